Source: an optimization exercise on an open RTL-to-GDS flow (aim: small area). Production flows keep margins and buffers that such runs may drop. Where RTL was checked, it was by simulation tests only, not by an equivalence proof against the original. Runs are listed by start time; runs that overlapped did not see each other's results, and the first one shown may already differ from the original design. Some runs may be left out. An edit can pass the tests and still lose a function that they never use. Only the layout flow was run in runs 3 to 5; the RTL was not checked for function there. The clock cells of runs 10 to 14 come from the design's own scripts or RTL, not from TritonCTS. The flow treats the clock pin as an ideal source. Dropping or thinning the clock tree relies on that and would not hold on a real chip. Power and IR drop assume default switching activity.

==> flow/design.v <==
module UnitGenerator #(parameter CLK_SPEED=16_000_000)
(
  input  CLK,           
  input  rst,           
  output wire UnitClock,
  output wire UnitTick,  
  input  PIN_24,  
  input  PIN_23,
  input  PIN_22,
  input  PIN_21,
  input  PIN_19,  
  input  PIN_18,
  input  PIN_17,
  input  PIN_16,
  input  PIN_15,
  input  PIN_14
  );
  reg morse_clk;
  reg [31:0] result;
  reg [3:0] multiplier;
  reg [31:0] speed;
  reg [31:0] calculatedValue;
  reg [31:0] threshold;
  reg [31:0] clockCounter;
  function [31:0] funct (input [3:0] multiplierFlags);
    reg [31:0] out;
    begin
      case(multiplierFlags)
        4'b0001: out = 32'd1;
        4'b0010: out = 32'd10;
        4'b0100: out = 32'd1_000;  
        4'b1000: out = 32'd1_000_000;  
        default: out = 32'd0;
      endcase
      funct = out;
    end
  endfunction
  always @(*)
    begin
      multiplier = {PIN_24, PIN_23, PIN_22, PIN_21};
      result = funct(multiplier);
      speed = {26'd0, PIN_19, PIN_18, PIN_17, PIN_16, PIN_15, PIN_14};
      calculatedValue = result * speed;
      if (calculatedValue == 32'd0)
        threshold = 32'hFFFF_FFFF;
      else
        threshold = CLK_SPEED / calculatedValue;
    end
  wire hit = (clockCounter >= threshold);
  always @(posedge CLK)
    begin
      if (rst)
      begin
        morse_clk <= 1'b1;
        clockCounter <= 32'd0;
      end
      else if (hit)
      begin
        morse_clk <= ~morse_clk;
        clockCounter <= 32'd0;
      end
      else clockCounter <= clockCounter + 32'd1;
    end
  assign UnitClock = morse_clk;
  assign UnitTick = hit & ~morse_clk;
endmodule
module Sentence #(parameter CLK_SPEED=16_000_000)
  (
    input  CLK,
    input  rst,        
    input  UnitTick,   
    output wire ONOFF,
    output wire isDash
  );
  localparam [7:0] Sx = 8'd5;
  localparam [7:0] Ox = 8'd11;
  localparam [16:0] S = 17'b10101;
  localparam [16:0] O = 17'b11101110111;
  localparam CHAR = 0;
  localparam AFTER_CHAR = 1;
  localparam MAX = 3;
  reg        loading;               
  reg [3:0]  STATE;
  reg [7:0]  characterIncrementer;
  reg [31:0] bitIncrementer;
  reg        onoff;
  reg        indash;
  reg [16:0] currentCharacter;
  reg [7:0]  currentCharacterLength;
  function AreWeInADash (input [16:0] character,
                         input [31:0] bit_i);
    reg out;
    reg here, next, prev;
    begin
      here = (bit_i < 32'd17) ? character[bit_i[4:0]] : 1'b0;
      next = (bit_i < 32'd16) ? character[bit_i[4:0] + 5'd1] : 1'b0;
      prev = (bit_i >= 32'd1 && bit_i < 32'd18) ? character[bit_i[4:0] - 5'd1] : 1'b0;
      if (here && next)
        out = 1'b1;
      else if (here && prev)
        out = 1'b1;
      else
        out = 1'b0;
      AreWeInADash = out;
    end
  endfunction
  always @(*)
    begin
      case (characterIncrementer)
        8'd0: begin currentCharacter = S; currentCharacterLength = Sx; end
        8'd1: begin currentCharacter = O; currentCharacterLength = Ox; end
        8'd2: begin currentCharacter = S; currentCharacterLength = Sx; end
        default: begin currentCharacter = 17'd0; currentCharacterLength = 8'd0; end
      endcase
    end
  always @ (posedge CLK) begin
    if (rst)
    begin
      loading <= 1'b1;
      STATE <= CHAR;
      characterIncrementer <= 8'd0;
      bitIncrementer <= 32'd0;
      onoff <= 1'b0;
      indash <= 1'b0;
    end
    else if (UnitTick)
    begin
      if (loading)
        loading <= 1'b0;
      else
      begin
        case(STATE)
          CHAR:
            begin
              indash <= AreWeInADash(currentCharacter, bitIncrementer);
              if (bitIncrementer == {24'd0, currentCharacterLength})
              begin
                bitIncrementer <= 32'd0;
                characterIncrementer <= characterIncrementer + 8'd1;
                STATE <= AFTER_CHAR;
                onoff <= 1'b0;
              end
              else
              begin
                onoff <= (bitIncrementer < 32'd17) ? currentCharacter[bitIncrementer[4:0]] : 1'b0;
                bitIncrementer <= bitIncrementer + 32'd1;
              end
            end
          AFTER_CHAR:
            begin
              onoff <= 1'b0;
              if (bitIncrementer == 32'd3)
              begin
                if (characterIncrementer == MAX)
                begin
                  characterIncrementer <= 8'd0;
                  bitIncrementer <= 32'd0;
                  STATE <= CHAR;
                end
                else
                begin
                  bitIncrementer <= 32'd0;
                  STATE <= CHAR;
                end
              end
              else
              begin
                bitIncrementer <= bitIncrementer + 32'd1;
              end
            end
          default: ;
        endcase
      end
    end
  end
  assign ONOFF = onoff;
  assign isDash = indash;
endmodule
module LaserMorse_Top #(parameter CLK_SPEED=16_000_000)
  (input  CLK,           
   input  rst,           
   output PIN_12,
   output PIN_13,
   output LED,
   output USBPU,   
   input  PIN_24,  
   input  PIN_23,  
   input  PIN_22,  
   input  PIN_21,  
   input  PIN_19,  
   input  PIN_18,
   input  PIN_17,
   input  PIN_16,
   input  PIN_15,
   input  PIN_14
    );
  wire unitClock;
  wire unitTick;
  wire ledOnOff;
  wire isDash;
    UnitGenerator #(.CLK_SPEED(CLK_SPEED)) unit(.CLK(CLK),
                        .rst(rst),
                        .UnitClock(unitClock),
                        .UnitTick(unitTick),
                        .PIN_24(PIN_24),
                        .PIN_23(PIN_23),
                        .PIN_22(PIN_22),
                        .PIN_21(PIN_21),
                        .PIN_19(PIN_19),
                        .PIN_18(PIN_18),
                        .PIN_17(PIN_17),
                        .PIN_16(PIN_16),
                        .PIN_15(PIN_15),
                        .PIN_14(PIN_14)
                        );
    Sentence #(.CLK_SPEED(CLK_SPEED)) sentence(.CLK(CLK),
                      .rst(rst),
                      .UnitTick(unitTick),
                      .ONOFF(ledOnOff),
                      .isDash(isDash)
                      );
  assign LED = ledOnOff;
  assign PIN_13 = ledOnOff;
  assign PIN_12 = isDash;
  assign USBPU = 0;
endmodule
==> flow/run.sh <==
#!/bin/bash
# synth_recipe.tcl (not shown) runs the flow's synth.tcl, then flattens the netlist and writes it again
# the make line also repeats each setting of config.mk as NAME=value (left out here)
make -C /OpenROAD-flow-scripts/flow DESIGN_CONFIG=/design/flow/config.mk WORK_HOME=/design/flow/orfs CLKGATE_MAP_FILE= SYNTH_SCRIPT=/design/flow/synth_recipe.tcl finish
==> flow/config.mk <==
export PLATFORM = sky130hd
export DESIGN_NAME = LaserMorse_Top
export DESIGN_NICKNAME = LaserMorse_Top
export VERILOG_FILES = /design/flow/design.v
export SDC_FILE = /design/flow/constraint.sdc
export NUM_CORES = 4
export LEC_CHECK = 0
export CAP_MARGIN = 20
export CORE_MARGIN = 2
export CORE_UTILIZATION = 40
export SLEW_MARGIN = 20
==> flow/constraint.sdc <==
create_clock -name core_clock -period 130.0 [get_ports {CLK}]
set_input_delay 26.0000 -clock core_clock [delete_from_list [all_inputs] [get_ports {CLK}]]
set_output_delay 26.0000 -clock core_clock [all_outputs]
set_load 0.01 [all_outputs]
==> summary.txt, run 1 <==
STA
  • Slew Limit Fails: 0
  • Fmax: 0.00811 GHz
  • Final setup viols: 0
  • Tcrit/Tclk final: 94.8%
  • Setup_tns: 0 ps
  • Final Hold Vio Count: 0
  • Slew headroom: 15.0%
  • Worst slew pin tran: 1240 ps
  • Worst Clk Skew: 7.89 ps
  • Final setup margin: 6730 ps
  • Tmin final: 123270 ps
  • RSZ-0062 raised after global routing: no

Synth
  • Mean Syn Cell Area: 7.02 µm²
  • Primary FF master, synth: dfxtp_1
  • Post-synthesis sequential area ratio: 4.18%
  • Post-Synthesis Cell Area: 36900 µm²
  • Distinct cells, synth: 119
  • Post-Synthesis Cells: 5251
  • Synthesized flop and latch total: 77
  • Number of synthesized flops with an enable pin: 0
  • Async S/R FF share, synth: 0%
  • Yosys Warn Count: 2

GRT
  • Grt met2 use: 45.7%
  • Global-route wire length before repair: 214000 µm
  • GRT busiest layer: met2
  • Antenna violations before repair: 2
  • Largest net degree at the start of global routing: 38
  • Total grt overflow: 0
  • Met1 usage: 38.5%
  • Vias in the first global route: 36900
  • GRT Overall Usage: 28.5%
  • Met3 usage: 3.38%

Detailed routing
  • Initial drt markers: 3531
  • First-pass DRT Iterations: 7
  • Final WL: 140000 µm
  • Routed Antenna Nets: 0
  • DR DRC count: 0
  • Routed wire length per instance: 22.0 µm
  • Vias: 40000
  • Vias per cell: 6.28

Clock network
  • H-tree levels: 3
  • Cts bufs inserted: 9
  • CTS tree: yes
  • Clock Sinks: 77
  • Longest Clk Path Bufs: 2
  • Root Buffer: clkbuf_16
  • Clock Latency Late Sink: 330 ps
  • CTS clock-pin slew for the worst setup and hold paths: 60 ps

Floorplan
  • Core area: 91500 µm²
  • Row count: 111
  • Initial Utilization: 40.3%
  • Die X: 308 µm
  • IO Count: 16
  • Die ar.: 94600 µm²
  • Die Span Y: 308 µm

Worst setup path
  • Slowest CP cell: clkdlybuf4s50_1
  • Crit path largest cell delay: 1000 ps
  • Critical Path AT: 123470 ps
  • Worst setup EP type: flop
  • R2R Setup Slk: 124430 ps
  • Crit path kind: in2reg
  • WP data required: 130200 ps
  • Crit-path max FO: 37
  • Setup crit start kind: input pin

Placed design
  • Final GP Congestion: 1.01
  • # placed instances: 6353
  • Pre-CTS WS: 7050 ps
  • I/O Buffers: 14
  • Hpwl dp: 107000 µm

Final layout
  • Syn-to-layout area delta: 5.69%
  • Fillers: 9519
  • Final cell count without fillers: 6375
  • Final nets: 5799
  • Layout cell share with drive strength beyond 1: 6.42%
  • Core Util, Final: 42.6%

Outcome
  • Status: complete, no violations

Min path
  • Hold WC Path Type: reg2reg

Run
  • Max cap viols: 0
==> repair_timing <==
action                                 4_1_cts  5_1_grt
hold buffers                                 0        0
resized for setup                            0        6
endpoints found under the hold margin        0        0
setup buffers                                0        4
setup endpoints to repair                    0       77
==> worst paths after layout <==
| kind | startpoint | end | depth (start not counted) |
|---|---|---|---|
| worst max register to register | unit.clockCounter[0] | sentence.bitIncrementer[25] | 24 |
| worst min register to register | sentence.indash | sentence.indash | 1 |
| worst max-delay path | PIN_22 | sentence.bitIncrementer[25] | 360 |
| worst min-delay path | sentence.indash | sentence.indash | 1 |
==> per-layer routing <==
layer | vias up | wire [µm]
li1 | 19400 | -
met1 | 18700 | 62300
met2 | 1576 | 60700
met3 | 363 | 10600
met4 | 4 | 6850
met5 | - | 27
==> flip-flops by register name, indices dropped and copies added, names as in the netlist <==
| register | count |
|---|---|
| unit.morse_clk | 1 |
| sentence.bitIncrementer | 32 |
| sentence.indash | 1 |
| unit.clockCounter | 32 |
| sentence.onoff | 1 |
| sentence.loading | 1 |
| sentence.characterIncrementer | 8 |
| sentence.STATE | 1 |
==> cell usage after synthesis, types with 16 or more instances <==
cell | number | area share, %
nor2_1 | 596 | 6.1
ha_1 | 575 | 20
nand2_1 | 465 | 4.7
a21oi_1 | 417 | 5.7
xnor2_1 | 279 | 6.6
o21ai_0 | 274 | 3.7
a21o_1 | 226 | 4.6
inv_1 | 220 | 2.2
nor3_1 | 164 | 2.2
xor2_1 | 155 | 3.7
nand3_1 | 138 | 1.9
clkbuf_1 | 113 | 1.2
o21a_1 | 111 | 2.3
mux2_2 | 103 | 3.1
nand2b_1 | 83 | 1.4
dfxtp_1 | 77 | 4.2
a31oi_1 | 74 | 1.3
nand4_1 | 70 | 1.2
or3_1 | 56 | 0.95
and2_1 | 54 | 0.92
nor2b_1 | 53 | 0.90
a211oi_1 | 52 | 1.1
and3_1 | 50 | 0.85
o31ai_1 | 50 | 1.0
o211ai_1 | 46 | 0.94
nor4_1 | 45 | 0.76
or2_2 | 45 | 0.76
o21bai_1 | 42 | 0.86
mux2i_1 | 33 | 0.90
fa_1 | 28 | 1.5
a211o_1 | 25 | 0.59
buf_2 | 23 | 0.31
o21ai_1 | 23 | 0.31
a21boi_0 | 21 | 0.43
or4_1 | 21 | 0.43
o22ai_1 | 20 | 0.34
nor3b_1 | 19 | 0.39
buf_1 | 18 | 0.18
a2111oi_0 | 17 | 0.40
o221ai_1 | 16 | 0.38
o31a_1 | 16 | 0.38
==> cells in the final DEF, fill, tap and decap left out, types with 25 or more instances in the layout <==
cell | synthesis | final
o211ai_1 | 46 | 46
o31ai_1 | 50 | 49
xnor2_1 | 279 | 274
nor3_1 | 164 | 162
a31oi_1 | 74 | 74
or3_1 | 56 | 56
nor4_1 | 45 | 39
ha_1 | 575 | 575
nor2_1 | 596 | 594
nand3_1 | 138 | 138
o21ai_0 | 274 | 273
nand2_1 | 465 | 462
or2_2 | 45 | 45
a211o_1 | 25 | 25
nand4_1 | 70 | 70
fa_1 | 28 | 28
o21bai_1 | 42 | 42
mux2_2 | 103 | 103
o21a_1 | 111 | 111
a21o_1 | 226 | 226
xor2_1 | 155 | 152
a211oi_1 | 52 | 52
a21oi_1 | 417 | 416
and3_1 | 50 | 50
inv_1 | 220 | 217
buf_4 | 7 | 68
nor2b_1 | 53 | 53
nand2b_1 | 83 | 83
mux2i_1 | 33 | 33
and2_1 | 54 | 54
dfxtp_1 | 77 | 77
==> critical path, delay by kind of cell <==
kind                       cells  cell delay (ps)
adders and majority gates     35            11490
xor gates and xnor gates       3              450
and+or+nand+nor              110            28860
AOI/OAI and AO/OA            185            48300
muxes                          7             2510
buffers and inverters         20             5580
==> through the flow <==
step	hold slack, ps	instance area (µm²)
detailed placement	484	38500
CTS	500	38800
floorplan	441	36900
finish	498	39000
global route	544	38900
global placement	485	38500
==> cell type report <==
type	count	area (µm²)	area share, %
antenna	1	2.50	0.00642
clock buffer	11	233	0.597
clock inverter	4	73.8	0.190
inverter	222	833	2.14
multi-input combinational	4790	34100	87.6
sequential	77	1540	3.96
tap	1186	1480	3.81
timing repair buffer	84	678	1.74
==> cell families after synthesis <==
family / count (synthesis) / synth area share (%)
mux: 150 / 4.51
other cells: 1 / 0.0102
xor+xnor: 434 / 10.3
compound gates: 1675 / 30.7
fa+ha+maj: 603 / 21.0
buf+inv: 385 / 4.11
flops: 77 / 4.18
simple gates: 1926 / 25.2
Power of run 1 is not shown: default switching activity piles up to over one toggle a cycle in this logic, so the estimate is an artifact.
==> run 2: changes to the inputs <==
==> flow/design.v (replaced) <==
module UnitGenerator
(
  input  CLK,           
  input  rst,           
  output wire UnitClock,
  output wire UnitTick,  
  input  PIN_24,  
  input  PIN_23,
  input  PIN_22,
  input  PIN_21,
  input  PIN_19,  
  input  PIN_18,
  input  PIN_17,
  input  PIN_16,
  input  PIN_15,
  input  PIN_14
  );
  reg        morse_clk;
  reg [38:0] cnt;
  wire [3:0] m = {PIN_24, PIN_23, PIN_22, PIN_21};
  wire [5:0] s = {PIN_19, PIN_18, PIN_17, PIN_16, PIN_15, PIN_14};
  reg [31:0] t1;   
  always @(*)
    case (s)
      6'd0: t1 = 32'h00000000;
      6'd1: t1 = 32'h16000000;
      6'd2: t1 = 32'h08000000;
      6'd3: t1 = 32'h05333333;
      6'd4: t1 = 32'h04000000;
      6'd5: t1 = 32'h03200000;
      6'd6: t1 = 32'h02666666;
      6'd7: t1 = 32'h02285714;
      6'd8: t1 = 32'h02000000;
      6'd9: t1 = 32'h01777777;
      6'd10: t1 = 32'h01600000;
      6'd11: t1 = 32'h01454545;
      6'd12: t1 = 32'h01333333;
      6'd13: t1 = 32'h01230769;
      6'd14: t1 = 32'h01142857;
      6'd15: t1 = 32'h01066666;
      6'd16: t1 = 32'h01000000;
      6'd17: t1 = 32'h00941176;
      6'd18: t1 = 32'h00888888;
      6'd19: t1 = 32'h00842105;
      6'd20: t1 = 32'h00800000;
      6'd21: t1 = 32'h00761904;
      6'd22: t1 = 32'h00727272;
      6'd23: t1 = 32'h00695652;
      6'd24: t1 = 32'h00666666;
      6'd25: t1 = 32'h00640000;
      6'd26: t1 = 32'h00615384;
      6'd27: t1 = 32'h00592592;
      6'd28: t1 = 32'h00571428;
      6'd29: t1 = 32'h00551724;
      6'd30: t1 = 32'h00533333;
      6'd31: t1 = 32'h00516129;
      6'd32: t1 = 32'h00500000;
      6'd33: t1 = 32'h00484848;
      6'd34: t1 = 32'h00470588;
      6'd35: t1 = 32'h00457142;
      6'd36: t1 = 32'h00444444;
      6'd37: t1 = 32'h00432432;
      6'd38: t1 = 32'h00421052;
      6'd39: t1 = 32'h00410256;
      6'd40: t1 = 32'h00400000;
      6'd41: t1 = 32'h00390243;
      6'd42: t1 = 32'h00380952;
      6'd43: t1 = 32'h00372093;
      6'd44: t1 = 32'h00363636;
      6'd45: t1 = 32'h00355555;
      6'd46: t1 = 32'h00347826;
      6'd47: t1 = 32'h00340425;
      6'd48: t1 = 32'h00333333;
      6'd49: t1 = 32'h00326530;
      6'd50: t1 = 32'h00320000;
      6'd51: t1 = 32'h00313725;
      6'd52: t1 = 32'h00307692;
      6'd53: t1 = 32'h00301886;
      6'd54: t1 = 32'h00296296;
      6'd55: t1 = 32'h00290909;
      6'd56: t1 = 32'h00285714;
      6'd57: t1 = 32'h00280701;
      6'd58: t1 = 32'h00275862;
      6'd59: t1 = 32'h00271186;
      6'd60: t1 = 32'h00266666;
      6'd61: t1 = 32'h00262295;
      6'd62: t1 = 32'h00258064;
      6'd63: t1 = 32'h00253968;
    endcase
  reg [38:0] inc;
  reg        c;
  integer i;
  always @(*) begin
    c = 1'b1;
    for (i = 0; i < 9; i = i + 1) begin
      inc[4*i +: 4] = (c && cnt[4*i +: 4] == 4'd9) ? 4'd0 : cnt[4*i +: 4] + {3'd0, c};
      c = c && cnt[4*i +: 4] == 4'd9;
    end
    inc[38:36] = cnt[38:36] + {2'd0, c};
  end
  wire ones = (cnt == 39'h4_2949_6729_5);    
  function ge(input [31:0] a, input [31:0] b, input integer w);
    integer k;
    reg g;
    begin
      g = 1'b1;
      for (k = 0; k < w; k = k + 1)
        g = (a[k] & ~b[k]) | (a[k] & g) | (~b[k] & g);
      ge = g;
    end
  endfunction
  wire ge1    = (|cnt[38:32]) || ge(cnt[31:0], t1, 32);
  wire ge10   = (|cnt[38:28]) || ge({4'd0, cnt[27:0]}, {4'd0, t1[31:4]}, 28);
  wire ge1k   = (|cnt[38:20]) || ge({12'd0, cnt[19:0]}, {12'd0, t1[31:12]}, 20);
  wire ge1m   = (|cnt[38:8])  || ge({24'd0, cnt[7:0]}, {24'd0, t1[31:24]}, 8);
  reg ge_sel;
  always @(*)
    case (m)
      4'b0001: ge_sel = ge1;
      4'b0010: ge_sel = ge10;
      4'b0100: ge_sel = ge1k;
      4'b1000: ge_sel = ge1m;
      default: ge_sel = 1'b0;
    endcase
  wire hit = ones || (ge_sel && s != 6'd0);
  always @(posedge CLK)
    if (rst) begin
      morse_clk <= 1'b1;
      cnt <= 39'd0;
    end else if (hit) begin
      morse_clk <= ~morse_clk;
      cnt <= 39'd0;
    end else
      cnt <= inc;
  assign UnitClock = morse_clk;
  assign UnitTick = hit & ~morse_clk;
endmodule
module Sentence
  (
    input  CLK,
    input  rst,        
    input  UnitTick,   
    output wire ONOFF,
    output wire isDash
  );
  localparam [1:0] SEG_S2 = 2'b00;
  localparam [1:0] SEG_S1 = 2'b01;
  localparam [1:0] SEG_O  = 2'b10;
  reg [1:0] seg;
  reg [3:0] rem;
  reg       onoff;
  reg       indash;
  reg [1:0] seg_n;
  reg [3:0] rem_n;
  always @(*) begin
    seg_n = seg;
    rem_n = rem;
    if (rst) begin
      seg_n = SEG_S2;
      rem_n = 4'd0;
    end else if (UnitTick) begin
      if (rem == 4'd0) begin
        seg_n = (seg == SEG_S2) ? SEG_S1 : (seg == SEG_S1) ? SEG_O : SEG_S2;
        rem_n = (seg == SEG_S1) ? 4'd15 : 4'd9;
      end else
        rem_n = rem - 4'd1;
    end
  end
  wire on_n   = (rem_n[3] | rem_n[2]) & (seg_n[1] ? ~(rem_n[1] & rem_n[0]) : ~rem_n[0]);
  always @(posedge CLK) begin
    seg    <= seg_n;
    rem    <= rem_n;
    onoff  <= on_n;
    indash <= on_n & seg_n[1];
  end
  assign ONOFF = onoff;
  assign isDash = indash;
endmodule
module LaserMorse_Top #(parameter CLK_SPEED=16_000_000)
  (input  CLK,           
   input  rst,           
   output PIN_12,
   output PIN_13,
   output LED,
   output USBPU,   
   input  PIN_24,  
   input  PIN_23,  
   input  PIN_22,  
   input  PIN_21,  
   input  PIN_19,  
   input  PIN_18,
   input  PIN_17,
   input  PIN_16,
   input  PIN_15,
   input  PIN_14
    );
  wire unitClock;
  wire unitTick;
  wire ledOnOff;
  wire isDash;
  UnitGenerator unit(.CLK(CLK), .rst(rst),
                     .UnitClock(unitClock), .UnitTick(unitTick),
                     .PIN_24(PIN_24), .PIN_23(PIN_23), .PIN_22(PIN_22), .PIN_21(PIN_21),
                     .PIN_19(PIN_19), .PIN_18(PIN_18), .PIN_17(PIN_17),
                     .PIN_16(PIN_16), .PIN_15(PIN_15), .PIN_14(PIN_14));
  Sentence sentence(.CLK(CLK), .rst(rst), .UnitTick(unitTick),
                    .ONOFF(ledOnOff), .isDash(isDash));
  assign LED = ledOnOff;
  assign PIN_13 = ledOnOff;
  assign PIN_12 = isDash;
  assign USBPU = 1'b0;
endmodule
--- a/flow/config.mk
+++ b/flow/config.mk
@@ -6,4 +6,5 @@
 export NUM_CORES = 4
 export LEC_CHECK = 0
+export ABC_AREA = 1
 export CAP_MARGIN = 20
 export CORE_MARGIN = 2
==> summary.txt, run 2 <==
Worst setup path
  • Crit-path max FO: 12 (was 37)
  • Crit path kind: in2reg (unchanged)
  • Worst r2r path cells: 19 (was 24)
  • Critical Path AT: 30620 ps (was 123470 ps)
  • Worst flop-to-flop path startpoint: unit.cnt[4] (was unit.clockCounter[0])
  • Delay-heaviest family, CP: simple AND/OR/NAND/NOR gates (was compound AO/OA/AOI/OAI gates)
  • WP data required: 130240 ps (was 130200 ps)
  • Worst Setup SP: PIN_15 (was PIN_22)
  • Crit path top cell by count: nand2_1
  • Worst r2r dst: unit.cnt[38] (was sentence.bitIncrementer[25])
  • Worst setup path end: unit.cnt[13] (was sentence.bitIncrementer[25])
  • Slowest CP cell: clkdlybuf4s50_1 (unchanged)
  • Setup crit start kind: input pin (unchanged)
  • Crit path largest cell delay: 740 ps (was 1000 ps)
  • Worst setup EP type: flop (unchanged)
  • CP Depth: 37 (was 360)
  • CP bufs+invs: 3 (was 20)
  • R2R Setup Slk: 126490 ps (was 124430 ps)

Clock network
  • H-tree levels: 2 (was 3)
  • CTS tree: yes (unchanged)
  • Clock Latency Late Sink: 290 ps (was 330 ps)
  • Root Buffer: clkbuf_16 (unchanged)
  • Hold Buf Count CTS: 0 (unchanged)
  • Clock Sinks: 48 (was 77)
  • Longest Clk Path Bufs: 2 (unchanged)
  • Setup Buffers After CTS: 0 (unchanged)
  • CTS clock-pin slew for the worst setup and hold paths: 60 ps (about the same)
  • Post-CTS sizing: 0 (unchanged)
  • Cts bufs inserted: 5 (was 9)

Placed design
  • Final GP Congestion: 1.01 (about the same)
  • I/O Buffers: 14 (unchanged)
  • Hpwl dp: 12300 µm (was 107000 µm)
  • Post-detailed-placement cell area: 5540 µm² (was 38500 µm²)
  • # placed instances: 1084 (was 6353)
  • Pre-CTS WS: 99400 ps (was 7050 ps)

Outcome
  • Status: complete, no violations (unchanged)

Final layout
  • Final cell count without fillers: 1091 (was 6375)
  • Commonest non-fill, non-tap cell in the layout: nand2_1 (was nor2_1)
  • Final nets: 961 (was 5799)
  • Top reg by flops: unit.cnt
  • Highest-count cells in the layout ignoring fill and taps: 260 x nand2_1, 140 x inv_1, 87 x nor2_1, 74 x nand3_1, 48 x dfxtp_1 (was 594 x nor2_1, 575 x ha_1, 462 x nand2_1, 416 x a21oi_1, 274 x xnor2_1)
  • Layout cell share with drive strength beyond 1: 5.68% (was 6.42%)
  • Fillers: 1445 (was 9519)
  • Post-route cell area: 5680 µm² (was 39000 µm²)
  • Syn-to-layout area delta: 6.69% (was 5.69%)
  • Largest regs: unit.cnt x39, sentence.rem x4, sentence.seg x2 (was sentence.bitIncrementer x32, unit.clockCounter x32, sentence.characterIncrementer x8)
  • # diodes: 0 (was 1)
  • Max reg flops: 39

Pwr
  • Final Total Pwr: 39.5 µW
  • Leakage power: 2.84 nW
  • Power Density: 6.95 nW/µm²
  • Worst VDD drop: 0.00000584 V

Synth
  • Post-Synthesis Cells: 921 (was 5251)
  • Number of synthesized flops with an enable pin: 0 (unchanged)
  • Commonest cells in the netlist: 260 x nand2_1, 140 x inv_1, 87 x nor2_1 (was 596 x nor2_1, 575 x ha_1, 465 x nand2_1)
  • Async S/R FF share, synth: 0% (unchanged)
  • Most frequent cell after synthesis: nand2_1 (was nor2_1)
  • Top area cells in the synthesized netlist: nand2_1 18%, dfxtp_1 18%, inv_1 9.9% (was ha_1 20%, xnor2_1 6.6%, nor2_1 6.1%)
  • Distinct cells, synth: 48 (was 119)
  • Top cell type by total area after synthesis: nand2_1 (was ha_1)
  • Mean Syn Cell Area: 5.78 µm² (was 7.02 µm²)
  • Yosys Warn Count: 2 (unchanged)
  • Area share of the largest cell type after synthesis: 18.3% (was 19.5%)
  • Post-synthesis sequential area ratio: 18.0% (was 4.18%)
  • Post-Synthesis Cell Area: 5330 µm² (was 36900 µm²)
  • Synthesized flop and latch total: 48 (was 77)
  • Primary FF master, synth: dfxtp_1 (unchanged)

Floorplan
  • Die ar.: 14300 µm² (was 94600 µm²)
  • Initial Utilization: 40.6% (was 40.3%)
  • Core area: 13100 µm² (was 91500 µm²)
  • Row count: 42 (was 111)
  • Die X: 119 µm (was 308 µm)
  • Die Span Y: 119 µm (was 308 µm)
  • IO Count: 16 (unchanged)

Run
  • Max cap viols: 0 (unchanged)

GRT
  • Global-route wire length before repair: 26800 µm (was 214000 µm)
  • Antenna violations before repair: 0 (was 2)
  • GRT Overall Usage: 23.2% (was 28.5%)
  • Vias in the first global route: 5286 (was 36900)
  • Total grt overflow: 0 (unchanged)
  • Largest net degree at the start of global routing: 40 (was 38)

STA
  • Final Hold Vio Count: 0 (unchanged)
  • Worst slew pin tran: 612 ps (was 1240 ps)
  • Slew Limit Fails: 0 (unchanged)
  • RSZ-0062 raised after global routing: no (unchanged)
  • Tcrit/Tclk final: 23.4% (was 94.8%)
  • Tmin final: 30380 ps (was 123270 ps)
  • Fmax: 0.0329 GHz (was 0.00811 GHz)
  • Worst Clk Skew: 4.81 ps (was 7.89 ps)
  • Final setup viols: 0 (unchanged)
  • Setup_tns: 0 ps (unchanged)
  • Slew headroom: 58.9% (was 15.0%)
  • Final setup margin: 99620 ps (was 6730 ps)

Detailed routing
  • Vias per cell: 5.39 (was 6.28)
  • DR DRC count: 0 (unchanged)
  • Routed Antenna Nets: 0 (unchanged)
  • Initial drt markers: 811 (was 3531)
  • Routed wire length per instance: 15.0 µm (was 22.0 µm)
  • Vias: 5877 (was 40000)
  • Final WL: 16400 µm (was 140000 µm)
  • First-pass DRT Iterations: 7 (unchanged)

Min path
  • Hold Path Depth: 2 (was 1)
  • Hold WC Path Type: reg2reg (unchanged)
run 2: changes by cell type in the layout (fill, tap and decap cells not counted), moves of 77 or more:
cell	previous run	this run
ha_1	575	34
nor2_1	594	87
a21oi_1	416	37
xnor2_1	274	10
o21ai_0	273	37
a21o_1	226	0
nand2_1	462	260
nor3_1	162	13
xor2_1	152	9
o21a_1	111	0
mux2_2	103	0
nand2b_1	83	0
inv_1	217	140
run 2: area by class of cell:
type	instances	area [µm²]	share of cell area, %
clock buffer	6	139	2.44
clock inverter	1	8.76	0.154
inverter	152	571	10.0
multi-input combinational	688	3600	63.3
sequential	48	961	16.9
tap	176	220	3.87
timing repair buffer	20	185	3.26
run 2: worst min path at each step:
stage                     slack, ps             from         endpoint
after floorplan                 460      unit.cnt[0]      unit.cnt[0]
final                           510  sentence.seg[0]  sentence.seg[0]
after global placement          480  sentence.seg[0]  sentence.seg[0]
after detailed placement        490  sentence.seg[0]  sentence.seg[0]
after CTS                       500  sentence.seg[0]  sentence.seg[0]
after global routing            550  sentence.seg[1]  sentence.seg[1]
run 2: kinds of logic after synthesis:
family	Yosys count	synth area share, %
AND/OR/NAND/NOR	478	38.5
buffers and inverters	185	14.4
AO/OA/AOI/OAI	156	17.8
flip-flops	48	18.0
adder cells (fa/ha/maj)	34	7.99
XOR/XNOR	19	3.12
other	1	0.0704
run 2: metrics by stage:
stage / utilization [%] / hold slack (ps)
2_1_floorplan: - / 456
3_3_place_gp: 42.1 / 481
3_5_place_dp: 42.1 / 493
4_1_cts: 43.3 / 504
5_1_grt: 43.3 / 547
6_report: 43.3 / 506
run 2: power breakdown:
group / leakage [nW] / switching, mW / total (mW) / internal, mW
sequential: 0.387 / 0.000244 / 0.0151 / 0.0148
clock: 0.0729 / 0.00544 / 0.0130 / 0.00758
combinational: 2.38 / 0.00795 / 0.0114 / 0.00348
run 2: worst register-to-register path, delay by kind of cell, from the launching register on:
family	cells	cell delay, ps
AND/OR/NAND/NOR	10	1750
buffers and inverters	6	710
flip-flops	1	500
adder cells (fa/ha/maj)	2	330
XOR/XNOR	1	110
run 2: layer usage:
metal / vias to the layer above / track usage, % / share of wire [%]
li1: 2966 / - / -
met1: 2563 / 33.4 / 46
met2: 299 / 33.8 / 41
met3: 49 / 4.07 / 9.6
met4: 0 / 9.85 / 3.7
met5: - / 0 / 0
==> run 3: changes to the inputs <==
--- a/flow/design.v
+++ b/flow/design.v
@@ -17,5 +17,6 @@
   );
   reg        morse_clk;
-  reg [38:0] cnt;
+  reg [5:0]  hi;
+  reg [31:0] lo;
   wire [3:0] m = {PIN_24, PIN_23, PIN_22, PIN_21};
   wire [5:0] s = {PIN_19, PIN_18, PIN_17, PIN_16, PIN_15, PIN_14};
@@ -88,16 +89,20 @@
       6'd63: t1 = 32'h00253968;
     endcase
-  reg [38:0] inc;
+  reg [31:0] lo_inc;
+  reg [5:0]  hi_inc;
   reg        c;
   integer i;
   always @(*) begin
     c = 1'b1;
-    for (i = 0; i < 9; i = i + 1) begin
-      inc[4*i +: 4] = (c && cnt[4*i +: 4] == 4'd9) ? 4'd0 : cnt[4*i +: 4] + {3'd0, c};
-      c = c && cnt[4*i +: 4] == 4'd9;
-    end
-    inc[38:36] = cnt[38:36] + {2'd0, c};
-  end
-  wire ones = (cnt == 39'h4_2949_6729_5);    
+    for (i = 0; i < 8; i = i + 1) begin
+      lo_inc[4*i]   = lo[4*i] ^ c;
+      lo_inc[4*i+1] = (lo[4*i+1] ^ (c & lo[4*i])) & ~(c & lo[4*i+3]);
+      lo_inc[4*i+2] = lo[4*i+2] ^ (c & lo[4*i+1] & lo[4*i]);
+      lo_inc[4*i+3] = c ? ((lo[4*i+3] & ~lo[4*i]) | (lo[4*i+2] & lo[4*i+1] & lo[4*i])) : lo[4*i+3];
+      c = c & lo[4*i+3] & lo[4*i];
+    end
+    hi_inc = hi + {5'd0, c};
+  end
+  wire ones = (hi == 6'd42) && (lo == 32'h94967295);    
   function ge(input [31:0] a, input [31:0] b, input integer w);
     integer k;
@@ -110,27 +115,31 @@
     end
   endfunction
-  wire ge1    = (|cnt[38:32]) || ge(cnt[31:0], t1, 32);
-  wire ge10   = (|cnt[38:28]) || ge({4'd0, cnt[27:0]}, {4'd0, t1[31:4]}, 28);
-  wire ge1k   = (|cnt[38:20]) || ge({12'd0, cnt[19:0]}, {12'd0, t1[31:12]}, 20);
-  wire ge1m   = (|cnt[38:8])  || ge({24'd0, cnt[7:0]}, {24'd0, t1[31:24]}, 8);
-  reg ge_sel;
-  always @(*)
+  reg [31:0] t;
+  reg        mok;
+  always @(*) begin
+    t = t1; mok = 1'b1;
     case (m)
-      4'b0001: ge_sel = ge1;
-      4'b0010: ge_sel = ge10;
-      4'b0100: ge_sel = ge1k;
-      4'b1000: ge_sel = ge1m;
-      default: ge_sel = 1'b0;
+      4'b0001: t = t1;
+      4'b0010: t = {4'd0, t1[31:4]};
+      4'b0100: t = {12'd0, t1[31:12]};
+      4'b1000: t = {24'd0, t1[31:24]};
+      default: mok = 1'b0;
     endcase
+  end
+  wire ge_sel = mok & ((|hi) | ge(lo, t, 32));
   wire hit = ones || (ge_sel && s != 6'd0);
   always @(posedge CLK)
     if (rst) begin
       morse_clk <= 1'b1;
-      cnt <= 39'd0;
+      hi <= 6'd0;
+      lo <= 32'd0;
     end else if (hit) begin
       morse_clk <= ~morse_clk;
-      cnt <= 39'd0;
-    end else
-      cnt <= inc;
+      hi <= 6'd0;
+      lo <= 32'd0;
+    end else begin
+      hi <= hi_inc;
+      lo <= lo_inc;
+    end
   assign UnitClock = morse_clk;
   assign UnitTick = hit & ~morse_clk;
==> flow/flow/run.sh (new file) <==
#!/bin/bash
# Own layout flow: the standard layout (standard.sh), except that the
# synthesis maps the logic with an area-only ABC script (flow/abc_min.script)
# instead of ORFS's abc_area.script, which also buffers and upsizes for a
# delay target. Everything else in synthesis is ORFS's synth.tcl as
# synth_recipe.tcl runs it, so the registers are the standard ones.
set -euo pipefail
here=$(pwd)
flowdir=$here/flow

# synth.tcl with the ABC script replaced
sed "s|^source \$::env(SCRIPTS_DIR)/synth_preamble.tcl\$|&\nset abc_args [lreplace \$abc_args 1 1 $flowdir/abc_min.script]|" \
  "$FLOW_HOME/scripts/synth.tcl" > "$here/synth_min.tcl"
grep -q "abc_min.script" "$here/synth_min.tcl"
# synth_recipe.tcl, sourcing that instead of ORFS's synth.tcl
sed "s|^source \$::env(SCRIPTS_DIR)/synth.tcl\$|source $here/synth_min.tcl|" \
  "$here/synth_recipe.tcl" > "$here/synth_own.tcl"
grep -q "synth_min.tcl" "$here/synth_own.tcl"

bash "$here/standard.sh" SYNTH_SCRIPT="$here/synth_own.tcl" finish > "$here/flow_make.log" 2>&1
==> flow/flow/abc_min.script (new file) <==
strash
dch
map -a
topo
==> flow/standard.sh (new file) <==
#!/bin/bash
# synth_recipe.tcl (not shown) runs the flow's synth.tcl, then flattens the netlist and writes it again
# the make line also repeats each setting of config.mk as NAME=value (left out here)
make -C /OpenROAD-flow-scripts/flow DESIGN_CONFIG=/design/flow/config.mk WORK_HOME=/design/flow/orfs CLKGATE_MAP_FILE= SYNTH_SCRIPT=/design/flow/synth_recipe.tcl "${@:-finish}"
removed: flow/run.sh
==> summary.txt, run 3 <==
Pwr
  • Power Density: 7.56 nW/µm² (was 6.95 nW/µm²)
  • Sequential power share: 39.4% (was 38.1%)
  • Clock network power share: 31.3% (was 33.0%)
  • P_sw: 13.6 µW (about the same)
  • Leakage power: 1.70 nW (was 2.84 nW)
  • Comb power frac: 29.3% (was 28.9%)
  • Internal power: 23.5 µW (was 25.9 µW)
  • Worst VDD drop: 0.00000413 V (was 0.00000584 V)
  • Net Sw Frac: 36.5% (was 34.5%)

Clock network
  • Clock Latency Late Sink: 320 ps (was 290 ps)
  • Longest Clk Path Bufs: 2 (unchanged)
  • Hold Buf Count CTS: 0 (unchanged)
  • Post-CTS sizing: 0 (unchanged)
  • CTS clock-pin slew for the worst setup and hold paths: 90 ps (was 60 ps)
  • CTS tree: yes (unchanged)
  • Clock Sinks: 47 (was 48)
  • H-tree levels: 2 (unchanged)
  • Cts bufs inserted: 5 (unchanged)
  • Root Buffer: clkbuf_8 (was clkbuf_16)
  • Setup Buffers After CTS: 0 (unchanged)

Synth
  • Most frequent cell after synthesis: nor2_1 (was nand2_1)
  • Async S/R FF share, synth: 0% (unchanged)
  • Top area cells in the synthesized netlist: dfxtp_1 21%, nor2_1 11%, clkinv_1 9.6% (was nand2_1 18%, dfxtp_1 18%, inv_1 9.9%)
  • Post-Synthesis Cell Area: 4420 µm² (was 5330 µm²)
  • Commonest cells in the netlist: 125 x nor2_1, 113 x clkinv_1, 80 x nand2_1 (was 260 x nand2_1, 140 x inv_1, 87 x nor2_1)
  • Synthesized flop and latch total: 47 (was 48)
  • Top cell type by total area after synthesis: dfxtp_1 (was nand2_1)
  • Distinct cells, synth: 37 (was 48)
  • Post-Synthesis Cells: 708 (was 921)
  • Primary FF master, synth: dfxtp_1 (unchanged)
  • Post-synthesis sequential area ratio: 21.3% (was 18.0%)
  • Yosys Warn Count: 2 (unchanged)
  • Number of synthesized flops with an enable pin: 0 (unchanged)
  • Area share of the largest cell type after synthesis: 21.3% (was 18.3%)
  • Mean Syn Cell Area: 6.24 µm² (was 5.78 µm²)

Worst setup path
  • Slowest CP cell: o311ai_0 (was clkdlybuf4s50_1)
  • Crit path largest cell delay: 790 ps (was 740 ps)
  • Crit-path max FO: 11 (was 12)
  • Setup crit start kind: input pin (unchanged)
  • Delay-heaviest family, CP: compound AO/OA/AOI/OAI gates (was simple AND/OR/NAND/NOR gates)
  • WP data required: 130270 ps (was 130240 ps)
  • Critical Path AT: 34560 ps (was 30620 ps)
  • R2R Setup Slk: 123960 ps (was 126490 ps)
  • Worst setup EP type: flop (unchanged)
  • CP bufs+invs: 7 (was 3)
  • Crit path kind: in2reg (unchanged)
  • Crit path top cell by count: nor2_1 (was nand2_1)

Run
  • Max cap viols: 0 (unchanged)

STA
  • Final Hold Vio Count: 0 (unchanged)
  • Tcrit/Tclk final: 26.4% (was 23.4%)
  • Tmin final: 34290 ps (was 30380 ps)
  • Slew Limit Fails: 0 (unchanged)
  • Worst slew pin tran: 862 ps (was 612 ps)
  • Final setup viols: 0 (unchanged)
  • Worst Clk Skew: 10.8 ps (was 4.81 ps)
  • RSZ-0062 raised after global routing: no (unchanged)
  • Setup_tns: 0 ps (unchanged)
  • Slew headroom: 41.8% (was 58.9%)
  • Fmax: 0.0292 GHz (was 0.0329 GHz)

Placed design
  • Hpwl dp: 13400 µm (was 12300 µm)
  • Final GP Congestion: 1.02 (was 1.01)
  • I/O Buffers: 14 (unchanged)
  • # placed instances: 868 (was 1084)

Final layout
  • Highest-count cells in the layout ignoring fill and taps: 125 x nor2_1, 112 x clkinv_1, 80 x nand2_1, 62 x o21ai_0, 61 x a21oi_1 (was 260 x nand2_1, 140 x inv_1, 87 x nor2_1, 74 x nand3_1, 48 x dfxtp_1)
  • Final nets: 777 (was 961)
  • # diodes: 0 (unchanged)
  • Final cell count without fillers: 876 (was 1091)
  • Multi-input gate area in the final layout: 3050 µm² (was 3600 µm²)
  • Layout cell share with drive strength beyond 1: 4.35% (was 5.68%)
  • Fillers: 1173 (was 1445)
  • Reg area: 941 µm² (was 961 µm²)
  • Syn-to-layout area delta: 11.0% (was 6.69%)
  • Commonest non-fill, non-tap cell in the layout: nor2_1 (was nand2_1)

GRT
  • Antenna violations before repair: 0 (unchanged)
  • Total grt overflow: 0 (unchanged)
  • Vias in the first global route: 4956 (was 5286)
  • GRT Overall Usage: 29.5% (was 23.2%)
  • Largest net degree at the start of global routing: 38 (was 40)
  • Global-route wire length before repair: 27000 µm (was 26800 µm)

Detailed routing
  • DR DRC count: 0 (unchanged)
  • Routed Antenna Nets: 0 (unchanged)
  • Final WL: 17000 µm (was 16400 µm)
  • Initial drt markers: 407 (was 811)
  • Vias: 5331 (was 5877)
  • Vias per cell: 6.09 (was 5.39)
  • Routed wire length per instance: 19.4 µm (was 15.0 µm)
  • First-pass DRT Iterations: 5 (was 7)

Floorplan
  • Core area: 10800 µm² (was 13100 µm²)
  • Row count: 38 (was 42)
  • Die X: 109 µm (was 119 µm)
  • Die ar.: 11900 µm² (was 14300 µm²)
  • Die Span Y: 109 µm (was 119 µm)
  • Initial Utilization: 41.0% (was 40.6%)
  • IO Count: 16 (unchanged)

Outcome
  • Status: complete, no violations (unchanged)

Min path
  • Hold WC Path Type: reg2reg (unchanged)
run 3: cell count changes after synthesis, moves of 19 or more:
cell / change
a21oi_1: +24
clkinv_1: +112
inv_1: -140
nand2_1: -180
nand3_1: -51
nor2_1: +38
nor3_1: +19
o21ai_0: +25
run 3: layout make-up:
class | count | share of cell area [%]
multi-input combinational | 546 | 62.2
tap | 140 | 3.57
inverter | 113 | 8.64
sequential | 47 | 19.2
clock inverter | 3 | 0.943
clock buffer | 5 | 1.40
timing repair buffer | 22 | 4.08
run 3: worst reg2reg max path: cells and delay by family, from the launching register on:
| kind | cells | cell delay [ps] |
|---|---|---|
| AND/OR/NAND/NOR | 11 | 1080 |
| adder cells (fa/ha/maj) | 5 | 1360 |
| AO/OA/AOI/OAI | 24 | 2750 |
| buffers and inverters | 4 | 400 |
| flip-flops | 1 | 400 |
run 3: logic make-up after synthesis:
| group | synth area share [%] |
|---|---|
| AND/OR/NAND/NOR | 27.7 |
| AO/OA/AOI/OAI | 29.6 |
| buffers and inverters | 9.93 |
| flip-flops | 21.3 |
| adder cells (fa/ha/maj) | 9.62 |
| XOR/XNOR | 1.59 |
| other | 0.0848 |
| multiplexers | 0.255 |
run 3: final timing paths:
| path | endpoint | start | cells after the start |
|---|---|---|---|
| hold reg to reg | unit.lo[1] | flop | 1 |
| setup / recovery | sentence.indash | PIN_15 | 51 |
| setup reg to reg | sentence.indash | unit.lo[0] | 44 |
| hold / removal | unit.lo[1] | flop | 1 |
run 3: power groups by stage:
stage	Sequential, mW	Clock, mW	Combinational, mW
detailed placement	0.0150	0	0.0104
global placement	0.0149	0	0.0107
global route	0.0146	0.0124	0.0117
CTS	0.0146	0.0119	0.0104
floorplan	0.0149	0	0.00655
finish	0.0146	0.0116	0.0109
run 3: metrics by stage:
| stage | worst slack (ps) | hold slack (ps) | power [mW] | util (%) | cell area, µm² |
|---|---|---|---|---|---|
| 6_report | 95710 | 452 | 0.0371 | 45.5 | 4910 |
| 5_1_grt | 94670 | 484 | 0.0387 | 45.5 | 4910 |
| 4_1_cts | 95460 | 441 | 0.0369 | 45.5 | 4910 |
| 3_5_place_dp | 95180 | 426 | 0.0253 | 44.4 | 4790 |
| 3_3_place_gp | 95300 | 410 | 0.0256 | 44.4 | 4790 |
| 2_1_floorplan | 96300 | 407 | 0.0215 | - | 4420 |
run 3: routing by layer:
| layer | global-route usage [%] | wire [µm] |
|---|---|---|
| met1 | 39.5 | 7380 |
| met4 | 10.8 | 580 |
| met3 | 4.30 | 1380 |
| met5 | 0 | 0 |
| met2 | 47.9 | 7700 |
==> run 4: changes to the inputs <==
==> flow/flow/run.sh (replaced) <==
#!/bin/bash
# Own layout flow: the standard layout (standard.sh) with these changes:
#  - synthesis maps the logic with an area-only ABC script (flow/abc_min.script)
#    instead of ORFS's abc_area.script (which buffers and upsizes for a delay
#    target), and leaves adders to ABC instead of mapping them to ha/fa cells
#    first. Everything else is ORFS's synth.tcl as synth_recipe.tcl runs it, so
#    the registers are the standard ones.
#  - port buffers are the smallest buffer, sky130_fd_sc_hd__buf_1.
set -euo pipefail
here=$(pwd)
flowdir=$here/flow

sed -e "s|^source \$::env(SCRIPTS_DIR)/synth_preamble.tcl\$|&\nset abc_args [lreplace \$abc_args 1 1 $flowdir/abc_min.script]|" \
    -e 's|^  \[env_var_exists_and_non_empty ADDER_MAP_FILE\] &&$|  0 \&\&|' \
  "$FLOW_HOME/scripts/synth.tcl" > "$here/synth_min.tcl"
grep -q "abc_min.script" "$here/synth_min.tcl"
grep -q "^  0 &&" "$here/synth_min.tcl"
sed "s|^source \$::env(SCRIPTS_DIR)/synth.tcl\$|source $here/synth_min.tcl|" \
  "$here/synth_recipe.tcl" > "$here/synth_own.tcl"
grep -q "synth_min.tcl" "$here/synth_own.tcl"

bash "$here/standard.sh" SYNTH_SCRIPT="$here/synth_own.tcl" \
  "BUFFER_PORTS_ARGS=-buffer_cell sky130_fd_sc_hd__buf_1" finish > "$here/flow_make.log" 2>&1
--- a/flow/config.mk
+++ b/flow/config.mk
@@ -6,7 +6,7 @@
 export NUM_CORES = 4
 export LEC_CHECK = 0
-export ABC_AREA = 1
 export CAP_MARGIN = 20
 export CORE_MARGIN = 2
 export CORE_UTILIZATION = 40
+export CTS_BUF_LIST = sky130_fd_sc_hd__clkbuf_8
 export SLEW_MARGIN = 20
==> summary.txt, run 4 <==
STA
  • Final setup margin: 95880 ps (was 95710 ps)
  • Slew headroom: 39.3% (was 41.8%)
  • Fmax: 0.0293 GHz (was 0.0292 GHz)
  • Final Hold Vio Count: 0 (unchanged)
  • Setup_tns: 0 ps (unchanged)
  • Tcrit/Tclk final: 26.2% (was 26.4%)
  • Final setup viols: 0 (unchanged)
  • Worst slew pin tran: 899 ps (was 862 ps)
  • Slew Limit Fails: 0 (unchanged)
  • RSZ-0062 raised after global routing: no (unchanged)
  • Worst Clk Skew: 6.91 ps (was 10.8 ps)
  • Tmin final: 34120 ps (was 34290 ps)
  • Final hold slack: 480 ps (was 452 ps)

Final layout
  • Commonest non-fill, non-tap cell in the layout: nor2_1 (unchanged)
  • Syn-to-layout area delta: 10.8% (was 11.0%)
  • Multi-input gate area in the final layout: 2570 µm² (was 3050 µm²)
  • Fillers: 1083 (was 1173)
  • Final nets: 711 (was 777)
  • # diodes: 0 (unchanged)
  • Reg area: 941 µm² (unchanged)
  • Highest-count cells in the layout ignoring fill and taps: 163 x nor2_1, 108 x clkinv_1, 67 x nand2_1, 55 x a21oi_1, 55 x o21ai_0 (was 125 x nor2_1, 112 x clkinv_1, 80 x nand2_1, 62 x o21ai_0, 61 x a21oi_1)
  • Layout cell share with drive strength beyond 1: 3.43% (was 4.35%)
  • Core Util, Final: 45.1% (was 45.5%)

Pwr
  • Leakage power: 1.38 nW (was 1.70 nW)
  • Sequential power share: 38.6% (was 39.4%)
  • Power Density: 8.66 nW/µm² (was 7.56 nW/µm²)
  • Final Total Pwr: 37.6 µW (was 37.1 µW)
  • Comb power frac: 26.1% (was 29.3%)
  • Worst VDD drop: 0.00000417 V (was 0.00000413 V)
  • Clock network power share: 35.3% (was 31.3%)
  • Internal power: 25.0 µW (was 23.5 µW)
  • Net Sw Frac: 33.7% (was 36.5%)
  • P_sw: 12.7 µW (was 13.6 µW)

Min path
  • Hold Path Depth: 2 (was 1)
  • Hold WC Path Type: reg2reg (unchanged)
  • Worst hold start: sentence.seg[0]
  • Min-Delay Endpoint: sentence.seg[0] (was unit.lo[1])

Synth
  • Mean Syn Cell Area: 5.85 µm² (was 6.24 µm²)
  • Commonest cells in the netlist: 163 x nor2_1, 108 x clkinv_1, 67 x nand2_1 (was 125 x nor2_1, 113 x clkinv_1, 80 x nand2_1)
  • Distinct cells, synth: 32 (was 37)
  • Post-synthesis sequential area ratio: 24.0% (was 21.3%)
  • Async S/R FF share, synth: 0% (unchanged)
  • Post-Synthesis Cells: 671 (was 708)
  • Top area cells in the synthesized netlist: dfxtp_1 24%, nor2_1 16%, clkinv_1 10% (was dfxtp_1 21%, nor2_1 11%, clkinv_1 9.6%)
  • Number of synthesized flops with an enable pin: 0 (unchanged)
  • Post-Synthesis Cell Area: 3920 µm² (was 4420 µm²)
  • Most frequent cell after synthesis: nor2_1 (unchanged)
  • Top cell type by total area after synthesis: dfxtp_1 (unchanged)
  • Synthesized flop and latch total: 47 (unchanged)
  • Yosys Warn Count: 2 (unchanged)
  • Primary FF master, synth: dfxtp_1 (unchanged)
  • Area share of the largest cell type after synthesis: 24.0% (was 21.3%)

GRT
  • Vias in the first global route: 4575 (was 4956)
  • GRT Overall Usage: 29.7% (was 29.5%)
  • Total grt overflow: 0 (unchanged)
  • Grt met2 use: 47.8% (was 47.9%)
  • Global-route wire length before repair: 24100 µm (was 27000 µm)
  • Met1 usage: 38.6% (was 39.5%)
  • Met3 usage: 5.56% (was 4.30%)
  • GRT busiest layer: met2 (unchanged)
  • Antenna violations before repair: 0 (unchanged)
  • Largest net degree at the start of global routing: 31 (was 38)

Worst setup path
  • Crit path top cell by count: nor2_1 (unchanged)
  • Worst flop-to-flop path startpoint: unit.lo[0] (unchanged)
  • Crit path largest cell delay: 730 ps (was 790 ps)
  • Setup crit start kind: input pin (unchanged)
  • Worst setup EP type: flop (unchanged)
  • R2R Setup Slk: 123650 ps (was 123960 ps)
  • Slowest CP cell: clkinv_1 (was o311ai_0)
  • Crit-path max FO: 30 (was 11)
  • Critical Path AT: 34380 ps (was 34560 ps)
  • CP bufs+invs: 7 (unchanged)
  • Delay-heaviest family, CP: compound AO/OA/AOI/OAI gates (unchanged)
  • Worst r2r dst: sentence.indash (unchanged)
  • WP data required: 130260 ps (was 130270 ps)
  • Worst r2r path cells: 38 (was 44)
  • Crit path kind: in2reg (unchanged)

Clock network
  • CTS tree: yes (unchanged)
  • H-tree levels: 2 (unchanged)
  • CTS clock-pin slew for the worst setup and hold paths: 100 ps (was 90 ps)
  • Cts bufs inserted: 5 (unchanged)
  • Clock Latency Late Sink: 310 ps (was 320 ps)
  • Clock Sinks: 47 (unchanged)
  • Root Buffer: clkbuf_8 (unchanged)
  • Post-CTS sizing: 0 (unchanged)
  • Longest Clk Path Bufs: 2 (unchanged)
  • Hold Buf Count CTS: 0 (unchanged)
  • Setup Buffers After CTS: 0 (unchanged)

Detailed routing
  • Vias: 5057 (was 5331)
  • Initial drt markers: 450 (was 407)
  • Routed wire length per instance: 18.4 µm (was 19.4 µm)
  • Routed Antenna Nets: 0 (unchanged)
  • First-pass DRT Iterations: 5 (unchanged)
  • Vias per cell: 6.07 (was 6.09)
  • Final WL: 15300 µm (was 17000 µm)
  • DR DRC count: 0 (unchanged)

Floorplan
  • Row count: 36 (was 38)
  • IO Count: 16 (unchanged)
  • Core area: 9640 µm² (was 10800 µm²)
  • Initial Utilization: 40.7% (was 41.0%)
  • Die ar.: 10600 µm² (was 11900 µm²)
  • Die X: 103 µm (was 109 µm)
  • Die Span Y: 103 µm (was 109 µm)

Placed design
  • Pre-CTS WS: 95910 ps (was 95180 ps)
  • I/O Buffers: 14 (unchanged)
  • Hpwl dp: 12000 µm (was 13400 µm)
  • Final GP Congestion: 1.02 (about the same)

Run
  • Max cap viols: 0 (unchanged)

Outcome
  • Status: complete, no violations (unchanged)
-- run 4: worst max path at each step --
| stage | start | end | cells after the start |
|---|---|---|---|
| 6_report | PIN_17 | sentence.indash | 46 |
| 5_1_grt | PIN_17 | sentence.indash | 46 |
| 4_1_cts | PIN_17 | sentence.indash | 46 |
| 3_5_place_dp | PIN_17 | sentence.indash | 46 |
| 3_3_place_gp | PIN_17 | sentence.indash | 46 |
| 2_1_floorplan | PIN_22 | sentence.indash | 39 |
-- run 4: power by group through the flow --
stage | logic (mW) | registers, mW | clock network, mW
floorplan | 0.00605 | 0.0148 | 0
global placement | 0.00966 | 0.0149 | 0
detailed placement | 0.00936 | 0.0149 | 0
CTS | 0.00940 | 0.0145 | 0.0137
global route | 0.0107 | 0.0146 | 0.0141
finish | 0.00984 | 0.0145 | 0.0133
-- run 4: area by class of cell --
class	instances	area share (%)
multi-input combinational	514	59.2
sequential	47	21.6
inverter	108	9.33
tap	133	3.83
timing repair buffer	23	2.76
clock inverter	3	1.64
clock buffer	5	1.58
-- run 4: per-stage QoR --
| stage | area [µm²] | std cells |
|---|---|---|
| 2_1_floorplan | 3920 | 671 |
| 5_1_grt | 4350 | 833 |
| 6_report | 4350 | 833 |
| 4_1_cts | 4350 | 833 |
| 3_5_place_dp | 4210 | 825 |
| 3_3_place_gp | 4210 | 825 |
-- run 4: layer usage --
metal	part of all wire [%]	wire, µm
met5	0	0
met4	4.4	678
met3	8.5	1310
met2	45	6970
met1	42	6380
-- run 4: worst register-to-register path, delay by kind of cell, from the launching register on --
kind / cells / cell delay (ps)
and+or+nand+nor: 10 / 1450
AOI/OAI and AO/OA: 24 / 3630
adders and majority gates: 1 / 330
DFF: 1 / 450
buffers and inverters: 3 / 440
-- run 4: cell families after synthesis --
logic type	after synthesis	synth area share, %
AND/OR/NAND/NOR	313	33.4
AO/OA/AOI/OAI	198	31.3
buffers and inverters	110	10.7
flip-flops	47	24.0
XOR/XNOR	1	0.223
adder cells (fa/ha/maj)	1	0.255
other	1	0.0956
==> run 5: changes to the inputs <==
--- a/flow/design.v
+++ b/flow/design.v
@@ -17,6 +17,6 @@
   );
   reg        morse_clk;
-  reg [5:0]  hi;
-  reg [31:0] lo;
+  reg [8:0]  hi;
+  reg [27:0] lo;
   wire [3:0] m = {PIN_24, PIN_23, PIN_22, PIN_21};
   wire [5:0] s = {PIN_19, PIN_18, PIN_17, PIN_16, PIN_15, PIN_14};
@@ -89,11 +89,11 @@
       6'd63: t1 = 32'h00253968;
     endcase
-  reg [31:0] lo_inc;
-  reg [5:0]  hi_inc;
+  reg [27:0] lo_inc;
+  reg [8:0]  hi_inc;
   reg        c;
   integer i;
   always @(*) begin
     c = 1'b1;
-    for (i = 0; i < 8; i = i + 1) begin
+    for (i = 0; i < 7; i = i + 1) begin
       lo_inc[4*i]   = lo[4*i] ^ c;
       lo_inc[4*i+1] = (lo[4*i+1] ^ (c & lo[4*i])) & ~(c & lo[4*i+3]);
@@ -102,7 +102,7 @@
       c = c & lo[4*i+3] & lo[4*i];
     end
-    hi_inc = hi + {5'd0, c};
-  end
-  wire ones = (hi == 6'd42) && (lo == 32'h94967295);    
+    hi_inc = hi + {8'd0, c};
+  end
+  wire ones = (hi == 9'd429) && (lo == 28'h4967295);    
   function ge(input [31:0] a, input [31:0] b, input integer w);
     integer k;
@@ -127,15 +127,15 @@
     endcase
   end
-  wire ge_sel = mok & ((|hi) | ge(lo, t, 32));
+  wire ge_sel = mok & ((hi > {5'd0, t[31:28]}) | ((hi == {5'd0, t[31:28]}) & ge({4'd0, lo}, {4'd0, t[27:0]}, 28)));
   wire hit = ones || (ge_sel && s != 6'd0);
   always @(posedge CLK)
     if (rst) begin
       morse_clk <= 1'b1;
-      hi <= 6'd0;
-      lo <= 32'd0;
+      hi <= 9'd0;
+      lo <= 28'd0;
     end else if (hit) begin
       morse_clk <= ~morse_clk;
-      hi <= 6'd0;
-      lo <= 32'd0;
+      hi <= 9'd0;
+      lo <= 28'd0;
     end else begin
       hi <= hi_inc;
==> summary.txt, run 5 <==
Outcome
  • Status: complete, no violations (unchanged)

STA
  • Slew Limit Fails: 0 (unchanged)
  • Final setup margin: 95370 ps (was 95880 ps)
  • Setup_tns: 0 ps (unchanged)
  • Worst slew pin tran: 1140 ps (was 899 ps)
  • Final setup viols: 0 (unchanged)
  • Slew headroom: 23.4% (was 39.3%)
  • Fmax: 0.0289 GHz (was 0.0293 GHz)
  • Final Hold Vio Count: 0 (unchanged)
  • Worst Clk Skew: 4.85 ps (was 6.91 ps)
  • Tcrit/Tclk final: 26.6% (was 26.2%)
  • Tmin final: 34630 ps (was 34120 ps)
  • RSZ-0062 raised after global routing: no (unchanged)

Pwr
  • Power Density: 8.58 nW/µm² (was 8.66 nW/µm²)
  • Leakage power: 1.27 nW (was 1.38 nW)
  • Worst VDD drop: 0.00000515 V (was 0.00000417 V)

Floorplan
  • Die X: 102 µm (was 103 µm)
  • Core area: 9330 µm² (was 9640 µm²)
  • Die Span Y: 102 µm (was 103 µm)
  • Row count: 35 (was 36)
  • IO Count: 16 (unchanged)
  • Die ar.: 10500 µm² (was 10600 µm²)
  • Initial Utilization: 41.4% (was 40.7%)

Detailed routing
  • DR DRC count: 0 (unchanged)
  • Final WL: 14300 µm (was 15300 µm)
  • Vias per cell: 6.14 (was 6.07)
  • Routed wire length per instance: 17.6 µm (was 18.4 µm)
  • Initial drt markers: 479 (was 450)
  • Vias: 4965 (was 5057)
  • First-pass DRT Iterations: 5 (unchanged)
  • Routed Antenna Nets: 0 (unchanged)

Worst setup path
  • WP data required: 130250 ps (was 130260 ps)
  • Worst r2r path cells: 36 (was 38)
  • Worst r2r dst: sentence.indash (unchanged)
  • Critical Path AT: 34880 ps (was 34380 ps)
  • Crit path kind: in2reg (unchanged)
  • Slowest CP cell: nor2_1 (was clkinv_1)
  • Crit path largest cell delay: 590 ps (was 730 ps)
  • R2R Setup Slk: 123350 ps (was 123650 ps)
  • Crit-path max FO: 10 (was 30)
  • Setup crit start kind: input pin (unchanged)
  • Worst flop-to-flop path startpoint: unit.lo[0] (unchanged)
  • Worst setup EP type: flop (unchanged)

Min path
  • Hold Path Depth: 2 (unchanged)
  • Min-Delay Endpoint: sentence.seg[0] (unchanged)
  • Hold WC Path Type: reg2reg (unchanged)
  • Worst hold start: sentence.seg[0] (unchanged)

GRT
  • Vias in the first global route: 4592 (was 4575)
  • Total grt overflow: 0 (unchanged)
  • Antenna violations before repair: 0 (unchanged)
  • Global-route wire length before repair: 23100 µm (was 24100 µm)
  • GRT Overall Usage: 28.0% (was 29.7%)
  • Largest net degree at the start of global routing: 38 (was 31)

Placed design
  • Pre-CTS WS: 95300 ps (was 95910 ps)
  • I/O Buffers: 14 (unchanged)
  • Final GP Congestion: 1.05 (was 1.02)
  • # placed instances: 801 (was 825)
  • Hpwl dp: 11100 µm (was 12000 µm)

Final layout
  • Final cell count without fillers: 809 (was 833)
  • Final nets: 691 (was 711)
  • Layout cell share with drive strength beyond 1: 2.65% (was 3.43%)
  • Commonest non-fill, non-tap cell in the layout: nor2_1 (unchanged)
  • # diodes: 0 (unchanged)
  • Highest-count cells in the layout ignoring fill and taps: 145 x nor2_1, 108 x clkinv_1, 67 x o21ai_0, 60 x nand2_1, 46 x dfxtp_1 (was 163 x nor2_1, 108 x clkinv_1, 67 x nand2_1, 55 x a21oi_1, 55 x o21ai_0)
  • Syn-to-layout area delta: 9.87% (was 10.8%)

Synth
  • Post-Synthesis Cells: 654 (was 671)
  • Top area cells in the synthesized netlist: dfxtp_1 24%, nor2_1 14%, clkinv_1 10% (was dfxtp_1 24%, nor2_1 16%, clkinv_1 10%)
  • Commonest cells in the netlist: 145 x nor2_1, 108 x clkinv_1, 67 x o21ai_0 (was 163 x nor2_1, 108 x clkinv_1, 67 x nand2_1)
  • Area share of the largest cell type after synthesis: 23.8% (was 24.0%)
  • Most frequent cell after synthesis: nor2_1 (unchanged)
  • Mean Syn Cell Area: 5.91 µm² (was 5.85 µm²)
  • Top cell type by total area after synthesis: dfxtp_1 (unchanged)
  • Number of synthesized flops with an enable pin: 0 (unchanged)
  • Async S/R FF share, synth: 0% (unchanged)
  • Primary FF master, synth: dfxtp_1 (unchanged)
  • Yosys Warn Count: 2 (unchanged)
  • Synthesized flop and latch total: 46 (was 47)
  • Post-synthesis sequential area ratio: 23.8% (was 24.0%)
  • Distinct cells, synth: 32 (unchanged)
  • Post-Synthesis Cell Area: 3870 µm² (was 3920 µm²)

Clock network
  • CTS tree: yes (unchanged)
  • Longest Clk Path Bufs: 2 (unchanged)
  • Root Buffer: clkbuf_8 (unchanged)
  • Clock Sinks: 46 (was 47)
  • Post-CTS sizing: 0 (unchanged)
  • Clock Latency Late Sink: 300 ps (was 310 ps)
  • Cts bufs inserted: 5 (unchanged)
  • Setup Buffers After CTS: 0 (unchanged)
  • CTS clock-pin slew for the worst setup and hold paths: 80 ps (was 100 ps)
  • H-tree levels: 2 (unchanged)
  • Hold Buf Count CTS: 0 (unchanged)

Run
  • Max cap viols: 0 (unchanged)
run 5: cell types whose count changed after synthesis, moves of 7 or more:
cell / delta
o22ai_1: +10
nand2_1: -7
a21oi_1: -10
a22oi_1: -7
o21ai_0: +12
nor2_1: -18
run 5: where the power goes:
group / internal [mW] / switching, mW / total, mW / leakage [nW]
clock: 0.00770 / 0.00477 / 0.0125 / 0.0683
sequential: 0.0141 / 0.0000830 / 0.0142 / 0.371
combinational: 0.00259 / 0.00716 / 0.00976 / 0.830
total: 0.0244 / 0.0120 / 0.0365 / 1.27
run 5: worst max-delay path, delay by kind of cell:
family,cells,cell delay [ps]
AOI/OAI and AO/OA,21,3280
buffers and inverters,4,1060
adders and majority gates,6,2010
and+or+nand+nor,12,2500
run 5: cells by family (layout without fill, tap and decap cells):
logic type      count (synthesis)  after routing  share of synthesized area [%]
xor+xnor                        2              2                          0.453
fa+ha+maj                       6              6                           1.55
simple gates                  286            286                           31.3
buf+inv                       110            136                           10.9
flops                          46             46                           23.8
compound gates                203            203                           31.9
other cells                     1              1                         0.0970
run 5: routing by layer:
| metal | track usage, % | up-vias | wire [µm] |
|---|---|---|---|
| li1 | - | 2368 | - |
| met1 | 37.7 | 2277 | 6130 |
| met2 | 43.9 | 268 | 6030 |
| met3 | 8.55 | 52 | 1620 |
| met4 | 7.08 | 0 | 484 |
| met5 | 0 | - | 0 |
run 5: worst max-delay path by stage:
stage | from | endpoint | slack, ps
finish | PIN_14 | sentence.indash | 95370
global placement | PIN_17 | sentence.indash | 95280
floorplan | PIN_22 | sentence.indash | 96330
detailed placement | PIN_17 | sentence.indash | 95300
global route | PIN_17 | sentence.indash | 94660
CTS | PIN_17 | sentence.indash | 95560
run 5: area by class of cell:
class | instances | area [µm²]
multi-input combinational | 498 | 2520
fill | 1062 | 5080
sequential | 46 | 921
clock buffer | 5 | 68.8
clock inverter | 3 | 68.8
tap | 129 | 161
timing repair buffer | 20 | 97.6
inverter | 108 | 405
run 5: metrics by stage:
| step | instance area (µm²) | total power, mW | hold WS [ps] | util, % |
|---|---|---|---|---|
| after floorplan | 3870 | 0.0205 | 433 | - |
| after global placement | 4110 | 0.0242 | 449 | 44.1 |
| after detailed placement | 4110 | 0.0238 | 458 | 44.1 |
| after CTS | 4250 | 0.0363 | 474 | 45.5 |
| after global routing | 4250 | 0.0382 | 499 | 45.5 |
| final | 4250 | 0.0365 | 468 | 45.5 |
==> run 6: changes to the inputs <==
--- a/flow/design.v
+++ b/flow/design.v
@@ -24,5 +24,5 @@
   always @(*)
     case (s)
-      6'd0: t1 = 32'h00000000;
+      6'd0: t1 = 32'h08000000;
       6'd1: t1 = 32'h16000000;
       6'd2: t1 = 32'h08000000;
@@ -99,5 +99,5 @@
       lo_inc[4*i+1] = (lo[4*i+1] ^ (c & lo[4*i])) & ~(c & lo[4*i+3]);
       lo_inc[4*i+2] = lo[4*i+2] ^ (c & lo[4*i+1] & lo[4*i]);
-      lo_inc[4*i+3] = c ? ((lo[4*i+3] & ~lo[4*i]) | (lo[4*i+2] & lo[4*i+1] & lo[4*i])) : lo[4*i+3];
+      lo_inc[4*i+3] = lo[4*i+3] ^ (c & lo[4*i] & (lo[4*i+3] | (lo[4*i+2] & lo[4*i+1])));
       c = c & lo[4*i+3] & lo[4*i];
     end
--- a/flow/flow/run.sh
+++ b/flow/flow/run.sh
@@ -1,10 +1,14 @@
 #!/bin/bash
 # Own layout flow: the standard layout (standard.sh) with these changes:
-#  - synthesis maps the logic with an area-only ABC script (flow/abc_min.script)
+#  - synthesis maps the logic with an area-only ABC script (flow/abc_min.script:
+#    a long AIG optimisation, then mapping with area recovery)
 #    instead of ORFS's abc_area.script (which buffers and upsizes for a delay
 #    target), and leaves adders to ABC instead of mapping them to ha/fa cells
 #    first. Everything else is ORFS's synth.tcl as synth_recipe.tcl runs it, so
 #    the registers are the standard ones.
-#  - port buffers are the smallest buffer, sky130_fd_sc_hd__buf_1.
+#  - port buffers, and synthesis's buffers for outputs that share a net, are
+#    the smallest buffer, sky130_fd_sc_hd__buf_1.
+#  - clock tree synthesis gets its arguments from flow/cts_args (ORFS's own
+#    arguments, the buffer list and no dummy loads).
 set -euo pipefail
 here=$(pwd)
@@ -21,3 +25,5 @@
 
 bash "$here/standard.sh" SYNTH_SCRIPT="$here/synth_own.tcl" \
-  "BUFFER_PORTS_ARGS=-buffer_cell sky130_fd_sc_hd__buf_1" finish > "$here/flow_make.log" 2>&1
+  "BUFFER_PORTS_ARGS=-buffer_cell sky130_fd_sc_hd__buf_1" \
+  "MIN_BUF_CELL_AND_PORTS=sky130_fd_sc_hd__buf_1 A X" \
+  "CTS_ARGS=$(cat "$flowdir/cts_args")" finish > "$here/flow_make.log" 2>&1
==> flow/flow/abc_min.script (replaced) <==
strash
&get -n
&deepsyn -T 150
&nf -R 1000 -p
&put
topo
==> flow/flow/cts_args (new file) <==
-sink_clustering_enable -repair_clock_nets -buf_list sky130_fd_sc_hd__clkbuf_8 -dont_use_dummy_load
--- a/flow/config.mk
+++ b/flow/config.mk
@@ -9,4 +9,4 @@
 export CORE_MARGIN = 2
 export CORE_UTILIZATION = 40
-export CTS_BUF_LIST = sky130_fd_sc_hd__clkbuf_8
+export GPL_TIMING_DRIVEN = 0
 export SLEW_MARGIN = 20
==> summary.txt, run 6 <==
Outcome
  • Status: complete, no violations (unchanged)

Pwr
  • Final Total Pwr: 30.4 µW (was 36.5 µW)
  • Worst VDD drop: 0.00000422 V (was 0.00000515 V)
  • Net Sw Frac: 33.4% (was 33.0%)
  • Comb power frac: 26.7% (was 26.8%)
  • Internal power: 20.2 µW (was 24.4 µW)
  • Leakage power: 1.27 nW (about the same)
  • Power Density: 7.68 nW/µm² (was 8.58 nW/µm²)
  • P_sw: 10.2 µW (was 12.0 µW)
  • Clock network power share: 26.3% (was 34.2%)
  • Sequential power share: 47.1% (was 39.0%)

Detailed routing
  • First-pass DRT Iterations: 5 (unchanged)
  • Routed wire length per instance: 20.2 µm (was 17.6 µm)
  • Vias per cell: 6.83 (was 6.14)
  • DR DRC count: 0 (unchanged)
  • Initial drt markers: 448 (was 479)
  • Final WL: 12800 µm (was 14300 µm)
  • Vias: 4343 (was 4965)
  • Routed Antenna Nets: 0 (unchanged)

STA
  • Worst Clk Skew: 35.1 ps (was 4.85 ps)
  • Worst slew pin tran: 1100 ps (was 1140 ps)
  • Fmax: 0.0295 GHz (was 0.0289 GHz)
  • RSZ-0062 raised after global routing: no (unchanged)
  • Tmin final: 33900 ps (was 34630 ps)
  • Setup_tns: 0 ps (unchanged)
  • Tcrit/Tclk final: 26.1% (was 26.6%)
  • Slew headroom: 26.5% (was 23.4%)
  • Final setup viols: 0 (unchanged)
  • Final Hold Vio Count: 0 (unchanged)
  • Final setup margin: 96100 ps (was 95370 ps)
  • Final hold slack: 465 ps (was 468 ps)
  • Slew Limit Fails: 0 (unchanged)

Synth
  • Top area cells in the synthesized netlist: dfxtp_1 25%, nor2_1 7.3%, nand2_1 4.7% (was dfxtp_1 24%, nor2_1 14%, clkinv_1 10%)
  • Post-synthesis sequential area ratio: 25.2% (was 23.8%)
  • Number of synthesized flops with an enable pin: 0 (unchanged)
  • Area share of the largest cell type after synthesis: 25.2% (was 23.8%)
  • Primary FF master, synth: dfxtp_1 (unchanged)
  • Most frequent cell after synthesis: nor2_1 (unchanged)
  • Commonest cells in the netlist: 71 x nor2_1, 46 x dfxtp_1, 46 x nand2_1 (was 145 x nor2_1, 108 x clkinv_1, 67 x o21ai_0)
  • Distinct cells, synth: 54 (was 32)
  • Mean Syn Cell Area: 7.22 µm² (was 5.91 µm²)
  • Post-Synthesis Cells: 506 (was 654)
  • Post-Synthesis Cell Area: 3650 µm² (was 3870 µm²)
  • Synthesized flop and latch total: 46 (unchanged)
  • Async S/R FF share, synth: 0% (unchanged)
  • Top cell type by total area after synthesis: dfxtp_1 (unchanged)
  • Yosys Warn Count: 2 (unchanged)

GRT
  • Total grt overflow: 0 (unchanged)
  • Global-route wire length before repair: 20600 µm (was 23100 µm)
  • GRT Overall Usage: 25.8% (was 28.0%)
  • Antenna violations before repair: 0 (unchanged)
  • Vias in the first global route: 4015 (was 4592)
  • Largest net degree at the start of global routing: 41 (was 38)

Worst setup path
  • CP bufs+invs: 1 (was 4)
  • WP data required: 130180 ps (was 130250 ps)
  • Crit-path max FO: 24 (was 10)
  • CP Depth: 36 (was 43)
  • Slowest CP cell: a2111oi_1 (was nor2_1)
  • Worst r2r dst: sentence.indash (unchanged)
  • R2R Setup Slk: 124350 ps (was 123350 ps)
  • Worst setup path end: sentence.indash (unchanged)
  • Crit path top cell by count: a21oi_1
  • Worst Setup SP: PIN_17 (was PIN_14)
  • Crit path kind: in2reg (unchanged)
  • Worst flop-to-flop path startpoint: unit.lo[1] (was unit.lo[0])
  • Worst setup EP type: flop (unchanged)
  • Worst r2r path cells: 30 (was 36)
  • Setup crit start kind: input pin (unchanged)
  • Delay-heaviest family, CP: compound AO/OA/AOI/OAI gates (unchanged)
  • Crit path largest cell delay: 980 ps (was 590 ps)
  • Critical Path AT: 34080 ps (was 34880 ps)

Placed design
  • Pre-CTS WS: 96020 ps (was 95300 ps)
  • Final GP Congestion: 1.02 (was 1.05)
  • Hpwl dp: 9470 µm (was 11100 µm)
  • Post-detailed-placement cell area: 3880 µm² (was 4110 µm²)
  • I/O Buffers: 14 (unchanged)

Floorplan
  • IO Count: 16 (unchanged)
  • Die ar.: 9920 µm² (was 10500 µm²)
  • Row count: 34 (was 35)
  • Initial Utilization: 41.5% (was 41.4%)
  • Die Span Y: 99.6 µm (was 102 µm)
  • Die X: 99.6 µm (was 102 µm)
  • Core area: 8810 µm² (was 9330 µm²)

Clock network
  • Post-CTS sizing: 0 (unchanged)
  • Root Buffer: clkbuf_8 (unchanged)
  • Clock Sinks: 46 (unchanged)
  • Cts bufs inserted: 5 (unchanged)
  • Setup Buffers After CTS: 0 (unchanged)
  • CTS tree: yes (unchanged)
  • Clock Latency Late Sink: 310 ps (was 300 ps)
  • Hold Buf Count CTS: 0 (unchanged)
  • Longest Clk Path Bufs: 2 (unchanged)
  • H-tree levels: 2 (unchanged)
  • CTS clock-pin slew for the worst setup and hold paths: 80 ps (about the same)

Final layout
  • Commonest non-fill, non-tap cell in the layout: nor2_1 (unchanged)
  • Post-route cell area: 3960 µm² (was 4250 µm²)
  • Layout cell share with drive strength beyond 1: 2.65% (about the same)
  • # diodes: 0 (unchanged)
  • Final nets: 542 (was 691)
  • Top reg by flops: unit.lo
  • Max reg flops: 28
  • Syn-to-layout area delta: 8.32% (was 9.87%)
  • Highest-count cells in the layout ignoring fill and taps: 71 x nor2_1, 46 x nand2_1, 46 x dfxtp_1, 33 x a21oi_1, 32 x o21ai_0 (was 145 x nor2_1, 108 x clkinv_1, 67 x o21ai_0, 60 x nand2_1, 46 x dfxtp_1)
  • Fillers: 924 (was 1062)
  • Largest regs: unit.lo x28, unit.hi x9, sentence.rem x4

Run
  • Max cap viols: 0 (unchanged)

Min path
  • Hold Path Depth: 2 (unchanged)
  • Hold WC Path Type: reg2reg (unchanged)
## run 6: cell types whose count changed after synthesis, sizes merged, moves of 8 or more
cell,previous run,this run
nand2b,0,18
nand2,60,46
nor2,145,71
clkinv,108,6
a21oi,45,33
nand3,17,9
xor2,0,11
o211ai,10,2
nor2b,0,14
and2,1,9
o22ai,25,11
o21ai,67,32
a222oi,0,14
## run 6: logic make-up after synthesis
| logic type | Yosys count | synth area share (%) |
|---|---|---|
| DFF | 46 | 25.2 |
| xor gates and xnor gates | 13 | 3.12 |
| AOI/OAI and AO/OA | 183 | 35.1 |
| other | 1 | 0.103 |
| and+or+nand+nor | 251 | 34.6 |
| adders and majority gates | 2 | 0.548 |
| buffers and inverters | 8 | 0.822 |
| muxes | 2 | 0.548 |
## run 6: metal layers
layer / routed length [µm] / vias up / global-route usage (%)
li1: - / 2061 / -
met5: 0 / - / 0
met4: 586 / 0 / 14.1
met2: 5840 / 225 / 41.5
met1: 5500 / 2006 / 33.6
met3: 907 / 51 / 3.30
## run 6: how the worst min path moves through the flow
stage / startpoint / endpoint
finish: unit.morse_clk / unit.morse_clk
floorplan: unit.morse_clk / unit.morse_clk
detailed placement: unit.morse_clk / unit.morse_clk
global placement: unit.morse_clk / unit.morse_clk
global route: unit.morse_clk / unit.morse_clk
CTS: unit.morse_clk / unit.morse_clk
## run 6: tightest hold or removal path, delay by kind of cell (launching register included)
kind / cells / cell delay [ps]
DFF: 1 / 330
and+or+nand+nor: 2 / 100
## run 6: cell type report
cell class	instances	area, µm²	share of cell area, %
flip-flops and latches	46	921	23.3
clock buffers	5	68.8	1.74
repair buffers	17	91.3	2.31
multi-input cells	452	2710	68.5
inverters	6	22.5	0.569
plain buffers	2	7.51	0.190
well taps	108	135	3.41
## run 6: power groups by stage
stage                     combinational [mW]  clock, mW  sequential (mW)
after CTS                            0.00776    0.00827           0.0143
final                                0.00811    0.00798           0.0143
after floorplan                      0.00475          0           0.0146
after detailed placement             0.00773          0           0.0146
after global routing                 0.00872    0.00881           0.0143
after global placement               0.00782          0           0.0146
## run 6: through the flow
stage / std cells / util [%]
finish: 636 / 45.0
global route: 636 / 45.0
CTS: 635 / 44.8
detailed placement: 630 / 44.0
global placement: 628 / 43.6
floorplan: 506 / -
==> run 7: changes to the inputs <==
--- a/flow/design.v
+++ b/flow/design.v
@@ -104,5 +104,12 @@
     hi_inc = hi + {8'd0, c};
   end
-  wire ones = (hi == 9'd429) && (lo == 28'h4967295);    
+  wire ones = hi[8] & hi[7] & hi[5] & hi[3] & hi[2] & hi[0]
+            & lo[26] & ~lo[25] & ~lo[24]                  
+            & lo[23] & lo[20]                             
+            & lo[18] & lo[17] & ~lo[16]                   
+            & lo[14] & lo[13] & lo[12]                    
+            & ~lo[10] & lo[9] & ~lo[8]                    
+            & lo[7] & lo[4]                               
+            & lo[2] & ~lo[1] & lo[0];                     
   function ge(input [31:0] a, input [31:0] b, input integer w);
     integer k;
==> summary.txt, run 7 <==
Synth
  • Distinct cells, synth: 53 (was 54)
  • Number of synthesized flops with an enable pin: 0 (unchanged)
  • Area share of the largest cell type after synthesis: 25.3% (was 25.2%)
  • Top area cells in the synthesized netlist: dfxtp_1 25%, nor2_1 8.0%, o21ai_0 6.5% (was dfxtp_1 25%, nor2_1 7.3%, nand2_1 4.7%)
  • Mux contribution to synthesized area: 0% (was 0.548%)
  • Compound-Gate Fraction of Synth Area: 37.0% (was 35.1%)
  • Yosys Warn Count: 2 (unchanged)
  • Commonest cells in the netlist: 78 x nor2_1, 57 x nand2_1, 47 x o21ai_0 (was 71 x nor2_1, 46 x dfxtp_1, 46 x nand2_1)
  • Synthesized flop and latch total: 46 (unchanged)
  • Post-Synthesis Cells: 523 (was 506)
  • Main combinational cell family by area after synthesis: compound AO/OA/AOI/OAI gates (unchanged)
  • Primary FF master, synth: dfxtp_1 (unchanged)
  • Simple-gate share of the synthesized area: 31.0% (was 34.6%)
  • Most frequent cell after synthesis: nor2_1 (unchanged)
  • Post-synthesis sequential area ratio: 25.3% (was 25.2%)
  • Mean Syn Cell Area: 6.97 µm² (was 7.22 µm²)
  • Post-Synthesis Cell Area: 3640 µm² (was 3650 µm²)
  • Async S/R FF share, synth: 0% (unchanged)
  • Synth Area in XOR/XNOR: 3.37% (was 3.12%)
  • Top cell type by total area after synthesis: dfxtp_1 (unchanged)
  • Adder-cell share of the synthesized area: 1.65% (was 0.548%)

GRT
  • Largest net degree at the start of global routing: 44 (was 41)
  • Total grt overflow: 0 (unchanged)
  • Antenna violations before repair: 0 (unchanged)
  • Vias in the first global route: 3966 (was 4015)
  • GRT Overall Usage: 26.0% (was 25.8%)
  • Global-route wire length before repair: 20700 µm (was 20600 µm)

Floorplan
  • Core area: 8760 µm² (was 8810 µm²)
  • Die ar.: 9890 µm² (was 9920 µm²)
  • IO Count: 16 (unchanged)
  • Initial Utilization: 41.6% (was 41.5%)
  • Die Span Y: 99.4 µm (was 99.6 µm)
  • Die X: 99.4 µm (was 99.6 µm)
  • Row count: 34 (unchanged)

Worst setup path
  • WP data required: 130250 ps (was 130180 ps)
  • Worst setup EP type: flop (unchanged)
  • Crit path top cell by count: maj3_1 (was a21oi_1)
  • Crit path largest cell delay: 750 ps (was 980 ps)
  • Setup crit start kind: input pin (unchanged)
  • Slowest CP cell: buf_1 (was a2111oi_1)
  • Critical Path AT: 35370 ps (was 34080 ps)
  • CP bufs+invs: 1 (unchanged)
  • Crit path kind: in2reg (unchanged)
  • Crit-path max FO: 23 (was 24)
  • Delay-heaviest family, CP: compound AO/OA/AOI/OAI gates (unchanged)

Detailed routing
  • Met2 routed WL: 5380 µm (was 5840 µm)
  • First-pass DRT Iterations: 7 (was 5)
  • Initial drt markers: 577 (was 448)
  • Routed met3 length: 1320 µm (was 907 µm)
  • DR DRC count: 0 (unchanged)
  • Final WL: 12700 µm (was 12800 µm)
  • Routed Antenna Nets: 0 (unchanged)
  • Vias: 4399 (was 4343)
  • Met1 WL: 5710 µm (was 5500 µm)
  • Vias per cell: 6.73 (was 6.83)
  • Routed wire length per instance: 19.5 µm (was 20.2 µm)
  • Max Used Layer: met4 (unchanged)

Clock network
  • Root Buffer: clkbuf_8 (unchanged)
  • Clock Latency Late Sink: 300 ps (was 310 ps)
  • CTS clock-pin slew for the worst setup and hold paths: 90 ps (was 80 ps)
  • Cts bufs inserted: 5 (unchanged)
  • Longest Clk Path Bufs: 2 (unchanged)
  • Hold Buf Count CTS: 0 (unchanged)
  • Post-CTS sizing: 0 (unchanged)
  • Setup Buffers After CTS: 0 (unchanged)
  • CTS tree: yes (unchanged)
  • H-tree levels: 2 (unchanged)
  • Clock Sinks: 46 (unchanged)

STA
  • Worst slew pin tran: 1040 ps (was 1100 ps)
  • Tcrit/Tclk final: 27.0% (was 26.1%)
  • Final setup viols: 0 (unchanged)
  • Worst Clk Skew: 11.6 ps (was 35.1 ps)
  • Slew headroom: 30.6% (was 26.5%)
  • RSZ-0062 raised after global routing: no (unchanged)
  • Fmax: 0.0285 GHz (was 0.0295 GHz)
  • Slew Limit Fails: 0 (unchanged)
  • Tmin final: 35110 ps (was 33900 ps)
  • Final Hold Vio Count: 0 (unchanged)
  • Setup_tns: 0 ps (unchanged)

Pwr
  • Leakage power: 1.30 nW (was 1.27 nW)
  • Final Total Pwr: 31.6 µW (was 30.4 µW)
  • Worst VDD drop: 0.00000428 V (was 0.00000422 V)
  • Power Density: 7.99 nW/µm² (was 7.68 nW/µm²)

Run
  • Max cap viols: 0 (unchanged)

Final layout
  • Commonest non-fill, non-tap cell in the layout: nor2_1 (unchanged)
  • Largest regs: unit.lo x28, unit.hi x9, sentence.rem x4 (unchanged)
  • Top reg by flops: unit.lo (unchanged)
  • Final nets: 560 (was 542)
  • Max reg flops: 28 (unchanged)
  • # diodes: 0 (unchanged)
  • Syn-to-layout area delta: 8.48% (was 8.32%)
  • Core Util, Final: 45.1% (was 45.0%)
  • Layout cell share with drive strength beyond 1: 3.30% (was 2.65%)
  • Highest-count cells in the layout ignoring fill and taps: 78 x nor2_1, 57 x nand2_1, 47 x o21ai_0, 46 x dfxtp_1, 44 x a21oi_1 (was 71 x nor2_1, 46 x nand2_1, 46 x dfxtp_1, 33 x a21oi_1, 32 x o21ai_0)

Outcome
  • Status: complete, no violations (unchanged)

Min path
  • Hold WC Path Type: reg2reg (unchanged)

Placed design
  • Final GP Congestion: 0.985 (was 1.02)
  • I/O Buffers: 14 (unchanged)
  • Hpwl dp: 9490 µm (was 9470 µm)
[run 7: cell types whose count changed after synthesis, sizes merged, moves of 5 or more]
cell,change
nor2b,-5
nand2,+11
clkinv,+8
a21oi,+11
nor2,+7
nand2b,-11
nand4,-5
nor3,-8
o21ai,+15
or3,-7
a222oi,-7
[run 7: worst min-delay path, delay by kind of cell, from the launching register on]
family                 cells  cell delay [ps]
buffers and inverters      1               60
AOI/OAI and AO/OA          1               80
DFF                        1              310
[run 7: layout make-up]
cell class,instances,area (µm²)
Inverter,14,52.6
Sequential cell,46,921
Buffer,2,7.51
Tap cell,108,135
Timing Repair Buffer,18,87.6
Multi-Input combinational cell,461,2680
Fill cell,933,4810
Clock buffer,5,68.8
[run 7: path summary, 6_finish.rpt]
check	from	to	slack [ps]	cells after the start
worst max-delay path	PIN_16	sentence.indash	94890	43
worst min-delay path	unit.morse_clk	unit.morse_clk	500	2
worst max register to register	unit.lo[0]	sentence.indash	123180	35
worst min register to register	unit.morse_clk	unit.morse_clk	500	2
[run 7: per-layer routing]
metal  vias up  track usage, %
li1       2082               -
met1      2037            37.1
met2       250            38.1
met3        30            6.75
met4         0            8.32
met5         -               0
[run 7: per-stage QoR]
step	cell area, µm²	hold slack (ps)	setup slack (ps)	cells
6_report	3950	497	94890	654
5_1_grt	3950	542	94250	654
4_1_cts	3950	506	94980	654
3_5_place_dp	3880	489	94670	649
3_3_place_gp	3830	476	93790	645
2_1_floorplan	3640	455	95870	523
[run 7: where the power goes]
group / leakage [nW] / internal, mW / total, mW / switching (mW)
combinational: 0.898 / 0.00285 / 0.00923 / 0.00638
sequential: 0.371 / 0.0142 / 0.0143 / 0.000151
clock: 0.0359 / 0.00348 / 0.00804 / 0.00457
total: 1.30 / 0.0205 / 0.0316 / 0.0111
[run 7: cells by family after synthesis]
| family | after synthesis |
|---|---|
| adders and majority gates | 6 |
| DFF | 46 |
| other | 1 |
| xor gates and xnor gates | 14 |
| AOI/OAI and AO/OA | 204 |
| buffers and inverters | 16 |
| and+or+nand+nor | 236 |
==> run 8: changes to the inputs <==
--- a/flow/config.mk
+++ b/flow/config.mk
@@ -6,7 +6,7 @@
 export NUM_CORES = 4
 export LEC_CHECK = 0
-export CAP_MARGIN = 20
+export CAP_MARGIN = 0
 export CORE_MARGIN = 2
 export CORE_UTILIZATION = 40
 export GPL_TIMING_DRIVEN = 0
-export SLEW_MARGIN = 20
+export SLEW_MARGIN = 0
==> summary.txt, run 8 <==
Pwr
  • Final Total Pwr: 31.6 µW (about the same)
  • Worst VDD drop: 0.00000470 V (was 0.00000428 V)
  • Leakage power: 1.32 nW (was 1.30 nW)
  • Power Density: 7.90 nW/µm² (was 7.99 nW/µm²)

Synth
  • Yosys Warn Count: 2 (unchanged)
  • Top cell type by total area after synthesis: dfxtp_1 (unchanged)
  • Top area cells in the synthesized netlist: dfxtp_1 25%, nor2_1 8.0%, o21ai_0 6.5% (unchanged)
  • Post-synthesis sequential area ratio: 25.3% (unchanged)
  • Mean Syn Cell Area: 6.97 µm² (unchanged)
  • Post-Synthesis Cells: 523 (unchanged)
  • Number of synthesized flops with an enable pin: 0 (unchanged)
  • Commonest cells in the netlist: 78 x nor2_1, 57 x nand2_1, 47 x o21ai_0 (unchanged)
  • Async S/R FF share, synth: 0% (unchanged)
  • Area share of the largest cell type after synthesis: 25.3% (unchanged)
  • Primary FF master, synth: dfxtp_1 (unchanged)
  • Distinct cells, synth: 53 (unchanged)
  • Most frequent cell after synthesis: nor2_1 (unchanged)
  • Synthesized flop and latch total: 46 (unchanged)
  • Post-Synthesis Cell Area: 3640 µm² (unchanged)

Final layout
  • Commonest non-fill, non-tap cell in the layout: nor2_1 (unchanged)
  • Max reg flops: 28 (unchanged)
  • Top reg by flops: unit.lo (unchanged)
  • Syn-to-layout area delta: 9.68% (was 8.48%)
  • Highest-count cells in the layout ignoring fill and taps: 78 x nor2_1, 57 x nand2_1, 47 x o21ai_0, 46 x dfxtp_1, 44 x a21oi_1 (unchanged)
  • # diodes: 0 (unchanged)
  • Layout cell share with drive strength beyond 1: 2.92% (was 3.30%)
  • Post-route cell area: 4000 µm² (was 3950 µm²)
  • Largest regs: unit.lo x28, unit.hi x9, sentence.rem x4 (unchanged)
  • Fillers: 931 (was 933)
  • Final nets: 562 (was 560)

Clock network
  • Clock Sinks: 46 (unchanged)
  • Root Buffer: clkbuf_8 (unchanged)
  • Hold Buf Count CTS: 0 (unchanged)
  • Clock Latency Late Sink: 300 ps (about the same)
  • CTS tree: yes (unchanged)
  • Setup Buffers After CTS: 0 (unchanged)
  • Cts bufs inserted: 5 (unchanged)
  • H-tree levels: 2 (unchanged)
  • Post-CTS sizing: 0 (unchanged)
  • CTS clock-pin slew for the worst setup and hold paths: 80 ps (was 90 ps)
  • Longest Clk Path Bufs: 2 (unchanged)

GRT
  • Largest net degree at the start of global routing: 44 (unchanged)
  • Global-route wire length before repair: 20500 µm (was 20700 µm)
  • Vias in the first global route: 4008 (was 3966)
  • Antenna violations before repair: 0 (unchanged)
  • Total grt overflow: 0 (unchanged)
  • GRT Overall Usage: 25.6% (was 26.0%)

Worst setup path
  • WP data required: 130250 ps (about the same)
  • Crit path top cell by count: maj3_1 (unchanged)
  • Crit path largest cell delay: 820 ps (was 750 ps)
  • Critical Path AT: 35450 ps (was 35370 ps)
  • Crit path kind: in2reg (unchanged)
  • Worst setup EP type: flop (unchanged)
  • Crit-path max FO: 27 (was 23)
  • Slowest CP cell: buf_1 (unchanged)
  • Setup crit start kind: input pin (unchanged)

Placed design
  • Post-detailed-placement cell area: 3930 µm² (was 3880 µm²)
  • Hpwl dp: 9490 µm (about the same)
  • Final GP Congestion: 0.985 (unchanged)
  • I/O Buffers: 14 (unchanged)

Floorplan
  • Die X: 99.4 µm (unchanged)
  • Die ar.: 9890 µm² (unchanged)
  • Row count: 34 (unchanged)
  • Die Span Y: 99.4 µm (unchanged)
  • Initial Utilization: 41.6% (unchanged)
  • Core area: 8760 µm² (unchanged)
  • IO Count: 16 (unchanged)

STA
  • Tcrit/Tclk final: 27.1% (was 27.0%)
  • Tmin final: 35200 ps (was 35110 ps)
  • RSZ-0062 raised after global routing: no (unchanged)
  • Setup_tns: 0 ps (unchanged)
  • Worst slew pin tran: 1250 ps (was 1040 ps)
  • Fmax: 0.0284 GHz (was 0.0285 GHz)
  • Worst Clk Skew: 11.7 ps (was 11.6 ps)
  • Slew Limit Fails: 0 (unchanged)
  • Final setup viols: 0 (unchanged)
  • Slew headroom: 16.4% (was 30.6%)
  • Final Hold Vio Count: 0 (unchanged)

Detailed routing
  • First-pass DRT Iterations: 8 (was 7)
  • Routed Antenna Nets: 0 (unchanged)
  • Final WL: 12700 µm (about the same)
  • DR DRC count: 0 (unchanged)
  • Vias per cell: 6.74 (was 6.73)
  • Vias: 4420 (was 4399)
  • Routed wire length per instance: 19.3 µm (was 19.5 µm)
  • Initial drt markers: 595 (was 577)

Run
  • Max cap viols: 0 (unchanged)

Outcome
  • Status: complete, no violations (unchanged)

Min path
  • Hold WC Path Type: reg2reg (unchanged)
==> run 8: cell types whose count changed in the layout (fill, tap and decap cells not counted) <==
cell / before / now
clkbuf_2: 1 / 0
buf_16: 0 / 1
or2_1: 0 / 1
buf_2: 6 / 2
buf_4: 1 / 3
buf_1: 11 / 14
buf_8: 0 / 1
or2_2: 1 / 0
==> run 8: worst paths after layout <==
| check | start | to | slack [ps] | cells after the start |
|---|---|---|---|---|
| setup / recovery | PIN_14 | sentence.indash | 94800 | 43 |
| setup reg to reg | unit.lo[0] | sentence.indash | 123270 | 35 |
| hold / removal | unit.morse_clk | unit.morse_clk | 490 | 2 |
| hold reg to reg | unit.morse_clk | unit.morse_clk | 490 | 2 |
==> run 8: per-layer routing <==
layer / GRT usage, % / vias up / share of wire [%]
li1: - / 2085 / -
met1: 35.4 / 2034 / 43
met2: 39.0 / 268 / 43
met3: 6.82 / 33 / 11
met4: 8.01 / 0 / 2.9
met5: 0 / - / 0
==> run 8: kinds of logic after synthesis <==
group / share of synthesized area (%)
other cells: 0.103
flops: 25.3
simple gates: 31.0
xor+xnor: 3.37
compound gates: 37.0
buf+inv: 1.65
fa+ha+maj: 1.65
==> run 8: per-stage QoR <==
stage          worst slack (ps)  hold slack [ps]  util (%)  std cells
2_1_floorplan             95870              455         -        523
3_3_place_gp              93790              476      43.7        645
3_5_place_dp              94690              485      44.8        651
4_1_cts                   94980              500      45.6        656
5_1_grt                   94140              543      45.6        656
6_report                  94800              491      45.6        656
==> run 8: area by class of cell <==
cell class	count	area [µm²]	share of cell area, %
multi-input cells	461	2680	67.1
plain buffers	2	7.51	0.188
flip-flops and latches	46	921	23.0
inverters	14	52.6	1.31
clock buffers	5	68.8	1.72
well taps	108	135	3.38
repair buffers	20	131	3.29
==> run 8: critical path, delay by kind of cell <==
family,cells,cell delay [ps]
simple gates,13,2740
buf+inv,1,820
compound gates,23,3730
fa+ha+maj,6,2140
==> run 8: report_power, final <==
part           total, mW  internal [mW]  switching [mW]
combinational    0.00939        0.00298         0.00641
sequential        0.0143         0.0142        0.000158
clock            0.00789        0.00347         0.00442
==> run 9: changes to the inputs <==
--- a/flow/design.v
+++ b/flow/design.v
@@ -155,38 +155,38 @@
   (
     input  CLK,
-    input  rst,        
-    input  UnitTick,   
+    input  rst,
+    input  UnitTick,
     output wire ONOFF,
     output wire isDash
   );
-  localparam [1:0] SEG_S2 = 2'b00;
-  localparam [1:0] SEG_S1 = 2'b01;
-  localparam [1:0] SEG_O  = 2'b10;
+  localparam [1:0] SEG_S1 = 2'b00;
+  localparam [1:0] SEG_O  = 2'b01;
+  localparam [1:0] SEG_S2 = 2'b10;
   reg [1:0] seg;
-  reg [3:0] rem;
+  reg [3:0] pos;
   reg       onoff;
   reg       indash;
   reg [1:0] seg_n;
-  reg [3:0] rem_n;
+  reg [3:0] pos_n;
   always @(*) begin
     seg_n = seg;
-    rem_n = rem;
+    pos_n = pos;
     if (rst) begin
       seg_n = SEG_S2;
-      rem_n = 4'd0;
+      pos_n = 4'd15;
     end else if (UnitTick) begin
-      if (rem == 4'd0) begin
-        seg_n = (seg == SEG_S2) ? SEG_S1 : (seg == SEG_S1) ? SEG_O : SEG_S2;
-        rem_n = (seg == SEG_S1) ? 4'd15 : 4'd9;
+      if (pos == 4'd15) begin
+        seg_n = (seg == SEG_S1) ? SEG_O : (seg == SEG_O) ? SEG_S2 : SEG_S1;
+        pos_n = (seg == SEG_S1) ? 4'd0 : 4'd6;
       end else
-        rem_n = rem - 4'd1;
-    end
-  end
-  wire on_n   = (rem_n[3] | rem_n[2]) & (seg_n[1] ? ~(rem_n[1] & rem_n[0]) : ~rem_n[0]);
+        pos_n = pos + 4'd1;
+    end
+  end
+  wire on_n = ~(pos_n[3] & pos_n[2]) & (seg_n[0] ? (pos_n[1] | pos_n[0]) : pos_n[0]);
   always @(posedge CLK) begin
     seg    <= seg_n;
-    rem    <= rem_n;
+    pos    <= pos_n;
     onoff  <= on_n;
-    indash <= on_n & seg_n[1];
+    indash <= on_n & seg_n[0];
   end
   assign ONOFF = onoff;
--- a/flow/config.mk
+++ b/flow/config.mk
@@ -6,7 +6,7 @@
 export NUM_CORES = 4
 export LEC_CHECK = 0
-export CAP_MARGIN = 0
+export CAP_MARGIN = 20
 export CORE_MARGIN = 2
 export CORE_UTILIZATION = 40
 export GPL_TIMING_DRIVEN = 0
-export SLEW_MARGIN = 0
+export SLEW_MARGIN = 20
==> summary.txt, run 9 <==
STA
  • Tmin final: 33660 ps (was 35200 ps)
  • Slew Limit Fails: 0 (unchanged)
  • Final setup viols: 0 (unchanged)
  • Worst slew pin tran: 1190 ps (was 1250 ps)
  • Tcrit/Tclk final: 25.9% (was 27.1%)
  • Worst Clk Skew: 17.1 ps (was 11.7 ps)
  • Setup_tns: 0 ps (unchanged)
  • Fmax: 0.0297 GHz (was 0.0284 GHz)
  • RSZ-0062 raised after global routing: no (unchanged)
  • Slew headroom: 20.9% (was 16.4%)
  • Final Hold Vio Count: 0 (unchanged)

GRT
  • Grt met2 use: 43.3% (was 39.0%)
  • GRT Overall Usage: 26.9% (was 25.6%)
  • Met3 usage: 3.55% (was 6.82%)
  • Largest net degree at the start of global routing: 38 (was 44)
  • Total grt overflow: 0 (unchanged)
  • Antenna violations before repair: 0 (unchanged)
  • Vias in the first global route: 4014 (was 4008)
  • Met1 usage: 35.4% (about the same)
  • Global-route wire length before repair: 20800 µm (was 20500 µm)
  • GRT busiest layer: met2 (unchanged)

Worst setup path
  • Worst setup EP type: flop (unchanged)
  • WP data required: 130250 ps (about the same)
  • Critical Path AT: 33920 ps (was 35450 ps)
  • Slowest CP cell: nor2_1 (was buf_1)
  • Crit path largest cell delay: 670 ps (was 820 ps)
  • Setup crit start kind: input pin (unchanged)
  • Crit path top cell by count: a21oi_1 (was maj3_1)
  • Crit path kind: in2reg (unchanged)
  • Crit-path max FO: 11 (was 27)

Synth
  • Distinct cells, synth: 49 (was 53)
  • Top cell type by total area after synthesis: dfxtp_1 (unchanged)
  • Adder-cell share of the synthesized area: 0.280% (was 1.65%)
  • Compound-Gate Fraction of Synth Area: 33.8% (was 37.0%)
  • Commonest cells in the netlist: 79 x nor2_1, 70 x nand2_1, 46 x dfxtp_1 (was 78 x nor2_1, 57 x nand2_1, 47 x o21ai_0)
  • Post-Synthesis Cell Area: 3570 µm² (was 3640 µm²)
  • Top area cells in the synthesized netlist: dfxtp_1 26%, nor2_1 8.3%, nand2_1 7.4% (was dfxtp_1 25%, nor2_1 8.0%, o21ai_0 6.5%)
  • Post-synthesis sequential area ratio: 25.8% (was 25.3%)
  • Most frequent cell after synthesis: nor2_1 (unchanged)
  • Area share of the largest cell type after synthesis: 25.8% (was 25.3%)
  • Synth Area in XOR/XNOR: 3.68% (was 3.37%)
  • Synthesized flop and latch total: 46 (unchanged)
  • Async S/R FF share, synth: 0% (unchanged)
  • Simple-gate share of the synthesized area: 35.3% (was 31.0%)
  • Yosys Warn Count: 2 (unchanged)
  • Main combinational cell family by area after synthesis: simple AND/OR/NAND/NOR gates (was compound AO/OA/AOI/OAI gates)
  • Mux contribution to synthesized area: 0% (unchanged)
  • Number of synthesized flops with an enable pin: 0 (unchanged)
  • Primary FF master, synth: dfxtp_1 (unchanged)
  • Mean Syn Cell Area: 6.88 µm² (was 6.97 µm²)
  • Post-Synthesis Cells: 519 (was 523)

Detailed routing
  • Initial drt markers: 506 (was 595)
  • Routed wire length per instance: 20.6 µm (was 19.3 µm)
  • Vias: 4391 (was 4420)
  • Routed Antenna Nets: 0 (unchanged)
  • Vias per cell: 6.75 (was 6.74)
  • DR DRC count: 0 (unchanged)
  • Final WL: 13400 µm (was 12700 µm)
  • First-pass DRT Iterations: 8 (unchanged)

Pwr
  • Leakage power: 1.30 nW (was 1.32 nW)
  • Power Density: 7.96 nW/µm² (was 7.90 nW/µm²)
  • Worst VDD drop: 0.00000412 V (was 0.00000470 V)

Clock network
  • Longest Clk Path Bufs: 2 (unchanged)
  • H-tree levels: 2 (unchanged)
  • Hold Buf Count CTS: 0 (unchanged)
  • Clock Sinks: 46 (unchanged)
  • Clock Latency Late Sink: 300 ps (about the same)
  • CTS tree: yes (unchanged)
  • Post-CTS sizing: 0 (unchanged)
  • Setup Buffers After CTS: 0 (unchanged)
  • Cts bufs inserted: 5 (unchanged)
  • Root Buffer: clkbuf_8 (unchanged)
  • CTS clock-pin slew for the worst setup and hold paths: 90 ps (was 80 ps)

Floorplan
  • Initial Utilization: 41.1% (was 41.6%)
  • Die X: 98.5 µm (was 99.4 µm)
  • Die ar.: 9700 µm² (was 9890 µm²)
  • Row count: 34 (unchanged)
  • IO Count: 16 (unchanged)
  • Core area: 8680 µm² (was 8760 µm²)
  • Die Span Y: 98.5 µm (was 99.4 µm)

Placed design
  • I/O Buffers: 14 (unchanged)
  • Hpwl dp: 9860 µm (was 9490 µm)
  • # placed instances: 644 (was 651)
  • Final GP Congestion: 1.01 (was 0.985)

Min path
  • Hold WC Path Type: reg2reg (unchanged)

Final layout
  • Layout cell share with drive strength beyond 1: 2.76% (was 2.92%)
  • Max reg flops: 28 (unchanged)
  • Top reg by flops: unit.lo (unchanged)
  • Commonest non-fill, non-tap cell in the layout: nor2_1 (unchanged)
  • Highest-count cells in the layout ignoring fill and taps: 79 x nor2_1, 70 x nand2_1, 46 x dfxtp_1, 39 x a21oi_1, 36 x o21ai_0 (was 78 x nor2_1, 57 x nand2_1, 47 x o21ai_0, 46 x dfxtp_1, 44 x a21oi_1)
  • Syn-to-layout area delta: 8.79% (was 9.68%)
  • # diodes: 0 (unchanged)
  • Largest regs: unit.lo x28, unit.hi x9, sentence.pos x4 (was unit.lo x28, unit.hi x9, sentence.rem x4)
  • Final nets: 557 (was 562)
  • Final cell count without fillers: 651 (was 656)

Run
  • Max cap viols: 0 (unchanged)

Outcome
  • Status: complete, no violations (unchanged)
run 9: worst max-delay path: cells and delay by family:
family                 cells  cell delay [ps]
AO/OA/AOI/OAI             27             4370
buffers and inverters      2              910
AND/OR/NAND/NOR           14             2620
run 9: path summary, 6_finish.rpt:
kind / depth (start not counted) / slack [ps] / endpoint / startpoint
worst min register to register: 2 / 470 / unit.morse_clk / unit.morse_clk
worst max register to register: 33 / 124430 / sentence.indash / unit.lo[0]
worst min-delay path: 2 / 470 / unit.morse_clk / unit.morse_clk
worst max-delay path: 43 / 96340 / sentence.indash / PIN_14
run 9: metrics by stage:
| stage | power [mW] | worst slack (ps) | util [%] | hold WS [ps] | area, µm² |
|---|---|---|---|---|---|
| final | 0.0309 | 96340 | 44.8 | 468 | 3880 |
| after detailed placement | 0.0227 | 95590 | 43.7 | 458 | 3790 |
| after global placement | 0.0228 | 95360 | 43.3 | 453 | 3760 |
| after global routing | 0.0323 | 95540 | 44.8 | 509 | 3880 |
| after floorplan | 0.0196 | 97360 | - | 434 | 3570 |
| after CTS | 0.0309 | 95880 | 44.5 | 470 | 3860 |
run 9: area by class of cell:
type / instances / area [µm²]
Tap cell: 108 / 135
Multi-Input combinational cell: 463 / 2620
Inverter: 8 / 30.0
Timing Repair Buffer: 19 / 105
Fill cell: 949 / 4790
Buffer: 2 / 7.51
Sequential cell: 46 / 921
Clock buffer: 5 / 68.8
run 9: kinds of logic after synthesis:
family          after synthesis
flops                        46
xor+xnor                     15
other cells                   1
buf+inv                      10
compound gates              181
fa+ha+maj                     1
simple gates                265
run 9: per-layer routing:
layer / part of all wire (%) / vias up
met5: 0 / -
met4: 4.7 / 0
met3: 8.4 / 45
met2: 46 / 226
met1: 41 / 2057
li1: - / 2063
run 9: where the power goes:
group          internal [mW]  switching [mW]  total (mW)  leakage [nW]
Clock                0.00348         0.00459     0.00806        0.0359
Sequential            0.0142        0.000169      0.0143         0.371
Combinational        0.00262         0.00591     0.00853         0.893
==> run 10: changes to the inputs <==
--- a/flow/flow/run.sh
+++ b/flow/flow/run.sh
@@ -9,6 +9,7 @@
 #  - port buffers, and synthesis's buffers for outputs that share a net, are
 #    the smallest buffer, sky130_fd_sc_hd__buf_1.
-#  - clock tree synthesis gets its arguments from flow/cts_args (ORFS's own
-#    arguments, the buffer list and no dummy loads).
+#  - the clock is buffered by flow/manual_cts.tcl (three clock buffers, each
+#    driving a cluster of registers) in place of TritonCTS, whose H-tree puts
+#    five buffers on this small design.
 set -euo pipefail
 here=$(pwd)
@@ -27,3 +28,3 @@
   "BUFFER_PORTS_ARGS=-buffer_cell sky130_fd_sc_hd__buf_1" \
   "MIN_BUF_CELL_AND_PORTS=sky130_fd_sc_hd__buf_1 A X" \
-  "CTS_ARGS=$(cat "$flowdir/cts_args")" finish > "$here/flow_make.log" 2>&1
+  "PRE_CTS_TCL=$flowdir/manual_cts.tcl" finish > "$here/flow_make.log" 2>&1
==> flow/flow/manual_cts.tcl (new file) <==
# Clock buffering in place of TritonCTS, for a small design: the clock port
# drives $nbuf clock buffers of cell $cell; the registers are split into
# $nbuf groups by k-means on their positions, and each buffer, placed at the
# centre of its group, drives that group's clock pins.
proc manual_clock_buffers {clkname cell nbuf} {
  set block [ord::get_db_block]
  set clknet [$block findNet $clkname]
  set master [[ord::get_db] findMaster $cell]
  set pts {}
  foreach it [$clknet getITerms] {
    set bb [[$it getInst] getBBox]
    lappend pts [list [expr {([$bb xMin] + [$bb xMax]) / 2.0}] [expr {([$bb yMin] + [$bb yMax]) / 2.0}] $it]
  }
  set n [llength $pts]
  # initial centres: points spread along x
  set sorted [lsort -real -index 0 $pts]
  set cs {}
  for {set g 0} {$g < $nbuf} {incr g} {
    set p [lindex $sorted [expr {int(($g + 0.5) * $n / $nbuf)}]]
    lappend cs [list [lindex $p 0] [lindex $p 1]]
  }
  for {set iter 0} {$iter < 50} {incr iter} {
    set sums {}
    for {set g 0} {$g < $nbuf} {incr g} { lappend sums {0 0 0} }
    set assign {}
    foreach p $pts {
      set best 0; set bd 1e30
      for {set g 0} {$g < $nbuf} {incr g} {
        set c [lindex $cs $g]
        set d [expr {abs([lindex $p 0] - [lindex $c 0]) + abs([lindex $p 1] - [lindex $c 1])}]
        if {$d < $bd} { set bd $d; set best $g }
      }
      lappend assign $best
      set s [lindex $sums $best]
      lset sums $best [list [expr {[lindex $s 0] + [lindex $p 0]}] [expr {[lindex $s 1] + [lindex $p 1]}] [expr {[lindex $s 2] + 1}]]
    }
    for {set g 0} {$g < $nbuf} {incr g} {
      set s [lindex $sums $g]
      if {[lindex $s 2] > 0} { lset cs $g [list [expr {[lindex $s 0] / [lindex $s 2]}] [expr {[lindex $s 1] / [lindex $s 2]}]] }
    }
  }
  for {set g 0} {$g < $nbuf} {incr g} {
    set inst [odb::dbInst_create $block $master "clkbuf_manual_$g"]
    set net [odb::dbNet_create $block "clknet_manual_$g"]
    $net setSigType CLOCK
    set k 0
    foreach p $pts a $assign {
      if {$a != $g} continue
      set it [lindex $p 2]
      $it disconnect
      $it connect $net
      incr k
    }
    [$inst findITerm A] connect $clknet
    [$inst findITerm X] connect $net
    set c [lindex $cs $g]
    $inst setLocation [expr {int([lindex $c 0])}] [expr {int([lindex $c 1])}]
    $inst setPlacementStatus PLACED
    puts "manual clock buffer $g: $cell driving $k clock pins"
  }
}

# Used as ORFS's PRE_CTS_TCL hook: cts.tcl's call of clock_tree_synthesis
# then buffers the clock this way instead.
proc clock_tree_synthesis {args} {
  puts "clock_tree_synthesis replaced by manual_clock_buffers (ORFS arguments: $args)"
  manual_clock_buffers CLK sky130_fd_sc_hd__clkbuf_8 3
}
removed: flow/flow/cts_args
==> summary.txt, run 10 <==
Outcome
  • Status: complete, no violations (unchanged)

Worst setup path
  • Crit path top cell by count: a21oi_1 (unchanged)
  • CP bufs+invs: 1 (was 2)
  • Crit path kind: in2reg (unchanged)
  • Worst r2r path cells: 33 (unchanged)
  • Crit-path max FO: 26 (was 11)
  • Slowest CP cell: buf_1 (was nor2_1)
  • Worst flop-to-flop path startpoint: unit.lo[0] (unchanged)
  • Setup crit start kind: input pin (unchanged)
  • Crit path largest cell delay: 850 ps (was 670 ps)
  • CP Depth: 42 (was 43)
  • WP data required: 130100 ps (was 130250 ps)
  • R2R Setup Slk: 124420 ps (was 124430 ps)
  • Worst setup EP type: flop (unchanged)
  • Delay-heaviest family, CP: compound AO/OA/AOI/OAI gates (unchanged)
  • Critical Path AT: 33890 ps (was 33920 ps)
  • Worst r2r dst: sentence.indash (unchanged)

Synth
  • Mean Syn Cell Area: 6.88 µm² (unchanged)
  • Post-synthesis sequential area ratio: 25.8% (unchanged)
  • Most frequent cell after synthesis: nor2_1 (unchanged)
  • Top cell type by total area after synthesis: dfxtp_1 (unchanged)
  • Top area cells in the synthesized netlist: dfxtp_1 26%, nor2_1 8.3%, nand2_1 7.4% (unchanged)
  • Post-Synthesis Cell Area: 3570 µm² (unchanged)
  • Area share of the largest cell type after synthesis: 25.8% (unchanged)
  • Synthesized flop and latch total: 46 (unchanged)
  • Async S/R FF share, synth: 0% (unchanged)
  • Primary FF master, synth: dfxtp_1 (unchanged)
  • Yosys Warn Count: 2 (unchanged)
  • Number of synthesized flops with an enable pin: 0 (unchanged)
  • Post-Synthesis Cells: 519 (unchanged)
  • Distinct cells, synth: 49 (unchanged)
  • Commonest cells in the netlist: 79 x nor2_1, 70 x nand2_1, 46 x dfxtp_1 (unchanged)

STA
  • Final setup viols: 0 (unchanged)
  • Tcrit/Tclk final: 26.0% (was 25.9%)
  • Slew Limit Fails: 0 (unchanged)
  • Setup_tns: 0 ps (unchanged)
  • Worst Clk Skew: 11.7 ps (was 17.1 ps)
  • RSZ-0062 raised after global routing: no (unchanged)
  • Worst slew pin tran: 1190 ps (about the same)
  • Slew headroom: 20.8% (was 20.9%)
  • Final Hold Vio Count: 0 (unchanged)
  • Tmin final: 33800 ps (was 33660 ps)
  • Final hold slack: 467 ps (was 468 ps)
  • Fmax: 0.0296 GHz (was 0.0297 GHz)

GRT
  • Largest net degree at the start of global routing: 38 (unchanged)
  • Vias in the first global route: 4003 (was 4014)
  • Antenna violations before repair: 0 (unchanged)
  • GRT Overall Usage: 25.9% (was 26.9%)
  • Total grt overflow: 0 (unchanged)
  • Global-route wire length before repair: 20700 µm (was 20800 µm)

Placed design
  • Hpwl dp: 9860 µm (unchanged)
  • Final GP Congestion: 1.01 (unchanged)
  • I/O Buffers: 14 (unchanged)

Clock network
  • Clock Latency Late Sink: 160 ps (was 300 ps)
  • Post-CTS sizing: 0 (unchanged)
  • Hold Buf Count CTS: 0 (unchanged)
  • Setup Buffers After CTS: 0 (unchanged)
  • CTS clock-pin slew for the worst setup and hold paths: 90 ps (about the same)

Floorplan
  • IO Count: 16 (unchanged)
  • Die X: 98.5 µm (unchanged)
  • Die ar.: 9700 µm² (unchanged)
  • Core area: 8680 µm² (unchanged)
  • Die Span Y: 98.5 µm (unchanged)
  • Row count: 34 (unchanged)
  • Initial Utilization: 41.1% (unchanged)

Final layout
  • Syn-to-layout area delta: 8.02% (was 8.79%)
  • Highest-count cells in the layout ignoring fill and taps: 79 x nor2_1, 70 x nand2_1, 46 x dfxtp_1, 39 x a21oi_1, 36 x o21ai_0 (unchanged)
  • Top reg by flops: unit.lo (unchanged)
  • Final nets: 555 (was 557)
  • # diodes: 0 (unchanged)
  • Layout cell share with drive strength beyond 1: 2.40% (was 2.76%)
  • Max reg flops: 28 (unchanged)
  • Largest regs: unit.lo x28, unit.hi x9, sentence.pos x4 (unchanged)
  • Commonest non-fill, non-tap cell in the layout: nor2_1 (unchanged)

Run
  • Max cap viols: 0 (unchanged)

Min path
  • Hold WC Path Type: reg2reg (unchanged)
  • Min-Delay Endpoint: unit.morse_clk (unchanged)
  • Hold Path Depth: 2 (unchanged)
  • Worst hold start: unit.morse_clk (unchanged)

Pwr
  • Worst VDD drop: 0.00000555 V (was 0.00000412 V)
  • Power Density: 7.36 nW/µm² (was 7.96 nW/µm²)
  • Leakage power: 1.29 nW (was 1.30 nW)

Detailed routing
  • First-pass DRT Iterations: 5 (was 8)
  • Routed wire length per instance: 20.2 µm (was 20.6 µm)
  • Final WL: 13100 µm (was 13400 µm)
  • Vias: 4330 (was 4391)
  • Initial drt markers: 420 (was 506)
  • Vias per cell: 6.67 (was 6.75)
  • DR DRC count: 0 (unchanged)
  • Routed Antenna Nets: 0 (unchanged)
## run 10: cell counts after synthesis
No cell type changed its count.
## run 10: worst min-delay path, stage by stage (launching register included)
cell,delay (ps)
dfxtp_1,310
clkinv_1,50
o21ai_0,70
## run 10: worst max path at each step
stage                                  to   start  slack, ps
after floorplan           sentence.indash  PIN_22      97360
after global placement         unit.lo[3]  PIN_14      95360
after detailed placement  sentence.indash  PIN_14      95590
after CTS                 sentence.indash  PIN_14      95560
after global routing      sentence.indash  PIN_14      95390
final                     sentence.indash  PIN_15      96200
## run 10: per-stage QoR
step / instances / cell area (µm²) / setup slack (ps) / util [%] / total power, mW
after floorplan: 519 / 3570 / 97360 / - / 0.0196
after global placement: 641 / 3760 / 95360 / 43.3 / 0.0228
after detailed placement: 644 / 3790 / 95590 / 43.7 / 0.0227
after CTS: 647 / 3830 / 95560 / 44.2 / 0.0270
after global routing: 649 / 3860 / 95390 / 44.4 / 0.0298
final: 649 / 3860 / 96200 / 44.4 / 0.0284
## run 10: layer usage
metal  up-vias  GRT usage, %  share of wire, %
met5         -             0                 0
met3        42          2.27               8.3
met2       215          42.9                46
met1      2007          35.0                41
met4         0          10.4               4.3
li1       2066             -                 -
## run 10: layout make-up
class	instances	area [µm²]
well taps	108	135
repair buffers	19	105
plain buffers	5	48.8
fillers	947	4820
multi-input cells	463	2620
inverters	8	30.0
flip-flops and latches	46	921
## run 10: power breakdown
part	internal [mW]	leakage (nW)	switching (mW)
Sequential	0.0142	0.371	0.000166
Clock	0.00213	0.0216	0.00346
Combinational	0.00262	0.893	0.00586
Total	0.0189	1.29	0.00948
## run 10: logic make-up after synthesis
| logic type | share of synthesized area [%] |
|---|---|
| AO/OA/AOI/OAI | 33.8 |
| XOR/XNOR | 3.68 |
| adder cells (fa/ha/maj) | 0.280 |
| buffers and inverters | 1.05 |
| flip-flops | 25.8 |
| other | 0.105 |
| AND/OR/NAND/NOR | 35.3 |
==> run 11: changes to the inputs <==
--- a/flow/flow/run.sh
+++ b/flow/flow/run.sh
@@ -27,4 +27,4 @@
 bash "$here/standard.sh" SYNTH_SCRIPT="$here/synth_own.tcl" \
   "BUFFER_PORTS_ARGS=-buffer_cell sky130_fd_sc_hd__buf_1" \
-  "MIN_BUF_CELL_AND_PORTS=sky130_fd_sc_hd__buf_1 A X" \
+  "MIN_BUF_CELL_AND_PORTS=sky130_fd_sc_hd__buf_1 A X" SYNTH_INSBUF=0 \
   "PRE_CTS_TCL=$flowdir/manual_cts.tcl" finish > "$here/flow_make.log" 2>&1
==> summary.txt, run 11 <==
Worst setup path
  • Crit-path max FO: 23 (was 26)
  • Setup crit start kind: input pin (unchanged)
  • Slowest CP cell: nor2_1 (was buf_1)
  • Crit path top cell by count: a21oi_1 (unchanged)
  • WP data required: 130090 ps (was 130100 ps)
  • Critical Path AT: 33680 ps (was 33890 ps)
  • Crit path largest cell delay: 580 ps (was 850 ps)
  • Worst setup EP type: flop (unchanged)
  • Crit path kind: in2reg (unchanged)

Synth
  • Synthesized flop and latch total: 46 (unchanged)
  • Primary FF master, synth: dfxtp_1 (unchanged)
  • Post-Synthesis Cells: 517 (was 519)
  • Most frequent cell after synthesis: nor2_1 (unchanged)
  • Number of synthesized flops with an enable pin: 0 (unchanged)
  • Async S/R FF share, synth: 0% (unchanged)
  • Mean Syn Cell Area: 6.89 µm² (was 6.88 µm²)
  • Top cell type by total area after synthesis: dfxtp_1 (unchanged)
  • Post-Synthesis Cell Area: 3560 µm² (was 3570 µm²)
  • Post-synthesis sequential area ratio: 25.8% (about the same)
  • Area share of the largest cell type after synthesis: 25.8% (about the same)
  • Distinct cells, synth: 48 (was 49)
  • Top area cells in the synthesized netlist: dfxtp_1 26%, nor2_1 8.3%, nand2_1 7.4% (unchanged)
  • Yosys Warn Count: 2 (unchanged)
  • Commonest cells in the netlist: 79 x nor2_1, 70 x nand2_1, 46 x dfxtp_1 (unchanged)

Pwr
  • Worst VDD drop: 0.00000725 V (was 0.00000555 V)
  • Leakage power: 1.28 nW (was 1.29 nW)
  • Power Density: 7.38 nW/µm² (was 7.36 nW/µm²)
  • Final Total Pwr: 28.3 µW (was 28.4 µW)

STA
  • Tmin final: 33590 ps (was 33800 ps)
  • Final Hold Vio Count: 0 (unchanged)
  • Fmax: 0.0298 GHz (was 0.0296 GHz)
  • RSZ-0062 raised after global routing: no (unchanged)
  • Slew Limit Fails: 0 (unchanged)
  • Setup_tns: 0 ps (unchanged)
  • Final setup viols: 0 (unchanged)
  • Tcrit/Tclk final: 25.8% (was 26.0%)
  • Worst Clk Skew: 11.4 ps (was 11.7 ps)
  • Worst slew pin tran: 901 ps (was 1190 ps)
  • Slew headroom: 39.9% (was 20.8%)

Clock network
  • Post-CTS sizing: 0 (unchanged)
  • Setup Buffers After CTS: 0 (unchanged)
  • Clock Latency Late Sink: 150 ps (was 160 ps)
  • CTS clock-pin slew for the worst setup and hold paths: 80 ps (was 90 ps)
  • Hold Buf Count CTS: 0 (unchanged)

Final layout
  • Top reg by flops: unit.lo (unchanged)
  • Layout cell share with drive strength beyond 1: 2.61% (was 2.40%)
  • Syn-to-layout area delta: 7.62% (was 8.02%)
  • Largest regs: unit.lo x28, unit.hi x9, sentence.pos x4 (unchanged)
  • Post-route cell area: 3830 µm² (was 3860 µm²)
  • Final nets: 551 (was 555)
  • Commonest non-fill, non-tap cell in the layout: nor2_1 (unchanged)
  • Max reg flops: 28 (unchanged)
  • # diodes: 0 (unchanged)
  • Highest-count cells in the layout ignoring fill and taps: 79 x nor2_1, 70 x nand2_1, 46 x dfxtp_1, 39 x a21oi_1, 36 x o21ai_0 (unchanged)

Placed design
  • Hpwl dp: 9770 µm (was 9860 µm)
  • Final GP Congestion: 1.02 (was 1.01)
  • I/O Buffers: 14 (unchanged)
  • Post-detailed-placement cell area: 3780 µm² (was 3790 µm²)

Outcome
  • Status: complete, no violations (unchanged)

GRT
  • GRT Overall Usage: 26.4% (was 25.9%)
  • Antenna violations before repair: 0 (unchanged)
  • Met3 usage: 3.72% (was 2.27%)
  • Grt met2 use: 42.0% (was 42.9%)
  • Total grt overflow: 0 (unchanged)
  • Global-route wire length before repair: 21100 µm (was 20700 µm)
  • Met1 usage: 35.1% (was 35.0%)
  • GRT busiest layer: met2 (unchanged)
  • Largest net degree at the start of global routing: 38 (unchanged)
  • Vias in the first global route: 4055 (was 4003)

Detailed routing
  • Vias per cell: 6.74 (was 6.67)
  • DR DRC count: 0 (unchanged)
  • Vias: 4346 (was 4330)
  • Routed wire length per instance: 20.5 µm (was 20.2 µm)
  • First-pass DRT Iterations: 5 (unchanged)
  • Routed Antenna Nets: 0 (unchanged)
  • Initial drt markers: 632 (was 420)
  • Final WL: 13200 µm (was 13100 µm)

Floorplan
  • Core area: 8680 µm² (unchanged)
  • IO Count: 16 (unchanged)
  • Die Span Y: 98.4 µm (was 98.5 µm)
  • Initial Utilization: 41.1% (about the same)
  • Die ar.: 9680 µm² (was 9700 µm²)
  • Die X: 98.4 µm (was 98.5 µm)
  • Row count: 34 (unchanged)

Run
  • Max cap viols: 0 (unchanged)

Min path
  • Hold WC Path Type: reg2reg (unchanged)
==> run 11: cells by family (layout without fill, tap and decap cells) <==
kind of cell / count (synthesis) / count (layout) / share of synthesized area (%)
adder cells (fa/ha/maj): 1 / 1 / 0.281
AO/OA/AOI/OAI: 181 / 181 / 33.8
flip-flops: 46 / 46 / 25.8
AND/OR/NAND/NOR: 265 / 265 / 35.4
XOR/XNOR: 15 / 15 / 3.69
buffers and inverters: 8 / 28 / 0.843
other: 1 / 1 / 0.105
==> run 11: worst paths after layout <==
check                           depth (start not counted)            from  slack [ps]               to
worst max-delay path                                   43          PIN_14       96410  sentence.indash
worst min register to register                          2  unit.morse_clk         470   unit.morse_clk
worst min-delay path                                    2  unit.morse_clk         470   unit.morse_clk
worst max register to register                         33      unit.lo[0]      124500  sentence.indash
==> run 11: per-stage QoR <==
stage / utilization, % / hold WS [ps] / std cells / setup WS, ps
final: 44.2 / 474 / 645 / 96410
after floorplan: - / 434 / 517 / 97360
after CTS: 44.0 / 463 / 644 / 96230
after detailed placement: 43.5 / 460 / 641 / 96260
after global placement: 43.2 / 452 / 639 / 95390
after global routing: 44.2 / 525 / 645 / 95660
==> run 11: final cells by class <==
type | instances | area [µm²]
Fill cell | 952 | 4840
Multi-Input combinational cell | 463 | 2620
Sequential cell | 46 | 921
Tap cell | 108 | 135
Timing Repair Buffer | 17 | 90.1
Buffer | 3 | 41.3
Inverter | 8 | 30.0
==> run 11: routing by layer <==
metal | routed length, µm | share of wire, % | up-vias
met4 | 709 | 5.4 | 0
li1 | - | - | 2056
met1 | 5570 | 42 | 2014
met2 | 5850 | 44 | 223
met3 | 1100 | 8.3 | 53
met5 | 0 | 0 | -
==> run 11: worst max-delay path: cells and delay by family <==
family | cells | cell delay [ps]
buffers and inverters | 2 | 860
AOI/OAI and AO/OA | 27 | 4320
and+or+nand+nor | 14 | 2460
==> run 11: power by group <==
group | internal, mW | switching (mW)
clock | 0.00213 | 0.00341
combinational | 0.00258 | 0.00587
sequential | 0.0142 | 0.000152
==> run 12: changes to the inputs <==
--- a/flow/flow/run.sh
+++ b/flow/flow/run.sh
@@ -7,6 +7,7 @@
 #    first. Everything else is ORFS's synth.tcl as synth_recipe.tcl runs it, so
 #    the registers are the standard ones.
-#  - port buffers, and synthesis's buffers for outputs that share a net, are
-#    the smallest buffer, sky130_fd_sc_hd__buf_1.
+#  - port buffers are the smallest buffer, sky130_fd_sc_hd__buf_1; synthesis
+#    adds no buffers of its own for outputs that share a net or a constant
+#    (SYNTH_INSBUF=0), since every output port gets its port buffer anyway.
 #  - the clock is buffered by flow/manual_cts.tcl (three clock buffers, each
 #    driving a cluster of registers) in place of TritonCTS, whose H-tree puts
==> summary.txt, run 12 <==
Final layout
  • Fillers: 952 (unchanged)
  • Largest regs: unit.lo x28, unit.hi x9, sentence.pos x4 (unchanged)
  • Highest-count cells in the layout ignoring fill and taps: 79 x nor2_1, 70 x nand2_1, 46 x dfxtp_1, 39 x a21oi_1, 36 x o21ai_0 (unchanged)
  • Max reg flops: 28 (unchanged)
  • Commonest non-fill, non-tap cell in the layout: nor2_1 (unchanged)
  • # diodes: 0 (unchanged)
  • Layout cell share with drive strength beyond 1: 2.61% (unchanged)
  • Top reg by flops: unit.lo (unchanged)
  • Core Util, Final: 44.2% (unchanged)
  • Final nets: 551 (unchanged)
  • Syn-to-layout area delta: 7.62% (unchanged)

Floorplan
  • Die Span Y: 98.4 µm (unchanged)
  • Row count: 34 (unchanged)
  • Core area: 8680 µm² (unchanged)
  • IO Count: 16 (unchanged)
  • Initial Utilization: 41.1% (unchanged)
  • Die ar.: 9680 µm² (unchanged)
  • Die X: 98.4 µm (unchanged)

STA
  • Worst slew pin tran: 901 ps (unchanged)
  • RSZ-0062 raised after global routing: no (unchanged)
  • Final Hold Vio Count: 0 (unchanged)
  • Setup_tns: 0 ps (unchanged)
  • Final setup viols: 0 (unchanged)
  • Fmax: 0.0298 GHz (unchanged)
  • Slew headroom: 39.9% (unchanged)
  • Slew Limit Fails: 0 (unchanged)
  • Tcrit/Tclk final: 25.8% (unchanged)
  • Worst Clk Skew: 11.4 ps (unchanged)
  • Tmin final: 33590 ps (unchanged)

Worst setup path
  • Worst setup EP type: flop (unchanged)
  • Worst flop-to-flop path startpoint: unit.lo[0] (unchanged)
  • Crit path top cell by count: a21oi_1 (unchanged)
  • Worst Setup SP: PIN_14 (unchanged)
  • Setup crit start kind: input pin (unchanged)
  • Slowest CP cell: nor2_1 (unchanged)
  • Crit-path max FO: 23 (unchanged)
  • WP data required: 130090 ps (about the same)
  • Crit path largest cell delay: 580 ps (about the same)
  • Critical Path AT: 33680 ps (about the same)
  • Crit path kind: in2reg (unchanged)

Synth
  • Compound-Gate Fraction of Synth Area: 33.8% (unchanged)
  • Area share of the largest cell type after synthesis: 25.8% (unchanged)
  • Most frequent cell after synthesis: nor2_1 (unchanged)
  • Top area cells in the synthesized netlist: dfxtp_1 26%, nor2_1 8.3%, nand2_1 7.4% (unchanged)
  • Simple-gate share of the synthesized area: 35.4% (unchanged)
  • Adder-cell share of the synthesized area: 0.281% (unchanged)
  • Synthesized flop and latch total: 46 (unchanged)
  • Main combinational cell family by area after synthesis: simple AND/OR/NAND/NOR gates (unchanged)
  • Distinct cells, synth: 48 (unchanged)
  • Commonest cells in the netlist: 79 x nor2_1, 70 x nand2_1, 46 x dfxtp_1 (unchanged)
  • Mean Syn Cell Area: 6.89 µm² (unchanged)
  • Post-synthesis sequential area ratio: 25.8% (unchanged)
  • Top cell type by total area after synthesis: dfxtp_1 (unchanged)
  • Number of synthesized flops with an enable pin: 0 (unchanged)
  • Async S/R FF share, synth: 0% (unchanged)
  • Post-Synthesis Cell Area: 3560 µm² (unchanged)
  • Synth Area in XOR/XNOR: 3.69% (unchanged)
  • Primary FF master, synth: dfxtp_1 (unchanged)
  • Post-Synthesis Cells: 517 (unchanged)
  • Yosys Warn Count: 2 (unchanged)
  • Mux contribution to synthesized area: 0% (unchanged)

Min path
  • Worst hold start: unit.morse_clk (unchanged)
  • Hold WC Path Type: reg2reg (unchanged)

Placed design
  • Final GP Congestion: 1.02 (unchanged)
  • I/O Buffers: 14 (unchanged)
  • Hpwl dp: 9770 µm (unchanged)

Detailed routing
  • Vias per cell: 6.74 (unchanged)
  • Vias: 4346 (unchanged)
  • Routed Antenna Nets: 0 (unchanged)
  • Routed wire length per instance: 20.5 µm (unchanged)
  • DR DRC count: 0 (unchanged)
  • First-pass DRT Iterations: 5 (unchanged)
  • Initial drt markers: 632 (unchanged)
  • Final WL: 13200 µm (unchanged)

Clock network
  • Setup Buffers After CTS: 0 (unchanged)
  • CTS clock-pin slew for the worst setup and hold paths: 80 ps (about the same)
  • Clock Latency Late Sink: 150 ps (about the same)
  • Hold Buf Count CTS: 0 (unchanged)
  • Post-CTS sizing: 0 (unchanged)

Pwr
  • Leakage power: 1.28 nW (unchanged)
  • Worst VDD drop: 0.00000725 V (unchanged)
  • Power Density: 7.38 nW/µm² (unchanged)

GRT
  • GRT Overall Usage: 26.4% (unchanged)
  • Largest net degree at the start of global routing: 38 (unchanged)
  • Vias in the first global route: 4055 (unchanged)
  • Antenna violations before repair: 0 (unchanged)
  • Total grt overflow: 0 (unchanged)
  • Global-route wire length before repair: 21100 µm (unchanged)

Outcome
  • Status: complete, no violations (unchanged)

Run
  • Max cap viols: 0 (unchanged)
run 12: cell counts in the layout (fill, tap and decap cells not counted):
Identical to the previous run, type by type.
run 12: routing by layer:
metal | track usage, % | wire [µm] | part of all wire (%)
met1 | 35.1 | 5570 | 42
met2 | 42.0 | 5850 | 44
met3 | 3.72 | 1100 | 8.3
met4 | 13.2 | 709 | 5.4
met5 | 0 | 0 | 0
run 12: final timing paths:
check	end	slack, ps	cells after the start
worst min-delay path	unit.morse_clk	470	2
worst max register to register	sentence.indash	124500	33
worst min register to register	unit.morse_clk	470	2
worst max-delay path	sentence.indash	96410	43
run 12: cells by family after synthesis:
kind of cell | Yosys count
simple gates | 265
compound gates | 181
flops | 46
xor+xnor | 15
buf+inv | 8
fa+ha+maj | 1
other cells | 1
run 12: power breakdown:
| part | total, mW | switching [mW] | internal [mW] |
|---|---|---|---|
| registers | 0.0143 | 0.000152 | 0.0142 |
| clock network | 0.00554 | 0.00341 | 0.00213 |
| logic | 0.00845 | 0.00587 | 0.00258 |
run 12: area by class of cell:
class	instances	area (µm²)	share of cell area (%)
multi-input combinational	463	2620	68.3
buffer	3	41.3	1.08
sequential	46	921	24.0
tap	108	135	3.52
inverter	8	30.0	0.783
timing repair buffer	17	90.1	2.35
run 12: per-stage QoR:
step	power, mW	setup WS [ps]	std cells	hold slack [ps]	instance area [µm²]
after global placement	0.0228	95390	639	452	3750
after global routing	0.0297	95660	645	525	3830
after detailed placement	0.0226	96260	641	460	3780
after floorplan	0.0196	97360	517	434	3560
after CTS	0.0269	96230	644	463	3820
final	0.0283	96410	645	474	3830
run 12: worst max-delay path: cells and delay by family:
family          cells  cell delay [ps]
compound gates     27             4320
buf+inv             2              860
simple gates       14             2460
==> run 13: changes to the inputs <==
--- a/flow/config.mk
+++ b/flow/config.mk
@@ -10,3 +10,4 @@
 export CORE_UTILIZATION = 40
 export GPL_TIMING_DRIVEN = 0
+export PLACE_DENSITY = 0.85
 export SLEW_MARGIN = 20
==> summary.txt, run 13 <==
Synth
  • Number of synthesized flops with an enable pin: 0 (unchanged)
  • Commonest cells in the netlist: 79 x nor2_1, 70 x nand2_1, 46 x dfxtp_1 (unchanged)
  • Synthesized flop and latch total: 46 (unchanged)
  • Yosys Warn Count: 2 (unchanged)
  • Most frequent cell after synthesis: nor2_1 (unchanged)
  • Area share of the largest cell type after synthesis: 25.8% (unchanged)
  • Post-synthesis sequential area ratio: 25.8% (unchanged)
  • Mean Syn Cell Area: 6.89 µm² (unchanged)
  • Post-Synthesis Cell Area: 3560 µm² (unchanged)
  • Async S/R FF share, synth: 0% (unchanged)
  • Top area cells in the synthesized netlist: dfxtp_1 26%, nor2_1 8.3%, nand2_1 7.4% (unchanged)
  • Distinct cells, synth: 48 (unchanged)
  • Top cell type by total area after synthesis: dfxtp_1 (unchanged)
  • Primary FF master, synth: dfxtp_1 (unchanged)
  • Post-Synthesis Cells: 517 (unchanged)

Floorplan
  • IO Count: 16 (unchanged)
  • Initial Utilization: 41.1% (unchanged)
  • Core area: 8680 µm² (unchanged)
  • Row count: 34 (unchanged)
  • Die Span Y: 98.4 µm (unchanged)
  • Die X: 98.4 µm (unchanged)
  • Die ar.: 9680 µm² (unchanged)

STA
  • Fmax: 0.0291 GHz (was 0.0298 GHz)
  • RSZ-0062 raised after global routing: no (unchanged)
  • Final setup margin: 95600 ps (was 96410 ps)
  • Tcrit/Tclk final: 26.5% (was 25.8%)
  • Final Hold Vio Count: 0 (unchanged)
  • Final hold slack: 480 ps (was 474 ps)
  • Slew headroom: 20.2% (was 39.9%)
  • Setup_tns: 0 ps (unchanged)
  • Tmin final: 34400 ps (was 33590 ps)
  • Slew Limit Fails: 0 (unchanged)
  • Final setup viols: 0 (unchanged)
  • Worst Clk Skew: 13.0 ps (was 11.4 ps)
  • Worst slew pin tran: 1200 ps (was 901 ps)

Pwr
  • Leakage power: 1.28 nW (about the same)
  • Power Density: 7.41 nW/µm² (was 7.38 nW/µm²)
  • Worst VDD drop: 0.00000741 V (was 0.00000725 V)

Min path
  • Hold WC Path Type: reg2reg (unchanged)
  • Hold Path Depth: 2 (unchanged)

GRT
  • Vias in the first global route: 4050 (was 4055)
  • Met3 usage: 3.87% (was 3.72%)
  • Met1 usage: 37.0% (was 35.1%)
  • Largest net degree at the start of global routing: 34 (was 38)
  • Antenna violations before repair: 0 (unchanged)
  • Total grt overflow: 0 (unchanged)
  • Global-route wire length before repair: 21000 µm (was 21100 µm)
  • GRT Overall Usage: 25.9% (was 26.4%)
  • Grt met2 use: 40.9% (was 42.0%)
  • GRT busiest layer: met2 (unchanged)

Final layout
  • Syn-to-layout area delta: 7.41% (was 7.62%)
  • Final cell count without fillers: 644 (was 645)
  • # diodes: 0 (unchanged)
  • Fillers: 923 (was 952)
  • Layout cell share with drive strength beyond 1: 2.24% (was 2.61%)
  • Max reg flops: 28 (unchanged)
  • Largest regs: unit.lo x28, unit.hi x9, sentence.pos x4 (unchanged)
  • Commonest non-fill, non-tap cell in the layout: nor2_1 (unchanged)
  • Top reg by flops: unit.lo (unchanged)
  • Highest-count cells in the layout ignoring fill and taps: 79 x nor2_1, 70 x nand2_1, 46 x dfxtp_1, 39 x a21oi_1, 36 x o21ai_0 (unchanged)
  • Final nets: 550 (was 551)

Clock network
  • Post-CTS sizing: 0 (unchanged)
  • Clock Latency Late Sink: 160 ps (was 150 ps)
  • Hold Buf Count CTS: 0 (unchanged)
  • CTS clock-pin slew for the worst setup and hold paths: 100 ps (was 80 ps)
  • Setup Buffers After CTS: 0 (unchanged)

Worst setup path
  • Crit path top cell by count: a21oi_1 (unchanged)
  • Crit path largest cell delay: 860 ps (was 580 ps)
  • Critical Path AT: 34510 ps (was 33680 ps)
  • Worst setup EP type: flop (unchanged)
  • Crit-path max FO: 23 (unchanged)
  • Slowest CP cell: buf_1 (was nor2_1)
  • Setup crit start kind: input pin (unchanged)
  • WP data required: 130110 ps (was 130090 ps)
  • Worst r2r path cells: 33 (unchanged)
  • Crit path kind: in2reg (unchanged)

Outcome
  • Status: complete, no violations (unchanged)

Detailed routing
  • DR DRC count: 0 (unchanged)
  • Vias per cell: 6.97 (was 6.74)
  • Vias: 4491 (was 4346)
  • Routed Antenna Nets: 0 (unchanged)
  • Final WL: 13000 µm (was 13200 µm)
  • Routed wire length per instance: 20.2 µm (was 20.5 µm)
  • Initial drt markers: 840 (was 632)
  • First-pass DRT Iterations: 8 (was 5)

Placed design
  • Hpwl dp: 9610 µm (was 9770 µm)
  • Pre-CTS WS: 95800 ps (was 96260 ps)
  • Final GP Congestion: 1.01 (was 1.02)
  • I/O Buffers: 14 (unchanged)
  • # placed instances: 641 (unchanged)

Run
  • Max cap viols: 0 (unchanged)
==> run 13: cell counts after synthesis <==
No cell type changed its count.
==> run 13: path summary, 6_finish.rpt <==
check | start | to | slack [ps]
worst max register to register | unit.lo[0] | sentence.indash | 124510
worst max-delay path | PIN_14 | sentence.indash | 95600
worst min register to register | unit.morse_clk | unit.morse_clk | 480
worst min-delay path | unit.morse_clk | unit.morse_clk | 480
==> run 13: report_power, final <==
group	switching [mW]	internal, mW	leakage, nW	total, mW
combinational	0.00589	0.00256	0.883	0.00845
clock	0.00348	0.00213	0.0216	0.00561
sequential	0.000150	0.0142	0.371	0.0143
total	0.00952	0.0189	1.28	0.0284
==> run 13: kinds of logic after synthesis <==
logic type | share of synthesized area, %
XOR/XNOR | 3.69
AO/OA/AOI/OAI | 33.8
adder cells (fa/ha/maj) | 0.281
AND/OR/NAND/NOR | 35.4
other | 0.105
flip-flops | 25.8
buffers and inverters | 0.843
==> run 13: routing by layer <==
layer  up-vias  wire (µm)
met5         -          0
met2       340       5740
met1      2059       5270
met4         0        379
met3        40       1590
li1       2052          -
==> run 13: cell type report <==
class / instances / area [µm²] / area share, %
multi-input combinational: 463 / 2620 / 68.4
sequential: 46 / 921 / 24.1
tap: 108 / 135 / 3.53
timing repair buffer: 16 / 82.6 / 2.16
buffer: 3 / 41.3 / 1.08
inverter: 8 / 30.0 / 0.785
==> run 13: stage by stage <==
stage,instance area (µm²),power (mW),util (%)
after floorplan,3560,0.0196,-
after global placement,3750,0.0226,43.2
after detailed placement,3780,0.0226,43.6
after CTS,3820,0.0269,44.1
after global routing,3830,0.0295,44.1
final,3830,0.0284,44.1
==> run 13: critical path: cells and delay by family <==
kind	cells	cell delay, ps
simple gates	14	2620
buf+inv	2	1510
compound gates	27	4340
==> run 14: changes to the inputs <==
--- a/flow/config.mk
+++ b/flow/config.mk
@@ -8,6 +8,5 @@
 export CAP_MARGIN = 20
 export CORE_MARGIN = 2
-export CORE_UTILIZATION = 40
+export CORE_UTILIZATION = 60
 export GPL_TIMING_DRIVEN = 0
-export PLACE_DENSITY = 0.85
 export SLEW_MARGIN = 20
==> summary.txt, run 14 <==
Synth
  • Post-Synthesis Cell Area: 3560 µm² (unchanged)
  • Async S/R FF share, synth: 0% (unchanged)
  • Primary FF master, synth: dfxtp_1 (unchanged)
  • Yosys Warn Count: 2 (unchanged)
  • Mean Syn Cell Area: 6.89 µm² (unchanged)
  • Top area cells in the synthesized netlist: dfxtp_1 26%, nor2_1 8.3%, nand2_1 7.4% (unchanged)
  • Most frequent cell after synthesis: nor2_1 (unchanged)
  • Commonest cells in the netlist: 79 x nor2_1, 70 x nand2_1, 46 x dfxtp_1 (unchanged)
  • Number of synthesized flops with an enable pin: 0 (unchanged)
  • Synthesized flop and latch total: 46 (unchanged)
  • Post-synthesis sequential area ratio: 25.8% (unchanged)
  • Area share of the largest cell type after synthesis: 25.8% (unchanged)
  • Top cell type by total area after synthesis: dfxtp_1 (unchanged)
  • Post-Synthesis Cells: 517 (unchanged)
  • Distinct cells, synth: 48 (unchanged)

Min path
  • Hold WC Path Type: reg2reg (unchanged)

Placed design
  • Hpwl dp: 9190 µm (was 9610 µm)
  • I/O Buffers: 14 (unchanged)
  • Final GP Congestion: 1.06 (was 1.01)
  • Pre-CTS WS: 95730 ps (was 95800 ps)

STA
  • Setup_tns: 0 ps (unchanged)
  • Tmin final: 34680 ps (was 34400 ps)
  • Worst Clk Skew: 16.5 ps (was 13.0 ps)
  • Slew Limit Fails: 0 (unchanged)
  • Tcrit/Tclk final: 26.7% (was 26.5%)
  • RSZ-0062 raised after global routing: no (unchanged)
  • Final hold slack: 477 ps (was 480 ps)
  • Final Hold Vio Count: 0 (unchanged)
  • Fmax: 0.0288 GHz (was 0.0291 GHz)
  • Final setup margin: 95320 ps (was 95600 ps)
  • Worst slew pin tran: 1100 ps (was 1200 ps)
  • Final setup viols: 0 (unchanged)
  • Slew headroom: 26.6% (was 20.2%)

Clock network
  • Hold Buf Count CTS: 0 (unchanged)
  • CTS clock-pin slew for the worst setup and hold paths: 100 ps (about the same)
  • Post-CTS sizing: 0 (unchanged)
  • Clock Latency Late Sink: 160 ps (about the same)
  • Setup Buffers After CTS: 0 (unchanged)

Worst setup path
  • Crit path top cell by count: a21oi_1 (unchanged)
  • Crit-path max FO: 23 (unchanged)
  • WP data required: 130100 ps (was 130110 ps)
  • Setup crit start kind: input pin (unchanged)
  • Crit path largest cell delay: 800 ps (was 860 ps)
  • Crit path kind: in2reg (unchanged)
  • Slowest CP cell: buf_1 (unchanged)
  • Critical Path AT: 34780 ps (was 34510 ps)
  • Worst setup EP type: flop (unchanged)

Final layout
  • Top reg by flops: unit.lo (unchanged)
  • Largest regs: unit.lo x28, unit.hi x9, sentence.pos x4 (unchanged)
  • Final nets: 550 (unchanged)
  • Commonest non-fill, non-tap cell in the layout: nor2_1 (unchanged)
  • Fillers: 520 (was 923)
  • Highest-count cells in the layout ignoring fill and taps: 79 x nor2_1, 70 x nand2_1, 46 x dfxtp_1, 39 x a21oi_1, 36 x o21ai_0 (unchanged)
  • Layout cell share with drive strength beyond 1: 2.24% (unchanged)
  • # diodes: 0 (unchanged)
  • Core Util, Final: 65.1% (was 44.1%)
  • Max reg flops: 28 (unchanged)
  • Syn-to-layout area delta: 6.25% (was 7.41%)

GRT
  • GRT Overall Usage: 37.8% (was 25.9%)
  • Largest net degree at the start of global routing: 34 (unchanged)
  • Global-route wire length before repair: 19900 µm (was 21000 µm)
  • Total grt overflow: 0 (unchanged)
  • Antenna violations before repair: 1 (was 0)
  • Vias in the first global route: 4032 (was 4050)

Detailed routing
  • Vias: 4565 (was 4491)
  • Routed Antenna Nets: 0 (unchanged)
  • First-pass DRT Iterations: 7 (was 8)
  • Final WL: 12900 µm (was 13000 µm)
  • Initial drt markers: 1118 (was 840)
  • Routed wire length per instance: 21.0 µm (was 20.2 µm)
  • DR DRC count: 0 (unchanged)
  • Vias per cell: 7.47 (was 6.97)

Floorplan
  • Row count: 28 (was 34)
  • Initial Utilization: 61.3% (was 41.1%)
  • IO Count: 16 (unchanged)
  • Die ar.: 6570 µm² (was 9680 µm²)
  • Die X: 81.1 µm (was 98.4 µm)
  • Die Span Y: 81.1 µm (was 98.4 µm)
  • Core area: 5820 µm² (was 8680 µm²)

Run
  • Max cap viols: 0 (unchanged)

Outcome
  • Status: complete, no violations (unchanged)

Pwr
  • Leakage power: 1.28 nW (about the same)
  • Final Total Pwr: 28.3 µW (was 28.4 µW)
  • Worst VDD drop: 0.00000920 V (was 0.00000741 V)
  • Power Density: 7.48 nW/µm² (was 7.41 nW/µm²)
[run 14: cell types whose count changed in the layout (fill, tap and decap cells not counted), sizes merged]
cell    delta
buf        -2
clkbuf     +2
[run 14: per-stage QoR]
step	cells	area, µm²
after CTS	611	3780
after floorplan	517	3560
final	611	3790
after global placement	606	3710
after global routing	611	3790
after detailed placement	608	3740
[run 14: layout make-up]
cell class	instances	area (µm²)	share of cell area (%)
Multi-Input combinational cell	463	2620	69.1
Sequential cell	46	921	24.3
Tap cell	75	93.8	2.48
Timing Repair Buffer	16	82.6	2.18
Buffer	3	41.3	1.09
Inverter	8	30.0	0.793
[run 14: cell families (layout without fill, tap and decap cells)]
| logic type | Yosys count | in the layout | share of synthesized area [%] |
|---|---|---|---|
| buf+inv | 8 | 27 | 0.843 |
| other cells | 1 | 1 | 0.105 |
| compound gates | 181 | 181 | 33.8 |
| fa+ha+maj | 1 | 1 | 0.281 |
| simple gates | 265 | 265 | 35.4 |
| xor+xnor | 15 | 15 | 3.69 |
| flops | 46 | 46 | 25.8 |
[run 14: worst paths after layout]
| path | start | cells past startpoint | endpoint | slack (ps) |
|---|---|---|---|---|
| worst max-delay path | PIN_14 | 41 | sentence.indash | 95320 |
| worst min-delay path | unit.morse_clk | 2 | unit.morse_clk | 480 |
| worst max register to register | unit.lo[0] | 33 | sentence.indash | 124310 |
| worst min register to register | unit.morse_clk | 2 | unit.morse_clk | 480 |
[run 14: critical path: cells and delay by family]
kind / cells / cell delay, ps
AND/OR/NAND/NOR: 13 / 3010
AO/OA/AOI/OAI: 26 / 4280
buffers and inverters: 2 / 1480
[run 14: routing by layer]
layer,share of wire [%],track usage (%),wire (µm),up-vias
li1,-,-,-,2044
met1,38,52.3,4860,2044
met2,43,59.3,5490,407
met3,16,10.3,2000,70
met4,3.9,7.80,505,0
met5,0,0,0,-
[run 14: power breakdown]
part	switching, mW	total (mW)	internal [mW]
combinational	0.00580	0.00836	0.00256
sequential	0.000166	0.0143	0.0142
clock	0.00348	0.00562	0.00214
total	0.00945	0.0283	0.0189

re-timing with driven ports:
How much do the figures lean on ideal ports? The routed layouts below were timed once more, with nothing changed but the port constraints. Step 1 sets driving cells, clkbuf_16 on the clock port and buf_2 on the other inputs (assumed; they add their load-dependent delay and slew). Step 2 also shifts input and output timing later by t, the mid clock arrival at the registers, as if the neighbouring blocks saw the same clock. Three values: no drivers, after step 1, after step 2; two values: the first two.
| run | t (ns) | slack for setup (ns) | hold slack, ns | worst slew at a driven data input, ns |
|---|---|---|---|---|
| run 1 | 0.367 | 6.734 / 6.745 / 6.378 | 0.498 / 0.498 / 0.498 | 0.03 |
| run 2 | 0.327 | 99.621 / 99.636 / 99.309 | 0.506 / 0.506 / 0.506 | 0.03 |
| run 3 | 0.349 | 95.706 / 95.715 / 95.366 | 0.452 / 0.452 / 0.452 | 0.05 |
| run 4 | 0.339 | 95.883 / 95.895 / 95.556 | 0.480 / 0.480 / 0.480 | 0.04 |
| run 5 | 0.320 | 95.368 / 95.367 / 95.048 | 0.468 / 0.468 / 0.468 | 0.03 |
| run 6 | 0.322 | 96.101 / 96.100 / 95.778 | 0.465 / 0.465 / 0.465 | 0.03 |
| run 7 | 0.331 | 94.885 / 94.893 / 94.562 | 0.497 / 0.497 / 0.497 | 0.04 |
| run 8 | 0.325 | 94.800 / 94.804 / 94.480 | 0.491 / 0.491 / 0.491 | 0.03 |
| run 9 | 0.328 | 96.336 / 96.345 / 96.018 | 0.468 / 0.468 / 0.468 | 0.04 |
| run 10 | 0.203 | 96.202 / 96.223 / 96.020 | 0.467 / 0.467 / 0.467 | 0.04 |
| run 11 | 0.202 | 96.410 / 96.440 / 96.238 | 0.474 / 0.474 / 0.474 | 0.04 |
| run 12 | 0.202 | 96.410 / 96.440 / 96.238 | 0.474 / 0.474 / 0.474 | 0.04 |
| run 13 | 0.191 | 95.595 / 95.606 / 95.416 | 0.480 / 0.480 / 0.480 | 0.03 |
| run 14 | 0.194 | 95.322 / 95.336 / 95.143 | 0.477 / 0.477 / 0.477 | 0.05 |
After both steps every run listed still meets setup and hold. For run 1, which loses most, drivers alone change the setup slack by +0.011 ns; drivers and shift together by -0.356 ns.
